Context: an optimization exercise on an open-source flow, tuned for small area. The choices shown serve that exercise and are no tape-out recipe.
Function was checked by simulation only, so behaviour that the tests miss may differ from the original.
Order is by start time. A run may have started before the one above it ended, and the first run may already hold edits.
Not every run is shown, and edits may drop behaviour that the tests do not exercise.

[flow/design.v]
`timescale 1ns / 1ps
module flexible_clock(input basys_clock, input rst, input [31:0] m, output reg slow_clock, output tick);
    reg [31:0] count;
    assign tick = (count == 0) && !slow_clock;
    always @ (posedge basys_clock) begin
        if (rst) begin
            count <= 0;
            slow_clock <= 0;
        end else begin
            count <= (count == m) ? 0 : count + 1;
            slow_clock <= (count == 0) ? ~slow_clock : slow_clock;
        end
    end
endmodule
`timescale 1ns / 1ps
module lsfr_32bit(input clk, input rst, input en, output reg [3:0] out);
    reg [31:0] tempOut;
    wire random = tempOut[31] ^ tempOut[21] ^ tempOut[1] ^ tempOut[0];
    always @ (*) begin
        out = tempOut % 11;
    end
    always @ (posedge clk) begin
        if (rst) begin
            tempOut <= 1;
        end else if (en) begin
            tempOut <= {tempOut[30:0], random};
        end
    end
endmodule
`timescale 1ns / 1ps
module lfsr_12(
    input RST,
    input CLK,
    input EN,
    output reg [11:0] Q
    );
    always @ (posedge CLK) begin
        if (RST) begin
            Q <= 0;
        end    
        else if (EN) begin
            Q <= { Q[10:6], ~(Q[5]^Q[11]), Q[4], ~(Q[3]^Q[11]), Q[2:0], Q[11] };
        end
    end
endmodule
`timescale 1ns / 1ps
module get_shot_result(
    input rng_rst,
    input clr,
    input en_10hz,
    input clk_25m,
    input [6:0] ball_x,
    output reg scored
    );
    wire [11:0] random_num;
    lfsr_12 ran_gen (rng_rst, clk_25m, en_10hz, random_num);
    always @ (posedge clk_25m) begin
        if (clr) begin
            scored <= 0;
        end
        else begin
            scored <= (ball_x / 10) >= (random_num % 10) ? 1 : 0;
        end
    end
endmodule
`timescale 1ns / 1ps
module left_right_toggler(
    input btnL,
    input btnR,
    input clk,
    input rst,
    input started,
    output reg [1:0] state
    );
    reg [32:0] debounce_counter;  
    always @(posedge clk) begin
      if (rst) begin
        debounce_counter <= 0;
        state <= 0;
      end else begin
        if (btnL || btnR)
        debounce_counter <= debounce_counter + 1;
        else
        debounce_counter <= 0;
        if (debounce_counter == 20_00) begin
        if (btnL && state > 0 && started ==0)
            state <= state - 1;
        else if (btnR && state < 2 && started == 0)
            state <= state + 1;
        end
      end
    end
endmodule
`timescale 1ns / 1ps
module start_screen(
    input [63:0] x,
    input [63:0] y,
    input clk,
    input btnL,
    input btnR,
    input btnC,
    input reset,
    input rst,
    output reg [15:0] oled_data,
    output reg started,
    output reg [1:0] difficulty
    );
    localparam [15:0] orange = 16'b11101_011110_00001;
    localparam [15:0] white = 16'b11111_111111_11111;
    localparam [15:0] green = 16'b00010_100101_00001;
    localparam [15:0] yellow = 16'b11010_110110_00001;
    localparam [15:0] red = 16'b11100_000111_00010;
    localparam [15:0] black = 16'b00000_000000_00000;
    wire [1:0]difficulty_state;
    left_right_toggler difficulty_menu (.btnL(btnL),.btnR(btnR),.clk(clk),.rst(rst),.state(difficulty_state),.started(started));
    reg [32:0] debounce_counter;
    wire signed [40:0] circle_formula;
    assign circle_formula = (x-47)*(x-47) + (y-31)*(y-31);
    wire shouldDisplayCircle;
    assign shouldDisplayCircle = (circle_formula > 60 && circle_formula <68);
    wire signed [40:0] circle_formula_left;
    assign circle_formula_left = (x-0)*(x-0) + (y-31)*(y-31);
    wire shouldDisplayCircleLeft;
    assign shouldDisplayCircleLeft = (circle_formula_left > 390 && circle_formula_left <410);
    wire signed [40:0] circle_formula_right;
    assign circle_formula_right = (x-95)*(x-95) + (y-31)*(y-31);
    wire shouldDisplayCircleRight;
    assign shouldDisplayCircleRight = (circle_formula_right > 390 && circle_formula_right <410);
    always @ (posedge clk) begin
      if (rst) begin
        oled_data <= 0;
        started <= 0;
        debounce_counter <= 0;
        difficulty = 0;
      end else begin
        oled_data <= orange;
        if ( x >46 && x < 48 && y>9 && y< 52) begin
            oled_data <= white;
        end
        if (shouldDisplayCircle) begin
            oled_data <= white;
        end
        if (shouldDisplayCircleLeft) begin
            oled_data <= white;
        end
        if (shouldDisplayCircleRight) begin
            oled_data <= white;
        end
        if (x>0 && x < 10 && y >22 && y < 24) begin
            oled_data <= white;
        end
        else if ( x> 0 && x <10 && y>40 && y<42) begin
            oled_data <= white;
        end
        else if ( x > 8 && x < 11 && y >22 && y <42) begin
            oled_data <= white;
        end
        if (x>85 && x<95 && y>22 && y<24) begin
            oled_data <= white;
        end
        else if ( x>85 && x<95 && y>40 && y <42) begin
            oled_data <= white;
        end
        else if ( x>82 && x<85 && y >22 && y<42) begin
            oled_data <= white;
        end
        if (x > 30 && x <37 && y >50 && y < 52)begin
            oled_data <= green;
        end
        else if (x > 30 && x<37 && y >54 && y < 56)begin
            oled_data <= green;
        end
        else if (x > 30 && x<37 && y >58 && y < 60)begin
            oled_data <= green;
        end
        else if (x > 30 && x <33 && y >50 && y <60) begin
            oled_data <= green;
        end 
        if ( x > 42 && x<45 && y >50 && y <60) begin
            oled_data <= yellow;
        end
        else if ($signed(x - y) > -10&& $signed(x - y)<-6 && x>42 && x<47)begin
            oled_data <= yellow;
        end 
        else if ($signed(x + y) > 100 && $signed(x + y)<104 && x>47 && x<52) begin
            oled_data <= yellow;
        end
        else if ( x >50 && x <53  && y > 50 && y <60) begin
            oled_data <= yellow;
        end
        if ( x >58 && x < 61 && y > 50 && y < 60) begin
            oled_data <= red;
        end
        else if ( x > 65 && x<68 && y > 50 && y< 60 ) begin
            oled_data <= red;
        end
        else if (x>58 && x < 68 && y >54 && y < 56) begin 
            oled_data <= red;
        end
        if ( x > 30 && x <37 && y > 60 && y<63 && difficulty_state == 0) begin
           oled_data <= black ;
        end
        else if (x > 42 && x<53 && y > 60 && y<63 && difficulty_state ==1) begin
           oled_data <= black;
        end 
        else if ( x> 58 && x<68 && y > 60 && y<63 && difficulty_state == 2) begin 
            oled_data <= black;
        end
        if (reset) started <= 0;
        if (started == 0) begin
            if (btnC)
                debounce_counter <= debounce_counter + 1;
            else
                debounce_counter <= 0;
             if (debounce_counter == 20_00) begin
                started <= started+1;
             end
        end
        difficulty = difficulty_state;
      end
    end
endmodule
`timescale 1ns / 1ps
module end_screen(
    input [63:0] x,
    input [63:0] y,
    input clk,
    input btnC,
    input win,
    input reset,
    input rst,
    output reg [15:0] oled_data,
    output reg restart
    );
    reg [31:0] debounce;
    localparam [63:0] centerx = 47;
    localparam [63:0] centery = 31;
    localparam [15:0] brown = 16'b10100_011001_00001;
    localparam [15:0] black = 16'b00000_000000_00000;
    localparam [15:0] red = 16'b11100_000111_00010;
    localparam [15:0] green = 16'b00010_100101_00001;
    always @ (posedge clk) begin
      if (rst) begin
        oled_data <= 0;
        restart <= 0;
        debounce <= 0;
      end else begin
        oled_data <= brown;
        if (x>centerx - 20 && x< centerx-10 && y >10 && y< 13) begin
            oled_data <= black;
        end
        else if (x >centerx-20 && x < centerx-17 && y>10 && y<20) begin
            oled_data <= black;
        end
        else if (x > centerx-20 && x < centerx-10 && y>18 && y<20) begin
            oled_data <= black;
        end
        else if (x > centerx-13 && x < centerx-10 && y>15 && y <20) begin
            oled_data <= black;
        end
        else if ( x>centerx-15 && x<centerx-10 && y>15 && y<18) begin
            oled_data <= black;
        end
        if ($signed(2*x + y) > 90 && $signed(2*x + y) <96 && x>centerx-10 && x<centerx-5 ) begin
            oled_data <= black;
        end
        else if ($signed(y-2*x)< -72 && $signed(y-2*x)>-76 && x>=centerx-5 && x<centerx) begin
            oled_data <= black;
        end
        else if (x>centerx-10&& x<centerx && y>13 && y<15) begin
            oled_data <= black;
        end
        if (x > centerx && x < centerx +3 && y >10 && y <20) begin
            oled_data <= black;
        end
        else if ( x > centerx+7 && x<centerx+10 && y>10 && y<20) begin
            oled_data <= black;
        end
        else if ( $signed(y-x) < -35 &&$signed(y-x)>-39 && x>centerx && x<centerx+5) begin
            oled_data <= black;
        end
        else if ( $signed(x+y) > 65 && $signed(x+y) < 69 && x>centerx+5&& x<centerx+10) begin
            oled_data <= black;
        end
        if (x>centerx+10 && x<centerx+20 && y>10 && y<13) begin
            oled_data <= black;
        end
        else if (x>centerx+10 && x<centerx +13 && y>10 && y<20) begin
            oled_data <= black;
        end
        else if (x> centerx+10 && x <centerx+20 && y>14&& y<17) begin
            oled_data<= black;
        end
        else if (x> centerx+10 && x<centerx+20 && y>18 && y<20) begin
            oled_data <= black;
        end
        if ( x> centerx-20 && x <centerx-11 && y > 21 && y<23) begin
            oled_data <= black;
        end
        else if ( x>centerx-20 && x <centerx - 18 && y>21 && y<30) begin
            oled_data <= black;
        end
        else if ( x> centerx-20 && x < centerx -11 && y >27 && y<30 ) begin
            oled_data <= black;
        end
        else if (x > centerx -13 && x<centerx-11 && y>21 && y<30) begin
            oled_data <= black;
        end
        if ( $signed(y - 2*x) > -54 && $signed(y - 2*x) < -50 && x> centerx-11 && x <centerx-5) begin
            oled_data <= black;
        end
        else if ( $signed(y +2*x) > 112 && $signed(y +2*x) <116 && x>centerx-6 && x<centerx-1) begin
            oled_data <= black;
        end
        if ( x > centerx+1 && x< centerx+10 && y> 21 && y <24) begin
            oled_data <= black;
        end
        else if ( x > centerx+1 && x< centerx+10 && y>24 && y <26) begin
            oled_data <= black;
        end
        else if ( x > centerx+1 && x< centerx+10 && y>28 && y<30) begin
            oled_data <= black;
        end
        else if (x >centerx+1 && x<centerx+3 && y>21 && y<30) begin
            oled_data <= black;
        end
        if ( x > centerx+11 && x < centerx+20 && y>21 && y<24) begin
            oled_data <= black;
        end
        else if (x > centerx+11 && x< centerx+13 && y>21&& y<30) begin
            oled_data <= black;
        end
        else if ( x> centerx+11 && x<centerx+20 && y>24&& y<26) begin
            oled_data <= black;
        end
        else if (x > centerx+18 && x<centerx+20 && y>21 && y<26 ) begin
            oled_data <= black;
        end
        else if ($signed(y - x) < -31 && $signed(y - x)> -35 && x > centerx+11 && x<centerx+20 ) begin
            oled_data <= black;
        end
        if ( win) begin
            if ($signed(y-x) > 11 &&$signed(y-x) < 15 && x >27&& x<37) begin
            oled_data <= green;
            end
            else if ($signed(y+x) > 85 && $signed(y+x) < 89 &&x>37 && x<47) begin
            oled_data <= green;
            end
            else if ( $signed(y-x) > -9 &&$signed(y-x) < -5&& x>47&& x<57) begin
            oled_data <= green;
            end
            else if ( $signed(y+x) > 105&& $signed(y+x) < 109 && x >57 && x<67) begin
            oled_data <= green;
            end
        end
        else if (win == 0) begin 
            if (x > centerx-2 && x < centerx+2&& y > 40 && y <50) begin
                oled_data <= red;
            end
            else if ( x> centerx -2 && x < centerx+8 && y >47 && y<50) begin
                oled_data <= red;
            end
        end
        if (reset) begin
            if (btnC) debounce <= debounce + 1;
            else debounce <= 0;
            if (debounce >= 2000) restart <= 1;
        end else restart <= 0;
      end
    end
endmodule
`timescale 1ns / 1ps
module score_tracker(
    input show_top_score,  
    input clk_25Mhz_seg,  
    input rst,
    input en,  
    output reg [6:0] seg,
    output reg [3:0] an,
    input [5:0] score_player,
    input [5:0] score_ai
    );
    reg [5:0] highScore;
    localparam zero = 7'b1000000;
    localparam one = 7'b1111001;
    localparam two = 7'b0100100;
    localparam three = 7'b0110000;
    localparam four = 7'b0011001;
    localparam five = 7'b0010010;
    localparam six = 7'b0000010;
    localparam seven = 7'b1111000;
    localparam eight = 7'b0000000;
    localparam nine = 7'b0010000;
    reg [2:0] an_state;
    always @ (posedge clk_25Mhz_seg) begin
      if (rst) begin
        seg <= 7'b1111111;
        an <= 4'b1111;
        highScore <= 0;
        an_state <= 3;
      end else if (en) begin
        an_state <= an_state - 1;
        if (score_player > highScore) highScore <= score_player;
        if (show_top_score) begin
            if (an_state == 2) begin
                an <= 4'b1011;
                case (highScore / 10)
                    0: seg <= zero;
                    1: seg <= one;
                    2: seg <= two;
                    3: seg <= three;
                    4: seg <= four;
                    5: seg <= five;
                    6: seg <= six;
                    7: seg <= seven;
                    8: seg <= eight;
                    9: seg <= nine;
                endcase
            end
            if (an_state == 1) begin
                an <= 4'b1101;
                case (highScore % 10)
                    0: seg <= zero;
                    1: seg <= one;
                    2: seg <= two;
                    3: seg <= three;
                    4: seg <= four;
                    5: seg <= five;
                    6: seg <= six;
                    7: seg <= seven;
                    8: seg <= eight;
                    9: seg <= nine;
                endcase
            end
        end
        else if (an_state == 3) begin
            an <= 4'b0111;
            case (score_player / 10)
                0: seg <= zero;
                1: seg <= one;
                2: seg <= two;
                3: seg <= three;
                4: seg <= four;
                5: seg <= five;
                6: seg <= six;
                7: seg <= seven;
                8: seg <= eight;
                9: seg <= nine;
            endcase
        end
        else if (an_state == 2) begin
            an <= 4'b1011;
            case (score_player % 10)
                0: seg <= zero;
                1: seg <= one;
                2: seg <= two;
                3: seg <= three;
                4: seg <= four;
                5: seg <= five;
                6: seg <= six;
                7: seg <= seven;
                8: seg <= eight;
                9: seg <= nine;
            endcase
        end
        else if (an_state == 1) begin
            an <= 4'b1101;
            case (score_ai / 10)
                0: seg <= zero;
                1: seg <= one;
                2: seg <= two;
                3: seg <= three;
                4: seg <= four;
                5: seg <= five;
                6: seg <= six;
                7: seg <= seven;
                8: seg <= eight;
                9: seg <= nine;
            endcase
        end
        else if (an_state == 0) begin
            an <= 4'b1110;
            case (score_ai % 10)
                0: seg <= zero;
                1: seg <= one;
                2: seg <= two;
                3: seg <= three;
                4: seg <= four;
                5: seg <= five;
                6: seg <= six;
                7: seg <= seven;
                8: seg <= eight;
                9: seg <= nine;
            endcase
        end
      end
    end   
endmodule
`timescale 1ns / 1ps
module display_bball_court(
    input [63:0] x,
    input [63:0] y,
    input clk,
    input rst,
    output reg [15:0] oled_data
    );
    localparam [15:0] orange = 16'b11101_011110_00001;
    localparam [15:0] white = 16'b11111_111111_11111;
    localparam [15:0] green = 16'b00010_100101_00001;
    localparam [15:0] yellow = 16'b11010_110110_00001;
    localparam [15:0] red = 16'b11100_000111_00010;
    localparam [15:0] black = 16'b00000_000000_00000;
    localparam [15:0] blue = 16'b00001_101011_11010;
    always @ (posedge clk) begin
      if (rst) oled_data <= 0;
      else begin
        oled_data <= blue;
        if (y>60 && y<=63) begin
            oled_data <= orange;
        end
        else if ( x>=0 && x <2 && y>40 && y<=60) begin
            oled_data <= white;
        end
        else if ( x>=0 && x<2 && y>30 && y<=40) begin
            oled_data <= black;
        end
        else if (x>=0 && x <6 && y>38 && y<42) begin
            oled_data <= red;
        end
        if ( x>93 && x<=95 && y>40 && y<=60) begin
            oled_data <= white;
        end
        else if(x>93 && x <=95 && y>30&& y<=40) begin
            oled_data <= black;
        end
        else if(x>89&& x<=95 && y>38 && y<42) begin
            oled_data <= red;
        end
      end
    end
endmodule
`timescale 1ns / 1ps
module dunk_animation(
    input [63:0] x,
    input [63:0] y,
    input clk,
    input run,
    input rst,
    output reg [15:0] oled_data,
    output reg [1:0] animation_frame
    );
    localparam [15:0] orange = 16'b11101_011110_00001;
    localparam [15:0] black = 16'b00000_000000_00000;
    localparam [15:0] red = 16'b11100_000111_00010;
    localparam [15:0] blue = 16'b00001_101011_11010;
    localparam [15:0] white = 16'b11111_111111_11111;
    reg [63:0] frame_rate_counter;
    always @ (posedge clk) begin
      if (rst) begin
        oled_data <= 0;
        frame_rate_counter = 0;
        animation_frame <= 0;
      end else begin
        oled_data <= blue;
        if (run) begin
            frame_rate_counter = frame_rate_counter + 1;
            if (frame_rate_counter == 5_000) begin
                animation_frame <= animation_frame +1;
                frame_rate_counter = 0;
            end
        end
        else begin
            frame_rate_counter = 0;
            animation_frame <= 0;
        end
        case (run ? animation_frame : 2'd0)
            0: if (x>35 && x < 45 && y>0 && y <10) begin
                oled_data <= orange;
               end
            1: if (x >35 && x<45 && y >10 && y<20) begin
                oled_data <= orange;
               end 
            2: if (x >35 && x<45 && y>20 && y<30) begin
                oled_data <= orange;
               end 
            3: if (x > 35 && x<45 && y>30 && y<40) begin
                 oled_data <= orange;
               end
            default:if (x>35 && x < 45 && y>0 && y <10) begin
                oled_data <= orange;
               end
        endcase
        if (x > 30 && x <50 && y > 20 && y<25) begin
            oled_data <= red;
        end
        else if (x>50&& x<53 && y >0 && y <22) begin
            oled_data <= black;
        end
        else if ( x> 48 && x <50 && y >22 && y < 40) begin
            oled_data <= black;
        end
        else if ( x>40 && x < 43 && y >22 && y<40) begin
            oled_data <= black;
        end
        else if ( x>30 && x <33 && y>22 && y<40) begin
            oled_data <= black;
        end
        else if (x>30 && x <53 && y >28 && y<30) begin
            oled_data <= black;
        end
        else if (x>30 && x <53 && y>34 && y<37) begin
            oled_data <= black;
        end
        else if (x>50&& x<53 && y >22 && y <63)begin
            oled_data <= white;
        end
      end
    end
endmodule
`timescale 1ns / 1ps
module miss_animation(
    input [63:0] x,
    input [63:0] y,
    input clk,
    input run,
    input rst,
    output reg [15:0] oled_data,
    output reg [1:0] animation_frame
    );
    localparam [15:0] orange = 16'b11101_011110_00001;
    localparam [15:0] black = 16'b00000_000000_00000;
    localparam [15:0] red = 16'b11100_000111_00010;
    localparam [15:0] blue = 16'b00001_101011_11010;
    localparam [15:0] white = 16'b11111_111111_11111;
    reg [63:0] frame_rate_counter;
    always @ (posedge clk) begin
      if (rst) begin
        oled_data <= 0;
        frame_rate_counter = 0;
        animation_frame = 0;
      end else begin
        oled_data <= blue;
        if ( run) begin
            frame_rate_counter = frame_rate_counter + 1;
            if (frame_rate_counter == 10_000) begin
                animation_frame = animation_frame +1;
                frame_rate_counter = 0;
            end
        end
        else begin
            frame_rate_counter = 0;
            animation_frame = 0;
        end
        case (animation_frame)
            0: if (x>5 && x < 15 && y>10 && y <20) begin
                oled_data <= orange;
               end
            1: if (x >15 && x<25 && y >0 && y<10) begin
                oled_data <= orange;
               end 
            2: if (x >25 && x<35 && y>10 && y<20) begin
                oled_data <= orange;
               end 
            3: if (x > 15 && x<25 && y>0 && y<10) begin
                 oled_data <= orange;
               end
            default:if (x>5 && x < 15 && y>10 && y <20) begin
                oled_data <= orange;
               end
        endcase
        if (x > 30 && x <50 && y > 20 && y<25) begin
            oled_data <= red;
        end
        else if (x>50&& x<53 && y >0 && y <22) begin
            oled_data <= black;
        end
        else if ( x> 48 && x <50 && y >22 && y < 40) begin
            oled_data <= black;
        end
        else if ( x>40 && x < 43 && y >22 && y<40) begin
            oled_data <= black;
        end
        else if ( x>30 && x <33 && y>22 && y<40) begin
            oled_data <= black;
        end
        else if (x>30 && x <53 && y >28 && y<30) begin
            oled_data <= black;
        end
        else if (x>30 && x <53 && y>34 && y<37) begin
            oled_data <= black;
        end
        else if (x>50&& x<53 && y >22 && y <63)begin
            oled_data <= white;
        end
      end
    end
endmodule
`timescale 1ns / 1ps
module score_animation(
    input [63:0] x,
    input [63:0] y,
    input clk,
    input run,
    input rst,
    output reg [15:0] oled_data,
    output reg [1:0] animation_frame
    );
    localparam [15:0] orange = 16'b11101_011110_00001;
    localparam [15:0] black = 16'b00000_000000_00000;
    localparam [15:0] red = 16'b11100_000111_00010;
    localparam [15:0] blue = 16'b00001_101011_11010;
    localparam [15:0] white = 16'b11111_111111_11111;
    reg [63:0] frame_rate_counter;
    always @ (posedge clk) begin
      if (rst) begin
        oled_data <= 0;
        frame_rate_counter = 0;
        animation_frame = 0;
      end else begin
        oled_data <= blue;
        if (run) begin
            frame_rate_counter = frame_rate_counter + 1;
            if (frame_rate_counter == 10_000) begin
                animation_frame = animation_frame +1;
                frame_rate_counter = 0;
            end
        end
        else begin
            frame_rate_counter = 0;
            animation_frame = 0;
        end
        case (animation_frame)
            0: if (x>15 && x < 25 && y>10 && y <20) begin
                oled_data <= orange;
               end
            1: if (x >25 && x<35 && y >0 && y<10) begin
                oled_data <= orange;
               end 
            2: if (x >35 && x<45 && y>10 && y<20) begin
                oled_data <= orange;
               end 
            3: if (x > 35 && x<45 && y>30 && y<40) begin
                 oled_data <= orange;
               end
            default:if (x>15 && x < 25 && y>10 && y <20) begin
                oled_data <= orange;
               end
        endcase
        if (x > 30 && x <50 && y > 20 && y<25) begin
            oled_data <= red;
        end
        else if (x>50&& x<53 && y >0 && y <22) begin
            oled_data <= black;
        end
        else if ( x> 48 && x <50 && y >22 && y < 40) begin
            oled_data <= black;
        end
        else if ( x>40 && x < 43 && y >22 && y<40) begin
            oled_data <= black;
        end
        else if ( x>30 && x <33 && y>22 && y<40) begin
            oled_data <= black;
        end
        else if (x>30 && x <53 && y >28 && y<30) begin
            oled_data <= black;
        end
        else if (x>30 && x <53 && y>34 && y<37) begin
            oled_data <= black;
        end
        else if (x>50&& x<53 && y >22 && y <63)begin
            oled_data <= white;
        end
      end
    end
endmodule
`timescale 1ns / 1ps
module player(
    input [63:0] x,
    input [63:0] y,
    input [63:0]player_locx,
    input [63:0] player_locy,
    input [15:0] player_jersey_color,
    input clk,
    input rst,
    output reg [15:0] oled_data
    );
    localparam [15:0] beige = 16'b11110_110101_10101;
    localparam [15:0] white = 16'b11111_111111_11111;
    always @(posedge clk) begin
        if (rst) oled_data <= 0; else
        if (x >=player_locx && x<=player_locx+2 && y>=player_locy && y<=player_locy+2) begin
           oled_data <= beige;
        end 
        else if (x >= player_locx && x<=player_locx +2 && y>=player_locy+3 && y<player_locy+8) begin
            oled_data <=player_jersey_color;
        end
    end
endmodule
`timescale 1ns / 1ps
module Top_Student (input clk, input rst, input btnC, btnU, btnL, btnR, btnD, input [12:0] pixel_index,
    output [15:0] pixel_data, output reg [9:0] led, output [6:0] seg, output [3:0] an);
    wire clk_25m = clk;
    wire en_1h;
    wire en_10h;
    wire en_1k;
    wire slow_1h, slow_10h, slow_1k;
    reg [31:0] oled_data;
    assign pixel_data = oled_data[15:0];
    wire [5:0] row;
    wire [6:0] col;
    reg [5:0] game_timer;
    wire [31:0] start_screen_data;
    wire [31:0] end_screen_data;
    wire [31:0] bball_court_data;
    wire [31:0] scored_screen_data;
    wire [31:0] missed_screen_data;
    wire [31:0] dunked_screen_data;
    wire game_started;
    wire game_restart;
    wire [7:0] x;
    wire [7:0] y;
    wire [7:0] JX;
    wire [7:0] JY;
    wire [25:0] gravity = 90;
    wire [5:0] arc_max_height = (63 - 40);
    reg [25:0] player_speed;
    reg [25:0] ball_initial_grav;
    reg [5:0] player_row;
    reg [5:0] player_row_cur;  
    reg [6:0] player_col;
    wire [5:0] hoop_height = (63 - 20);
    wire [6:0] hoop_width = 3;
    wire [5:0] player_jump_max_height = 20;
    reg [5:0] player_curr_jump;
    wire [3:0] player_height = 8;
    wire [1:0] player_width = 2;
    reg [5:0] player_hand_row; 
    wire [1:0] ball_height = 1;
    wire [1:0] ball_width = 1;
    reg [6:0] ball_col;
    reg [5:0] ball_posvert_difference;
    reg [5:0] ball_negvert_difference;
    reg [6:0] initial_ball_col;
    reg [6:0] initial_ball_row;
    reg [5:0] ball_posvert_counter;
    reg [11:0] ball_row;
    wire [6:0] ball_row_offscreen = 0;
    reg [6:0] distance_to_basket;
    reg is_shot;
    reg playerHasBall;
    reg player_is_jumping;
    reg [25:0] player_jump_speed;
    reg [25:0] player_grav;
    reg [25:0] ball_grav;
    reg player_direction;  
    reg playerHasScored;
    wire playerHasScoredTemp;
    wire [1:0] aiState;
    wire [1:0] diffLevel;
    wire [6:0] shootingRange;
    wire [6:0] defendRange;
    wire [6:0] attackRange;
    wire [6:0] aggressiveness;
    wire isAggressive;
    wire canSteal;
    wire [2:0] stealChance;
    reg aiHasBall, isLooseBall, reset, canScore;
    reg aiDirection;  
    reg [6:0] aiLeft;
    reg [6:0] aiRight;
    reg [5:0] aiTop;
    reg [5:0] aiBottom;
    reg [6:0] aiDistanceToBasket;
    reg aiShotBall;
    reg aiScoreChance;
    wire aiHasScored;
    reg aiIsJumping;
    reg aiShotResult;
    wire [5:0] aiMaxJumpHeight;
    reg [5:0] aiCurrHeight;
    reg [25:0] aiJumpSpeed;
    reg [25:0] aiGrav;
    wire lsfrReset = rst;
    reg [31:0] counter;
    wire [3:0] randomCounter;
    wire [31:0] aiSpeed;
    wire [31:0] boost;
    wire [4:0] shotCorrection;
    parameter defending = 2'b00;
    parameter attacking = 2'b01;
    parameter shooting = 2'b10;
    parameter waiting = 2'b11;
    parameter easy = 2'b00;
    parameter normal = 2'b01;
    parameter hard = 2'b10;
    parameter left = 1;
    parameter right = 0;
    reg [31:0] ballSpeed;
    reg [5:0] aiScore;
    reg [5:0] playerScore;
    reg outcome;  
    reg game_end;
    reg resetGame;
    wire scoreUnitReset = rst;
    reg isDunkAni;
    reg isShootAni;
    reg isMissAni;
    wire [1:0] dunkFrame;
    wire [1:0] missFrame;
    wire [1:0] shootFrame;
    wire [31:0] player_data;
    wire [31:0] ai_data;
    reg playerShotResult;
    reg [6:0] playerShotPos;
    flexible_clock clk_1h_unit (.basys_clock(clk), .rst(rst), .m(12499), .slow_clock(slow_1h), .tick(en_1h));
    flexible_clock clk_10h_unit (.basys_clock(clk), .rst(rst), .m(1249), .slow_clock(slow_10h), .tick(en_10h));
    flexible_clock clk_1k_unit (.basys_clock(clk), .rst(rst), .m(12), .slow_clock(slow_1k), .tick(en_1k));
    lsfr_32bit ai_rng_unit (.clk(clk), .rst(lsfrReset), .en(en_1h), .out(randomCounter));
    start_screen start_unit (.x(col), .y(row), .clk(clk_25m), .rst(rst), .btnL(btnL), .btnR(btnR), .btnC(btnD), .oled_data(start_screen_data),
                             .started(game_started), .difficulty(diffLevel), .reset(resetGame));
    end_screen end_unit (.x(col), .y(row), .clk(clk_25m), .rst(rst), .btnC(btnD), .win(outcome), .oled_data(end_screen_data), .restart(game_restart), .reset(game_end));
    score_tracker score_tracker_unit (.show_top_score(!game_started), .clk_25Mhz_seg(clk), .rst(rst), .en(en_1k), .seg(seg[6:0]), .an(an), .score_player(playerScore), .score_ai(aiScore));
    get_shot_result score_unit (.rng_rst(scoreUnitReset), .clr(scoreUnitReset), .en_10hz(en_10h), .clk_25m(clk_25m),
                                .ball_x(player_col), .scored(playerHasScoredTemp));
    display_bball_court bball_court (.x(col), .y(row), .clk(clk_25m), .rst(rst), .oled_data(bball_court_data));
    dunk_animation dunk (.x(col), .y(row), .clk(clk_25m), .rst(rst), .run(isDunkAni), .oled_data(dunked_screen_data), .animation_frame(dunkFrame));
    miss_animation miss (.x(col), .y(row), .clk(clk_25m), .rst(rst), .run(isMissAni), .oled_data(missed_screen_data), .animation_frame(missFrame));
    score_animation score (.x(col), .y(row), .clk(clk_25m), .rst(rst), .run(isShootAni), .oled_data(scored_screen_data), .animation_frame(shootFrame));
    player player_unit (.x(col), .y(row), .player_locx(player_col), .player_locy(player_row), .clk(clk_25m), .rst(rst), .player_jersey_color(16'b00000_000000_11111), .oled_data(player_data));
    player ai_unit (.x(col), .y(row), .player_locx(aiLeft), .player_locy(aiTop), .clk(clk_25m), .rst(rst), .player_jersey_color(16'b00000_111111_00000), .oled_data(ai_data));
    assign col = pixel_index % 96;
    assign row = pixel_index / 96;
    always @ (posedge clk) begin
      if (rst) begin
        game_timer <= 59;
        led = 10'b0;
      end else if (en_1h) begin
        if (!game_started) begin
            game_timer <= 59;
            led[9:0] = 10'b1111111111;
        end
        else if (game_timer < 0) begin
            led[9:0] = 10'b0000000000;
        end
        else begin
            if (game_timer <= 9) begin
                led[game_timer] = 1'b0;
            end
            if (game_timer > 0) begin
                game_timer <= game_timer - 1;
            end
        end
      end
    end
    always @ (posedge clk_25m) begin
      player_row_cur = player_row;
      if (rst) begin
        player_speed <= 0;
        ball_initial_grav <= 0;
        player_row <= 52;
        player_col <= 15;
        player_curr_jump <= 0;
        player_hand_row <= 0;
        ball_col <= 0;
        ball_posvert_difference <= 0;
        ball_negvert_difference <= 0;
        initial_ball_col <= 0;
        initial_ball_row <= 0;
        ball_posvert_counter <= 0;
        ball_row <= 0;
        distance_to_basket <= 0;
        is_shot <= 0;
        playerHasBall <= 1;
        player_is_jumping <= 0;
        player_jump_speed <= 0;
        player_grav <= 0;
        ball_grav <= 0;
        player_direction <= 0;
        aiLeft <= 90;
        aiRight <= 92;
        aiTop <= 52;
        aiBottom <= 60;
        aiDistanceToBasket <= 0;
        aiShotBall <= 0;
        aiIsJumping <= 0;
        aiShotResult <= 0;
        aiCurrHeight <= 0;
        aiJumpSpeed <= 0;
        aiGrav <= 0;
        counter <= 0;
        ballSpeed <= 0;
        aiScore <= 0;
        playerScore <= 0;
        outcome <= 0;
        game_end <= 0;
        resetGame <= 0;
        isDunkAni <= 0;
        isShootAni <= 0;
        isMissAni <= 0;
        playerShotResult <= 0;
        playerShotPos <= 0;
        playerHasScored <= 0;
        aiHasBall <= 0;
        isLooseBall <= 0;
        reset <= 0;
        canScore <= 0;
        aiDirection <= 0;
        oled_data <= 0;
      end else begin
        counter <= counter + 1;
        player_jump_speed <= (player_jump_speed == 10 + player_grav) ? 0 : player_jump_speed + 1;
        ballSpeed <= (ballSpeed == 1 + ball_grav) ? 0 : ballSpeed + 1;
        aiJumpSpeed <= (aiJumpSpeed == 10 + aiGrav) ? 0 : aiJumpSpeed + 1;
        player_speed <= (player_speed == 1033) ? 0 : player_speed + 1;
        player_hand_row <= player_row + 2;
        if (~game_started && ~game_end) begin
            oled_data <= start_screen_data;
            resetGame <= 0;
            aiScore <= 0;
            playerScore <= 0;
            reset <= 1;
            playerHasBall <= 1;
            is_shot <= 0;
            aiIsJumping <= 0;
            aiShotBall <= 0;
            aiHasBall <= 0;
            isLooseBall <= 0;
            aiShotResult <= 0;
            ball_grav <= 0;
            player_grav <= 0;
            aiGrav <= 0;
            distance_to_basket <= 0;
            ball_posvert_counter <= 0;
            ball_negvert_difference <= 0;
            ball_posvert_difference <= 0;
            ball_initial_grav <= 0;
            playerShotResult <= 0;
        end
        else if (game_started && !game_end) begin
            if (game_timer == 0 && !is_shot && !aiShotBall && !aiCurrHeight && !player_curr_jump && !aiIsJumping && !player_is_jumping) begin
                outcome <= aiScore > playerScore ? 0 : 1;
                game_end <= 1;
            end
            if (reset) begin
                reset <= 0;
                aiLeft <= 90;
                aiRight <= 92;
                player_col <= 15;
                isLooseBall <= 0;
                isDunkAni <= 0;
                isShootAni <= 0;
                isMissAni <= 0;
                canScore <= 0;
                aiShotResult <= 0;
                playerShotResult <= 0;
                player_row <= 52;
            end
            if (!reset) begin
                oled_data <= bball_court_data;
                if (row >= player_row && row <= player_row + player_height && col >= player_col && col <= player_col + player_width) begin
                    oled_data <= player_data;
                end    
                if (row >= player_hand_row && row <= player_hand_row + ball_height && col >= player_col + player_width && col <= player_col + player_width + ball_width && player_direction == 0 && playerHasBall) begin
                    ball_col <= player_col + player_width;
                    initial_ball_col <= ball_col;
                    ball_row <= player_hand_row;
                    initial_ball_row <= ball_row;
                    distance_to_basket <= (95 - ball_col);
                    oled_data <= 16'b11111_100000_00000;
                end
                else if (row >= player_hand_row && row <= player_hand_row + ball_height && col >= player_col - ball_width && col <= player_col && player_direction == 1 && playerHasBall) begin
                    ball_col <= player_col + player_width;
                    initial_ball_col <= ball_col;
                    ball_row <= player_hand_row;
                    initial_ball_row <= ball_row;
                    distance_to_basket <= (95 - ball_col);            
                    oled_data <= 16'b11111_100000_00000;
                end
                else if (is_shot && row >= ball_row && row <= ball_row + ball_height && col >= ball_col && col <= ball_col + ball_width) begin
                    oled_data <= 16'b11111_100000_00000;
                end
                if (btnR && btnL) begin
                end
                else if (player_speed == 1033 && btnR) begin
                    player_col <= (player_col + player_width + ball_width == 95) ? 92 : player_col + 1;
                    player_direction <= 0;
                end
                else if (player_speed == 1033 && btnL) begin
                    player_col <= (player_col - ball_width == 0) ? 1 : player_col - 1;
                    player_direction <= 1;
                end
                if (btnU && player_curr_jump == 0) begin
                    player_is_jumping <= 1;
                end
                if (player_is_jumping) begin
                    if (player_jump_speed == 0) begin
                        player_grav <= player_grav + gravity;
                        player_curr_jump <= player_curr_jump + 1;
                        player_row <= (player_row == 0) ? 0 : player_row - 1;
                    end     
                    if (player_curr_jump == player_jump_max_height) begin
                        player_is_jumping <= 0;
                    end
                end
                else if (player_jump_speed == 0 && ~player_is_jumping) begin
                    player_grav <= (player_grav == 0) ? 0 : player_grav - gravity;
                    player_row_cur = (player_row + player_height == 60) ? 52 : player_row + 1;
                    player_row <= player_row_cur;
                    if (player_row_cur == 52) begin
                        player_curr_jump <= 0;
                        player_grav <= 0;
                    end
                end
                if (btnC && playerHasBall) begin
                    is_shot <= 1;
                    if (playerHasScoredTemp) begin
                        playerHasScored <= 1;
                        playerShotPos <= player_col + player_width;
                    end else begin
                        playerHasScored <= 0;
                    end
                    playerHasBall <= 0;
                    isLooseBall <= 1;
                    aiHasBall <= 0;
                end
                if (is_shot) begin
                    if (ballSpeed == 0) begin
                        ball_posvert_difference <= (initial_ball_row < hoop_height) ? hoop_height - initial_ball_row : 0;
                        ball_initial_grav <= (initial_ball_row < hoop_height) ? (hoop_height - initial_ball_row) * gravity * 2 : 0;
                        ball_negvert_difference <= (initial_ball_row > hoop_height) ? initial_ball_row - hoop_height : 0;
                        if (ball_col < (distance_to_basket / 2) + initial_ball_col + ball_negvert_difference / 2 - ball_posvert_difference / 2) begin
                            ball_grav <= ball_initial_grav + gravity * ball_posvert_counter;
                            ball_posvert_counter <= ball_posvert_counter + 1;
                            ball_row <= ball_row - 1;
                        end
                        else begin
                            ball_grav <= (ball_grav <= 0) ? 0 : (ball_grav - gravity);
                            ball_row <= ball_row + 1;                
                        end
                    end
                    if (player_speed == 1033) begin
                        ball_col <= (ball_col + ball_width >= 92) ? 92 : ball_col + 1;
                    end
                    if (ball_col >= 92) begin
                        if (playerShotResult == 0) begin
                            playerShotResult <= 1;
                            if (playerHasScored) begin
                                if (playerShotPos > 85) isDunkAni <= 1;
                                else isShootAni <= 1;
                            end else isMissAni <= 1;
                        end
                        if (dunkFrame == 3 || shootFrame == 3 || missFrame == 3) begin
                            if (dunkFrame == 3 || shootFrame == 3) playerScore <= playerScore + 1;
                            playerHasBall <= 0;
                            aiHasBall <= 1;
                            is_shot <= 0;
                            ball_grav <= 0;
                            ball_posvert_counter <= 0;
                            isLooseBall <= 0;
                            reset <= 1;
                            isDunkAni <= 0;
                            isMissAni <= 0;
                            isShootAni <= 0;
                            playerShotResult <= 0;
                            playerHasScored <= 0;
                            if (game_timer == 0) begin
                                outcome <= aiScore > playerScore ? 0 : 1;
                                game_end <= 1;
                            end
                        end
                    end
                end
                if (~playerHasBall && ~is_shot && ~aiShotBall && btnD && player_row_cur + player_height >= ball_row && player_row_cur <= ball_row + ball_height && player_col <= ball_col + ball_width && player_col + player_width >= ball_col) begin
                    playerHasBall <= 1;
                    aiHasBall <= 0;
                end
                if (aiState == defending) begin
                    if (counter >= aiSpeed) begin  
                        counter <= 0;
                        if ((aiLeft < player_col + defendRange && aiRight < 95)) begin  
                            aiLeft <= aiLeft + 1;
                            aiRight <= aiRight + 1;
                            aiDirection <= right;
                        end else if ((aiLeft > player_col + player_width + defendRange && aiRight > 48) || (player_direction == left && player_col + player_width < 30)) begin
                            aiLeft <= aiLeft - 1;
                            aiRight <= aiRight - 1;
                            aiDirection <= left;
                        end
                    end
                    if (row >= aiTop && row <= aiBottom && col >= aiLeft && col <= aiRight) begin  
                        oled_data <= ai_data;
                    end
                    if (canSteal && (aiLeft <= player_col + player_width && aiLeft >= player_col || aiRight <= player_col + player_width && aiRight >= player_col) &&
                        aiTop <= ball_row)  
                    begin
                        playerHasBall <= 0;
                        aiHasBall <= 1;
                    end
                end else if (aiState == attacking) begin
                    if (row >= aiTop && row <= aiBottom && col >= aiLeft - 1 && col <= aiRight + 1) begin  
                        if (row >= aiTop && row <= aiBottom && col >= aiLeft && col <= aiRight) oled_data <= ai_data;
                        if (aiDirection == left && row >= aiTop + 2 && row <= aiTop + 3 && col >= aiLeft - 1 && col <= aiLeft && ~aiShotBall) begin
                            ball_col <= aiLeft - 1;
                            ball_row <= aiTop + 2;
                            initial_ball_col <= ball_col;
                            aiDistanceToBasket <= ball_col;
                            initial_ball_row <= ball_row;
                            oled_data <= 16'b11111_100000_00000;
                        end else if (aiDirection == right && row >= aiTop + 2 && row <= aiTop + 3 && col >= aiRight && col <= aiRight + 1 && ~aiShotBall) begin
                            ball_col <= aiRight;
                            ball_row <= aiTop + 2;
                            initial_ball_col <= ball_col;
                            aiDistanceToBasket <= ball_col;
                            initial_ball_row <= ball_row;                            
                            oled_data <= 16'b11111_100000_00000;
                        end
                    end
                    if (counter >= aiSpeed - boost * isAggressive) begin  
                        counter <= 0;
                        if (aiLeft < player_col + player_width + attackRange || aiLeft > 80 || player_col + player_width <= 50 || isAggressive) begin
                            aiLeft <= aiLeft - 1;
                            aiRight <= aiRight - 1;
                            aiDirection <= left;
                        end else begin
                            aiLeft <= aiLeft + 1;
                            aiRight <= aiRight + 1;
                            aiDirection <= right;
                        end
                    end
                    if ((aiLeft <= shootingRange && player_col + player_width < aiLeft - 2) && !isAggressive) begin  
                        canScore <= 1;
                        aiIsJumping <= 1;
                    end
                    else if (aiLeft <= 20 - attackRange) begin
                        canScore <= 1;
                    end
                end else if (aiState == shooting) begin
                    if (aiLeft <= 20 - attackRange) begin  
                        if (aiShotResult == 0) begin
                            aiShotResult <= 1;
                            if (aiHasScored) begin
                                aiScore <= aiScore + 1;
                                isDunkAni <= 1;
                            end else begin
                                isMissAni <= 1;
                            end
                        end
                        if (isDunkAni) oled_data <= dunked_screen_data;
                        else if (isMissAni) oled_data <= missed_screen_data;
                        if (dunkFrame == 3 || missFrame == 3) begin
                            canScore <= 0;
                            playerHasBall <= 1;
                            aiHasBall <= 0;
                            reset <= 1;
                            isDunkAni <= 0;
                            isMissAni <= 0;
                            aiShotResult <= 0;
                            if (game_timer == 0) begin
                                outcome <= aiScore > playerScore ? 0 : 1;
                                game_end <= 1;
                            end
                        end
                    end else begin  
                        if (row >= aiTop && row <= aiBottom && col >= aiLeft && col <= aiRight) oled_data <= ai_data;
                        if (row >= ball_row && row <= ball_row + ball_height && col >= ball_col && col <= ball_col + ball_width) oled_data <= 16'b11111_100000_00000;
                    end
                end else if (aiState == waiting) begin
                    if (row >= aiTop && row <= aiBottom && col >= aiLeft && col <= aiRight) oled_data <= ai_data;  
                end
                if (aiIsJumping) begin
                    if (aiJumpSpeed == 0) begin
                        aiGrav <= aiGrav + gravity;
                        aiTop <= aiTop - 1;
                        aiBottom <= aiBottom - 1;
                        ball_row <= aiTop + 2;
                        initial_ball_row <= ball_row;                            
                        ball_col <= aiLeft - 1;
                        aiDistanceToBasket <= ball_col;
                        aiCurrHeight <= aiCurrHeight + 1;
                    end
                    if (aiCurrHeight == aiMaxJumpHeight) begin
                        aiIsJumping <= 0;
                        if (aiHasBall) begin
                            aiShotBall <= 1;
                        end
                    end
                end else if (aiJumpSpeed == 0 && ~aiIsJumping) begin
                    aiGrav <= aiGrav <= 0 ? 0 : aiGrav - gravity;
                    if (aiTop < 52) begin
                        aiTop <= aiTop + 1;
                        aiBottom <= aiBottom + 1;
                    end else begin
                        aiGrav <= 0;
                        aiCurrHeight <= 0;
                    end
                end
                if (aiShotBall) begin
                    if (ballSpeed == 0) begin
                        ball_posvert_difference <= (initial_ball_row < hoop_height) ? hoop_height - initial_ball_row : 0;
                        ball_initial_grav <= (initial_ball_row < hoop_height) ? (hoop_height - initial_ball_row) * gravity * 2 : 0;
                        ball_negvert_difference <= (initial_ball_row > hoop_height) ? initial_ball_row - hoop_height : 0;
                        if (ball_col > (aiDistanceToBasket / 2) - ball_negvert_difference / 2 + ball_posvert_difference / 2) begin
                            ball_grav <= ball_initial_grav + gravity * ball_posvert_counter;
                            ball_posvert_counter <= ball_posvert_counter + 1;
                            ball_row <= ball_row - 1;
                        end
                        else begin
                            ball_grav <= (ball_grav <= 0) ? 0 : (ball_grav - gravity);
                            ball_row <= ball_row + 1;                
                        end
                    end
                    if (player_speed == 1033) begin
                        ball_col <= (ball_col == 0) ? 0 : ball_col - 1;
                    end                
                        if (ball_col <= 3) begin
                            if (aiShotResult == 0) begin
                                aiShotResult <= 1;
                                if (aiHasScored) begin
                                    aiScore <= aiScore + 1;
                                    isShootAni <= 1;
                                end else begin
                                    isMissAni <= 1;
                                end
                            end
                            if (shootFrame == 3 || missFrame == 3) begin
                                playerHasBall <= 1;
                                aiHasBall <= 0;
                                aiShotBall <= 0;
                                canScore <= 0;
                                ball_grav <= 0;
                                ball_posvert_counter <= 0;                                
                                reset <= 1;
                                isShootAni <= 0;
                                isMissAni <= 0;
                                aiShotResult <= 0;
                                if (game_timer == 0) begin
                                    outcome <= aiScore > playerScore ? 0 : 1;
                                    game_end <= 1;
                                end
                            end
                        end
                    if (isShootAni) oled_data <= scored_screen_data;
                    else if (isMissAni) oled_data <= missed_screen_data;
                end
                if (is_shot) begin
                    if (isShootAni) oled_data <= scored_screen_data;
                    else if (isDunkAni) oled_data <= dunked_screen_data;
                    else if (isMissAni) oled_data <= missed_screen_data;
                end
            end
        end
        else if (game_end) begin
            oled_data <= end_screen_data;
            if (game_restart) begin
                resetGame <= 1;
                game_end <= 0;
            end
        end
      end
    end
    assign shootingRange = diffLevel == easy ? 40 : diffLevel == normal ? 50 : diffLevel == hard ? 55 : 40;
    assign defendRange = diffLevel == easy ? 7 : diffLevel == normal ? 3 : diffLevel == hard ? 1 : 8;
    assign attackRange = diffLevel == easy ? 8 : diffLevel == normal ? 5 : diffLevel == hard ? 3 : 8;
    assign aiHasScored = canScore ? diffLevel == easy ? randomCounter <= 3 : diffLevel == normal ? randomCounter <= 6 :
                         diffLevel == hard ? randomCounter <= 9 : 0 : 0;
    assign aggressiveness = diffLevel == easy ? 0 : diffLevel == normal ? 3 : diffLevel == hard ? 6 : 0;
    assign isAggressive = diffLevel == easy ? 0 : randomCounter <= aggressiveness ? 1 : 0;
    assign stealChance = diffLevel == easy ? 0 : diffLevel == normal ? 3 : diffLevel == hard ? 6 : 0;
    assign canSteal = diffLevel == easy ? 0 : randomCounter <= stealChance ? 1 : 0;
    assign boost = diffLevel == easy ? 0 : diffLevel == normal ? 50 : diffLevel == hard ? 100 : 0;
    assign aiMaxJumpHeight = diffLevel == easy ? 15 : diffLevel == normal ? 18 : diffLevel == hard ? 22 : 15;
    assign shotCorrection = diffLevel == easy ? 0 : diffLevel == normal ? 1 : diffLevel == hard ? 2 : 0;
    assign aiSpeed = diffLevel == easy ? 1233 : diffLevel == normal ? 1033 : diffLevel == hard ? 833 : 1233;
    assign aiState = playerHasBall ? defending : aiHasBall ? canScore ? shooting : attacking : isLooseBall ? waiting : defending;
endmodule
[flow/run.sh]
#!/bin/bash
# synth_recipe.tcl (not shown) runs the flow's synth.tcl, then flattens the netlist and writes it again
# the make line also repeats each setting of config.mk as NAME=value (left out here)
make -C /OpenROAD-flow-scripts/flow DESIGN_CONFIG=/design/flow/config.mk WORK_HOME=/design/flow/orfs CLKGATE_MAP_FILE= SYNTH_SCRIPT=/design/flow/synth_recipe.tcl finish
[flow/config.mk]
export PLATFORM = sky130hd
export DESIGN_NAME = Top_Student
export DESIGN_NICKNAME = Top_Student
export VERILOG_FILES = /design/flow/design.v
export SDC_FILE = /design/flow/constraint.sdc
export NUM_CORES = 4
export LEC_CHECK = 0
export CAP_MARGIN = 20
export CORE_MARGIN = 2
export CORE_UTILIZATION = 40
export SLEW_MARGIN = 20
[flow/constraint.sdc]
create_clock -name core_clock -period 35.0 [get_ports {clk}]
set_input_delay 7.0000 -clock core_clock [delete_from_list [all_inputs] [get_ports {clk}]]
set_output_delay 7.0000 -clock core_clock [all_outputs]
set_load 0.01 [all_outputs]
==> report_table.html, run 1 <==
<table>
<tr><th>Metric</th><th>Value</th></tr>
<tr><th colspan="2">Finish</th></tr>
<tr><td>Fillcell total</td><td>28185</td></tr>
<tr><td>Multi-input logic area</td><td>85000 um2</td></tr>
<tr><td>Final layout net count</td><td>15816</td></tr>
<tr><td>Share of final-layout standard cells stronger than drive strength 1</td><td>4.21%</td></tr>
<tr><td>Area growth syn-to-layout</td><td>7.22%</td></tr>
<tr><td>Seq. cell area</td><td>18900 um2</td></tr>
<tr><th colspan="2">Critical path</th></tr>
<tr><td>Crit path max-delay cell type</td><td>sky130_fd_sc_hd__fa_1</td></tr>
<tr><td>Delay of the slowest critical-path stage</td><td>0.83 ns</td></tr>
<tr><td>Dominant delay contributor by cell family on the critical path</td><td>adder cells</td></tr>
<tr><td>Count of buffer and inverter cells on the critical path</td><td>21</td></tr>
<tr><td>Startpoint kind of the worst setup timing path</td><td>primary input</td></tr>
<tr><td>Internal reg-to-reg setup slack</td><td>between 10 and 15 ns</td></tr>
<tr><td>Crit end category</td><td>flop</td></tr>
<tr><td>Data required time at the worst endpoint</td><td>approximately 36 ns</td></tr>
<tr><td>Largest driver fanout on the critical path</td><td>32</td></tr>
<tr><td>Reg2Reg Depth</td><td>79</td></tr>
<tr><td>Capturing point of the worst reg2reg path</td><td>aiLeft[3]</td></tr>
<tr><td>RR Startpoint</td><td>ai_rng_unit.tempOut[27]</td></tr>
<tr><td>Type of the worst setup path</td><td>in2reg</td></tr>
<tr><td>Data arrival time of the critical path</td><td>31.63 ns</td></tr>
<tr><td>Critical Path Most Common Cell</td><td>sky130_fd_sc_hd__a21oi_1</td></tr>
<tr><th colspan="2">Clock tree</th></tr>
<tr><td>Inserted Clock Buffers</td><td>between 100 and 150</td></tr>
<tr><td>Clock transition time at the flip-flop clock pins of the worst setup and hold paths</td><td>~0.06 ns</td></tr>
<tr><td>Total of hold buffers inserted after clock tree synthesis</td><td>0</td></tr>
<tr><td>Worst-skew pair later-pin latency</td><td>approximately 0.77 ns</td></tr>
<tr><td>Sink Count</td><td>between 900 and 1000</td></tr>
<tr><td>Postcts setup bufs</td><td>0</td></tr>
<tr><td>CTS tree</td><td>built</td></tr>
<tr><td>CTS root buffer</td><td>sky130_fd_sc_hd__clkbuf_16</td></tr>
<tr><td>Max H-tree Level</td><td>3</td></tr>
<tr><td>CTS resizes</td><td>0</td></tr>
<tr><td>Largest buffer count on any clock path</td><td>3</td></tr>
<tr><th colspan="2">GRT</th></tr>
<tr><td>Antenna violations before repair</td><td>11</td></tr>
<tr><td>Vias in the first global route</td><td>a little over 90000</td></tr>
<tr><td>All-Layer GR Usage</td><td>a little over a fifth</td></tr>
<tr><td>Grt ovf</td><td>0</td></tr>
<tr><td>Wire length of the first global-routing pass</td><td>~500000 um</td></tr>
<tr><td>Pin count of the biggest net entering global routing</td><td>70</td></tr>
<tr><th colspan="2">Yosys</th></tr>
<tr><td>Count of warnings emitted by yosys</td><td>42</td></tr>
<tr><td>Synth Area in Simple Gates</td><td>about a fifth</td></tr>
<tr><td>Adder-cell share of the synthesized area</td><td>between 20 and 30%</td></tr>
<tr><td>Total standard cell area after synthesis</td><td>roughly 110000 um2</td></tr>
<tr><td>Cell with the most instances after synthesis</td><td>sky130_fd_sc_hd__inv_1</td></tr>
<tr><td>Dominant combinational cell family by area after synthesis</td><td>adder cells</td></tr>
<tr><td>Cell types with the highest counts after synthesis</td><td>sky130_fd_sc_hd__inv_1, sky130_fd_sc_hd__nor2_1, sky130_fd_sc_hd__ha_1</td></tr>
<tr><td>Post-Syn Area per Cell</td><td>between 8 and 9 um2</td></tr>
<tr><td>Area contributors post-synth</td><td>sky130_fd_sc_hd__fa_1, sky130_fd_sc_hd__dfxtp_1, sky130_fd_sc_hd__ha_1, sky130_fd_sc_hd__inv_1, sky130_fd_sc_hd__nor2_1</td></tr>
<tr><td>Synthesized instance count</td><td>approximately 14000</td></tr>
<tr><td>Fraction of registers with async set/reset</td><td>0%</td></tr>
<tr><td>Yosys top cell by area</td><td>sky130_fd_sc_hd__fa_1</td></tr>
<tr><td>Area fraction in compound gates after synthesis</td><td>between 10% and 20%</td></tr>
<tr><td>Mux cell area share after synthesis</td><td>1.39%</td></tr>
<tr><td>Synthesized-area fraction occupied by xor and xnor cells</td><td>~8.6%</td></tr>
<tr><td>Top cell type's share of synthesized area</td><td>17.6%</td></tr>
<tr><td>Sequential share of the synthesized area</td><td>16.8%</td></tr>
<tr><td>Flops &amp; latches, synth</td><td>943</td></tr>
<tr><td>Distinct cell type count after synthesis</td><td>between 100 and 150</td></tr>
<tr><td>Number of enable-type register cells in the synthesized netlist</td><td>0</td></tr>
<tr><td>Prevailing post-synth register cell</td><td>sky130_fd_sc_hd__dfxtp_1</td></tr>
<tr><th colspan="2">Routing</th></tr>
<tr><td>Iteration-0 DRC Markers</td><td>approximately 7400</td></tr>
<tr><td>TritonRoute pass-1 iters</td><td>6</td></tr>
<tr><td>Total Wirelength</td><td>311000 um</td></tr>
<tr><td>Number of vias per cell after detailed routing</td><td>roughly 5.4</td></tr>
<tr><td>Number of antenna-violating nets in the routed design</td><td>0</td></tr>
<tr><td>WL/cell</td><td>17.7 um</td></tr>
<tr><td>Number of vias in the routed layout</td><td>between 90000 and 100k</td></tr>
<tr><td>DRC Markers</td><td>0</td></tr>
<tr><th colspan="2">Place</th></tr>
<tr><td>I/O Buffers</td><td>56</td></tr>
<tr><td>Placer Congestion</td><td>between 0.9 and 1</td></tr>
<tr><td>Detailed placement HPWL</td><td>around 240000 um</td></tr>
<tr><th colspan="2">STA</th></tr>
<tr><td>Sum Neg Setup Slack</td><td>0 ns</td></tr>
<tr><td>Peak Freq</td><td>32.2 MHz</td></tr>
<tr><td>Final Setup Violations</td><td>0</td></tr>
<tr><td>Actual slew at the worst max-slew pin</td><td>approximately 1.1 ns</td></tr>
<tr><td>Unrepaired setup endpoints after global routing</td><td>no</td></tr>
<tr><td>Max_slew headroom</td><td>a little under a quarter</td></tr>
<tr><td>Crit share post-route</td><td>about nine tenths</td></tr>
<tr><td>Worst Hold Margin</td><td>approximately 0.45 ns</td></tr>
<tr><td>Final Slew Violations</td><td>0</td></tr>
<tr><td>Crit path time final</td><td>just over 30 ns</td></tr>
<tr><td>Number of endpoints with negative hold slack in the final report</td><td>0</td></tr>
<tr><td>Post-Route Skew</td><td>between 0.07 and 0.08 ns</td></tr>
<tr><th colspan="2">Hold path</th></tr>
<tr><td>Worst hold path depth</td><td>1</td></tr>
<tr><td>Path category of the worst min-delay check</td><td>reg2reg</td></tr>
<tr><td>Worst Hold End</td><td>dunk.frame_rate_counter[0]</td></tr>
<tr><td>Startpoint of the lowest-slack hold path</td><td>dunk.frame_rate_counter[0]</td></tr>
<tr><th colspan="2">Floorplan</th></tr>
<tr><td>Initial Utilization</td><td>a little over 40%</td></tr>
<tr><td>Die width</td><td>between 500 and 600 um</td></tr>
<tr><td>Number of top-level pins</td><td>57</td></tr>
<tr><td>Standard-cell row count</td><td>approximately 190</td></tr>
<tr><td>Die ar.</td><td>285000 um2</td></tr>
<tr><td>Die Ht</td><td>roughly 530 um</td></tr>
<tr><td>Core region area</td><td>between 200000 and 300000 um2</td></tr>
<tr><th colspan="2">Outcome</th></tr>
<tr><td>Outcome</td><td>finished clean</td></tr>
<tr><th colspan="2">Flow run</th></tr>
<tr><td>Maximum Capacitance Violations</td><td>0</td></tr>
</table>
## cells by family (layout without fill, tap and decap cells)
group,count (synthesis),count (layout)
other cells,1,5
xor+xnor,1101,1101
buf+inv,2310,2098
mux,149,149
flops,943,943
fa+ha+maj,2064,2064
compound gates,2837,2837
simple gates,4640,4640
## sequential cells by signal, summed over array words and instances (netlist names), 26 cells and up
name and count:
aiJumpSpeed 26, miss.frame_rate_counter 64, ball_initial_grav 26, counter 32, clk_10h_unit.count 32, ball_grav 26
end_unit.debounce 32, start_unit.difficulty_menu.debounce_counter 33, start_unit.debounce_counter 33, score.frame_rate_counter 64, clk_1h_unit.count 32, ballSpeed 32
player_speed 26, player_jump_speed 26, dunk.frame_rate_counter 64, ai_rng_unit.tempOut 32, clk_1k_unit.count 32
## routing by layer
metal	vias up	global-route usage [%]	wire length, um
met5	-	0.0666	9
met4	2	7.02	10700
met3	479	2.80	16500
met2	2384	35.2	143000
met1	45520	29.4	141000
li1	47083	-	-
## how the worst max path moves through the flow
stage               startpoint                       to  slack [ns]  cells after the start
2_1_floorplan  pixel_index[11]  start_unit.oled_data[5]        5.17                     81
5_1_grt        pixel_index[12]  start_unit.oled_data[5]        1.89                     98
3_3_place_gp   pixel_index[12]  start_unit.oled_data[5]        3.69                     98
3_5_place_dp   pixel_index[12]  start_unit.oled_data[5]        3.35                     98
4_1_cts        pixel_index[12]  start_unit.oled_data[5]        4.08                     98
6_report       pixel_index[12]  start_unit.oled_data[5]        3.96                     98
## layout make-up
class,count,area share [%]
multi-input cells,10792,70.5
clock buffers,157,2.70
well taps,3724,3.87
repair buffers,202,1.36
inverters,1692,5.27
flip-flops and latches,943,15.7
diodes,4,0.00830
clock inverters,47,0.628
## cells in the final DEF, fill, tap and decap left out, types with 29 or more instances in the layout
cell,n
sky130_fd_sc_hd__o21bai_1,93
sky130_fd_sc_hd__a21o_1,108
sky130_fd_sc_hd__inv_1,1648
sky130_fd_sc_hd__nand4_1,176
sky130_fd_sc_hd__and3_1,187
sky130_fd_sc_hd__a22oi_1,50
sky130_fd_sc_hd__xnor2_1,611
sky130_fd_sc_hd__nor2_1,1502
sky130_fd_sc_hd__xor2_1,485
sky130_fd_sc_hd__clkbuf_8,29
sky130_fd_sc_hd__nand3_1,454
sky130_fd_sc_hd__a31oi_1,112
sky130_fd_sc_hd__ha_1,1063
sky130_fd_sc_hd__o221ai_1,54
sky130_fd_sc_hd__o21ai_0,650
sky130_fd_sc_hd__nand2b_1,151
sky130_fd_sc_hd__o22ai_1,71
sky130_fd_sc_hd__nor3_1,339
sky130_fd_sc_hd__dfxtp_1,941
sky130_fd_sc_hd__mux2i_1,115
sky130_fd_sc_hd__buf_4,146
sky130_fd_sc_hd__o211ai_1,87
sky130_fd_sc_hd__nor4_1,161
sky130_fd_sc_hd__or4_1,29
sky130_fd_sc_hd__o31ai_1,43
sky130_fd_sc_hd__or2_2,57
sky130_fd_sc_hd__and2_1,99
sky130_fd_sc_hd__and4_1,30
sky130_fd_sc_hd__clkdlybuf4s50_1,52
sky130_fd_sc_hd__nand2_1,1028
sky130_fd_sc_hd__clkbuf_16,112
sky130_fd_sc_hd__a21oi_1,888
sky130_fd_sc_hd__a221oi_1,38
sky130_fd_sc_hd__fa_1,988
sky130_fd_sc_hd__nor2b_1,136
sky130_fd_sc_hd__o21a_1,123
sky130_fd_sc_hd__a211oi_1,85
sky130_fd_sc_hd__o2111ai_1,30
sky130_fd_sc_hd__or3_1,108
## through the flow
stage	setup WS (ns)	cell area, um2	cells	utilization [%]
finish	3.96	121000	17561	43.1
global route	1.89	121000	17560	43.1
CTS	4.08	121000	17557	43.1
detailed placement	3.35	117000	17353	41.7
global placement	3.69	117000	17353	41.7
floorplan	5.17	112000	14045	-
Power of run 1 is left out: the tool's default activity adds up to more than one toggle a clock period on the data nets, which glitch-free logic cannot reach.
==> run 2, diff against run 1 <==
==> flow/design.v (replaced) <==
`timescale 1ns / 1ps
module flexible_clock(input clk, input rst, output en_1h, output en_10h, output en_1k);
    reg [4:0] c26;
    reg [11:0] c2500;
    reg [3:0] c10;
    assign en_1k = (c26 == 5'd0);
    assign en_10h = (c2500 == 12'd0);
    assign en_1h = en_10h && (c10 == 4'd0);
    always @ (posedge clk) begin
        if (rst) begin
            c26 <= 0;
            c2500 <= 0;
            c10 <= 0;
        end else begin
            c26 <= (c26 == 5'd25) ? 5'd0 : c26 + 5'd1;
            c2500 <= (c2500 == 12'd2499) ? 12'd0 : c2500 + 12'd1;
            if (c2500 == 12'd2499) c10 <= (c10 == 4'd9) ? 4'd0 : c10 + 4'd1;
        end
    end
endmodule
`timescale 1ns / 1ps
module lsfr_32bit(input clk, input rst, input en, output reg [3:0] out);
    reg [31:0] tempOut;
    wire random = tempOut[31] ^ tempOut[21] ^ tempOut[1] ^ tempOut[0];
    wire [4:0] v = {out, 1'b0} + {4'd0, random} + (tempOut[31] ? 5'd7 : 5'd0);
    wire [4:0] v1 = (v >= 5'd22) ? v - 5'd22 : (v >= 5'd11) ? v - 5'd11 : v;
    always @ (posedge clk) begin
        if (rst) begin
            tempOut <= 1;
            out <= 1;
        end else if (en) begin
            tempOut <= {tempOut[30:0], random};
            out <= v1[3:0];
        end
    end
endmodule
`timescale 1ns / 1ps
module lfsr_12(
    input RST,
    input CLK,
    input EN,
    output reg [11:0] Q
    );
    always @ (posedge CLK) begin
        if (RST) begin
            Q <= 0;
        end
        else if (EN) begin
            Q <= { Q[10:6], ~(Q[5]^Q[11]), Q[4], ~(Q[3]^Q[11]), Q[2:0], Q[11] };
        end
    end
endmodule
`timescale 1ns / 1ps
module get_shot_result(
    input rng_rst,
    input en_10hz,
    input clk_25m,
    input [6:0] ball_x,
    output reg scored
    );
    wire [11:0] q;
    lfsr_12 ran_gen (rng_rst, clk_25m, en_10hz, q);
    wire [5:0] s = q[3:0] + q[7:4] + q[11:8];
    reg [2:0] m5;
    always @ (*) begin
        case (s)
            6'd0, 6'd5, 6'd10, 6'd15, 6'd20, 6'd25, 6'd30, 6'd35, 6'd40, 6'd45: m5 = 3'd0;
            6'd1, 6'd6, 6'd11, 6'd16, 6'd21, 6'd26, 6'd31, 6'd36, 6'd41: m5 = 3'd1;
            6'd2, 6'd7, 6'd12, 6'd17, 6'd22, 6'd27, 6'd32, 6'd37, 6'd42: m5 = 3'd2;
            6'd3, 6'd8, 6'd13, 6'd18, 6'd23, 6'd28, 6'd33, 6'd38, 6'd43: m5 = 3'd3;
            default: m5 = 3'd4;
        endcase
    end
    wire [3:0] r10 = (m5[0] == q[0]) ? {1'b0, m5} : {1'b0, m5} + 4'd5;
    reg [3:0] d10;
    always @ (*) begin
        if (ball_x >= 7'd120) d10 = 12;
        else if (ball_x >= 7'd110) d10 = 11;
        else if (ball_x >= 7'd100) d10 = 10;
        else if (ball_x >= 7'd90) d10 = 9;
        else if (ball_x >= 7'd80) d10 = 8;
        else if (ball_x >= 7'd70) d10 = 7;
        else if (ball_x >= 7'd60) d10 = 6;
        else if (ball_x >= 7'd50) d10 = 5;
        else if (ball_x >= 7'd40) d10 = 4;
        else if (ball_x >= 7'd30) d10 = 3;
        else if (ball_x >= 7'd20) d10 = 2;
        else if (ball_x >= 7'd10) d10 = 1;
        else d10 = 0;
    end
    always @ (posedge clk_25m) begin
        if (rng_rst) scored <= 0;
        else scored <= (d10 >= r10);
    end
endmodule
`timescale 1ns / 1ps
module left_right_toggler(
    input btnL,
    input btnR,
    input clk,
    input rst,
    input started,
    output reg [1:0] state
    );
    reg [32:0] debounce_counter;
    always @(posedge clk) begin
      if (rst) begin
        debounce_counter <= 0;
        state <= 0;
      end else begin
        if (btnL || btnR)
            debounce_counter <= debounce_counter + 1;
        else
            debounce_counter <= 0;
        if (debounce_counter == 33'd2000 && !started) begin
            if (btnL && state != 2'd0)
                state <= state - 2'd1;
            else if (btnR && state < 2'd2)
                state <= state + 2'd1;
        end
      end
    end
endmodule
`timescale 1ns / 1ps
module start_screen(
    input [6:0] x,
    input [5:0] y,
    input clk,
    input btnL,
    input btnR,
    input btnC,
    input reset,
    input rst,
    output reg [2:0] oled_data,
    output reg started,
    output reg [1:0] difficulty
    );
    localparam [2:0] black = 3'd0, white = 3'd1, orange = 3'd3, red = 3'd4, green = 3'd5, yellow = 3'd6;
    wire [1:0] difficulty_state;
    left_right_toggler difficulty_menu (.btnL(btnL),.btnR(btnR),.clk(clk),.rst(rst),.state(difficulty_state),.started(started));
    reg [32:0] debounce_counter;
    wire signed [8:0] sx = {2'b00, x};
    wire signed [8:0] sy = {3'b000, y};
    wire signed [8:0] dxc = sx - 9'sd47;
    wire signed [8:0] dxr = sx - 9'sd95;
    wire signed [8:0] dy = sy - 9'sd31;
    wire [13:0] dx2c = dxc * dxc;
    wire [13:0] dx2l = sx * sx;
    wire [13:0] dx2r = dxr * dxr;
    wire [13:0] dy2 = dy * dy;
    wire [14:0] fc = dx2c + dy2;
    wire [14:0] fl = dx2l + dy2;
    wire [14:0] fr = dx2r + dy2;
    wire circ = (fc > 60 && fc < 68) || (fl > 390 && fl < 410) || (fr > 390 && fr < 410);
    wire cline = (x == 7'd47) && y > 9 && y < 52;
    wire keys = (x > 0 && x < 10 && y > 22 && y < 24) || (x > 0 && x < 10 && y > 40 && y < 42) || (x > 8 && x < 11 && y > 22 && y < 42)
             || (x > 85 && x < 95 && y > 22 && y < 24) || (x > 85 && x < 95 && y > 40 && y < 42) || (x > 82 && x < 85 && y > 22 && y < 42);
    wire easy = (x > 30 && x < 37 && ((y > 50 && y < 52) || (y > 54 && y < 56) || (y > 58 && y < 60))) || (x > 30 && x < 33 && y > 50 && y < 60);
    wire signed [8:0] xmy = sx - sy;
    wire [7:0] xpy = x + y;
    wire mdm = (x > 42 && x < 45 && y > 50 && y < 60) || (xmy > -9'sd10 && xmy < -9'sd6 && x > 42 && x < 47)
               || (xpy > 100 && xpy < 104 && x > 47 && x < 52) || (x > 50 && x < 53 && y > 50 && y < 60);
    wire hard = (x > 58 && x < 61 && y > 50 && y < 60) || (x > 65 && x < 68 && y > 50 && y < 60) || (x > 58 && x < 68 && y > 54 && y < 56);
    wire sel = y > 60 && y < 63 && ((x > 30 && x < 37 && difficulty_state == 2'd0) || (x > 42 && x < 53 && difficulty_state == 2'd1)
                                   || (x > 58 && x < 68 && difficulty_state == 2'd2));
    always @ (posedge clk) begin
      if (rst) begin
        oled_data <= black;
        started <= 0;
        debounce_counter <= 0;
        difficulty <= 0;
      end else begin
        oled_data <= sel ? black : hard ? red : mdm ? yellow : easy ? green : (cline || circ || keys) ? white : orange;
        if (reset) started <= 0;
        if (started == 0) begin
            if (btnC)
                debounce_counter <= debounce_counter + 1;
            else
                debounce_counter <= 0;
            if (debounce_counter == 33'd2000)
                started <= 1;
        end
        difficulty <= difficulty_state;
      end
    end
endmodule
`timescale 1ns / 1ps
module end_screen(
    input [6:0] x,
    input [5:0] y,
    input clk,
    input btnC,
    input win,
    input reset,
    input rst,
    output reg [2:0] oled_data,
    output reg restart
    );
    localparam [2:0] black = 3'd0, red = 3'd4, green = 3'd5, brown = 3'd7;
    reg [31:0] debounce;
    wire signed [9:0] sx = {3'b000, x};
    wire signed [9:0] sy = {4'b0000, y};
    wire signed [9:0] x2py = 2*sx + sy;
    wire signed [9:0] ym2x = sy - 2*sx;
    wire signed [9:0] ymx = sy - sx;
    wire signed [9:0] ypx = sy + sx;
    wire G = (x > 27 && x < 37 && y > 10 && y < 13) || (x > 27 && x < 30 && y > 10 && y < 20) || (x > 27 && x < 37 && y > 18 && y < 20)
          || (x > 34 && x < 37 && y > 15 && y < 20) || (x > 32 && x < 37 && y > 15 && y < 18);
    wire A = (x2py > 90 && x2py < 96 && x > 37 && x < 42) || (ym2x < -72 && ym2x > -76 && x >= 42 && x < 47)
          || (x > 37 && x < 47 && y > 13 && y < 15);
    wire M = (x > 47 && x < 50 && y > 10 && y < 20) || (x > 54 && x < 57 && y > 10 && y < 20)
          || (ymx < -35 && ymx > -39 && x > 47 && x < 52) || (ypx > 65 && ypx < 69 && x > 52 && x < 57);
    wire E1 = (x > 57 && x < 67 && y > 10 && y < 13) || (x > 57 && x < 60 && y > 10 && y < 20)
           || (x > 57 && x < 67 && y > 14 && y < 17) || (x > 57 && x < 67 && y > 18 && y < 20);
    wire O = (x > 27 && x < 36 && y > 21 && y < 23) || (x > 27 && x < 29 && y > 21 && y < 30)
          || (x > 27 && x < 36 && y > 27 && y < 30) || (x > 34 && x < 36 && y > 21 && y < 30);
    wire V = (ym2x > -54 && ym2x < -50 && x > 36 && x < 42) || (x2py > 112 && x2py < 116 && x > 41 && x < 46);
    wire E2 = (x > 48 && x < 57 && y > 21 && y < 24) || (x > 48 && x < 57 && y > 24 && y < 26)
           || (x > 48 && x < 57 && y > 28 && y < 30) || (x > 48 && x < 50 && y > 21 && y < 30);
    wire R = (x > 58 && x < 67 && y > 21 && y < 24) || (x > 58 && x < 60 && y > 21 && y < 30)
          || (x > 58 && x < 67 && y > 24 && y < 26) || (x > 65 && x < 67 && y > 21 && y < 26)
          || (ymx < -31 && ymx > -35 && x > 58 && x < 67);
    wire W = (ymx > 11 && ymx < 15 && x > 27 && x < 37) || (ypx > 85 && ypx < 89 && x > 37 && x < 47)
          || (ymx > -9 && ymx < -5 && x > 47 && x < 57) || (ypx > 105 && ypx < 109 && x > 57 && x < 67);
    wire L = (x > 45 && x < 49 && y > 40 && y < 50) || (x > 45 && x < 55 && y > 47 && y < 50);
    always @ (posedge clk) begin
      if (rst) begin
        oled_data <= black;
        restart <= 0;
        debounce <= 0;
      end else begin
        if (win && W) oled_data <= green;
        else if (!win && L) oled_data <= red;
        else if (G || A || M || E1 || O || V || E2 || R) oled_data <= black;
        else oled_data <= brown;
        if (reset) begin
            if (btnC) debounce <= debounce + 1;
            else debounce <= 0;
            if (debounce >= 2000) restart <= 1;
        end else restart <= 0;
      end
    end
endmodule
`timescale 1ns / 1ps
module score_tracker(
    input show_top_score,
    input clk_25Mhz_seg,
    input rst,
    input en,
    output reg [6:0] seg,
    output reg [3:0] an,
    input [5:0] score_player,
    input [5:0] score_ai
    );
    reg [5:0] highScore;
    reg [2:0] an_state;
    function [6:0] seg7(input [3:0] d);
        case (d)
            4'd0: seg7 = 7'b1000000;
            4'd1: seg7 = 7'b1111001;
            4'd2: seg7 = 7'b0100100;
            4'd3: seg7 = 7'b0110000;
            4'd4: seg7 = 7'b0011001;
            4'd5: seg7 = 7'b0010010;
            4'd6: seg7 = 7'b0000010;
            4'd7: seg7 = 7'b1111000;
            4'd8: seg7 = 7'b0000000;
            default: seg7 = 7'b0010000;
        endcase
    endfunction
    function [7:0] bcd(input [5:0] v);
        reg [5:0] u;
        begin
            u = (v >= 60) ? v - 6'd60 : (v >= 50) ? v - 6'd50 : (v >= 40) ? v - 6'd40 :
                (v >= 30) ? v - 6'd30 : (v >= 20) ? v - 6'd20 : (v >= 10) ? v - 6'd10 : v;
            bcd[7:4] = (v >= 60) ? 4'd6 : (v >= 50) ? 4'd5 : (v >= 40) ? 4'd4 : (v >= 30) ? 4'd3 : (v >= 20) ? 4'd2 : (v >= 10) ? 4'd1 : 4'd0;
            bcd[3:0] = u[3:0];
        end
    endfunction
    wire top_digit = show_top_score ? (an_state == 3'd2 || an_state == 3'd1) : !an_state[2];
    wire [5:0] v = show_top_score ? highScore : an_state[1] ? score_player : score_ai;
    wire [7:0] b = bcd(v);
    wire tens = show_top_score ? an_state[1] : an_state[0];
    always @ (posedge clk_25Mhz_seg) begin
      if (rst) begin
        seg <= 7'b1111111;
        an <= 4'b1111;
        highScore <= 0;
        an_state <= 3;
      end else if (en) begin
        an_state <= an_state - 1;
        if (score_player > highScore) highScore <= score_player;
        if (top_digit) begin
            seg <= seg7(tens ? b[7:4] : b[3:0]);
            case (an_state[1:0])
                2'd3: an <= 4'b0111;
                2'd2: an <= 4'b1011;
                2'd1: an <= 4'b1101;
                default: an <= 4'b1110;
            endcase
        end
      end
    end
endmodule
`timescale 1ns / 1ps
module display_bball_court(
    input [6:0] x,
    input [5:0] y,
    input clk,
    input rst,
    output reg [2:0] oled_data
    );
    localparam [2:0] black = 3'd0, white = 3'd1, blue = 3'd2, orange = 3'd3, red = 3'd4;
    always @ (posedge clk) begin
      if (rst) oled_data <= black;
      else begin
        if (x > 93 && y > 40 && y <= 60) oled_data <= white;
        else if (x > 93 && y > 30 && y <= 40) oled_data <= black;
        else if (x > 89 && y > 38 && y < 42) oled_data <= red;
        else if (y > 60) oled_data <= orange;
        else if (x < 2 && y > 40) oled_data <= white;
        else if (x < 2 && y > 30) oled_data <= black;
        else if (x < 6 && y > 38 && y < 42) oled_data <= red;
        else oled_data <= blue;
      end
    end
endmodule
`timescale 1ns / 1ps
module dunk_animation(
    input [6:0] x,
    input [5:0] y,
    input clk,
    input run,
    input rst,
    output reg [2:0] oled_data,
    output reg [1:0] animation_frame
    );
    localparam [2:0] black = 3'd0, white = 3'd1, blue = 3'd2, orange = 3'd3, red = 3'd4;
    reg [12:0] frame_rate_counter;
    wire wrap = (frame_rate_counter == 5000 - 1);
    wire [1:0] frame_next = run ? (wrap ? animation_frame + 2'd1 : animation_frame) : 2'd0;
    wire [1:0] f = run ? animation_frame : 2'd0;
    reg ball;
    always @ (*) begin
        case (f)
            2'd0: ball = x > 35 && x < 45 && y > 0 && y < 10;
            2'd1: ball = x > 35 && x < 45 && y > 10 && y < 20;
            2'd2: ball = x > 35 && x < 45 && y > 20 && y < 30;
            default: ball = x > 35 && x < 45 && y > 30 && y < 40;
        endcase
    end
    wire hoop_red = x > 30 && x < 50 && y > 20 && y < 25;
    wire hoop_black = (x > 50 && x < 53 && y > 0 && y < 22) || (x > 48 && x < 50 && y > 22 && y < 40)
                   || (x > 40 && x < 43 && y > 22 && y < 40) || (x > 30 && x < 33 && y > 22 && y < 40)
                   || (x > 30 && x < 53 && y > 28 && y < 30) || (x > 30 && x < 53 && y > 34 && y < 37);
    wire hoop_white = x > 50 && x < 53 && y > 22 && y < 63;
    always @ (posedge clk) begin
      if (rst) begin
        oled_data <= black;
        frame_rate_counter <= 0;
        animation_frame <= 0;
      end else begin
        frame_rate_counter <= (run && !wrap) ? frame_rate_counter + 1'b1 : 0;
        animation_frame <= frame_next;
        oled_data <= hoop_red ? red : hoop_black ? black : hoop_white ? white : ball ? orange : blue;
      end
    end
endmodule
`timescale 1ns / 1ps
module miss_animation(
    input [6:0] x,
    input [5:0] y,
    input clk,
    input run,
    input rst,
    output reg [2:0] oled_data,
    output reg [1:0] animation_frame
    );
    localparam [2:0] black = 3'd0, white = 3'd1, blue = 3'd2, orange = 3'd3, red = 3'd4;
    reg [13:0] frame_rate_counter;
    wire wrap = (frame_rate_counter == 10000 - 1);
    wire [1:0] frame_next = run ? (wrap ? animation_frame + 2'd1 : animation_frame) : 2'd0;
    wire [1:0] f = frame_next;
    reg ball;
    always @ (*) begin
        case (f)
            2'd0: ball = x > 5 && x < 15 && y > 10 && y < 20;
            2'd1: ball = x > 15 && x < 25 && y > 0 && y < 10;
            2'd2: ball = x > 25 && x < 35 && y > 10 && y < 20;
            default: ball = x > 15 && x < 25 && y > 0 && y < 10;
        endcase
    end
    wire hoop_red = x > 30 && x < 50 && y > 20 && y < 25;
    wire hoop_black = (x > 50 && x < 53 && y > 0 && y < 22) || (x > 48 && x < 50 && y > 22 && y < 40)
                   || (x > 40 && x < 43 && y > 22 && y < 40) || (x > 30 && x < 33 && y > 22 && y < 40)
                   || (x > 30 && x < 53 && y > 28 && y < 30) || (x > 30 && x < 53 && y > 34 && y < 37);
    wire hoop_white = x > 50 && x < 53 && y > 22 && y < 63;
    always @ (posedge clk) begin
      if (rst) begin
        oled_data <= black;
        frame_rate_counter <= 0;
        animation_frame <= 0;
      end else begin
        frame_rate_counter <= (run && !wrap) ? frame_rate_counter + 1'b1 : 0;
        animation_frame <= frame_next;
        oled_data <= hoop_red ? red : hoop_black ? black : hoop_white ? white : ball ? orange : blue;
      end
    end
endmodule
`timescale 1ns / 1ps
module score_animation(
    input [6:0] x,
    input [5:0] y,
    input clk,
    input run,
    input rst,
    output reg [2:0] oled_data,
    output reg [1:0] animation_frame
    );
    localparam [2:0] black = 3'd0, white = 3'd1, blue = 3'd2, orange = 3'd3, red = 3'd4;
    reg [13:0] frame_rate_counter;
    wire wrap = (frame_rate_counter == 10000 - 1);
    wire [1:0] frame_next = run ? (wrap ? animation_frame + 2'd1 : animation_frame) : 2'd0;
    wire [1:0] f = frame_next;
    reg ball;
    always @ (*) begin
        case (f)
            2'd0: ball = x > 15 && x < 25 && y > 10 && y < 20;
            2'd1: ball = x > 25 && x < 35 && y > 0 && y < 10;
            2'd2: ball = x > 35 && x < 45 && y > 10 && y < 20;
            default: ball = x > 35 && x < 45 && y > 30 && y < 40;
        endcase
    end
    wire hoop_red = x > 30 && x < 50 && y > 20 && y < 25;
    wire hoop_black = (x > 50 && x < 53 && y > 0 && y < 22) || (x > 48 && x < 50 && y > 22 && y < 40)
                   || (x > 40 && x < 43 && y > 22 && y < 40) || (x > 30 && x < 33 && y > 22 && y < 40)
                   || (x > 30 && x < 53 && y > 28 && y < 30) || (x > 30 && x < 53 && y > 34 && y < 37);
    wire hoop_white = x > 50 && x < 53 && y > 22 && y < 63;
    always @ (posedge clk) begin
      if (rst) begin
        oled_data <= black;
        frame_rate_counter <= 0;
        animation_frame <= 0;
      end else begin
        frame_rate_counter <= (run && !wrap) ? frame_rate_counter + 1'b1 : 0;
        animation_frame <= frame_next;
        oled_data <= hoop_red ? red : hoop_black ? black : hoop_white ? white : ball ? orange : blue;
      end
    end
endmodule
`timescale 1ns / 1ps
module player(
    input [6:0] x,
    input [5:0] y,
    input [6:0] player_locx,
    input [5:0] player_locy,
    input clk,
    input rst,
    output reg [1:0] oled_data
    );
    wire inx = x >= player_locx && {1'b0, x} <= {1'b0, player_locx} + 8'd2;
    wire [6:0] ly = {1'b0, player_locy};
    always @(posedge clk) begin
        if (rst) oled_data <= 2'd0;
        else if (inx && y >= player_locy && {1'b0, y} <= ly + 7'd2) oled_data <= 2'd1;
        else if (inx && {1'b0, y} >= ly + 7'd3 && {1'b0, y} < ly + 7'd8) oled_data <= 2'd2;
    end
endmodule
`timescale 1ns / 1ps
module Top_Student (input clk, input rst, input btnC, btnU, btnL, btnR, btnD, input [12:0] pixel_index,
    output reg [15:0] pixel_data, output reg [9:0] led, output [6:0] seg, output [3:0] an);
    wire clk_25m = clk;
    wire en_1h;
    wire en_10h;
    wire en_1k;
    localparam [3:0] C_BLACK = 4'd0, C_ORANGE = 4'd11;
    reg [3:0] oled_data;
    always @ (*) begin
        case (oled_data)
            4'd0: pixel_data = 16'b00000_000000_00000;
            4'd1: pixel_data = 16'b11111_111111_11111;
            4'd2: pixel_data = 16'b00001_101011_11010;
            4'd3: pixel_data = 16'b11101_011110_00001;
            4'd4: pixel_data = 16'b11100_000111_00010;
            4'd5: pixel_data = 16'b00010_100101_00001;
            4'd6: pixel_data = 16'b11010_110110_00001;
            4'd7: pixel_data = 16'b10100_011001_00001;
            4'd8: pixel_data = 16'b11110_110101_10101;
            4'd9: pixel_data = 16'b00000_000000_11111;
            4'd10: pixel_data = 16'b00000_111111_00000;
            default: pixel_data = 16'b11111_100000_00000;
        endcase
    end
    wire [7:0] h = pixel_index[12:5];
    reg [5:0] row;
    reg [1:0] hm3;
    always @ (*) begin
        row = h / 3;
        hm3 = h - 3 * row;
    end
    wire [6:0] col = {hm3, pixel_index[4:0]};
    reg [5:0] game_timer;
    wire [2:0] start_screen_data;
    wire [2:0] end_screen_data;
    wire [2:0] bball_court_data;
    wire [2:0] scored_screen_data;
    wire [2:0] missed_screen_data;
    wire [2:0] dunked_screen_data;
    wire game_started;
    wire game_restart;
    wire [25:0] gravity = 90;
    wire [5:0] arc_max_height = (63 - 40);
    reg [10:0] player_speed;
    reg [12:0] ball_initial_grav;
    reg [5:0] player_row;
    reg [5:0] player_row_cur;  
    reg [6:0] player_col;
    wire [5:0] hoop_height = (63 - 20);
    wire [6:0] hoop_width = 3;
    wire [5:0] player_jump_max_height = 20;
    reg [4:0] player_curr_jump;
    wire [3:0] player_height = 8;
    wire [1:0] player_width = 2;
    reg [5:0] player_hand_row;
    wire [1:0] ball_height = 1;
    wire [1:0] ball_width = 1;
    reg [6:0] ball_col;
    reg [5:0] ball_posvert_difference;
    reg [5:0] ball_negvert_difference;
    reg [6:0] initial_ball_col;
    reg [6:0] initial_ball_row;
    reg [5:0] ball_posvert_counter;
    reg [11:0] ball_row;
    reg [6:0] distance_to_basket;
    reg is_shot;
    reg playerHasBall;
    reg player_is_jumping;
    reg [25:0] player_jump_speed;
    reg [10:0] player_grav;
    reg [13:0] ball_grav;
    reg player_direction;  
    reg playerHasScored;
    wire playerHasScoredTemp;
    wire [1:0] aiState;
    wire [1:0] diffLevel;
    wire [6:0] shootingRange;
    wire [6:0] defendRange;
    wire [6:0] attackRange;
    wire [6:0] aggressiveness;
    wire isAggressive;
    wire canSteal;
    wire [2:0] stealChance;
    reg aiHasBall, isLooseBall, reset, canScore;
    reg aiDirection;  
    reg [6:0] aiLeft;
    wire [6:0] aiRight = aiLeft + 7'd2;    
    reg [5:0] aiTop;
    wire [5:0] aiBottom = aiTop + 6'd8;    
    reg [6:0] aiDistanceToBasket;
    reg aiShotBall;
    wire aiHasScored;
    reg aiIsJumping;
    reg aiShotResult;
    wire [5:0] aiMaxJumpHeight;
    reg [5:0] aiCurrHeight;
    reg [25:0] aiJumpSpeed;
    reg [25:0] aiGrav;
    reg [31:0] counter;
    wire [3:0] randomCounter;
    wire [31:0] aiSpeed;
    wire [31:0] boost;
    parameter defending = 2'b00;
    parameter attacking = 2'b01;
    parameter shooting = 2'b10;
    parameter waiting = 2'b11;
    parameter easy = 2'b00;
    parameter normal = 2'b01;
    parameter hard = 2'b10;
    parameter left = 1;
    parameter right = 0;
    reg [31:0] ballSpeed;
    reg [5:0] aiScore;
    reg [5:0] playerScore;
    reg outcome;  
    reg game_end;
    reg resetGame;
    reg isDunkAni;
    reg isShootAni;
    reg isMissAni;
    wire [1:0] dunkFrame;
    wire [1:0] missFrame;
    wire [1:0] shootFrame;
    wire [1:0] player_data;
    wire [1:0] ai_data;
    wire [3:0] player_code = {|player_data, 2'b00, player_data[1]};    
    wire [3:0] ai_code = {|ai_data, 1'b0, ai_data[1], 1'b0};            
    reg playerShotResult;
    reg [6:0] playerShotPos;
    flexible_clock time_base (.clk(clk), .rst(rst), .en_1h(en_1h), .en_10h(en_10h), .en_1k(en_1k));
    lsfr_32bit ai_rng_unit (.clk(clk), .rst(rst), .en(en_1h), .out(randomCounter));
    start_screen start_unit (.x(col), .y(row), .clk(clk), .rst(rst), .btnL(btnL), .btnR(btnR), .btnC(btnD), .oled_data(start_screen_data),
                             .started(game_started), .difficulty(diffLevel), .reset(resetGame));
    end_screen end_unit (.x(col), .y(row), .clk(clk), .rst(rst), .btnC(btnD), .win(outcome), .oled_data(end_screen_data), .restart(game_restart), .reset(game_end));
    score_tracker score_tracker_unit (.show_top_score(!game_started), .clk_25Mhz_seg(clk), .rst(rst), .en(en_1k), .seg(seg[6:0]), .an(an), .score_player(playerScore), .score_ai(aiScore));
    get_shot_result score_unit (.rng_rst(rst), .en_10hz(en_10h), .clk_25m(clk), .ball_x(player_col), .scored(playerHasScoredTemp));
    display_bball_court bball_court (.x(col), .y(row), .clk(clk), .rst(rst), .oled_data(bball_court_data));
    dunk_animation dunk (.x(col), .y(row), .clk(clk), .rst(rst), .run(isDunkAni), .oled_data(dunked_screen_data), .animation_frame(dunkFrame));
    miss_animation miss (.x(col), .y(row), .clk(clk), .rst(rst), .run(isMissAni), .oled_data(missed_screen_data), .animation_frame(missFrame));
    score_animation score (.x(col), .y(row), .clk(clk), .rst(rst), .run(isShootAni), .oled_data(scored_screen_data), .animation_frame(shootFrame));
    player player_unit (.x(col), .y(row), .player_locx(player_col), .player_locy(player_row), .clk(clk), .rst(rst), .oled_data(player_data));
    player ai_unit (.x(col), .y(row), .player_locx(aiLeft), .player_locy(aiTop), .clk(clk), .rst(rst), .oled_data(ai_data));
    always @ (posedge clk) begin
      if (rst) begin
        game_timer <= 59;
        led = 10'b0;
      end else if (en_1h) begin
        if (!game_started) begin
            game_timer <= 59;
            led[9:0] = 10'b1111111111;
        end
        else begin
            if (game_timer <= 9) begin
                led[game_timer] = 1'b0;
            end
            if (game_timer > 0) begin
                game_timer <= game_timer - 1;
            end
        end
      end
    end
    always @ (posedge clk_25m) begin
      player_row_cur = player_row;
      if (rst) begin
        player_speed <= 0;
        ball_initial_grav <= 0;
        player_row <= 52;
        player_col <= 15;
        player_curr_jump <= 0;
        player_hand_row <= 0;
        ball_col <= 0;
        ball_posvert_difference <= 0;
        ball_negvert_difference <= 0;
        initial_ball_col <= 0;
        initial_ball_row <= 0;
        ball_posvert_counter <= 0;
        ball_row <= 0;
        distance_to_basket <= 0;
        is_shot <= 0;
        playerHasBall <= 1;
        player_is_jumping <= 0;
        player_jump_speed <= 0;
        player_grav <= 0;
        ball_grav <= 0;
        player_direction <= 0;
        aiLeft <= 90;
        aiTop <= 52;
        aiDistanceToBasket <= 0;
        aiShotBall <= 0;
        aiIsJumping <= 0;
        aiShotResult <= 0;
        aiCurrHeight <= 0;
        aiJumpSpeed <= 0;
        aiGrav <= 0;
        counter <= 0;
        ballSpeed <= 0;
        aiScore <= 0;
        playerScore <= 0;
        outcome <= 0;
        game_end <= 0;
        resetGame <= 0;
        isDunkAni <= 0;
        isShootAni <= 0;
        isMissAni <= 0;
        playerShotResult <= 0;
        playerShotPos <= 0;
        playerHasScored <= 0;
        aiHasBall <= 0;
        isLooseBall <= 0;
        reset <= 0;
        canScore <= 0;
        aiDirection <= 0;
        oled_data <= 0;
      end else begin
        counter <= counter + 1;
        player_jump_speed <= (player_jump_speed == 10 + player_grav) ? 0 : player_jump_speed + 1;
        ballSpeed <= (ballSpeed == 1 + ball_grav) ? 0 : ballSpeed + 1;
        aiJumpSpeed <= (aiJumpSpeed == 10 + aiGrav) ? 0 : aiJumpSpeed + 1;
        player_speed <= (player_speed == 1033) ? 0 : player_speed + 1;
        player_hand_row <= player_row + 2;
        if (~game_started && ~game_end) begin
            oled_data <= {1'b0, start_screen_data};
            resetGame <= 0;
            aiScore <= 0;
            playerScore <= 0;
            reset <= 1;
            playerHasBall <= 1;
            is_shot <= 0;
            aiIsJumping <= 0;
            aiShotBall <= 0;
            aiHasBall <= 0;
            isLooseBall <= 0;
            aiShotResult <= 0;
            ball_grav <= 0;
            player_grav <= 0;
            aiGrav <= 0;
            distance_to_basket <= 0;
            ball_posvert_counter <= 0;
            ball_negvert_difference <= 0;
            ball_posvert_difference <= 0;
            ball_initial_grav <= 0;
            playerShotResult <= 0;
        end
        else if (game_started && !game_end) begin
            if (game_timer == 0 && !is_shot && !aiShotBall && !aiCurrHeight && !player_curr_jump && !aiIsJumping && !player_is_jumping) begin
                outcome <= aiScore > playerScore ? 0 : 1;
                game_end <= 1;
            end
            if (reset) begin
                reset <= 0;
                aiLeft <= 90;
                player_col <= 15;
                isLooseBall <= 0;
                isDunkAni <= 0;
                isShootAni <= 0;
                isMissAni <= 0;
                canScore <= 0;
                aiShotResult <= 0;
                playerShotResult <= 0;
                player_row <= 52;
            end
            if (!reset) begin
                oled_data <= {1'b0, bball_court_data};
                if (row >= player_row && row <= player_row + player_height && col >= player_col && col <= player_col + player_width) begin
                    oled_data <= player_code;
                end    
                if (row >= player_hand_row && row <= player_hand_row + ball_height && col >= player_col + player_width && col <= player_col + player_width + ball_width && player_direction == 0 && playerHasBall) begin
                    ball_col <= player_col + player_width;
                    initial_ball_col <= ball_col;
                    ball_row <= player_hand_row;
                    initial_ball_row <= ball_row;
                    distance_to_basket <= (95 - ball_col);
                    oled_data <= C_ORANGE;
                end
                else if (row >= player_hand_row && row <= player_hand_row + ball_height && col >= player_col - ball_width && col <= player_col && player_direction == 1 && playerHasBall) begin
                    ball_col <= player_col + player_width;
                    initial_ball_col <= ball_col;
                    ball_row <= player_hand_row;
                    initial_ball_row <= ball_row;
                    distance_to_basket <= (95 - ball_col);            
                    oled_data <= C_ORANGE;
                end
                else if (is_shot && row >= ball_row && row <= ball_row + ball_height && col >= ball_col && col <= ball_col + ball_width) begin
                    oled_data <= C_ORANGE;
                end
                if (btnR && btnL) begin
                end
                else if (player_speed == 1033 && btnR) begin
                    player_col <= (player_col + player_width + ball_width == 95) ? 92 : player_col + 1;
                    player_direction <= 0;
                end
                else if (player_speed == 1033 && btnL) begin
                    player_col <= (player_col - ball_width == 0) ? 1 : player_col - 1;
                    player_direction <= 1;
                end
                if (btnU && player_curr_jump == 0) begin
                    player_is_jumping <= 1;
                end
                if (player_is_jumping) begin
                    if (player_jump_speed == 0) begin
                        player_grav <= player_grav + gravity;
                        player_curr_jump <= player_curr_jump + 1;
                        player_row <= (player_row == 0) ? 0 : player_row - 1;
                    end     
                    if (player_curr_jump == player_jump_max_height) begin
                        player_is_jumping <= 0;
                    end
                end
                else if (player_jump_speed == 0 && ~player_is_jumping) begin
                    player_grav <= (player_grav == 0) ? 0 : player_grav - gravity;
                    player_row_cur = (player_row + player_height == 60) ? 52 : player_row + 1;
                    player_row <= player_row_cur;
                    if (player_row_cur == 52) begin
                        player_curr_jump <= 0;
                        player_grav <= 0;
                    end
                end
                if (btnC && playerHasBall) begin
                    is_shot <= 1;
                    if (playerHasScoredTemp) begin
                        playerHasScored <= 1;
                        playerShotPos <= player_col + player_width;
                    end else begin
                        playerHasScored <= 0;
                    end
                    playerHasBall <= 0;
                    isLooseBall <= 1;
                    aiHasBall <= 0;
                end
                if (is_shot) begin
                    if (ballSpeed == 0) begin
                        ball_posvert_difference <= (initial_ball_row < hoop_height) ? hoop_height - initial_ball_row : 0;
                        ball_initial_grav <= (initial_ball_row < hoop_height) ? (hoop_height - initial_ball_row) * gravity * 2 : 0;
                        ball_negvert_difference <= (initial_ball_row > hoop_height) ? initial_ball_row - hoop_height : 0;
                        if (ball_col < (distance_to_basket / 2) + initial_ball_col + ball_negvert_difference / 2 - ball_posvert_difference / 2) begin
                            ball_grav <= ball_initial_grav + gravity * ball_posvert_counter;
                            ball_posvert_counter <= ball_posvert_counter + 1;
                            ball_row <= ball_row - 1;
                        end
                        else begin
                            ball_grav <= (ball_grav <= 0) ? 0 : (ball_grav - gravity);
                            ball_row <= ball_row + 1;                
                        end
                    end
                    if (player_speed == 1033) begin
                        ball_col <= (ball_col + ball_width >= 92) ? 92 : ball_col + 1;
                    end
                    if (ball_col >= 92) begin
                        if (playerShotResult == 0) begin
                            playerShotResult <= 1;
                            if (playerHasScored) begin
                                if (playerShotPos > 85) isDunkAni <= 1;
                                else isShootAni <= 1;
                            end else isMissAni <= 1;
                        end
                        if (dunkFrame == 3 || shootFrame == 3 || missFrame == 3) begin
                            if (dunkFrame == 3 || shootFrame == 3) playerScore <= playerScore + 1;
                            playerHasBall <= 0;
                            aiHasBall <= 1;
                            is_shot <= 0;
                            ball_grav <= 0;
                            ball_posvert_counter <= 0;
                            isLooseBall <= 0;
                            reset <= 1;
                            isDunkAni <= 0;
                            isMissAni <= 0;
                            isShootAni <= 0;
                            playerShotResult <= 0;
                            playerHasScored <= 0;
                            if (game_timer == 0) begin
                                outcome <= aiScore > playerScore ? 0 : 1;
                                game_end <= 1;
                            end
                        end
                    end
                end
                if (~playerHasBall && ~is_shot && ~aiShotBall && btnD && player_row_cur + player_height >= ball_row && player_row_cur <= ball_row + ball_height && player_col <= ball_col + ball_width && player_col + player_width >= ball_col) begin
                    playerHasBall <= 1;
                    aiHasBall <= 0;
                end
                if (aiState == defending) begin
                    if (counter >= aiSpeed) begin  
                        counter <= 0;
                        if ((aiLeft < player_col + defendRange && aiRight < 95)) begin  
                            aiLeft <= aiLeft + 1;
                            aiDirection <= right;
                        end else if ((aiLeft > player_col + player_width + defendRange && aiRight > 48) || (player_direction == left && player_col + player_width < 30)) begin
                            aiLeft <= aiLeft - 1;
                            aiDirection <= left;
                        end
                    end
                    if (row >= aiTop && row <= aiBottom && col >= aiLeft && col <= aiRight) begin  
                        oled_data <= ai_code;
                    end
                    if (canSteal && (aiLeft <= player_col + player_width && aiLeft >= player_col || aiRight <= player_col + player_width && aiRight >= player_col) &&
                        aiTop <= ball_row)  
                    begin
                        playerHasBall <= 0;
                        aiHasBall <= 1;
                    end
                end else if (aiState == attacking) begin
                    if (row >= aiTop && row <= aiBottom && col >= aiLeft - 1 && col <= aiRight + 1) begin  
                        if (row >= aiTop && row <= aiBottom && col >= aiLeft && col <= aiRight) oled_data <= ai_code;
                        if (aiDirection == left && row >= aiTop + 2 && row <= aiTop + 3 && col >= aiLeft - 1 && col <= aiLeft && ~aiShotBall) begin
                            ball_col <= aiLeft - 1;
                            ball_row <= aiTop + 2;
                            initial_ball_col <= ball_col;
                            aiDistanceToBasket <= ball_col;
                            initial_ball_row <= ball_row;
                            oled_data <= C_ORANGE;
                        end else if (aiDirection == right && row >= aiTop + 2 && row <= aiTop + 3 && col >= aiRight && col <= aiRight + 1 && ~aiShotBall) begin
                            ball_col <= aiRight;
                            ball_row <= aiTop + 2;
                            initial_ball_col <= ball_col;
                            aiDistanceToBasket <= ball_col;
                            initial_ball_row <= ball_row;                            
                            oled_data <= C_ORANGE;
                        end
                    end
                    if (counter >= aiSpeed - boost * isAggressive) begin  
                        counter <= 0;
                        if (aiLeft < player_col + player_width + attackRange || aiLeft > 80 || player_col + player_width <= 50 || isAggressive) begin
                            aiLeft <= aiLeft - 1;
                            aiDirection <= left;
                        end else begin
                            aiLeft <= aiLeft + 1;
                            aiDirection <= right;
                        end
                    end
                    if ((aiLeft <= shootingRange && player_col + player_width < aiLeft - 2) && !isAggressive) begin  
                        canScore <= 1;
                        aiIsJumping <= 1;
                    end
                    else if (aiLeft <= 20 - attackRange) begin
                        canScore <= 1;
                    end
                end else if (aiState == shooting) begin
                    if (aiLeft <= 20 - attackRange) begin  
                        if (aiShotResult == 0) begin
                            aiShotResult <= 1;
                            if (aiHasScored) begin
                                aiScore <= aiScore + 1;
                                isDunkAni <= 1;
                            end else begin
                                isMissAni <= 1;
                            end
                        end
                        if (isDunkAni) oled_data <= {1'b0, dunked_screen_data};
                        else if (isMissAni) oled_data <= {1'b0, missed_screen_data};
                        if (dunkFrame == 3 || missFrame == 3) begin
                            canScore <= 0;
                            playerHasBall <= 1;
                            aiHasBall <= 0;
                            reset <= 1;
                            isDunkAni <= 0;
                            isMissAni <= 0;
                            aiShotResult <= 0;
                            if (game_timer == 0) begin
                                outcome <= aiScore > playerScore ? 0 : 1;
                                game_end <= 1;
                            end
                        end
                    end else begin  
                        if (row >= aiTop && row <= aiBottom && col >= aiLeft && col <= aiRight) oled_data <= ai_code;
                        if (row >= ball_row && row <= ball_row + ball_height && col >= ball_col && col <= ball_col + ball_width) oled_data <= C_ORANGE;
                    end
                end else if (aiState == waiting) begin
                    if (row >= aiTop && row <= aiBottom && col >= aiLeft && col <= aiRight) oled_data <= ai_code;  
                end
                if (aiIsJumping) begin
                    if (aiJumpSpeed == 0) begin
                        aiGrav <= aiGrav + gravity;
                        aiTop <= aiTop - 1;
                        ball_row <= aiTop + 2;
                        initial_ball_row <= ball_row;                            
                        ball_col <= aiLeft - 1;
                        aiDistanceToBasket <= ball_col;
                        aiCurrHeight <= aiCurrHeight + 1;
                    end
                    if (aiCurrHeight == aiMaxJumpHeight) begin
                        aiIsJumping <= 0;
                        if (aiHasBall) begin
                            aiShotBall <= 1;
                        end
                    end
                end else if (aiJumpSpeed == 0 && ~aiIsJumping) begin
                    aiGrav <= aiGrav <= 0 ? 0 : aiGrav - gravity;
                    if (aiTop < 52) begin
                        aiTop <= aiTop + 1;
                    end else begin
                        aiGrav <= 0;
                        aiCurrHeight <= 0;
                    end
                end
                if (aiShotBall) begin
                    if (ballSpeed == 0) begin
                        ball_posvert_difference <= (initial_ball_row < hoop_height) ? hoop_height - initial_ball_row : 0;
                        ball_initial_grav <= (initial_ball_row < hoop_height) ? (hoop_height - initial_ball_row) * gravity * 2 : 0;
                        ball_negvert_difference <= (initial_ball_row > hoop_height) ? initial_ball_row - hoop_height : 0;
                        if (ball_col > (aiDistanceToBasket / 2) - ball_negvert_difference / 2 + ball_posvert_difference / 2) begin
                            ball_grav <= ball_initial_grav + gravity * ball_posvert_counter;
                            ball_posvert_counter <= ball_posvert_counter + 1;
                            ball_row <= ball_row - 1;
                        end
                        else begin
                            ball_grav <= (ball_grav <= 0) ? 0 : (ball_grav - gravity);
                            ball_row <= ball_row + 1;                
                        end
                    end
                    if (player_speed == 1033) begin
                        ball_col <= (ball_col == 0) ? 0 : ball_col - 1;
                    end                
                        if (ball_col <= 3) begin
                            if (aiShotResult == 0) begin
                                aiShotResult <= 1;
                                if (aiHasScored) begin
                                    aiScore <= aiScore + 1;
                                    isShootAni <= 1;
                                end else begin
                                    isMissAni <= 1;
                                end
                            end
                            if (shootFrame == 3 || missFrame == 3) begin
                                playerHasBall <= 1;
                                aiHasBall <= 0;
                                aiShotBall <= 0;
                                canScore <= 0;
                                ball_grav <= 0;
                                ball_posvert_counter <= 0;                                
                                reset <= 1;
                                isShootAni <= 0;
                                isMissAni <= 0;
                                aiShotResult <= 0;
                                if (game_timer == 0) begin
                                    outcome <= aiScore > playerScore ? 0 : 1;
                                    game_end <= 1;
                                end
                            end
                        end
                    if (isShootAni) oled_data <= {1'b0, scored_screen_data};
                    else if (isMissAni) oled_data <= {1'b0, missed_screen_data};
                end
                if (is_shot) begin
                    if (isShootAni) oled_data <= {1'b0, scored_screen_data};
                    else if (isDunkAni) oled_data <= {1'b0, dunked_screen_data};
                    else if (isMissAni) oled_data <= {1'b0, missed_screen_data};
                end
            end
        end
        else if (game_end) begin
            oled_data <= {1'b0, end_screen_data};
            if (game_restart) begin
                resetGame <= 1;
                game_end <= 0;
            end
        end
      end
    end
    assign shootingRange = diffLevel == easy ? 40 : diffLevel == normal ? 50 : diffLevel == hard ? 55 : 40;
    assign defendRange = diffLevel == easy ? 7 : diffLevel == normal ? 3 : diffLevel == hard ? 1 : 8;
    assign attackRange = diffLevel == easy ? 8 : diffLevel == normal ? 5 : diffLevel == hard ? 3 : 8;
    assign aiHasScored = canScore ? diffLevel == easy ? randomCounter <= 3 : diffLevel == normal ? randomCounter <= 6 :
                         diffLevel == hard ? randomCounter <= 9 : 0 : 0;
    assign aggressiveness = diffLevel == easy ? 0 : diffLevel == normal ? 3 : diffLevel == hard ? 6 : 0;
    assign isAggressive = diffLevel == easy ? 0 : randomCounter <= aggressiveness ? 1 : 0;
    assign stealChance = diffLevel == easy ? 0 : diffLevel == normal ? 3 : diffLevel == hard ? 6 : 0;
    assign canSteal = diffLevel == easy ? 0 : randomCounter <= stealChance ? 1 : 0;
    assign boost = diffLevel == easy ? 0 : diffLevel == normal ? 50 : diffLevel == hard ? 100 : 0;
    assign aiMaxJumpHeight = diffLevel == easy ? 15 : diffLevel == normal ? 18 : diffLevel == hard ? 22 : 15;
    assign aiSpeed = diffLevel == easy ? 1233 : diffLevel == normal ? 1033 : diffLevel == hard ? 833 : 1233;
    assign aiState = playerHasBall ? defending : aiHasBall ? canScore ? shooting : attacking : isLooseBall ? waiting : defending;
endmodule
==> run 2 against run 1 <==
Effect of this change:
- still clean on timing, DRC and antenna
- routed wire length is 46% lower
- die area shrank 49%
- worst setup slack better by 12 ns
- cell count is 48% lower
- synthesized area fell by 50%
- worst hold slack lost 0.0074 ns
- highest routed layer unchanged
==> report_table.html, run 2 <==
<table>
<tr><th>Metric</th><th>Value</th></tr>
<tr><th colspan="2">Routing</th></tr>
<tr><td>Iteration-0 DRC Markers</td><td>3965 (-47%)</td></tr>
<tr><td>TritonRoute pass-1 iters</td><td>6 (unchanged)</td></tr>
<tr><td>Total Wirelength</td><td>167000 um (-46%)</td></tr>
<tr><td>Number of antenna-violating nets in the routed design</td><td>0 (unchanged)</td></tr>
<tr><td>WL/cell</td><td>18.3 um (+3.1%)</td></tr>
<tr><td>Number of vias in the routed layout</td><td>51733 (-46%)</td></tr>
<tr><td>Number of vias per cell after detailed routing</td><td>5.65 (+3.9%)</td></tr>
<tr><td>DRC Markers</td><td>0 (unchanged)</td></tr>
<tr><th colspan="2">Yosys</th></tr>
<tr><td>Post-Syn Area per Cell</td><td>7.77 um2 (-3.0%)</td></tr>
<tr><td>Area contributors post-synth</td><td>sky130_fd_sc_hd__dfxtp_1, sky130_fd_sc_hd__ha_1, sky130_fd_sc_hd__fa_1, sky130_fd_sc_hd__nor2_1, sky130_fd_sc_hd__xnor2_1</td></tr>
<tr><td>Number of enable-type register cells in the synthesized netlist</td><td>0 (unchanged)</td></tr>
<tr><td>Cell with the most instances after synthesis</td><td>sky130_fd_sc_hd__nor2_1</td></tr>
<tr><td>Fraction of registers with async set/reset</td><td>0% (unchanged)</td></tr>
<tr><td>Yosys top cell by area</td><td>sky130_fd_sc_hd__dfxtp_1</td></tr>
<tr><td>Sequential share of the synthesized area</td><td>21.5% (+4.7 points)</td></tr>
<tr><td>Cell types with the highest counts after synthesis</td><td>sky130_fd_sc_hd__nor2_1, sky130_fd_sc_hd__ha_1, sky130_fd_sc_hd__nand2_1</td></tr>
<tr><td>Distinct cell type count after synthesis</td><td>100 (-29%)</td></tr>
<tr><td>Count of warnings emitted by yosys</td><td>14 (-67%)</td></tr>
<tr><td>Prevailing post-synth register cell</td><td>sky130_fd_sc_hd__dfxtp_1</td></tr>
<tr><td>Synthesized instance count</td><td>7309 (-48%)</td></tr>
<tr><td>Top cell type's share of synthesized area</td><td>21.5% (+3.9 points)</td></tr>
<tr><td>Flops &amp; latches, synth</td><td>610 (-35%)</td></tr>
<tr><td>Total standard cell area after synthesis</td><td>56800 um2 (-50%)</td></tr>
<tr><th colspan="2">GRT</th></tr>
<tr><td>All-Layer GR Usage</td><td>22.4% (+0.87 points)</td></tr>
<tr><td>Pin count of the biggest net entering global routing</td><td>70 (unchanged)</td></tr>
<tr><td>Antenna violations before repair</td><td>3 (-8)</td></tr>
<tr><td>Wire length of the first global-routing pass</td><td>269000 um (-47%)</td></tr>
<tr><td>Vias in the first global route</td><td>49695 (-45%)</td></tr>
<tr><td>Grt ovf</td><td>0 (unchanged)</td></tr>
<tr><th colspan="2">STA</th></tr>
<tr><td>Final Slew Violations</td><td>0 (unchanged)</td></tr>
<tr><td>Peak Freq</td><td>53.8 MHz (+67%)</td></tr>
<tr><td>Max_slew headroom</td><td>21.8% (-2.1 points)</td></tr>
<tr><td>Post-Route Skew</td><td>0.0345 ns (-0.0400 ns)</td></tr>
<tr><td>Number of endpoints with negative hold slack in the final report</td><td>0 (unchanged)</td></tr>
<tr><td>Actual slew at the worst max-slew pin</td><td>1.16 ns (+0.0312 ns)</td></tr>
<tr><td>Unrepaired setup endpoints after global routing</td><td>no</td></tr>
<tr><td>Crit share post-route</td><td>53.1% (-36 points)</td></tr>
<tr><td>Crit path time final</td><td>18.57 ns (-12.46 ns)</td></tr>
<tr><td>Sum Neg Setup Slack</td><td>0 ns (unchanged)</td></tr>
<tr><td>Final Setup Violations</td><td>0 (unchanged)</td></tr>
<tr><td>Worst Hold Margin</td><td>0.440 ns (-0.00736 ns)</td></tr>
<tr><th colspan="2">Critical path</th></tr>
<tr><td>Startpoint kind of the worst setup timing path</td><td>primary input</td></tr>
<tr><td>Data required time at the worst endpoint</td><td>35.56 ns (-0.03 ns)</td></tr>
<tr><td>Type of the worst setup path</td><td>in2reg</td></tr>
<tr><td>Data arrival time of the critical path</td><td>19.14 ns (-12.49 ns)</td></tr>
<tr><td>Crit end category</td><td>flop</td></tr>
<tr><td>RR Startpoint</td><td>start_unit.difficulty[0]</td></tr>
<tr><td>Internal reg-to-reg setup slack</td><td>28.39 ns (+16.85 ns)</td></tr>
<tr><td>Reg2Reg Depth</td><td>26 (-67%)</td></tr>
<tr><td>Largest driver fanout on the critical path</td><td>17 (-47%)</td></tr>
<tr><td>Delay of the slowest critical-path stage</td><td>0.80 ns (-0.03 ns)</td></tr>
<tr><td>Capturing point of the worst reg2reg path</td><td>aiLeft[6]</td></tr>
<tr><td>Dominant delay contributor by cell family on the critical path</td><td>adder cells</td></tr>
<tr><td>Count of buffer and inverter cells on the critical path</td><td>6 (-71%)</td></tr>
<tr><td>Crit path max-delay cell type</td><td>sky130_fd_sc_hd__clkdlybuf4s50_1</td></tr>
<tr><th colspan="2">Flow run</th></tr>
<tr><td>Maximum Capacitance Violations</td><td>0 (unchanged)</td></tr>
<tr><th colspan="2">Clock tree</th></tr>
<tr><td>Max H-tree Level</td><td>3 (unchanged)</td></tr>
<tr><td>CTS tree</td><td>built</td></tr>
<tr><td>Inserted Clock Buffers</td><td>76 (-32%)</td></tr>
<tr><td>CTS resizes</td><td>0 (unchanged)</td></tr>
<tr><td>Total of hold buffers inserted after clock tree synthesis</td><td>0 (unchanged)</td></tr>
<tr><td>Largest buffer count on any clock path</td><td>3 (unchanged)</td></tr>
<tr><td>Worst-skew pair later-pin latency</td><td>0.68 ns (-0.09 ns)</td></tr>
<tr><td>Sink Count</td><td>610 (-35%)</td></tr>
<tr><td>CTS root buffer</td><td>sky130_fd_sc_hd__clkbuf_16</td></tr>
<tr><td>Postcts setup bufs</td><td>0 (unchanged)</td></tr>
<tr><td>Clock transition time at the flip-flop clock pins of the worst setup and hold paths</td><td>0.06 ns (about the same)</td></tr>
<tr><th colspan="2">Finish</th></tr>
<tr><td>Share of final-layout standard cells stronger than drive strength 1</td><td>4.14% (-0.073 points)</td></tr>
<tr><td>Post-route non-filler standard cell count</td><td>9159 (-48%)</td></tr>
<tr><td>Post-route design area</td><td>61700 um2 (-49%)</td></tr>
<tr><td>Fillcell total</td><td>14331 (-49%)</td></tr>
<tr><td>Final layout net count</td><td>8084 (-49%)</td></tr>
<tr><td>Leading cell type in the layout, fill and taps excluded</td><td>sky130_fd_sc_hd__nor2_1</td></tr>
<tr><td>Commonest cells after routing, fill and taps aside</td><td>sky130_fd_sc_hd__nor2_1, sky130_fd_sc_hd__ha_1, sky130_fd_sc_hd__nand2_1, sky130_fd_sc_hd__dfxtp_1, sky130_fd_sc_hd__inv_1</td></tr>
<tr><td>Area growth syn-to-layout</td><td>8.66%</td></tr>
<tr><th colspan="2">Floorplan</th></tr>
<tr><td>Die ar.</td><td>145000 um2 (-49%)</td></tr>
<tr><td>Die Ht</td><td>381 um (-29%)</td></tr>
<tr><td>Die width</td><td>381 um (-29%)</td></tr>
<tr><td>Initial Utilization</td><td>40.2% (-0.053 points)</td></tr>
<tr><td>Standard-cell row count</td><td>138 (-29%)</td></tr>
<tr><td>Core region area</td><td>141000 um2 (-49%)</td></tr>
<tr><td>Number of top-level pins</td><td>57 (unchanged)</td></tr>
<tr><th colspan="2">Place</th></tr>
<tr><td>Placed Cells incl. Taps</td><td>9025 (-48%)</td></tr>
<tr><td>I/O Buffers</td><td>56 (unchanged)</td></tr>
<tr><td>Placement Cell Area</td><td>59100 um2 (-49%)</td></tr>
<tr><td>Placer Congestion</td><td>0.979 (+3.5%)</td></tr>
<tr><td>Detailed placement HPWL</td><td>124000 um (-48%)</td></tr>
<tr><th colspan="2">Hold path</th></tr>
<tr><td>Path category of the worst min-delay check</td><td>reg2reg</td></tr>
<tr><td>Worst hold path depth</td><td>2 (+1)</td></tr>
<tr><td>Worst Hold End</td><td>ai_rng_unit.tempOut[11]</td></tr>
<tr><td>Startpoint of the lowest-slack hold path</td><td>ai_rng_unit.tempOut[10]</td></tr>
<tr><th colspan="2">Outcome</th></tr>
<tr><td>Outcome</td><td>finished clean</td></tr>
</table>
run 2: worst min-delay path, cell delays in order (launching register included):
cell	delay (ns)
sky130_fd_sc_hd__dfxtp_1	0.31
sky130_fd_sc_hd__nand2_1	0.05
sky130_fd_sc_hd__a21oi_1	0.05
run 2: routing by layer:
metal  share of wire (%)  global-route usage, %  wire length, um  vias to the layer above
met5              0.0096                      0               16                        -
met4                 2.9                   6.78             4920                        2
met3                 6.0                   3.21            10100                      283
met2                  45                   36.7            75500                     1554
met1                  46                   30.5            76900                    24669
li1                    -                      -                -                    25225
run 2: worst max path at each step:
| stage | startpoint | to | cells past startpoint |
|---|---|---|---|
| global route | pixel_index[12] | start_unit.oled_data[1] | 42 |
| finish | pixel_index[12] | start_unit.oled_data[1] | 41 |
| detailed placement | pixel_index[12] | start_unit.oled_data[1] | 42 |
| floorplan | pixel_index[11] | start_unit.oled_data[1] | 44 |
| global placement | pixel_index[12] | start_unit.oled_data[1] | 42 |
| CTS | pixel_index[12] | start_unit.oled_data[1] | 42 |
run 2: through the flow:
step,setup WS (ns),util (%)
global placement,15.98,41.9
CTS,16.52,43.7
detailed placement,15.82,41.9
floorplan,17.26,-
finish,16.43,43.7
global route,15.68,43.7
run 2: layout make-up:
class | instances | area, um2 | area share, %
multi-input cells | 5773 | 41100 | 66.7
flip-flops and latches | 610 | 12200 | 19.8
well taps | 1890 | 2360 | 3.83
inverters | 619 | 2320 | 3.77
clock buffers | 100 | 2120 | 3.44
repair buffers | 133 | 1120 | 1.82
clock inverters | 32 | 414 | 0.671
diodes | 2 | 5.00 | 0.00811
run 2: cell families (layout without fill, tap and decap cells):
group,count (synthesis),count (layout),synth area share [%]
compound gates,1595,1595,17.9
xor+xnor,622,622,9.64
fa+ha+maj,851,851,21.1
buf+inv,927,884,6.16
flops,610,610,21.5
mux,119,119,2.17
other cells,1,4,0.00661
simple gates,2584,2584,21.5
Power of run 2 is not shown: the default activity estimate is doubtful for this run.
==> run 3, diff against run 2 <==
--- a/flow/config.mk
+++ b/flow/config.mk
@@ -7,2 +7,3 @@
 export LEC_CHECK = 0
+export ABC_AREA = 1
 export CAP_MARGIN = 20
@@ -10,2 +11,4 @@
 export CORE_UTILIZATION = 40
+export CTS_BUF_LIST = sky130_fd_sc_hd__clkbuf_8
+export CTS_CLUSTER_SIZE = 20
 export SLEW_MARGIN = 20
==> run 3 against run 2 <==
Effect of this change:
- still clean
- synthesized cell count increased by 15%
- cell count increased by 13%
- global-route usage up 1.1 points
- via count is 8.1% higher
- worst hold slack better by 0.012 ns
- clock skew increased by 0.0015 ns
- synthesized area is 1.9% higher
- sequential share of layout area shrank 0.39 points
- critical path depth is 30 higher
- register-to-register slack lost 0.38 ns
- flip-flop and latch count unchanged
- first-iteration DRC count is 14% higher
- critical endpoint unchanged
- largest cell class unchanged
==> report_table.html, run 3 <==
<table>
<tr><th>Metric</th><th>Value</th></tr>
<tr><th colspan="2">Outcome</th></tr>
<tr><td>Outcome</td><td>finished clean</td></tr>
<tr><th colspan="2">STA</th></tr>
<tr><td>Crit share post-route</td><td>57.6% (+4.5 points)</td></tr>
<tr><td>Final Setup Violations</td><td>0 (unchanged)</td></tr>
<tr><td>Unrepaired setup endpoints after global routing</td><td>no</td></tr>
<tr><td>Post-Route Skew</td><td>0.0360 ns (+0.00149 ns)</td></tr>
<tr><td>Peak Freq</td><td>49.6 MHz (-7.9%)</td></tr>
<tr><td>Actual slew at the worst max-slew pin</td><td>1.11 ns (-0.0531 ns)</td></tr>
<tr><td>Number of endpoints with negative hold slack in the final report</td><td>0 (unchanged)</td></tr>
<tr><td>Max_slew headroom</td><td>24.1% (+2.3 points)</td></tr>
<tr><td>Sum Neg Setup Slack</td><td>0 ns (unchanged)</td></tr>
<tr><td>Final Slew Violations</td><td>0 (unchanged)</td></tr>
<tr><td>Crit path time final</td><td>20.16 ns (+1.58 ns)</td></tr>
<tr><th colspan="2">Critical path</th></tr>
<tr><td>Capturing point of the worst reg2reg path</td><td>ball_row[4]</td></tr>
<tr><td>Crit end category</td><td>flop</td></tr>
<tr><td>RR Startpoint</td><td>aiLeft[0]</td></tr>
<tr><td>Largest driver fanout on the critical path</td><td>30 (+13)</td></tr>
<tr><td>Crit path max-delay cell type</td><td>sky130_fd_sc_hd__clkdlybuf4s50_1</td></tr>
<tr><td>Reg2Reg Depth</td><td>22 (-15%)</td></tr>
<tr><td>Worst setup endpoint</td><td>start_unit.oled_data[1]</td></tr>
<tr><td>Delay of the slowest critical-path stage</td><td>0.60 ns (-0.20 ns)</td></tr>
<tr><td>Startpoint kind of the worst setup timing path</td><td>primary input</td></tr>
<tr><td>Count of buffer and inverter cells on the critical path</td><td>11 (+5)</td></tr>
<tr><td>Startpoint of the worst setup timing path</td><td>pixel_index[12]</td></tr>
<tr><td>Type of the worst setup path</td><td>in2reg</td></tr>
<tr><td>Critical Path Most Common Cell</td><td>sky130_fd_sc_hd__nand2_1</td></tr>
<tr><td>Internal reg-to-reg setup slack</td><td>28.01 ns (-0.38 ns)</td></tr>
<tr><td>Number of cells on the critical path</td><td>71 (+73%)</td></tr>
<tr><td>Dominant delay contributor by cell family on the critical path</td><td>simple AND/OR/NAND/NOR gates</td></tr>
<tr><td>Data arrival time of the critical path</td><td>20.90 ns (+1.76 ns)</td></tr>
<tr><td>Data required time at the worst endpoint</td><td>35.74 ns (+0.18 ns)</td></tr>
<tr><th colspan="2">Hold path</th></tr>
<tr><td>Worst hold path depth</td><td>1 (-1)</td></tr>
<tr><td>Path category of the worst min-delay check</td><td>reg2reg</td></tr>
<tr><th colspan="2">Clock tree</th></tr>
<tr><td>Worst-skew pair later-pin latency</td><td>0.86 ns (+0.18 ns)</td></tr>
<tr><td>Postcts setup bufs</td><td>0 (unchanged)</td></tr>
<tr><td>Clock transition time at the flip-flop clock pins of the worst setup and hold paths</td><td>0.07 ns (about the same)</td></tr>
<tr><td>Sink Count</td><td>610 (unchanged)</td></tr>
<tr><td>CTS resizes</td><td>0 (unchanged)</td></tr>
<tr><td>Max H-tree Level</td><td>3 (unchanged)</td></tr>
<tr><td>Largest buffer count on any clock path</td><td>3 (unchanged)</td></tr>
<tr><td>CTS root buffer</td><td>sky130_fd_sc_hd__clkbuf_8</td></tr>
<tr><td>Total of hold buffers inserted after clock tree synthesis</td><td>0 (unchanged)</td></tr>
<tr><td>CTS tree</td><td>built</td></tr>
<tr><td>Inserted Clock Buffers</td><td>113 (+49%)</td></tr>
<tr><th colspan="2">Yosys</th></tr>
<tr><td>Synthesized-area fraction occupied by xor and xnor cells</td><td>5.54% (-4.1 points)</td></tr>
<tr><td>Synth Area in Simple Gates</td><td>23.3% (+1.8 points)</td></tr>
<tr><td>Distinct cell type count after synthesis</td><td>78 (-22%)</td></tr>
<tr><td>Area contributors post-synth</td><td>sky130_fd_sc_hd__dfxtp_1, sky130_fd_sc_hd__ha_1, sky130_fd_sc_hd__inv_1, sky130_fd_sc_hd__nand2_1, sky130_fd_sc_hd__nor2_1</td></tr>
<tr><td>Flops &amp; latches, synth</td><td>610 (unchanged)</td></tr>
<tr><td>Yosys top cell by area</td><td>sky130_fd_sc_hd__dfxtp_1</td></tr>
<tr><td>Sequential share of the synthesized area</td><td>21.1% (-0.41 points)</td></tr>
<tr><td>Area fraction in compound gates after synthesis</td><td>18.5% (+0.58 points)</td></tr>
<tr><td>Cell types with the highest counts after synthesis</td><td>sky130_fd_sc_hd__inv_1, sky130_fd_sc_hd__nand2_1, sky130_fd_sc_hd__nor2_1</td></tr>
<tr><td>Cell with the most instances after synthesis</td><td>sky130_fd_sc_hd__inv_1</td></tr>
<tr><td>Synthesized instance count</td><td>8384 (+15%)</td></tr>
<tr><td>Fraction of registers with async set/reset</td><td>0% (unchanged)</td></tr>
<tr><td>Dominant combinational cell family by area after synthesis</td><td>simple AND/OR/NAND/NOR gates</td></tr>
<tr><td>Count of warnings emitted by yosys</td><td>14 (unchanged)</td></tr>
<tr><td>Top cell type's share of synthesized area</td><td>21.1% (-0.41 points)</td></tr>
<tr><td>Prevailing post-synth register cell</td><td>sky130_fd_sc_hd__dfxtp_1</td></tr>
<tr><td>Post-Syn Area per Cell</td><td>6.90 um2 (-11%)</td></tr>
<tr><td>Adder-cell share of the synthesized area</td><td>20.7% (-0.40 points)</td></tr>
<tr><td>Total standard cell area after synthesis</td><td>57900 um2 (+1.9%)</td></tr>
<tr><td>Number of enable-type register cells in the synthesized netlist</td><td>0 (unchanged)</td></tr>
<tr><td>Mux cell area share after synthesis</td><td>0.0346% (-2.1 points)</td></tr>
<tr><th colspan="2">Floorplan</th></tr>
<tr><td>Core region area</td><td>144000 um2 (+1.7%)</td></tr>
<tr><td>Die width</td><td>384 um (+0.96%)</td></tr>
<tr><td>Die Ht</td><td>384 um (+0.96%)</td></tr>
<tr><td>Die ar.</td><td>148000 um2 (+1.9%)</td></tr>
<tr><td>Standard-cell row count</td><td>139 (+0.72%)</td></tr>
<tr><td>Initial Utilization</td><td>40.3% (+0.094 points)</td></tr>
<tr><td>Number of top-level pins</td><td>57 (unchanged)</td></tr>
<tr><th colspan="2">Flow run</th></tr>
<tr><td>Maximum Capacitance Violations</td><td>0 (unchanged)</td></tr>
<tr><th colspan="2">GRT</th></tr>
<tr><td>All-Layer GR Usage</td><td>23.5% (+1.1 points)</td></tr>
<tr><td>Wire length of the first global-routing pass</td><td>285000 um (+5.9%)</td></tr>
<tr><td>Vias in the first global route</td><td>53446 (+7.5%)</td></tr>
<tr><td>Grt ovf</td><td>0 (unchanged)</td></tr>
<tr><td>Antenna violations before repair</td><td>5 (+2)</td></tr>
<tr><td>Pin count of the biggest net entering global routing</td><td>76 (+8.6%)</td></tr>
<tr><th colspan="2">Place</th></tr>
<tr><td>Placer Congestion</td><td>0.970 (-0.88%)</td></tr>
<tr><td>Detailed placement HPWL</td><td>134000 um (+8.3%)</td></tr>
<tr><td>I/O Buffers</td><td>56 (unchanged)</td></tr>
<tr><th colspan="2">Routing</th></tr>
<tr><td>Number of vias in the routed layout</td><td>55921 (+8.1%)</td></tr>
<tr><td>WL/cell</td><td>17.0 um (-7.0%)</td></tr>
<tr><td>Number of antenna-violating nets in the routed design</td><td>0 (unchanged)</td></tr>
<tr><td>DRC Markers</td><td>0 (unchanged)</td></tr>
<tr><td>Number of vias per cell after detailed routing</td><td>5.38 (-4.8%)</td></tr>
<tr><td>TritonRoute pass-1 iters</td><td>8 (+2)</td></tr>
<tr><td>Iteration-0 DRC Markers</td><td>4504 (+14%)</td></tr>
<tr><td>Total Wirelength</td><td>177000 um (+5.5%)</td></tr>
<tr><th colspan="2">Finish</th></tr>
<tr><td>Share of final-layout standard cells stronger than drive strength 1</td><td>4.21% (+0.064 points)</td></tr>
<tr><td>Commonest cells after routing, fill and taps aside</td><td>sky130_fd_sc_hd__inv_1, sky130_fd_sc_hd__nand2_1, sky130_fd_sc_hd__nor2_1, sky130_fd_sc_hd__ha_1, sky130_fd_sc_hd__a21oi_1</td></tr>
<tr><td>Final layout net count</td><td>9276 (+15%)</td></tr>
<tr><td>Leading cell type in the layout, fill and taps excluded</td><td>sky130_fd_sc_hd__inv_1</td></tr>
<tr><td>Area growth syn-to-layout</td><td>8.72% (about the same)</td></tr>
</table>
run 3: cell count changes after synthesis, sizes merged, moves of 114 or more:
cell and delta:
inv +802, nand2 +574, xnor2 -269, o21ai +261, a21oi +149, nand3 +114
run 3: logic make-up after synthesis:
| group | after synthesis |
|---|---|
| AND/OR/NAND/NOR | 3074 |
| AO/OA/AOI/OAI | 1822 |
| buffers and inverters | 1658 |
| adder cells (fa/ha/maj) | 851 |
| flip-flops | 610 |
| XOR/XNOR | 366 |
| multiplexers | 2 |
| other | 1 |
run 3: metrics by stage:
step                util, %  setup WS [ns]  hold WS, ns  std cells  instance area, um2
detailed placement     42.1          14.03        0.442      10193               60500
global placement       42.1          14.38        0.429      10193               60500
floorplan                 -          17.48        0.418       8385               57900
global route           43.8          13.80        0.474      10395               62900
CTS                    43.8          14.91        0.455      10390               62900
finish                 43.8          14.84        0.452      10395               62900
run 3: final cells by class:
type | count | area [um2]
Inverter | 1437 | 5400
Tap cell | 1903 | 2380
Antenna cell | 5 | 12.5
Fill cell | 15003 | 80700
Clock buffer | 139 | 1910
Clock inverter | 58 | 473
Timing Repair Buffer | 126 | 1100
Sequential cell | 610 | 12200
Multi-Input combinational cell | 6117 | 39400
run 3: layer usage:
layer  vias to the layer above  wire, um  track usage (%)
met5                         -        13                0
li1                      27950         -                -
met2                      1617     78400             38.3
met4                         2      4480             6.32
met3                       290     11900             4.13
met1                     26062     81900             31.9
run 3: worst min path at each step:
stage,from,to,slack [ns]
final,start_unit.debounce_counter[32],start_unit.debounce_counter[32],0.45
after CTS,miss.frame_rate_counter[0],miss.frame_rate_counter[0],0.45
after detailed placement,miss.frame_rate_counter[0],miss.frame_rate_counter[0],0.44
after global routing,start_unit.debounce_counter[32],start_unit.debounce_counter[32],0.47
after global placement,dunk.frame_rate_counter[0],dunk.frame_rate_counter[0],0.43
after floorplan,miss.frame_rate_counter[0],miss.frame_rate_counter[0],0.42
Power of run 3 is not shown: the default activity estimate is doubtful for this run.
==> run 4, diff against run 3 <==
--- a/flow/design.v
+++ b/flow/design.v
@@ -2,5 +2,8 @@
 module flexible_clock(input clk, input rst, output en_1h, output en_10h, output en_1k);
-    reg [4:0] c26;
-    reg [11:0] c2500;
-    reg [3:0] c10;
+    reg [4:0] c26;       
+    reg [11:0] c2500;    
+    reg [3:0] c10;       
+    wire c26_end = (c26 == 5'h09);
+    wire c2500_end = (c2500 == 12'h206);
+    wire c10_end = (c10 == 4'h9);
     assign en_1k = (c26 == 5'd0);
@@ -14,5 +17,5 @@
         end else begin
-            c26 <= (c26 == 5'd25) ? 5'd0 : c26 + 5'd1;
-            c2500 <= (c2500 == 12'd2499) ? 12'd0 : c2500 + 12'd1;
-            if (c2500 == 12'd2499) c10 <= (c10 == 4'd9) ? 4'd0 : c10 + 4'd1;
+            c26 <= c26_end ? 5'd0 : {c26[3:0], ~(c26[4] ^ c26[2])};
+            c2500 <= c2500_end ? 12'd0 : {c2500[10:0], ~(c2500[11] ^ c2500[5] ^ c2500[3] ^ c2500[0])};
+            if (c2500_end) c10 <= c10_end ? 4'd0 : {c10[2:0], ~(c10[3] ^ c10[2])};
         end
@@ -105,2 +108,4 @@
     reg [32:0] debounce_counter;
+    wire db_fb = debounce_counter[32] ^ debounce_counter[19] ^ (debounce_counter[31:0] == 32'd0);
+    localparam [32:0] DB_2000 = 33'h0768b168;
     always @(posedge clk) begin
@@ -111,6 +116,6 @@
         if (btnL || btnR)
-            debounce_counter <= debounce_counter + 1;
+            debounce_counter <= {debounce_counter[31:0], db_fb};
         else
             debounce_counter <= 0;
-        if (debounce_counter == 33'd2000 && !started) begin
+        if (debounce_counter == DB_2000 && !started) begin
             if (btnL && state != 2'd0)
@@ -141,15 +146,31 @@
     reg [32:0] debounce_counter;
+    wire db_fb = debounce_counter[32] ^ debounce_counter[19] ^ (debounce_counter[31:0] == 32'd0);
+    localparam [32:0] DB_2000 = 33'h0768b168;
     wire signed [8:0] sx = {2'b00, x};
     wire signed [8:0] sy = {3'b000, y};
-    wire signed [8:0] dxc = sx - 9'sd47;
-    wire signed [8:0] dxr = sx - 9'sd95;
-    wire signed [8:0] dy = sy - 9'sd31;
-    wire [13:0] dx2c = dxc * dxc;
-    wire [13:0] dx2l = sx * sx;
-    wire [13:0] dx2r = dxr * dxr;
-    wire [13:0] dy2 = dy * dy;
-    wire [14:0] fc = dx2c + dy2;
-    wire [14:0] fl = dx2l + dy2;
-    wire [14:0] fr = dx2r + dy2;
-    wire circ = (fc > 60 && fc < 68) || (fl > 390 && fl < 410) || (fr > 390 && fr < 410);
+    wire [6:0] adx = (x >= 7'd47) ? x - 7'd47 : 7'd47 - x;
+    wire [5:0] ady = (y >= 6'd31) ? y - 6'd31 : 6'd31 - y;
+    wire [6:0] u = (x < 7'd48) ? x : 7'd95 - x;
+    reg circ;
+    always @ (*) begin
+        case (ady)
+            6'd0, 6'd1: circ = (adx == 7'd8) || (u == 7'd20);
+            6'd2, 6'd3: circ = (u == 7'd20);
+            6'd4: circ = (adx == 7'd7);
+            6'd5: circ = (adx == 7'd6);
+            6'd6: circ = (adx == 7'd5) || (u == 7'd19);
+            6'd7: circ = (adx == 7'd4);
+            6'd8: circ = (adx <= 7'd1);
+            6'd9: circ = (u == 7'd18);
+            6'd12: circ = (u == 7'd16);
+            6'd13: circ = (u == 7'd15);
+            6'd14: circ = (u == 7'd14);
+            6'd15: circ = (u == 7'd13);
+            6'd16: circ = (u == 7'd12);
+            6'd18: circ = (u == 7'd9);
+            6'd19: circ = (u == 7'd6);
+            6'd20: circ = (u <= 7'd3);
+            default: circ = 1'b0;
+        endcase
+    end
     wire cline = (x == 7'd47) && y > 9 && y < 52;
@@ -176,6 +197,6 @@
             if (btnC)
-                debounce_counter <= debounce_counter + 1;
+                debounce_counter <= {debounce_counter[31:0], db_fb};
             else
                 debounce_counter <= 0;
-            if (debounce_counter == 33'd2000)
+            if (debounce_counter == DB_2000)
                 started <= 1;
@@ -200,2 +221,6 @@
     reg [31:0] debounce;
+    reg debounce_ge;
+    wire db_fb = debounce[31] ^ debounce[21] ^ debounce[1] ^ debounce[0] ^ (debounce[30:0] == 31'd0);
+    localparam [31:0] DB_1999 = 32'h91a947ae;    
+    localparam [31:0] DB_LAST = 32'h80000000;    
     wire signed [9:0] sx = {3'b000, x};
@@ -230,2 +255,3 @@
         debounce <= 0;
+        debounce_ge <= 0;
       end else begin
@@ -236,5 +262,11 @@
         if (reset) begin
-            if (btnC) debounce <= debounce + 1;
-            else debounce <= 0;
-            if (debounce >= 2000) restart <= 1;
+            if (btnC) begin
+                debounce <= {debounce[30:0], db_fb};
+                if (debounce == DB_1999) debounce_ge <= 1;
+                else if (debounce == DB_LAST) debounce_ge <= 0;
+            end else begin
+                debounce <= 0;
+                debounce_ge <= 0;
+            end
+            if (debounce_ge) restart <= 1;
         end else restart <= 0;
@@ -249,4 +281,4 @@
     input en,
-    output reg [6:0] seg,
-    output reg [3:0] an,
+    output [6:0] seg,
+    output [3:0] an,
     input [5:0] score_player,
@@ -256,33 +288,41 @@
     reg [2:0] an_state;
-    function [6:0] seg7(input [3:0] d);
-        case (d)
-            4'd0: seg7 = 7'b1000000;
-            4'd1: seg7 = 7'b1111001;
-            4'd2: seg7 = 7'b0100100;
-            4'd3: seg7 = 7'b0110000;
-            4'd4: seg7 = 7'b0011001;
-            4'd5: seg7 = 7'b0010010;
-            4'd6: seg7 = 7'b0000010;
-            4'd7: seg7 = 7'b1111000;
-            4'd8: seg7 = 7'b0000000;
-            default: seg7 = 7'b0010000;
+    reg [3:0] seg_digit;
+    reg [2:0] an_pos;
+    wire [5:0] v;
+    reg [3:0] v_tens;
+    reg [5:0] v_units;
+    always @ (*) begin
+        if (v >= 6'd60) begin v_tens = 4'd6; v_units = v - 6'd60; end
+        else if (v >= 6'd50) begin v_tens = 4'd5; v_units = v - 6'd50; end
+        else if (v >= 6'd40) begin v_tens = 4'd4; v_units = v - 6'd40; end
+        else if (v >= 6'd30) begin v_tens = 4'd3; v_units = v - 6'd30; end
+        else if (v >= 6'd20) begin v_tens = 4'd2; v_units = v - 6'd20; end
+        else if (v >= 6'd10) begin v_tens = 4'd1; v_units = v - 6'd10; end
+        else begin v_tens = 4'd0; v_units = v; end
+    end
+    reg [6:0] seg_r;
+    always @ (*) begin
+        case (seg_digit)
+            4'd0: seg_r = 7'b1000000;
+            4'd1: seg_r = 7'b1111001;
+            4'd2: seg_r = 7'b0100100;
+            4'd3: seg_r = 7'b0110000;
+            4'd4: seg_r = 7'b0011001;
+            4'd5: seg_r = 7'b0010010;
+            4'd6: seg_r = 7'b0000010;
+            4'd7: seg_r = 7'b1111000;
+            4'd8: seg_r = 7'b0000000;
+            4'd9: seg_r = 7'b0010000;
+            default: seg_r = 7'b1111111;
         endcase
-    endfunction
-    function [7:0] bcd(input [5:0] v);
-        reg [5:0] u;
-        begin
-            u = (v >= 60) ? v - 6'd60 : (v >= 50) ? v - 6'd50 : (v >= 40) ? v - 6'd40 :
-                (v >= 30) ? v - 6'd30 : (v >= 20) ? v - 6'd20 : (v >= 10) ? v - 6'd10 : v;
-            bcd[7:4] = (v >= 60) ? 4'd6 : (v >= 50) ? 4'd5 : (v >= 40) ? 4'd4 : (v >= 30) ? 4'd3 : (v >= 20) ? 4'd2 : (v >= 10) ? 4'd1 : 4'd0;
-            bcd[3:0] = u[3:0];
-        end
-    endfunction
+    end
+    assign seg = seg_r;
     wire top_digit = show_top_score ? (an_state == 3'd2 || an_state == 3'd1) : !an_state[2];
-    wire [5:0] v = show_top_score ? highScore : an_state[1] ? score_player : score_ai;
-    wire [7:0] b = bcd(v);
+    assign v = show_top_score ? highScore : an_state[1] ? score_player : score_ai;
     wire tens = show_top_score ? an_state[1] : an_state[0];
+    assign an = an_pos[2] ? 4'b1111 : ~(4'b0001 << an_pos[1:0]);
     always @ (posedge clk_25Mhz_seg) begin
       if (rst) begin
-        seg <= 7'b1111111;
-        an <= 4'b1111;
+        seg_digit <= 4'd15;
+        an_pos <= 3'd4;
         highScore <= 0;
@@ -293,9 +333,4 @@
         if (top_digit) begin
-            seg <= seg7(tens ? b[7:4] : b[3:0]);
-            case (an_state[1:0])
-                2'd3: an <= 4'b0111;
-                2'd2: an <= 4'b1011;
-                2'd1: an <= 4'b1101;
-                default: an <= 4'b1110;
-            endcase
+            seg_digit <= tens ? v_tens : v_units[3:0];
+            an_pos <= {1'b0, an_state[1:0]};
         end
@@ -339,3 +374,3 @@
     reg [12:0] frame_rate_counter;
-    wire wrap = (frame_rate_counter == 5000 - 1);
+    wire wrap = (frame_rate_counter == 13'h6c1);
     wire [1:0] frame_next = run ? (wrap ? animation_frame + 2'd1 : animation_frame) : 2'd0;
@@ -362,3 +397,3 @@
       end else begin
-        frame_rate_counter <= (run && !wrap) ? frame_rate_counter + 1'b1 : 0;
+        frame_rate_counter <= (run && !wrap) ? {frame_rate_counter[11:0], ~(frame_rate_counter[12] ^ frame_rate_counter[3] ^ frame_rate_counter[2] ^ frame_rate_counter[0])} : 0;
         animation_frame <= frame_next;
@@ -380,3 +415,3 @@
     reg [13:0] frame_rate_counter;
-    wire wrap = (frame_rate_counter == 10000 - 1);
+    wire wrap = (frame_rate_counter == 14'h3ff3);
     wire [1:0] frame_next = run ? (wrap ? animation_frame + 2'd1 : animation_frame) : 2'd0;
@@ -403,3 +438,3 @@
       end else begin
-        frame_rate_counter <= (run && !wrap) ? frame_rate_counter + 1'b1 : 0;
+        frame_rate_counter <= (run && !wrap) ? {frame_rate_counter[12:0], ~(frame_rate_counter[13] ^ frame_rate_counter[4] ^ frame_rate_counter[2] ^ frame_rate_counter[0])} : 0;
         animation_frame <= frame_next;
@@ -421,3 +456,3 @@
     reg [13:0] frame_rate_counter;
-    wire wrap = (frame_rate_counter == 10000 - 1);
+    wire wrap = (frame_rate_counter == 14'h3ff3);
     wire [1:0] frame_next = run ? (wrap ? animation_frame + 2'd1 : animation_frame) : 2'd0;
@@ -444,3 +479,3 @@
       end else begin
-        frame_rate_counter <= (run && !wrap) ? frame_rate_counter + 1'b1 : 0;
+        frame_rate_counter <= (run && !wrap) ? {frame_rate_counter[12:0], ~(frame_rate_counter[13] ^ frame_rate_counter[4] ^ frame_rate_counter[2] ^ frame_rate_counter[0])} : 0;
         animation_frame <= frame_next;
@@ -452,6 +487,4 @@
 module player(
-    input [6:0] x,
-    input [5:0] y,
-    input [6:0] player_locx,
-    input [5:0] player_locy,
+    input signed [7:0] dx,
+    input signed [6:0] dy,
     input clk,
@@ -460,8 +493,7 @@
     );
-    wire inx = x >= player_locx && {1'b0, x} <= {1'b0, player_locx} + 8'd2;
-    wire [6:0] ly = {1'b0, player_locy};
+    wire inx = dx >= 0 && dx <= 2;
     always @(posedge clk) begin
         if (rst) oled_data <= 2'd0;
-        else if (inx && y >= player_locy && {1'b0, y} <= ly + 7'd2) oled_data <= 2'd1;
-        else if (inx && {1'b0, y} >= ly + 7'd3 && {1'b0, y} < ly + 7'd8) oled_data <= 2'd2;
+        else if (inx && dy >= 0 && dy <= 2) oled_data <= 2'd1;
+        else if (inx && dy >= 3 && dy <= 7) oled_data <= 2'd2;
     end
@@ -512,4 +544,5 @@
     wire [5:0] arc_max_height = (63 - 40);
-    reg [10:0] player_speed;
-    reg [12:0] ball_initial_grav;
+    reg [10:0] player_speed;    
+    wire ps_end = (player_speed == 11'h7ef);
+    reg [6:0] ball_initial_grav;    
     reg [5:0] player_row;
@@ -538,4 +571,6 @@
     reg [25:0] player_jump_speed;
-    reg [10:0] player_grav;
-    reg [13:0] ball_grav;
+    reg [4:0] player_grav;          
+    reg [7:0] ball_grav;            
+    wire [11:0] player_grav_v = 12'd10 + player_grav * 7'd90;
+    wire [14:0] ball_grav_v = 15'd1 + ball_grav * 7'd90;
     reg player_direction;  
@@ -597,3 +632,3 @@
     reg playerShotResult;
-    reg [6:0] playerShotPos;
+    reg playerShotPos_gt85;    
     flexible_clock time_base (.clk(clk), .rst(rst), .en_1h(en_1h), .en_10h(en_10h), .en_1k(en_1k));
@@ -609,4 +644,38 @@
     score_animation score (.x(col), .y(row), .clk(clk), .rst(rst), .run(isShootAni), .oled_data(scored_screen_data), .animation_frame(shootFrame));
-    player player_unit (.x(col), .y(row), .player_locx(player_col), .player_locy(player_row), .clk(clk), .rst(rst), .oled_data(player_data));
-    player ai_unit (.x(col), .y(row), .player_locx(aiLeft), .player_locy(aiTop), .clk(clk), .rst(rst), .oled_data(ai_data));
+    player player_unit (.dx(dc_p), .dy(dr_p), .clk(clk), .rst(rst), .oled_data(player_data));
+    player ai_unit (.dx(dc_a), .dy(dr_a), .clk(clk), .rst(rst), .oled_data(ai_data));
+    wire signed [7:0] dc_p = $signed({1'b0, col}) - $signed({1'b0, player_col});
+    wire signed [6:0] dr_p = $signed({1'b0, row}) - $signed({1'b0, player_row});
+    wire signed [6:0] dr_h = $signed({1'b0, row}) - $signed({1'b0, player_hand_row});
+    wire signed [7:0] dc_a = $signed({1'b0, col}) - $signed({1'b0, aiLeft});
+    wire signed [6:0] dr_a = $signed({1'b0, row}) - $signed({1'b0, aiTop});
+    wire signed [7:0] dc_ar = $signed({1'b0, col}) - $signed({1'b0, aiRight});
+    wire signed [7:0] dc_b = $signed({1'b0, col}) - $signed({1'b0, ball_col});
+    wire signed [12:0] dr_b = $signed({7'd0, row}) - $signed({1'b0, ball_row});
+    wire in_player = dr_p >= 0 && dr_p <= 8 && dc_p >= 0 && dc_p <= 2;
+    wire in_hand_r = dr_h >= 0 && dr_h <= 1 && dc_p >= 2 && dc_p <= 3;
+    wire in_hand_l = dr_h >= 0 && dr_h <= 1 && dc_p >= -1 && dc_p <= 0;
+    wire in_ball = dr_b >= 0 && dr_b <= 1 && dc_b >= 0 && dc_b <= 1;                     
+    wire ai_rows = aiTop <= 6'd55 && dr_a >= 0 && dr_a <= 8;                              
+    wire in_ai = ai_rows && aiLeft <= 7'd125 && dc_a >= 0 && dc_a <= 2;                    
+    wire in_ai_wide = ai_rows && aiLeft >= 7'd1 && aiLeft <= 7'd125 && dc_a >= -1 && dc_a <= 3;
+    wire ai_hand_rows = dr_a >= 2 && dr_a <= 3;
+    wire in_ai_hand_l = ai_hand_rows && aiLeft >= 7'd1 && dc_a >= -1 && dc_a <= 0;
+    wire in_ai_hand_r = ai_hand_rows && dc_ar >= 0 && dc_ar <= 1;
+    wire signed [9:0] p_bound = $signed({3'd0, distance_to_basket[6:1]}) + $signed({3'd0, initial_ball_col}) + $signed({4'd0, ball_negvert_difference[5:1]}) - $signed({4'd0, ball_posvert_difference[5:1]});
+    wire p_up = p_bound[9] || ($signed({3'd0, ball_col}) < p_bound);
+    wire signed [9:0] a_bound = $signed({4'd0, aiDistanceToBasket[6:1]}) - $signed({4'd0, ball_negvert_difference[5:1]}) + $signed({4'd0, ball_posvert_difference[5:1]});
+    wire a_up = !a_bound[9] && ($signed({3'd0, ball_col}) > a_bound);
+    wire cnt_hi = |counter[31:11];
+    wire [10:0] cnt_lo = counter[10:0];
+    wire ai_move_def = cnt_hi || (diffLevel == 2'd1 ? cnt_lo >= 11'd1033 : diffLevel == 2'd2 ? cnt_lo >= 11'd833 : cnt_lo >= 11'd1233);
+    wire ai_move_att = cnt_hi || (diffLevel == 2'd1 ? (isAggressive ? cnt_lo >= 11'd983 : cnt_lo >= 11'd1033) :
+                                  diffLevel == 2'd2 ? (isAggressive ? cnt_lo >= 11'd733 : cnt_lo >= 11'd833) : cnt_lo >= 11'd1233);
+    wire ai_shoot_cond = (diffLevel == 2'd1 ? aiLeft <= 7'd50 : diffLevel == 2'd2 ? aiLeft <= 7'd55 : aiLeft <= 7'd40)
+                         && (aiLeft < 7'd2 || {1'b0, player_col} + 8'd4 < {1'b0, aiLeft});
+    wire ai_dunk_cond = (diffLevel == 2'd1 ? aiLeft <= 7'd15 : diffLevel == 2'd2 ? aiLeft <= 7'd17 : aiLeft <= 7'd12);
+    reg led_off, led0_clr;
+    wire [25:0] aiGrav_step = aiGrav + (aiIsJumping ? 26'd90 : -26'd90);
+    wire ball_up = aiShotBall ? a_up : p_up;
+    wire [11:0] ball_row_step = ball_row + (ball_up ? 12'hfff : 12'd1);
     always @ (posedge clk) begin
@@ -614,12 +683,12 @@
         game_timer <= 59;
-        led = 10'b0;
+        led_off <= 1;
+        led0_clr <= 0;
       end else if (en_1h) begin
+        led_off <= 0;
         if (!game_started) begin
             game_timer <= 59;
-            led[9:0] = 10'b1111111111;
+            led0_clr <= 0;
         end
         else begin
-            if (game_timer <= 9) begin
-                led[game_timer] = 1'b0;
-            end
+            if (game_timer == 0) led0_clr <= 1;
             if (game_timer > 0) begin
@@ -630,2 +699,14 @@
     end
+    always @ (*) begin
+        led[0] = !led_off && !led0_clr;
+        led[1] = !led_off && game_timer >= 6'd1;
+        led[2] = !led_off && game_timer >= 6'd2;
+        led[3] = !led_off && game_timer >= 6'd3;
+        led[4] = !led_off && game_timer >= 6'd4;
+        led[5] = !led_off && game_timer >= 6'd5;
+        led[6] = !led_off && game_timer >= 6'd6;
+        led[7] = !led_off && game_timer >= 6'd7;
+        led[8] = !led_off && game_timer >= 6'd8;
+        led[9] = !led_off && game_timer >= 6'd9;
+    end
     always @ (posedge clk_25m) begin
@@ -674,3 +755,3 @@
         playerShotResult <= 0;
-        playerShotPos <= 0;
+        playerShotPos_gt85 <= 0;
         playerHasScored <= 0;
@@ -684,6 +765,6 @@
         counter <= counter + 1;
-        player_jump_speed <= (player_jump_speed == 10 + player_grav) ? 0 : player_jump_speed + 1;
-        ballSpeed <= (ballSpeed == 1 + ball_grav) ? 0 : ballSpeed + 1;
+        player_jump_speed <= (player_jump_speed == {14'd0, player_grav_v}) ? 0 : player_jump_speed + 1;
+        ballSpeed <= (ballSpeed == {17'd0, ball_grav_v}) ? 0 : ballSpeed + 1;
         aiJumpSpeed <= (aiJumpSpeed == 10 + aiGrav) ? 0 : aiJumpSpeed + 1;
-        player_speed <= (player_speed == 1033) ? 0 : player_speed + 1;
+        player_speed <= ps_end ? 11'd0 : {player_speed[9:0], ~(player_speed[10] ^ player_speed[8])};
         player_hand_row <= player_row + 2;
@@ -732,6 +813,6 @@
                 oled_data <= {1'b0, bball_court_data};
-                if (row >= player_row && row <= player_row + player_height && col >= player_col && col <= player_col + player_width) begin
+                if (in_player) begin
                     oled_data <= player_code;
                 end    
-                if (row >= player_hand_row && row <= player_hand_row + ball_height && col >= player_col + player_width && col <= player_col + player_width + ball_width && player_direction == 0 && playerHasBall) begin
+                if (in_hand_r && player_direction == 0 && playerHasBall) begin
                     ball_col <= player_col + player_width;
@@ -743,3 +824,3 @@
                 end
-                else if (row >= player_hand_row && row <= player_hand_row + ball_height && col >= player_col - ball_width && col <= player_col && player_direction == 1 && playerHasBall) begin
+                else if (in_hand_l && player_direction == 1 && playerHasBall) begin
                     ball_col <= player_col + player_width;
@@ -751,3 +832,3 @@
                 end
-                else if (is_shot && row >= ball_row && row <= ball_row + ball_height && col >= ball_col && col <= ball_col + ball_width) begin
+                else if (is_shot && in_ball) begin
                     oled_data <= C_ORANGE;
@@ -756,3 +837,3 @@
                 end
-                else if (player_speed == 1033 && btnR) begin
+                else if (ps_end && btnR) begin
                     player_col <= (player_col + player_width + ball_width == 95) ? 92 : player_col + 1;
@@ -760,3 +841,3 @@
                 end
-                else if (player_speed == 1033 && btnL) begin
+                else if (ps_end && btnL) begin
                     player_col <= (player_col - ball_width == 0) ? 1 : player_col - 1;
@@ -769,3 +850,3 @@
                     if (player_jump_speed == 0) begin
-                        player_grav <= player_grav + gravity;
+                        player_grav <= player_grav + 5'd1;
                         player_curr_jump <= player_curr_jump + 1;
@@ -778,3 +859,3 @@
                 else if (player_jump_speed == 0 && ~player_is_jumping) begin
-                    player_grav <= (player_grav == 0) ? 0 : player_grav - gravity;
+                    player_grav <= (player_grav == 0) ? 5'd0 : player_grav - 5'd1;
                     player_row_cur = (player_row + player_height == 60) ? 52 : player_row + 1;
@@ -790,3 +871,3 @@
                         playerHasScored <= 1;
-                        playerShotPos <= player_col + player_width;
+                        playerShotPos_gt85 <= (player_col + 7'd2) > 7'd85;
                     end else begin
@@ -801,15 +882,15 @@
                         ball_posvert_difference <= (initial_ball_row < hoop_height) ? hoop_height - initial_ball_row : 0;
-                        ball_initial_grav <= (initial_ball_row < hoop_height) ? (hoop_height - initial_ball_row) * gravity * 2 : 0;
+                        ball_initial_grav <= (initial_ball_row < 7'd43) ? {6'd43 - initial_ball_row[5:0], 1'b0} : 7'd0;
                         ball_negvert_difference <= (initial_ball_row > hoop_height) ? initial_ball_row - hoop_height : 0;
-                        if (ball_col < (distance_to_basket / 2) + initial_ball_col + ball_negvert_difference / 2 - ball_posvert_difference / 2) begin
-                            ball_grav <= ball_initial_grav + gravity * ball_posvert_counter;
+                        if (p_up) begin
+                            ball_grav <= ball_initial_grav + ball_posvert_counter;
                             ball_posvert_counter <= ball_posvert_counter + 1;
-                            ball_row <= ball_row - 1;
+                            ball_row <= ball_row_step;
                         end
                         else begin
-                            ball_grav <= (ball_grav <= 0) ? 0 : (ball_grav - gravity);
-                            ball_row <= ball_row + 1;                
+                            ball_grav <= (ball_grav == 0) ? 8'd0 : ball_grav - 8'd1;
+                            ball_row <= ball_row_step;                
                         end
                     end
-                    if (player_speed == 1033) begin
+                    if (ps_end) begin
                         ball_col <= (ball_col + ball_width >= 92) ? 92 : ball_col + 1;
@@ -820,3 +901,3 @@
                             if (playerHasScored) begin
-                                if (playerShotPos > 85) isDunkAni <= 1;
+                                if (playerShotPos_gt85) isDunkAni <= 1;
                                 else isShootAni <= 1;
@@ -850,3 +931,3 @@
                 if (aiState == defending) begin
-                    if (counter >= aiSpeed) begin  
+                    if (ai_move_def) begin  
                         counter <= 0;
@@ -860,3 +941,3 @@
                     end
-                    if (row >= aiTop && row <= aiBottom && col >= aiLeft && col <= aiRight) begin  
+                    if (in_ai) begin  
                         oled_data <= ai_code;
@@ -870,5 +951,5 @@
                 end else if (aiState == attacking) begin
-                    if (row >= aiTop && row <= aiBottom && col >= aiLeft - 1 && col <= aiRight + 1) begin  
-                        if (row >= aiTop && row <= aiBottom && col >= aiLeft && col <= aiRight) oled_data <= ai_code;
-                        if (aiDirection == left && row >= aiTop + 2 && row <= aiTop + 3 && col >= aiLeft - 1 && col <= aiLeft && ~aiShotBall) begin
+                    if (in_ai_wide) begin  
+                        if (in_ai) oled_data <= ai_code;
+                        if (aiDirection == left && in_ai_hand_l && ~aiShotBall) begin
                             ball_col <= aiLeft - 1;
@@ -879,3 +960,3 @@
                             oled_data <= C_ORANGE;
-                        end else if (aiDirection == right && row >= aiTop + 2 && row <= aiTop + 3 && col >= aiRight && col <= aiRight + 1 && ~aiShotBall) begin
+                        end else if (aiDirection == right && in_ai_hand_r && ~aiShotBall) begin
                             ball_col <= aiRight;
@@ -888,3 +969,3 @@
                     end
-                    if (counter >= aiSpeed - boost * isAggressive) begin  
+                    if (ai_move_att) begin  
                         counter <= 0;
@@ -898,3 +979,3 @@
                     end
-                    if ((aiLeft <= shootingRange && player_col + player_width < aiLeft - 2) && !isAggressive) begin  
+                    if (ai_shoot_cond && !isAggressive) begin  
                         canScore <= 1;
@@ -902,3 +983,3 @@
                     end
-                    else if (aiLeft <= 20 - attackRange) begin
+                    else if (ai_dunk_cond) begin
                         canScore <= 1;
@@ -906,3 +987,3 @@
                 end else if (aiState == shooting) begin
-                    if (aiLeft <= 20 - attackRange) begin  
+                    if (ai_dunk_cond) begin  
                         if (aiShotResult == 0) begin
@@ -932,7 +1013,7 @@
                     end else begin  
-                        if (row >= aiTop && row <= aiBottom && col >= aiLeft && col <= aiRight) oled_data <= ai_code;
-                        if (row >= ball_row && row <= ball_row + ball_height && col >= ball_col && col <= ball_col + ball_width) oled_data <= C_ORANGE;
+                        if (in_ai) oled_data <= ai_code;
+                        if (in_ball) oled_data <= C_ORANGE;
                     end
                 end else if (aiState == waiting) begin
-                    if (row >= aiTop && row <= aiBottom && col >= aiLeft && col <= aiRight) oled_data <= ai_code;  
+                    if (in_ai) oled_data <= ai_code;  
                 end
@@ -940,3 +1021,3 @@
                     if (aiJumpSpeed == 0) begin
-                        aiGrav <= aiGrav + gravity;
+                        aiGrav <= aiGrav_step;
                         aiTop <= aiTop - 1;
@@ -955,3 +1036,3 @@
                 end else if (aiJumpSpeed == 0 && ~aiIsJumping) begin
-                    aiGrav <= aiGrav <= 0 ? 0 : aiGrav - gravity;
+                    aiGrav <= (aiGrav == 26'd0) ? 26'd0 : aiGrav_step;
                     if (aiTop < 52) begin
@@ -966,15 +1047,15 @@
                         ball_posvert_difference <= (initial_ball_row < hoop_height) ? hoop_height - initial_ball_row : 0;
-                        ball_initial_grav <= (initial_ball_row < hoop_height) ? (hoop_height - initial_ball_row) * gravity * 2 : 0;
+                        ball_initial_grav <= (initial_ball_row < 7'd43) ? {6'd43 - initial_ball_row[5:0], 1'b0} : 7'd0;
                         ball_negvert_difference <= (initial_ball_row > hoop_height) ? initial_ball_row - hoop_height : 0;
-                        if (ball_col > (aiDistanceToBasket / 2) - ball_negvert_difference / 2 + ball_posvert_difference / 2) begin
-                            ball_grav <= ball_initial_grav + gravity * ball_posvert_counter;
+                        if (a_up) begin
+                            ball_grav <= ball_initial_grav + ball_posvert_counter;
                             ball_posvert_counter <= ball_posvert_counter + 1;
-                            ball_row <= ball_row - 1;
+                            ball_row <= ball_row_step;
                         end
                         else begin
-                            ball_grav <= (ball_grav <= 0) ? 0 : (ball_grav - gravity);
-                            ball_row <= ball_row + 1;                
+                            ball_grav <= (ball_grav == 0) ? 8'd0 : ball_grav - 8'd1;
+                            ball_row <= ball_row_step;                
                         end
                     end
-                    if (player_speed == 1033) begin
+                    if (ps_end) begin
                         ball_col <= (ball_col == 0) ? 0 : ball_col - 1;
==> flow/flow/run.sh (new file) <==
#!/bin/bash
# Own layout flow: the standard synthesis, then the combinational logic
# between the registers is re-mapped with a stronger ABC script (registers,
# their names and cell types are kept as the standard synthesis made them),
# then the standard layout from the re-mapped netlist.
set -euo pipefail
W=$(pwd)
P=${FLOW_PLATFORM:-sky130hd}
R=$W/orfs/results/$P/Top_Student/base
L=$W/orfs/logs/$P/Top_Student/base
LIB=$FLOW_HOME/platforms/$P/lib/sky130_fd_sc_hd__tt_025C_1v80.lib
YOSYS=$FLOW_HOME/../tools/install/yosys/bin/yosys
[ -x "$YOSYS" ] || YOSYS=yosys

bash standard.sh synth > std_synth.log 2>&1

cp $R/1_2_yosys.v $W/std_1_2_yosys.v
DU=$(grep -o -- "-dont_use [A-Za-z0-9_]*" $L/1_2_yosys.log | sort -u | tr '\n' ' ')
SEQ=$(grep -o "sky130_fd_sc_hd__[a-z0-9_]*" $W/std_1_2_yosys.v | sort -u | grep -E "__(df|ed|sd|dl|conb)" | tr '\n' ' ')
sed -e "s#@LIB@#$LIB#g" -e "s#@DU@#$DU#g" -e "s#@SEQ@#$SEQ#g" -e "s#@IN@#$W/std_1_2_yosys.v#g" -e "s#@OUT@#$W/reopt.v#g" \
    $W/flow/reopt.ys.in > $W/reopt.ys
$YOSYS -l $W/reopt.log $W/reopt.ys > /dev/null 2>&1

cp $W/reopt.v $R/1_2_yosys.v
rm -f $R/1_synth.odb $R/1_synth.sdc
bash standard.sh finish > std_finish.log 2>&1
==> flow/flow/reopt.ys.in (new file) <==
read_liberty -ignore_miss_func @LIB@
read_verilog @IN@
hierarchy -top Top_Student
setattr -mod -set keep_hierarchy 1 @SEQ@
flatten
opt -full
abc -liberty @LIB@ @DU@ -script +strash;&get,-n;&fraig,-x;&put;scorr;dc2;strash;&get,-n;&deepsyn,-T,150;&put;&get,-n;&dch,-f;&nf,-R,1000;&put
opt_clean -purge
hilomap -singleton -hicell sky130_fd_sc_hd__conb_1 HI -locell sky130_fd_sc_hd__conb_1 LO
splitnets
insbuf -buf sky130_fd_sc_hd__buf_4 A X
opt_clean -purge
stat -liberty @LIB@
select Top_Student
write_verilog -noattr -noexpr -nohex -nodec -selected @OUT@
==> flow/standard.sh (new file) <==
#!/bin/bash
# synth_recipe.tcl (not shown) runs the flow's synth.tcl, then flattens the netlist and writes it again
# the make line also repeats each setting of config.mk as NAME=value (left out here)
make -C /OpenROAD-flow-scripts/flow DESIGN_CONFIG=/design/flow/config.mk WORK_HOME=/design/flow/orfs CLKGATE_MAP_FILE= SYNTH_SCRIPT=/design/flow/synth_recipe.tcl "${@:-finish}"
--- a/flow/config.mk
+++ b/flow/config.mk
@@ -7,3 +7,2 @@
 export LEC_CHECK = 0
-export ABC_AREA = 1
 export CAP_MARGIN = 20
@@ -11,4 +10,2 @@
 export CORE_UTILIZATION = 40
-export CTS_BUF_LIST = sky130_fd_sc_hd__clkbuf_8
-export CTS_CLUSTER_SIZE = 20
 export SLEW_MARGIN = 20
removed: flow/run.sh
==> run 4 against run 3 <==
Effect of this change:
- still clean
- synthesized cell count decreased by 51%
- global-route usage is 0.59 points higher
- first-iteration DRC count fell by 30%
- synthesized area down 44%
- clock skew fell by 0.014 ns
- register-to-register slack gained 0.88 ns
- fmax is 45% higher
- cell area decreased by 41%
- critical path depth fell by 43
- critical path type unchanged
- highest routed layer unchanged
==> report_table.html, run 4 <==
<table>
<tr><th>Metric</th><th>Value</th></tr>
<tr><th colspan="2">Floorplan</th></tr>
<tr><td>Initial Utilization</td><td>40.2% (-0.11 points)</td></tr>
<tr><td>Die width</td><td>288 um (-25%)</td></tr>
<tr><td>Standard-cell row count</td><td>104 (-25%)</td></tr>
<tr><td>Die ar.</td><td>82800 um2 (-44%)</td></tr>
<tr><td>Core region area</td><td>80200 um2 (-44%)</td></tr>
<tr><td>Number of top-level pins</td><td>57 (unchanged)</td></tr>
<tr><td>Die Ht</td><td>288 um (-25%)</td></tr>
<tr><th colspan="2">Place</th></tr>
<tr><td>Placer Congestion</td><td>1.04 (+7.1%)</td></tr>
<tr><td>I/O Buffers</td><td>56 (unchanged)</td></tr>
<tr><td>Detailed placement HPWL</td><td>73600 um (-45%)</td></tr>
<tr><th colspan="2">Clock tree</th></tr>
<tr><td>Inserted Clock Buffers</td><td>72 (-36%)</td></tr>
<tr><td>Postcts setup bufs</td><td>0 (unchanged)</td></tr>
<tr><td>CTS root buffer</td><td>sky130_fd_sc_hd__clkbuf_16</td></tr>
<tr><td>Largest buffer count on any clock path</td><td>3 (unchanged)</td></tr>
<tr><td>Sink Count</td><td>584 (-4.3%)</td></tr>
<tr><td>Total of hold buffers inserted after clock tree synthesis</td><td>0 (unchanged)</td></tr>
<tr><td>Max H-tree Level</td><td>3 (unchanged)</td></tr>
<tr><td>Worst-skew pair later-pin latency</td><td>0.64 ns (-0.22 ns)</td></tr>
<tr><td>Clock transition time at the flip-flop clock pins of the worst setup and hold paths</td><td>0.06 ns (about the same)</td></tr>
<tr><td>CTS tree</td><td>built</td></tr>
<tr><td>CTS resizes</td><td>0 (unchanged)</td></tr>
<tr><th colspan="2">Critical path</th></tr>
<tr><td>Critical Path Most Common Cell</td><td>sky130_fd_sc_hd__a21oi_1</td></tr>
<tr><td>Startpoint of the worst setup timing path</td><td>pixel_index[10]</td></tr>
<tr><td>Data arrival time of the critical path</td><td>14.36 ns (-6.54 ns)</td></tr>
<tr><td>Crit path max-delay cell type</td><td>sky130_fd_sc_hd__a21oi_1</td></tr>
<tr><td>Capturing point of the worst reg2reg path</td><td>ball_row[10]</td></tr>
<tr><td>Worst setup endpoint</td><td>ball_row[10]</td></tr>
<tr><td>Internal reg-to-reg setup slack</td><td>28.89 ns (+0.88 ns)</td></tr>
<tr><td>Data required time at the worst endpoint</td><td>35.50 ns (-0.24 ns)</td></tr>
<tr><td>Startpoint kind of the worst setup timing path</td><td>primary input</td></tr>
<tr><td>Largest driver fanout on the critical path</td><td>16 (-47%)</td></tr>
<tr><td>RR Startpoint</td><td>ball_posvert_difference[1]</td></tr>
<tr><td>Delay of the slowest critical-path stage</td><td>0.84 ns (+0.24 ns)</td></tr>
<tr><td>Crit end category</td><td>flop</td></tr>
<tr><td>Type of the worst setup path</td><td>in2reg</td></tr>
<tr><td>Reg2Reg Depth</td><td>26 (+18%)</td></tr>
<tr><th colspan="2">Finish</th></tr>
<tr><td>Seq. cell area</td><td>11700 um2 (-4.3%)</td></tr>
<tr><td>Commonest cells after routing, fill and taps aside</td><td>sky130_fd_sc_hd__dfxtp_1, sky130_fd_sc_hd__nor2_1, sky130_fd_sc_hd__nand2_1, sky130_fd_sc_hd__a21oi_1, sky130_fd_sc_hd__o21ai_0</td></tr>
<tr><td>Area growth syn-to-layout</td><td>15.3%</td></tr>
<tr><td>Fillcell total</td><td>8115 (-46%)</td></tr>
<tr><td>Multi-input logic area</td><td>20200 um2 (-49%)</td></tr>
<tr><td>Leading cell type in the layout, fill and taps excluded</td><td>sky130_fd_sc_hd__dfxtp_1</td></tr>
<tr><td>Number of antenna diodes</td><td>0 (-5)</td></tr>
<tr><td>Final layout net count</td><td>4339 (-53%)</td></tr>
<tr><td>Share of final-layout standard cells stronger than drive strength 1</td><td>4.34% (+0.14 points)</td></tr>
<tr><th colspan="2">Routing</th></tr>
<tr><td>Iteration-0 DRC Markers</td><td>3159 (-30%)</td></tr>
<tr><td>Number of antenna-violating nets in the routed design</td><td>0 (unchanged)</td></tr>
<tr><td>Total Wirelength</td><td>103000 um (-42%)</td></tr>
<tr><td>Number of vias per cell after detailed routing</td><td>5.94 (+10%)</td></tr>
<tr><td>TritonRoute pass-1 iters</td><td>6 (-2)</td></tr>
<tr><td>DRC Markers</td><td>0 (unchanged)</td></tr>
<tr><td>Number of vias in the routed layout</td><td>32260 (-42%)</td></tr>
<tr><td>WL/cell</td><td>19.0 um (+12%)</td></tr>
<tr><th colspan="2">GRT</th></tr>
<tr><td>Vias in the first global route</td><td>29579 (-45%)</td></tr>
<tr><td>Grt ovf</td><td>0 (unchanged)</td></tr>
<tr><td>Wire length of the first global-routing pass</td><td>163000 um (-43%)</td></tr>
<tr><td>All-Layer GR Usage</td><td>24.1% (+0.59 points)</td></tr>
<tr><td>Pin count of the biggest net entering global routing</td><td>47 (-38%)</td></tr>
<tr><td>Antenna violations before repair</td><td>1 (-4)</td></tr>
<tr><th colspan="2">STA</th></tr>
<tr><td>Max_slew headroom</td><td>25.9% (+1.7 points)</td></tr>
<tr><td>Peak Freq</td><td>72.1 MHz (+45%)</td></tr>
<tr><td>Final Slew Violations</td><td>0 (unchanged)</td></tr>
<tr><td>Sum Neg Setup Slack</td><td>0 ns (unchanged)</td></tr>
<tr><td>Actual slew at the worst max-slew pin</td><td>1.10 ns (-0.00903 ns)</td></tr>
<tr><td>Final Setup Violations</td><td>0 (unchanged)</td></tr>
<tr><td>Unrepaired setup endpoints after global routing</td><td>no</td></tr>
<tr><td>Number of endpoints with negative hold slack in the final report</td><td>0 (unchanged)</td></tr>
<tr><td>Crit path time final</td><td>13.86 ns (-6.30 ns)</td></tr>
<tr><td>Post-Route Skew</td><td>0.0223 ns (-0.0137 ns)</td></tr>
<tr><td>Crit share post-route</td><td>39.6% (-18 points)</td></tr>
<tr><th colspan="2">Yosys</th></tr>
<tr><td>Synthesized instance count</td><td>4129 (-51%)</td></tr>
<tr><td>Post-Syn Area per Cell</td><td>7.80 um2 (+13%)</td></tr>
<tr><td>Count of warnings emitted by yosys</td><td>14 (unchanged)</td></tr>
<tr><td>Total standard cell area after synthesis</td><td>32200 um2 (-44%)</td></tr>
<tr><th colspan="2">Outcome</th></tr>
<tr><td>Outcome</td><td>finished clean</td></tr>
<tr><th colspan="2">Hold path</th></tr>
<tr><td>Startpoint of the lowest-slack hold path</td><td>player_speed[5]</td></tr>
<tr><td>Path category of the worst min-delay check</td><td>reg2reg</td></tr>
<tr><th colspan="2">Flow run</th></tr>
<tr><td>Maximum Capacitance Violations</td><td>0 (unchanged)</td></tr>
</table>
## run 4: worst min path at each step
stage | end | slack, ns | cells after the start
floorplan | oled_data[2] | 0.40 | 2
global placement | score.frame_rate_counter[4] | 0.43 | 1
finish | player_speed[6] | 0.45 | 1
global route | time_base.c2500[5] | 0.47 | 1
CTS | player_speed[6] | 0.46 | 1
detailed placement | score.frame_rate_counter[4] | 0.44 | 1
## run 4: layout make-up
cell class / count / share of cell area (%)
multi-input cells: 3438 / 54.3
clock buffers: 97 / 5.40
repair buffers: 116 / 2.74
well taps: 1060 / 3.57
flip-flops and latches: 584 / 31.5
clock inverters: 33 / 1.37
inverters: 107 / 1.08
## run 4: worst max-delay path, delay by kind of cell
kind | cells | cell delay, ns
simple gates | 9 | 1.94
compound gates | 12 | 3.04
fa+ha+maj | 1 | 0.26
buf+inv | 3 | 1.23
xor+xnor | 3 | 0.90
## run 4: through the flow
stage               setup slack [ns]  instance area [um2]  cells  hold WS, ns  utilization [%]
floorplan                      22.55                32200   4129        0.401                -
global placement               20.98                34600   5304        0.432             43.1
detailed placement             20.76                34600   5304        0.439             43.1
CTS                            21.40                37100   5434        0.457             46.3
global route                   20.61                37100   5435        0.470             46.3
finish                         21.14                37100   5435        0.453             46.3
## run 4: layer usage
layer	global-route usage (%)	part of all wire [%]	vias up
li1	-	-	15728
met1	32.9	45	15033
met2	37.3	43	1209
met3	4.02	6.7	288
met4	11.0	4.8	2
met5	0	0.015	-
Power of run 4 is not shown: the default activity estimate is doubtful for this run.
==> run 5, diff against run 4 <==
--- a/flow/config.mk
+++ b/flow/config.mk
@@ -10,2 +10,4 @@
 export CORE_UTILIZATION = 40
+export CTS_CLUSTER_DIAMETER = 100
+export CTS_CLUSTER_SIZE = 25
 export SLEW_MARGIN = 20
==> run 5 against run 4 <==
Effect of this change:
- routed wire length increased by 2.2%
- worst hold slack got worse by 0.0054 ns
- largest cell class unchanged
- register-to-register slack improved by 0.07 ns
- cell count decreased by 1.0%
- clock skew increased by 0.010 ns
- fmax decreased by 1.9%
- via count decreased by 0.47%
==> report_table.html, run 5 <==
<table>
<tr><th>Metric</th><th>Value</th></tr>
<tr><th colspan="2">Clock tree</th></tr>
<tr><td>Largest buffer count on any clock path</td><td>3 (unchanged)</td></tr>
<tr><td>Clock transition time at the flip-flop clock pins of the worst setup and hold paths</td><td>0.10 ns (+0.04 ns)</td></tr>
<tr><td>CTS resizes</td><td>0 (unchanged)</td></tr>
<tr><td>Max H-tree Level</td><td>1 (-2)</td></tr>
<tr><td>Total of hold buffers inserted after clock tree synthesis</td><td>0 (unchanged)</td></tr>
<tr><td>Sink Count</td><td>584 (unchanged)</td></tr>
<tr><td>Postcts setup bufs</td><td>0 (unchanged)</td></tr>
<tr><td>Inserted Clock Buffers</td><td>30 (-58%)</td></tr>
<tr><td>Worst-skew pair later-pin latency</td><td>0.65 ns (about the same)</td></tr>
<tr><td>CTS tree</td><td>built</td></tr>
<tr><td>CTS root buffer</td><td>sky130_fd_sc_hd__clkbuf_16</td></tr>
<tr><th colspan="2">Outcome</th></tr>
<tr><td>Outcome</td><td>finished clean</td></tr>
<tr><th colspan="2">Place</th></tr>
<tr><td>Placer Congestion</td><td>0.999 (-3.9%)</td></tr>
<tr><td>Worst slack after detailed placement</td><td>20.47 ns (-0.289 ns)</td></tr>
<tr><td>Detailed placement HPWL</td><td>77500 um (+5.3%)</td></tr>
<tr><td>I/O Buffers</td><td>56 (unchanged)</td></tr>
<tr><th colspan="2">Critical path</th></tr>
<tr><td>Count of buffer and inverter cells on the critical path</td><td>4 (+1)</td></tr>
<tr><td>Crit end category</td><td>flop</td></tr>
<tr><td>Type of the worst setup path</td><td>in2reg</td></tr>
<tr><td>Data arrival time of the critical path</td><td>14.66 ns (+0.30 ns)</td></tr>
<tr><td>Crit path max-delay cell type</td><td>sky130_fd_sc_hd__clkdlybuf4s50_1</td></tr>
<tr><td>Internal reg-to-reg setup slack</td><td>28.96 ns (+0.07 ns)</td></tr>
<tr><td>Data required time at the worst endpoint</td><td>35.53 ns (+0.03 ns)</td></tr>
<tr><td>Startpoint kind of the worst setup timing path</td><td>primary input</td></tr>
<tr><td>Delay of the slowest critical-path stage</td><td>0.68 ns (-0.16 ns)</td></tr>
<tr><td>Largest driver fanout on the critical path</td><td>16 (unchanged)</td></tr>
<tr><td>Dominant delay contributor by cell family on the critical path</td><td>compound AO/OA/AOI/OAI gates</td></tr>
<tr><td>Critical Path Most Common Cell</td><td>sky130_fd_sc_hd__a21oi_1</td></tr>
<tr><th colspan="2">Finish</th></tr>
<tr><td>Leading cell type in the layout, fill and taps excluded</td><td>sky130_fd_sc_hd__dfxtp_1</td></tr>
<tr><td>Area growth syn-to-layout</td><td>10.3%</td></tr>
<tr><td>Fillcell total</td><td>8243 (+1.6%)</td></tr>
<tr><td>Commonest cells after routing, fill and taps aside</td><td>sky130_fd_sc_hd__dfxtp_1, sky130_fd_sc_hd__nor2_1, sky130_fd_sc_hd__nand2_1, sky130_fd_sc_hd__a21oi_1, sky130_fd_sc_hd__o21ai_0</td></tr>
<tr><td>Seq. cell area</td><td>11700 um2 (unchanged)</td></tr>
<tr><td>Final core utilization</td><td>44.3% (-2.0 points)</td></tr>
<tr><td>Multi-input logic area</td><td>20200 um2 (+0.19%)</td></tr>
<tr><td>Final layout net count</td><td>4330 (-0.21%)</td></tr>
<tr><td>Share of final-layout standard cells stronger than drive strength 1</td><td>2.62% (-1.7 points)</td></tr>
<tr><th colspan="2">Routing</th></tr>
<tr><td>Number of vias in the routed layout</td><td>32107 (-0.47%)</td></tr>
<tr><td>Total Wirelength</td><td>105000 um (+2.2%)</td></tr>
<tr><td>TritonRoute pass-1 iters</td><td>8 (+2)</td></tr>
<tr><td>Number of antenna-violating nets in the routed design</td><td>0 (unchanged)</td></tr>
<tr><td>DRC Markers</td><td>0 (unchanged)</td></tr>
<tr><td>Number of vias per cell after detailed routing</td><td>5.97 (+0.54%)</td></tr>
<tr><td>WL/cell</td><td>19.6 um (+3.2%)</td></tr>
<tr><td>Iteration-0 DRC Markers</td><td>3287 (+4.1%)</td></tr>
<tr><th colspan="2">Floorplan</th></tr>
<tr><td>Die ar.</td><td>82800 um2 (about the same)</td></tr>
<tr><td>Die Ht</td><td>288 um (about the same)</td></tr>
<tr><td>Core region area</td><td>80200 um2 (unchanged)</td></tr>
<tr><td>Initial Utilization</td><td>40.2% (about the same)</td></tr>
<tr><td>Number of top-level pins</td><td>57 (unchanged)</td></tr>
<tr><td>Die width</td><td>288 um (about the same)</td></tr>
<tr><td>Standard-cell row count</td><td>104 (unchanged)</td></tr>
<tr><th colspan="2">STA</th></tr>
<tr><td>Number of endpoints with negative hold slack in the final report</td><td>0 (unchanged)</td></tr>
<tr><td>Post-Route Skew</td><td>0.0327 ns (+0.0105 ns)</td></tr>
<tr><td>Final WS setup</td><td>20.88 ns (-0.263 ns)</td></tr>
<tr><td>Final Slew Violations</td><td>0 (unchanged)</td></tr>
<tr><td>Peak Freq</td><td>70.8 MHz (-1.9%)</td></tr>
<tr><td>Crit share post-route</td><td>40.4% (+0.75 points)</td></tr>
<tr><td>Crit path time final</td><td>14.12 ns (+0.263 ns)</td></tr>
<tr><td>Actual slew at the worst max-slew pin</td><td>1.09 ns (-0.00578 ns)</td></tr>
<tr><td>Max_slew headroom</td><td>26.3% (+0.49 points)</td></tr>
<tr><td>Final Setup Violations</td><td>0 (unchanged)</td></tr>
<tr><td>Unrepaired setup endpoints after global routing</td><td>no</td></tr>
<tr><td>Sum Neg Setup Slack</td><td>0 ns (unchanged)</td></tr>
<tr><th colspan="2">Yosys</th></tr>
<tr><td>Total standard cell area after synthesis</td><td>32200 um2 (about the same)</td></tr>
<tr><td>Post-Syn Area per Cell</td><td>7.74 um2 (-0.73%)</td></tr>
<tr><td>Count of warnings emitted by yosys</td><td>14 (unchanged)</td></tr>
<tr><td>Synthesized instance count</td><td>4162 (+0.80%)</td></tr>
<tr><th colspan="2">GRT</th></tr>
<tr><td>Grt ovf</td><td>0 (unchanged)</td></tr>
<tr><td>Antenna violations before repair</td><td>1 (unchanged)</td></tr>
<tr><td>Pin count of the biggest net entering global routing</td><td>39 (-17%)</td></tr>
<tr><td>All-Layer GR Usage</td><td>24.7% (+0.55 points)</td></tr>
<tr><td>Wire length of the first global-routing pass</td><td>166000 um (+2.1%)</td></tr>
<tr><td>Vias in the first global route</td><td>29206 (-1.3%)</td></tr>
<tr><th colspan="2">Flow run</th></tr>
<tr><td>Maximum Capacitance Violations</td><td>0 (unchanged)</td></tr>
<tr><th colspan="2">Hold path</th></tr>
<tr><td>Path category of the worst min-delay check</td><td>reg2reg</td></tr>
</table>
[run 5: final cells by class]
| type | count | share of cell area, % |
|---|---|---|
| diodes | 1 | 0.00704 |
| well taps | 1060 | 3.73 |
| clock buffers | 31 | 2.18 |
| multi-input cells | 3479 | 56.8 |
| repair buffers | 116 | 2.84 |
| clock inverters | 10 | 0.472 |
| flip-flops and latches | 584 | 32.9 |
| inverters | 99 | 1.05 |
[run 5: final timing paths]
check,end,cells past startpoint,from
worst max-delay path,ball_row[8],25,pixel_index[10]
worst min-delay path,miss.frame_rate_counter[11],1,miss.frame_rate_counter[10]
worst max register to register,ball_row[8],19,aiLeft[1]
worst min register to register,miss.frame_rate_counter[11],1,miss.frame_rate_counter[10]
[run 5: routing by layer]
layer  vias up  global-route usage, %  part of all wire, %
met5         -                      0                    0
met4         0                   10.2                  4.4
met3       243                   3.24                  7.0
met2      1176                   38.1                   43
met1     15039                   34.6                   46
li1      15649                      -                    -
[run 5: metrics by stage]
| stage | area (um2) | std cells | hold slack [ns] |
|---|---|---|---|
| final | 35500 | 5380 | 0.447 |
| after global routing | 35500 | 5379 | 0.478 |
| after CTS | 35500 | 5379 | 0.456 |
| after detailed placement | 34600 | 5338 | 0.436 |
| after global placement | 34600 | 5338 | 0.432 |
| after floorplan | 32200 | 4162 | 0.422 |
Power of run 5 is not shown: the default activity estimate is doubtful for this run.
==> run 6, diff against run 5 <==
--- a/flow/design.v
+++ b/flow/design.v
@@ -94,4 +94,3 @@
     always @ (posedge clk_25m) begin
-        if (rng_rst) scored <= 0;
-        else scored <= (d10 >= r10);
+        scored <= (d10 >= r10);
     end
@@ -186,2 +185,3 @@
                                    || (x > 58 && x < 68 && difficulty_state == 2'd2));
+    always @ (posedge clk) difficulty <= difficulty_state;
     always @ (posedge clk) begin
@@ -191,3 +191,2 @@
         debounce_counter <= 0;
-        difficulty <= 0;
       end else begin
@@ -203,3 +202,2 @@
         end
-        difficulty <= difficulty_state;
       end
@@ -251,4 +249,9 @@
     always @ (posedge clk) begin
+        if (win && W) oled_data <= green;
+        else if (!win && L) oled_data <= red;
+        else if (G || A || M || E1 || O || V || E2 || R) oled_data <= black;
+        else oled_data <= brown;
+    end
+    always @ (posedge clk) begin
       if (rst) begin
-        oled_data <= black;
         restart <= 0;
@@ -257,6 +260,2 @@
       end else begin
-        if (win && W) oled_data <= green;
-        else if (!win && L) oled_data <= red;
-        else if (G || A || M || E1 || O || V || E2 || R) oled_data <= black;
-        else oled_data <= brown;
         if (reset) begin
@@ -349,4 +348,3 @@
     always @ (posedge clk) begin
-      if (rst) oled_data <= black;
-      else begin
+      begin
         if (x > 93 && y > 40 && y <= 60) oled_data <= white;
@@ -392,7 +390,3 @@
     always @ (posedge clk) begin
-      if (rst) begin
-        oled_data <= black;
-        frame_rate_counter <= 0;
-        animation_frame <= 0;
-      end else begin
+      begin
         frame_rate_counter <= (run && !wrap) ? {frame_rate_counter[11:0], ~(frame_rate_counter[12] ^ frame_rate_counter[3] ^ frame_rate_counter[2] ^ frame_rate_counter[0])} : 0;
@@ -433,7 +427,3 @@
     always @ (posedge clk) begin
-      if (rst) begin
-        oled_data <= black;
-        frame_rate_counter <= 0;
-        animation_frame <= 0;
-      end else begin
+      begin
         frame_rate_counter <= (run && !wrap) ? {frame_rate_counter[12:0], ~(frame_rate_counter[13] ^ frame_rate_counter[4] ^ frame_rate_counter[2] ^ frame_rate_counter[0])} : 0;
@@ -474,7 +464,3 @@
     always @ (posedge clk) begin
-      if (rst) begin
-        oled_data <= black;
-        frame_rate_counter <= 0;
-        animation_frame <= 0;
-      end else begin
+      begin
         frame_rate_counter <= (run && !wrap) ? {frame_rate_counter[12:0], ~(frame_rate_counter[13] ^ frame_rate_counter[4] ^ frame_rate_counter[2] ^ frame_rate_counter[0])} : 0;
@@ -711,2 +697,3 @@
     end
+    always @ (posedge clk) player_hand_row <= player_row + 2;
     always @ (posedge clk_25m) begin
@@ -719,3 +706,2 @@
         player_curr_jump <= 0;
-        player_hand_row <= 0;
         ball_col <= 0;
@@ -769,3 +755,2 @@
         player_speed <= ps_end ? 11'd0 : {player_speed[9:0], ~(player_speed[10] ^ player_speed[8])};
-        player_hand_row <= player_row + 2;
         if (~game_started && ~game_end) begin
--- a/flow/flow/run.sh
+++ b/flow/flow/run.sh
@@ -19,7 +19,18 @@
 SEQ=$(grep -o "sky130_fd_sc_hd__[a-z0-9_]*" $W/std_1_2_yosys.v | sort -u | grep -E "__(df|ed|sd|dl|conb)" | tr '\n' ' ')
-sed -e "s#@LIB@#$LIB#g" -e "s#@DU@#$DU#g" -e "s#@SEQ@#$SEQ#g" -e "s#@IN@#$W/std_1_2_yosys.v#g" -e "s#@OUT@#$W/reopt.v#g" \
-    $W/flow/reopt.ys.in > $W/reopt.ys
-$YOSYS -l $W/reopt.log $W/reopt.ys > /dev/null 2>&1
 
-cp $W/reopt.v $R/1_2_yosys.v
+# three ABC runs with different seeds for its deepsyn step; the smallest is kept
+for S in 1 2 3; do
+  sed -e "s#@LIB@#$LIB#g" -e "s#@DU@#$DU#g" -e "s#@SEQ@#$SEQ#g" -e "s#@IN@#$W/std_1_2_yosys.v#g" \
+      -e "s#@OUT@#$W/reopt_$S.v#g" -e "s#@SEED@#$S#g" $W/flow/reopt.ys.in > $W/reopt_$S.ys
+  $YOSYS -l $W/reopt_$S.log $W/reopt_$S.ys > /dev/null 2>&1 &
+done
+wait
+BEST=""; BESTA=""
+for S in 1 2 3; do
+  A=$(grep "Chip area for top module" $W/reopt_$S.log | tail -1 | awk '{print $NF}')
+  [ -n "$A" ] && [ -s $W/reopt_$S.v ] || continue
+  if [ -z "$BEST" ] || awk "BEGIN{exit !($A < $BESTA)}"; then BEST=$S; BESTA=$A; fi
+done
+echo "kept ABC run $BEST, area $BESTA" > $W/reopt_choice.log
+cp $W/reopt_$BEST.v $R/1_2_yosys.v
 rm -f $R/1_synth.odb $R/1_synth.sdc
--- a/flow/flow/reopt.ys.in
+++ b/flow/flow/reopt.ys.in
@@ -6,3 +6,3 @@
 opt -full
-abc -liberty @LIB@ @DU@ -script +strash;&get,-n;&fraig,-x;&put;scorr;dc2;strash;&get,-n;&deepsyn,-T,150;&put;&get,-n;&dch,-f;&nf,-R,1000;&put
+abc -liberty @LIB@ @DU@ -script +strash;&get,-n;&fraig,-x;&put;scorr;dc2;strash;&get,-n;&deepsyn,-T,150,-S,@SEED@;&put;&get,-n;&dch,-f;&nf,-R,1000;&put
 opt_clean -purge
==> run 6 against run 5 <==
Effect of this change:
- still clean on timing, DRC and antenna
- via count is 2.3% lower
- register-to-register slack worse by 0.31 ns
- synthesized area is 0.85% lower
- routed wire length is 5.9% lower
- clock skew is 0.012 ns lower
- cell area is 0.78% lower
- clock-buffer cell count is 2 higher
- critical path depth is 3 higher
- largest cell class unchanged
==> report_table.html, run 6 <==
<table>
<tr><th>Metric</th><th>Value</th></tr>
<tr><th colspan="2">Clock tree</th></tr>
<tr><td>CTS resizes</td><td>0 (unchanged)</td></tr>
<tr><td>Inserted Clock Buffers</td><td>31 (+3.3%)</td></tr>
<tr><td>Worst-skew pair later-pin latency</td><td>0.63 ns (-0.02 ns)</td></tr>
<tr><td>Largest buffer count on any clock path</td><td>3 (unchanged)</td></tr>
<tr><td>Postcts setup bufs</td><td>0 (unchanged)</td></tr>
<tr><td>Max H-tree Level</td><td>1 (unchanged)</td></tr>
<tr><td>Total of hold buffers inserted after clock tree synthesis</td><td>0 (unchanged)</td></tr>
<tr><td>CTS root buffer</td><td>sky130_fd_sc_hd__clkbuf_16</td></tr>
<tr><td>Clock transition time at the flip-flop clock pins of the worst setup and hold paths</td><td>0.10 ns (about the same)</td></tr>
<tr><td>CTS tree</td><td>built</td></tr>
<tr><td>Sink Count</td><td>584 (unchanged)</td></tr>
<tr><th colspan="2">STA</th></tr>
<tr><td>Final Slew Violations</td><td>0 (unchanged)</td></tr>
<tr><td>Sum Neg Setup Slack</td><td>0 ns (unchanged)</td></tr>
<tr><td>Peak Freq</td><td>72.4 MHz (+2.2%)</td></tr>
<tr><td>Actual slew at the worst max-slew pin</td><td>1.15 ns (+0.0586 ns)</td></tr>
<tr><td>Crit share post-route</td><td>39.5% (-0.88 points)</td></tr>
<tr><td>Final Setup Violations</td><td>0 (unchanged)</td></tr>
<tr><td>Post-Route Skew</td><td>0.0208 ns (-0.0119 ns)</td></tr>
<tr><td>Number of endpoints with negative hold slack in the final report</td><td>0 (unchanged)</td></tr>
<tr><td>Unrepaired setup endpoints after global routing</td><td>no</td></tr>
<tr><td>Crit path time final</td><td>13.82 ns (-0.307 ns)</td></tr>
<tr><td>Max_slew headroom</td><td>22.8% (-3.6 points)</td></tr>
<tr><th colspan="2">Finish</th></tr>
<tr><td>Share of final-layout standard cells stronger than drive strength 1</td><td>2.75% (+0.14 points)</td></tr>
<tr><td>Final layout net count</td><td>4259 (-1.6%)</td></tr>
<tr><td>Leading cell type in the layout, fill and taps excluded</td><td>sky130_fd_sc_hd__dfxtp_1</td></tr>
<tr><td>Area growth syn-to-layout</td><td>10.4% (about the same)</td></tr>
<tr><td>Commonest cells after routing, fill and taps aside</td><td>sky130_fd_sc_hd__dfxtp_1, sky130_fd_sc_hd__nor2_1, sky130_fd_sc_hd__nand2_1, sky130_fd_sc_hd__a21oi_1, sky130_fd_sc_hd__o21ai_0</td></tr>
<tr><th colspan="2">Place</th></tr>
<tr><td>Placer Congestion</td><td>1.01 (+1.5%)</td></tr>
<tr><td>I/O Buffers</td><td>56 (unchanged)</td></tr>
<tr><td>Detailed placement HPWL</td><td>72400 um (-6.6%)</td></tr>
<tr><th colspan="2">Critical path</th></tr>
<tr><td>Data arrival time of the critical path</td><td>14.35 ns (-0.31 ns)</td></tr>
<tr><td>Data required time at the worst endpoint</td><td>35.53 ns (about the same)</td></tr>
<tr><td>RR Startpoint</td><td>ball_negvert_difference[2]</td></tr>
<tr><td>Largest driver fanout on the critical path</td><td>17 (+1)</td></tr>
<tr><td>Type of the worst setup path</td><td>in2reg</td></tr>
<tr><td>Startpoint kind of the worst setup timing path</td><td>primary input</td></tr>
<tr><td>Startpoint of the worst setup timing path</td><td>pixel_index[11]</td></tr>
<tr><td>Crit end category</td><td>flop</td></tr>
<tr><th colspan="2">Routing</th></tr>
<tr><td>Number of vias in the routed layout</td><td>31380 (-2.3%)</td></tr>
<tr><td>Number of antenna-violating nets in the routed design</td><td>0 (unchanged)</td></tr>
<tr><td>WL/cell</td><td>18.7 um (-4.5%)</td></tr>
<tr><td>TritonRoute pass-1 iters</td><td>6 (-2)</td></tr>
<tr><td>Iteration-0 DRC Markers</td><td>2930 (-11%)</td></tr>
<tr><td>Number of vias per cell after detailed routing</td><td>5.92 (-0.83%)</td></tr>
<tr><td>DRC Markers</td><td>0 (unchanged)</td></tr>
<tr><td>Total Wirelength</td><td>99200 um (-5.9%)</td></tr>
<tr><th colspan="2">Hold path</th></tr>
<tr><td>Startpoint of the lowest-slack hold path</td><td>start_unit.difficulty_menu.state[0]</td></tr>
<tr><td>Path category of the worst min-delay check</td><td>reg2reg</td></tr>
<tr><th colspan="2">Floorplan</th></tr>
<tr><td>Number of top-level pins</td><td>57 (unchanged)</td></tr>
<tr><td>Initial Utilization</td><td>40.4% (+0.24 points)</td></tr>
<tr><td>Die width</td><td>287 um (-0.42%)</td></tr>
<tr><td>Die ar.</td><td>82100 um2 (-0.84%)</td></tr>
<tr><td>Standard-cell row count</td><td>103 (-0.96%)</td></tr>
<tr><td>Core region area</td><td>79000 um2 (-1.4%)</td></tr>
<tr><td>Die Ht</td><td>287 um (-0.42%)</td></tr>
<tr><th colspan="2">Yosys</th></tr>
<tr><td>Count of warnings emitted by yosys</td><td>14 (unchanged)</td></tr>
<tr><td>Synthesized instance count</td><td>4090 (-1.7%)</td></tr>
<tr><td>Post-Syn Area per Cell</td><td>7.81 um2 (+0.89%)</td></tr>
<tr><td>Total standard cell area after synthesis</td><td>31900 um2 (-0.85%)</td></tr>
<tr><th colspan="2">Outcome</th></tr>
<tr><td>Outcome</td><td>finished clean</td></tr>
<tr><th colspan="2">Flow run</th></tr>
<tr><td>Maximum Capacitance Violations</td><td>0 (unchanged)</td></tr>
<tr><th colspan="2">GRT</th></tr>
<tr><td>Wire length of the first global-routing pass</td><td>157000 um (-5.9%)</td></tr>
<tr><td>All-Layer GR Usage</td><td>23.2% (-1.5 points)</td></tr>
<tr><td>Pin count of the biggest net entering global routing</td><td>37 (-5.1%)</td></tr>
<tr><td>Grt ovf</td><td>0 (unchanged)</td></tr>
<tr><td>Antenna violations before repair</td><td>1 (unchanged)</td></tr>
<tr><td>Vias in the first global route</td><td>28252 (-3.3%)</td></tr>
</table>
## run 6: final timing paths
| kind | end | slack, ns | cells after the start |
|---|---|---|---|
| min reg2reg | start_unit.difficulty[0] | 0.45 | 0 |
| max reg2reg | ball_row[9] | 28.65 | 26 |
| max | ball_row[9] | 21.18 | 28 |
| min | start_unit.difficulty[0] | 0.45 | 0 |
## run 6: cell type report
type,count,area [um2]
fillers,7974,43700
multi-input cells,3409,19900
flip-flops and latches,584,11700
well taps,1050,1310
repair buffers,116,1010
clock buffers,33,803
inverters,97,364
clock inverters,12,166
diodes,1,2.50
## run 6: worst max-delay path, cell delays in order
cell and delay (ns):
sky130_fd_sc_hd__clkdlybuf4s50_1 0.43, sky130_fd_sc_hd__nor2b_1 0.14, sky130_fd_sc_hd__buf_4 0.19, sky130_fd_sc_hd__a21oi_1 0.16, sky130_fd_sc_hd__buf_4 0.27, sky130_fd_sc_hd__o21ai_0 0.15
sky130_fd_sc_hd__o21ai_0 0.68, sky130_fd_sc_hd__nand2_1 0.16, sky130_fd_sc_hd__nand2_1 0.13, sky130_fd_sc_hd__nor3_1 0.06, sky130_fd_sc_hd__nor3b_1 0.54, sky130_fd_sc_hd__nand2b_1 0.19
sky130_fd_sc_hd__and2_0 0.17, sky130_fd_sc_hd__buf_4 0.20, sky130_fd_sc_hd__a21oi_1 0.78, sky130_fd_sc_hd__xnor2_2 0.28, sky130_fd_sc_hd__xnor2_1 0.28, sky130_fd_sc_hd__a2111oi_0 0.11
sky130_fd_sc_hd__o21ai_0 0.50, sky130_fd_sc_hd__nor2_1 0.14, sky130_fd_sc_hd__nor2_1 0.31, sky130_fd_sc_hd__nand2_1 0.31, sky130_fd_sc_hd__a211oi_1 0.32, sky130_fd_sc_hd__buf_4 0.20
sky130_fd_sc_hd__nor2b_1 0.23, sky130_fd_sc_hd__nor2_1 0.09, sky130_fd_sc_hd__xor2_1 0.14, sky130_fd_sc_hd__and2_0 0.15
## run 6: per-layer routing
| layer | share of wire (%) | track usage (%) | up-vias |
|---|---|---|---|
| met1 | 47 | 33.1 | 14661 |
| met3 | 6.7 | 2.68 | 207 |
| met5 | 0 | 0 | - |
| met2 | 43 | 35.8 | 1065 |
| li1 | - | - | 15447 |
| met4 | 4.0 | 8.63 | 0 |
## run 6: metrics by stage
stage / cell area (um2) / utilization, % / setup slack (ns) / hold slack, ns / cells
6_report: 35300 / 44.6 / 21.18 / 0.446 / 5302
3_3_place_gp: 34300 / 43.4 / 20.78 / 0.429 / 5256
4_1_cts: 35300 / 44.6 / 21.36 / 0.441 / 5301
2_1_floorplan: 31900 / - / 21.22 / 0.392 / 4090
5_1_grt: 35300 / 44.6 / 20.54 / 0.459 / 5302
3_5_place_dp: 34300 / 43.4 / 20.71 / 0.423 / 5256
Power of run 6 is not shown: the default activity estimate is doubtful for this run.
==> run 7, diff against run 6 <==
--- a/flow/config.mk
+++ b/flow/config.mk
@@ -9,5 +9,6 @@
 export CORE_MARGIN = 2
-export CORE_UTILIZATION = 40
+export CORE_UTILIZATION = 60
 export CTS_CLUSTER_DIAMETER = 100
 export CTS_CLUSTER_SIZE = 25
+export GPL_TIMING_DRIVEN = 0
 export SLEW_MARGIN = 20
==> run 7 against run 6 <==
Effect of this change:
- critical path depth decreased by 3
- utilization up 21 points
- clock skew grew 0.0076 ns
- via count shrank 0.47%
- cell count shrank 7.8%
- global-route usage grew 8.4 points
- sequential share of layout area is 0.76 points higher
- flip-flop and latch count unchanged
- cell area is 2.2% lower
- non-clock buffer count fell by 45
- critical endpoint unchanged
- largest cell class unchanged
==> report_table.html, run 7 <==
<table>
<tr><th>Metric</th><th>Value</th></tr>
<tr><th colspan="2">Critical path</th></tr>
<tr><td>Data arrival time of the critical path</td><td>15.90 ns (+1.55 ns)</td></tr>
<tr><td>Reg2Reg Depth</td><td>26 (unchanged)</td></tr>
<tr><td>Internal reg-to-reg setup slack</td><td>28.70 ns (+0.05 ns)</td></tr>
<tr><td>Capturing point of the worst reg2reg path</td><td>ball_row[9]</td></tr>
<tr><td>Largest driver fanout on the critical path</td><td>17 (unchanged)</td></tr>
<tr><td>Type of the worst setup path</td><td>in2reg</td></tr>
<tr><td>Data required time at the worst endpoint</td><td>35.53 ns (about the same)</td></tr>
<tr><td>Crit end category</td><td>flop</td></tr>
<tr><td>RR Startpoint</td><td>ball_negvert_difference[2]</td></tr>
<tr><td>Startpoint kind of the worst setup timing path</td><td>primary input</td></tr>
<tr><th colspan="2">Clock tree</th></tr>
<tr><td>CTS tree</td><td>built</td></tr>
<tr><td>Total of hold buffers inserted after clock tree synthesis</td><td>0 (unchanged)</td></tr>
<tr><td>Postcts setup bufs</td><td>0 (unchanged)</td></tr>
<tr><td>Worst-skew pair later-pin latency</td><td>0.64 ns (about the same)</td></tr>
<tr><td>Sink Count</td><td>584 (unchanged)</td></tr>
<tr><td>Inserted Clock Buffers</td><td>29 (-6.5%)</td></tr>
<tr><td>Clock transition time at the flip-flop clock pins of the worst setup and hold paths</td><td>0.09 ns (about the same)</td></tr>
<tr><td>Max H-tree Level</td><td>1 (unchanged)</td></tr>
<tr><td>Largest buffer count on any clock path</td><td>3 (unchanged)</td></tr>
<tr><td>CTS resizes</td><td>0 (unchanged)</td></tr>
<tr><td>CTS root buffer</td><td>sky130_fd_sc_hd__clkbuf_16</td></tr>
<tr><th colspan="2">STA</th></tr>
<tr><td>Crit share post-route</td><td>43.9% (+4.4 points)</td></tr>
<tr><td>Post-Route Skew</td><td>0.0284 ns (+0.00757 ns)</td></tr>
<tr><td>Final Slew Violations</td><td>0 (unchanged)</td></tr>
<tr><td>Max_slew headroom</td><td>22.1% (-0.67 points)</td></tr>
<tr><td>Crit path time final</td><td>15.37 ns (+1.55 ns)</td></tr>
<tr><td>Sum Neg Setup Slack</td><td>0 ns (unchanged)</td></tr>
<tr><td>Peak Freq</td><td>65.1 MHz (-10%)</td></tr>
<tr><td>Unrepaired setup endpoints after global routing</td><td>no</td></tr>
<tr><td>Actual slew at the worst max-slew pin</td><td>1.17 ns (+0.0118 ns)</td></tr>
<tr><td>Number of endpoints with negative hold slack in the final report</td><td>0 (unchanged)</td></tr>
<tr><td>Final Setup Violations</td><td>0 (unchanged)</td></tr>
<tr><th colspan="2">Yosys</th></tr>
<tr><td>Count of warnings emitted by yosys</td><td>14 (unchanged)</td></tr>
<tr><td>Total standard cell area after synthesis</td><td>31900 um2 (unchanged)</td></tr>
<tr><td>Synthesized instance count</td><td>4090 (unchanged)</td></tr>
<tr><td>Post-Syn Area per Cell</td><td>7.81 um2 (unchanged)</td></tr>
<tr><th colspan="2">Place</th></tr>
<tr><td>Detailed placement HPWL</td><td>66200 um (-8.6%)</td></tr>
<tr><td>Placer Congestion</td><td>1.02 (+0.44%)</td></tr>
<tr><td>I/O Buffers</td><td>56 (unchanged)</td></tr>
<tr><th colspan="2">Floorplan</th></tr>
<tr><td>Die Ht</td><td>235 um (-18%)</td></tr>
<tr><td>Standard-cell row count</td><td>84 (-18%)</td></tr>
<tr><td>Number of top-level pins</td><td>57 (unchanged)</td></tr>
<tr><td>Die ar.</td><td>55100 um2 (-33%)</td></tr>
<tr><td>Die width</td><td>235 um (-18%)</td></tr>
<tr><td>Initial Utilization</td><td>60.8% (+20 points)</td></tr>
<tr><td>Core region area</td><td>52600 um2 (-33%)</td></tr>
<tr><th colspan="2">Routing</th></tr>
<tr><td>Number of antenna-violating nets in the routed design</td><td>0 (unchanged)</td></tr>
<tr><td>WL/cell</td><td>18.6 um (-0.40%)</td></tr>
<tr><td>Number of vias in the routed layout</td><td>31234 (-0.47%)</td></tr>
<tr><td>Number of vias per cell after detailed routing</td><td>6.39 (+8.0%)</td></tr>
<tr><td>Iteration-0 DRC Markers</td><td>3230 (+10%)</td></tr>
<tr><td>Total Wirelength</td><td>91100 um (-8.2%)</td></tr>
<tr><td>TritonRoute pass-1 iters</td><td>9 (+3)</td></tr>
<tr><td>DRC Markers</td><td>0 (unchanged)</td></tr>
<tr><th colspan="2">Finish</th></tr>
<tr><td>Share of final-layout standard cells stronger than drive strength 1</td><td>1.95% (-0.80 points)</td></tr>
<tr><td>Commonest cells after routing, fill and taps aside</td><td>sky130_fd_sc_hd__dfxtp_1, sky130_fd_sc_hd__nor2_1, sky130_fd_sc_hd__nand2_1, sky130_fd_sc_hd__a21oi_1, sky130_fd_sc_hd__o21ai_0</td></tr>
<tr><td>Number of antenna diodes</td><td>0 (-1)</td></tr>
<tr><td>Area growth syn-to-layout</td><td>7.94%</td></tr>
<tr><td>Final layout net count</td><td>4212 (-1.1%)</td></tr>
<tr><td>Leading cell type in the layout, fill and taps excluded</td><td>sky130_fd_sc_hd__dfxtp_1</td></tr>
<tr><th colspan="2">GRT</th></tr>
<tr><td>Grt ovf</td><td>0 (unchanged)</td></tr>
<tr><td>Pin count of the biggest net entering global routing</td><td>39 (+5.4%)</td></tr>
<tr><td>Vias in the first global route</td><td>28112 (-0.50%)</td></tr>
<tr><td>Wire length of the first global-routing pass</td><td>147000 um (-5.8%)</td></tr>
<tr><td>Antenna violations before repair</td><td>0 (-1)</td></tr>
<tr><td>All-Layer GR Usage</td><td>31.6% (+8.4 points)</td></tr>
<tr><th colspan="2">Hold path</th></tr>
<tr><td>Startpoint of the lowest-slack hold path</td><td>start_unit.difficulty_menu.debounce_counter[0]</td></tr>
<tr><td>Worst Hold End</td><td>start_unit.difficulty_menu.debounce_counter[1]</td></tr>
<tr><td>Worst hold path depth</td><td>1 (+1)</td></tr>
<tr><td>Path category of the worst min-delay check</td><td>reg2reg</td></tr>
<tr><th colspan="2">Outcome</th></tr>
<tr><td>Outcome</td><td>finished clean</td></tr>
<tr><th colspan="2">Flow run</th></tr>
<tr><td>Maximum Capacitance Violations</td><td>0 (unchanged)</td></tr>
</table>
[run 7: changes by cell type in the layout (fill, tap and decap cells not counted), moves of 4 or more]
| cell | before | now |
|---|---|---|
| sky130_fd_sc_hd__buf_6 | 0 | 7 |
| sky130_fd_sc_hd__a21oi_1 | 327 | 323 |
| sky130_fd_sc_hd__nor2_1 | 478 | 473 |
| sky130_fd_sc_hd__nor2_4 | 0 | 4 |
| sky130_fd_sc_hd__a21oi_2 | 0 | 4 |
| sky130_fd_sc_hd__buf_4 | 60 | 3 |
[run 7: metal layers]
layer,share of wire [%],GRT usage [%],vias to the layer above
li1,-,-,15355
met1,45,43.8,14437
met2,44,49.6,1195
met3,7.8,5.27,247
met4,4.0,11.4,0
met5,0,0,-
[run 7: worst max-delay path, stage by stage]
cell                              delay (ns)
sky130_fd_sc_hd__clkdlybuf4s50_1        0.49
sky130_fd_sc_hd__nor2b_2                0.63
sky130_fd_sc_hd__nor3_1                 0.18
sky130_fd_sc_hd__a21oi_1                0.20
sky130_fd_sc_hd__o21ai_0                0.12
sky130_fd_sc_hd__o21ai_0                0.76
sky130_fd_sc_hd__nand2_1                0.19
sky130_fd_sc_hd__nand2_1                0.14
sky130_fd_sc_hd__nor3_1                 0.07
sky130_fd_sc_hd__nor3b_1                0.68
sky130_fd_sc_hd__nand2b_1               0.23
sky130_fd_sc_hd__and2_0                 0.62
sky130_fd_sc_hd__a21oi_2                0.85
sky130_fd_sc_hd__xnor2_2                0.35
sky130_fd_sc_hd__xnor2_1                0.32
sky130_fd_sc_hd__a2111oi_0              0.13
sky130_fd_sc_hd__o21ai_0                0.51
sky130_fd_sc_hd__nor2_1                 0.13
sky130_fd_sc_hd__nor2_1                 0.31
sky130_fd_sc_hd__nand2_1                0.35
sky130_fd_sc_hd__a211oi_1               0.89
sky130_fd_sc_hd__nor2b_1                0.34
sky130_fd_sc_hd__nor2_1                 0.09
sky130_fd_sc_hd__xor2_1                 0.14
sky130_fd_sc_hd__and2_0                 0.14
[run 7: layout make-up]
type	instances	area [um2]
sequential	584	11700
clock buffer	30	739
clock inverter	9	108
timing repair buffer	71	724
inverter	97	365
fill	4740	18100
multi-input combinational	3409	20000
tap	688	861
[run 7: per-stage QoR]
step	setup slack, ns	instances	cell area [um2]	hold WS (ns)	util (%)
CTS	19.58	4885	34500	0.458	65.6
global route	19.10	4888	34500	0.479	65.6
floorplan	21.22	4090	31900	0.392	-
detailed placement	18.93	4846	33600	0.443	63.9
finish	19.63	4888	34500	0.461	65.6
global placement	17.23	4834	33400	0.434	63.5
[run 7: worst max-delay path by stage]
stage / startpoint / endpoint / slack, ns / cells past startpoint
3_3_place_gp: pixel_index[11] / ball_row[9] / 17.23 / 24
4_1_cts: pixel_index[11] / ball_row[9] / 19.58 / 25
6_report: pixel_index[11] / ball_row[9] / 19.63 / 25
2_1_floorplan: pixel_index[11] / ball_row[9] / 21.22 / 23
5_1_grt: pixel_index[11] / ball_row[9] / 19.10 / 25
3_5_place_dp: pixel_index[11] / ball_row[9] / 18.93 / 25
Power of run 7 is not shown: the default activity estimate is doubtful for this run.
==> run 8, diff against run 7 <==
--- a/flow/flow/run.sh
+++ b/flow/flow/run.sh
@@ -36,2 +36,4 @@
 rm -f $R/1_synth.odb $R/1_synth.sdc
-bash standard.sh finish > std_finish.log 2>&1
+# every port still gets a buffer (buffer_ports in global placement), the
+# smallest one, which is plenty for these ports at this clock period
+bash standard.sh finish "BUFFER_PORTS_ARGS=-buffer_cell sky130_fd_sc_hd__buf_1" > std_finish.log 2>&1
--- a/flow/flow/reopt.ys.in
+++ b/flow/flow/reopt.ys.in
@@ -6,3 +6,3 @@
 opt -full
-abc -liberty @LIB@ @DU@ -script +strash;&get,-n;&fraig,-x;&put;scorr;dc2;strash;&get,-n;&deepsyn,-T,150,-S,@SEED@;&put;&get,-n;&dch,-f;&nf,-R,1000;&put
+abc -liberty @LIB@ @DU@ -script +strash;&get,-n;&fraig,-x;&put;scorr;dc2;strash;&get,-n;&deepsyn,-T,300,-S,@SEED@;&put;&get,-n;&dch,-f;&nf,-R,1000;&put
 opt_clean -purge
==> run 8 against run 7 <==
Effect of this change:
- via count down 1.2%
- first-iteration DRC count is 6.6% lower
- synthesized area down 0.63%
- die area decreased by 0.61%
- global-route usage grew 0.47 points
- critical path depth increased by 1
- non-clock buffer count grew 5
- register-to-register slack worse by 0.04 ns
- cell count is 0.82% lower
- utilization fell by 0.44 points
- clock skew down 0.011 ns
==> report_table.html, run 8 <==
<table>
<tr><th>Metric</th><th>Value</th></tr>
<tr><th colspan="2">Finish</th></tr>
<tr><td>Final core utilization</td><td>65.2% (-0.44 points)</td></tr>
<tr><td>Share of final-layout standard cells stronger than drive strength 1</td><td>2.24% (+0.28 points)</td></tr>
<tr><td>Post-route design area</td><td>34200 um2 (-0.87%)</td></tr>
<tr><td>Area growth syn-to-layout</td><td>7.67%</td></tr>
<tr><td>Leading cell type in the layout, fill and taps excluded</td><td>sky130_fd_sc_hd__dfxtp_1</td></tr>
<tr><td>Fillcell total</td><td>4701 (-0.82%)</td></tr>
<tr><td>Commonest cells after routing, fill and taps aside</td><td>sky130_fd_sc_hd__dfxtp_1, sky130_fd_sc_hd__nor2_1, sky130_fd_sc_hd__nand2_1, sky130_fd_sc_hd__a21oi_1, sky130_fd_sc_hd__o21ai_0</td></tr>
<tr><td>Final layout net count</td><td>4169 (-1.0%)</td></tr>
<tr><th colspan="2">Place</th></tr>
<tr><td>Placement Cell Area</td><td>33300 um2 (-0.99%)</td></tr>
<tr><td>I/O Buffers</td><td>56 (unchanged)</td></tr>
<tr><td>Detailed placement HPWL</td><td>65600 um (-0.81%)</td></tr>
<tr><td>Placer Congestion</td><td>0.989 (-2.8%)</td></tr>
<tr><th colspan="2">Critical path</th></tr>
<tr><td>RR Startpoint</td><td>ball_posvert_difference[3]</td></tr>
<tr><td>Data required time at the worst endpoint</td><td>35.52 ns (about the same)</td></tr>
<tr><td>Internal reg-to-reg setup slack</td><td>28.66 ns (-0.04 ns)</td></tr>
<tr><td>Startpoint kind of the worst setup timing path</td><td>primary input</td></tr>
<tr><td>Count of buffer and inverter cells on the critical path</td><td>2 (+1)</td></tr>
<tr><td>Reg2Reg Depth</td><td>25 (-3.8%)</td></tr>
<tr><td>Largest driver fanout on the critical path</td><td>18 (+1)</td></tr>
<tr><td>Capturing point of the worst reg2reg path</td><td>ball_row[10]</td></tr>
<tr><td>Crit end category</td><td>flop</td></tr>
<tr><td>Crit path max-delay cell type</td><td>sky130_fd_sc_hd__a31oi_2</td></tr>
<tr><td>Delay of the slowest critical-path stage</td><td>0.87 ns (-0.02 ns)</td></tr>
<tr><td>Data arrival time of the critical path</td><td>16.68 ns (+0.78 ns)</td></tr>
<tr><td>Type of the worst setup path</td><td>in2reg</td></tr>
<tr><td>Dominant delay contributor by cell family on the critical path</td><td>simple AND/OR/NAND/NOR gates</td></tr>
<tr><td>Critical Path Most Common Cell</td><td>sky130_fd_sc_hd__nand2_1</td></tr>
<tr><th colspan="2">Outcome</th></tr>
<tr><td>Outcome</td><td>finished clean</td></tr>
<tr><th colspan="2">Hold path</th></tr>
<tr><td>Worst hold path depth</td><td>2 (+1)</td></tr>
<tr><td>Path category of the worst min-delay check</td><td>reg2reg</td></tr>
<tr><td>Startpoint of the lowest-slack hold path</td><td>time_base.c26[1]</td></tr>
<tr><td>Worst Hold End</td><td>time_base.c26[2]</td></tr>
<tr><th colspan="2">Clock tree</th></tr>
<tr><td>CTS root buffer</td><td>sky130_fd_sc_hd__clkbuf_16</td></tr>
<tr><td>Total of hold buffers inserted after clock tree synthesis</td><td>0 (unchanged)</td></tr>
<tr><td>Worst-skew pair later-pin latency</td><td>0.62 ns (-0.02 ns)</td></tr>
<tr><td>CTS tree</td><td>built</td></tr>
<tr><td>Clock transition time at the flip-flop clock pins of the worst setup and hold paths</td><td>0.10 ns (about the same)</td></tr>
<tr><td>CTS resizes</td><td>0 (unchanged)</td></tr>
<tr><td>Inserted Clock Buffers</td><td>30 (+3.4%)</td></tr>
<tr><td>Largest buffer count on any clock path</td><td>3 (unchanged)</td></tr>
<tr><td>Postcts setup bufs</td><td>0 (unchanged)</td></tr>
<tr><td>Sink Count</td><td>584 (unchanged)</td></tr>
<tr><td>Max H-tree Level</td><td>1 (unchanged)</td></tr>
<tr><th colspan="2">GRT</th></tr>
<tr><td>Pin count of the biggest net entering global routing</td><td>38 (-2.6%)</td></tr>
<tr><td>All-Layer GR Usage</td><td>32.1% (+0.47 points)</td></tr>
<tr><td>Grt ovf</td><td>0 (unchanged)</td></tr>
<tr><td>Antenna violations before repair</td><td>1 (+1)</td></tr>
<tr><td>Wire length of the first global-routing pass</td><td>144000 um (-2.1%)</td></tr>
<tr><td>Vias in the first global route</td><td>27478 (-2.3%)</td></tr>
<tr><th colspan="2">STA</th></tr>
<tr><td>Number of endpoints with negative hold slack in the final report</td><td>0 (unchanged)</td></tr>
<tr><td>Post-Route Skew</td><td>0.0176 ns (-0.0108 ns)</td></tr>
<tr><td>Final Setup Violations</td><td>0 (unchanged)</td></tr>
<tr><td>Crit share post-route</td><td>46.2% (+2.2 points)</td></tr>
<tr><td>Unrepaired setup endpoints after global routing</td><td>no</td></tr>
<tr><td>Peak Freq</td><td>61.9 MHz (-4.9%)</td></tr>
<tr><td>Max_slew headroom</td><td>18.6% (-3.5 points)</td></tr>
<tr><td>Actual slew at the worst max-slew pin</td><td>1.19 ns (+0.0249 ns)</td></tr>
<tr><td>Sum Neg Setup Slack</td><td>0 ns (unchanged)</td></tr>
<tr><td>Crit path time final</td><td>16.16 ns (+0.787 ns)</td></tr>
<tr><td>Final Slew Violations</td><td>0 (unchanged)</td></tr>
<tr><th colspan="2">Routing</th></tr>
<tr><td>TritonRoute pass-1 iters</td><td>8 (-1)</td></tr>
<tr><td>Iteration-0 DRC Markers</td><td>3018 (-6.6%)</td></tr>
<tr><td>WL/cell</td><td>18.7 um (+0.42%)</td></tr>
<tr><td>Number of vias per cell after detailed routing</td><td>6.37 (-0.37%)</td></tr>
<tr><td>DRC Markers</td><td>0 (unchanged)</td></tr>
<tr><td>Number of antenna-violating nets in the routed design</td><td>0 (unchanged)</td></tr>
<tr><td>Total Wirelength</td><td>90700 um (-0.41%)</td></tr>
<tr><td>Number of vias in the routed layout</td><td>30863 (-1.2%)</td></tr>
<tr><th colspan="2">Floorplan</th></tr>
<tr><td>Number of top-level pins</td><td>57 (unchanged)</td></tr>
<tr><td>Die Ht</td><td>234 um (-0.31%)</td></tr>
<tr><td>Initial Utilization</td><td>60.5% (-0.26 points)</td></tr>
<tr><td>Core region area</td><td>52400 um2 (-0.20%)</td></tr>
<tr><td>Die width</td><td>234 um (-0.31%)</td></tr>
<tr><td>Die ar.</td><td>54800 um2 (-0.61%)</td></tr>
<tr><td>Standard-cell row count</td><td>84 (unchanged)</td></tr>
<tr><th colspan="2">Flow run</th></tr>
<tr><td>Maximum Capacitance Violations</td><td>0 (unchanged)</td></tr>
<tr><th colspan="2">Yosys</th></tr>
<tr><td>Count of warnings emitted by yosys</td><td>14 (unchanged)</td></tr>
<tr><td>Post-Syn Area per Cell</td><td>7.86 um2 (+0.58%)</td></tr>
<tr><td>Total standard cell area after synthesis</td><td>31700 um2 (-0.63%)</td></tr>
<tr><td>Synthesized instance count</td><td>4041 (-1.2%)</td></tr>
</table>
run 8: worst min-delay path, cell delays in order, from the launching register on:
cell and delay (ns):
sky130_fd_sc_hd__dfxtp_1 0.33, sky130_fd_sc_hd__clkinv_1 0.06, sky130_fd_sc_hd__nor2_1 0.03
run 8: routing by layer:
metal  wire length [um]  global-route usage, %  vias to the layer above
met1              39900                   44.0                    14363
met4               3210                   11.3                        2
met2              40600                   52.0                     1177
met3               7070                   4.17                      187
met5                 14                      0                        -
li1                   -                      -                    15134
run 8: through the flow:
step	cells	worst slack (ns)	hold WS [ns]
6_report	4848	18.84	0.452
4_1_cts	4846	19.23	0.458
5_1_grt	4847	18.57	0.471
3_3_place_gp	4785	15.23	0.429
3_5_place_dp	4804	18.60	0.442
2_1_floorplan	4041	20.74	0.378
run 8: cell type report:
class / instances / area, um2 / share of cell area (%)
antenna: 1 / 2.50 / 0.00732
clock buffer: 32 / 779 / 2.28
clock inverter: 10 / 110 / 0.322
inverter: 106 / 398 / 1.16
multi-input combinational: 3351 / 19800 / 57.9
sequential: 584 / 11700 / 34.2
tap: 688 / 861 / 2.52
timing repair buffer: 76 / 536 / 1.57
run 8: worst max path at each step:
stage	depth (start not counted)	from	to
floorplan	26	pixel_index[11]	ball_row[0]
global placement	26	pixel_index[9]	ball_row[3]
detailed placement	27	pixel_index[9]	ball_row[3]
CTS	27	pixel_index[9]	ball_row[3]
global route	26	pixel_index[9]	ball_row[3]
finish	26	pixel_index[9]	ball_row[3]
Power of run 8 is not shown: the default activity estimate is doubtful for this run.
==> run 9, diff against run 8 <==
--- a/flow/config.mk
+++ b/flow/config.mk
@@ -9,5 +9,5 @@
 export CORE_MARGIN = 2
-export CORE_UTILIZATION = 60
-export CTS_CLUSTER_DIAMETER = 100
-export CTS_CLUSTER_SIZE = 25
+export CORE_UTILIZATION = 75
+export CTS_CLUSTER_DIAMETER = 80
+export CTS_CLUSTER_SIZE = 30
 export GPL_TIMING_DRIVEN = 0
==> run 9 against run 8 <==
Effect of this change:
- largest cell class unchanged
- die area decreased by 20%
- still clean on timing, DRC and antenna
- clock skew increased by 0.0078 ns
- register-to-register slack got worse by 0.23 ns
==> report_table.html, run 9 <==
<table>
<tr><th>Metric</th><th>Value</th></tr>
<tr><th colspan="2">Routing</th></tr>
<tr><td>Number of vias per cell after detailed routing</td><td>7.00 (+10%)</td></tr>
<tr><td>WL/cell</td><td>20.2 um (+7.7%)</td></tr>
<tr><td>Number of antenna-violating nets in the routed design</td><td>0 (unchanged)</td></tr>
<tr><td>DRC Markers</td><td>0 (unchanged)</td></tr>
<tr><td>Number of vias in the routed layout</td><td>32911 (+6.6%)</td></tr>
<tr><td>Iteration-0 DRC Markers</td><td>4776 (+58%)</td></tr>
<tr><td>TritonRoute pass-1 iters</td><td>11 (+3)</td></tr>
<tr><td>Total Wirelength</td><td>94700 um (+4.4%)</td></tr>
<tr><th colspan="2">STA</th></tr>
<tr><td>Number of endpoints with negative hold slack in the final report</td><td>0 (unchanged)</td></tr>
<tr><td>Crit path time final</td><td>16.58 ns (+0.415 ns)</td></tr>
<tr><td>Final Slew Violations</td><td>0 (unchanged)</td></tr>
<tr><td>Final Setup Violations</td><td>0 (unchanged)</td></tr>
<tr><td>Max_slew headroom</td><td>20.5% (+1.9 points)</td></tr>
<tr><td>Post-Route Skew</td><td>0.0254 ns (+0.00778 ns)</td></tr>
<tr><td>Sum Neg Setup Slack</td><td>0 ns (unchanged)</td></tr>
<tr><td>Peak Freq</td><td>60.3 MHz (-2.5%)</td></tr>
<tr><td>Actual slew at the worst max-slew pin</td><td>1.19 ns (+0.00263 ns)</td></tr>
<tr><td>Unrepaired setup endpoints after global routing</td><td>no</td></tr>
<tr><td>Crit share post-route</td><td>47.4% (+1.2 points)</td></tr>
<tr><th colspan="2">Yosys</th></tr>
<tr><td>Synthesized instance count</td><td>4041 (unchanged)</td></tr>
<tr><td>Count of warnings emitted by yosys</td><td>14 (unchanged)</td></tr>
<tr><td>Post-Syn Area per Cell</td><td>7.86 um2 (unchanged)</td></tr>
<tr><td>Total standard cell area after synthesis</td><td>31700 um2 (unchanged)</td></tr>
<tr><th colspan="2">Clock tree</th></tr>
<tr><td>Postcts setup bufs</td><td>0 (unchanged)</td></tr>
<tr><td>CTS resizes</td><td>0 (unchanged)</td></tr>
<tr><td>CTS tree</td><td>built</td></tr>
<tr><td>Inserted Clock Buffers</td><td>28 (-6.7%)</td></tr>
<tr><td>Clock transition time at the flip-flop clock pins of the worst setup and hold paths</td><td>0.11 ns (about the same)</td></tr>
<tr><td>Total of hold buffers inserted after clock tree synthesis</td><td>0 (unchanged)</td></tr>
<tr><td>CTS root buffer</td><td>sky130_fd_sc_hd__clkbuf_16</td></tr>
<tr><td>Sink Count</td><td>584 (unchanged)</td></tr>
<tr><td>Largest buffer count on any clock path</td><td>3 (unchanged)</td></tr>
<tr><td>Max H-tree Level</td><td>1 (unchanged)</td></tr>
<tr><td>Worst-skew pair later-pin latency</td><td>0.61 ns (about the same)</td></tr>
<tr><th colspan="2">Critical path</th></tr>
<tr><td>Count of buffer and inverter cells on the critical path</td><td>2 (unchanged)</td></tr>
<tr><td>Crit end category</td><td>flop</td></tr>
<tr><td>Data required time at the worst endpoint</td><td>35.51 ns (about the same)</td></tr>
<tr><td>Type of the worst setup path</td><td>in2reg</td></tr>
<tr><td>Data arrival time of the critical path</td><td>17.09 ns (+0.41 ns)</td></tr>
<tr><td>Dominant delay contributor by cell family on the critical path</td><td>simple AND/OR/NAND/NOR gates</td></tr>
<tr><td>Crit path max-delay cell type</td><td>sky130_fd_sc_hd__xnor2_1</td></tr>
<tr><td>Startpoint kind of the worst setup timing path</td><td>primary input</td></tr>
<tr><td>Internal reg-to-reg setup slack</td><td>28.43 ns (-0.23 ns)</td></tr>
<tr><td>Delay of the slowest critical-path stage</td><td>0.97 ns (+0.10 ns)</td></tr>
<tr><td>Largest driver fanout on the critical path</td><td>23 (+5)</td></tr>
<tr><th colspan="2">Floorplan</th></tr>
<tr><td>Die Ht</td><td>210 um (-10%)</td></tr>
<tr><td>Standard-cell row count</td><td>75 (-11%)</td></tr>
<tr><td>Die width</td><td>210 um (-10%)</td></tr>
<tr><td>Initial Utilization</td><td>75.9% (+15 points)</td></tr>
<tr><td>Number of top-level pins</td><td>57 (unchanged)</td></tr>
<tr><td>Die ar.</td><td>44000 um2 (-20%)</td></tr>
<tr><td>Core region area</td><td>41900 um2 (-20%)</td></tr>
<tr><th colspan="2">Finish</th></tr>
<tr><td>Number of antenna diodes</td><td>0 (-1)</td></tr>
<tr><td>Leading cell type in the layout, fill and taps excluded</td><td>sky130_fd_sc_hd__dfxtp_1</td></tr>
<tr><td>Fillcell total</td><td>2739 (-42%)</td></tr>
<tr><td>Commonest cells after routing, fill and taps aside</td><td>sky130_fd_sc_hd__dfxtp_1, sky130_fd_sc_hd__nor2_1, sky130_fd_sc_hd__nand2_1, sky130_fd_sc_hd__a21oi_1, sky130_fd_sc_hd__o21ai_0</td></tr>
<tr><td>Post-route non-filler standard cell count</td><td>4700 (-3.1%)</td></tr>
<tr><td>Final layout net count</td><td>4166 (-0.072%)</td></tr>
<tr><td>Area growth syn-to-layout</td><td>7.29%</td></tr>
<tr><td>Share of final-layout standard cells stronger than drive strength 1</td><td>2.21% (-0.025 points)</td></tr>
<tr><th colspan="2">GRT</th></tr>
<tr><td>Vias in the first global route</td><td>29893 (+8.8%)</td></tr>
<tr><td>Grt ovf</td><td>0 (unchanged)</td></tr>
<tr><td>All-Layer GR Usage</td><td>41.3% (+9.2 points)</td></tr>
<tr><td>Wire length of the first global-routing pass</td><td>152000 um (+5.1%)</td></tr>
<tr><td>Antenna violations before repair</td><td>1 (unchanged)</td></tr>
<tr><td>Pin count of the biggest net entering global routing</td><td>38 (unchanged)</td></tr>
<tr><th colspan="2">Place</th></tr>
<tr><td>Detailed placement HPWL</td><td>66500 um (+1.3%)</td></tr>
<tr><td>I/O Buffers</td><td>56 (unchanged)</td></tr>
<tr><td>Placed Cells incl. Taps</td><td>4654 (-3.1%)</td></tr>
<tr><td>Placer Congestion</td><td>1.04 (+4.8%)</td></tr>
<tr><th colspan="2">Hold path</th></tr>
<tr><td>Path category of the worst min-delay check</td><td>reg2reg</td></tr>
<tr><th colspan="2">Flow run</th></tr>
<tr><td>Maximum Capacitance Violations</td><td>0 (unchanged)</td></tr>
<tr><th colspan="2">Outcome</th></tr>
<tr><td>Outcome</td><td>finished clean</td></tr>
</table>
run 9: metal layers:
layer | routed length (um) | global-route usage (%) | part of all wire (%) | vias up
met2 | 42400 | 67.1 | 45 | 2073
met5 | 16 | 0 | 0.017 | -
met4 | 5070 | 19.7 | 5.4 | 2
met1 | 37300 | 53.6 | 39 | 15224
li1 | - | - | - | 15165
met3 | 9910 | 7.42 | 10 | 447
run 9: stage by stage:
stage / util [%] / area [um2] / setup slack [ns] / hold WS [ns]
detailed placement: 78.9 / 33000 / 18.54 / 0.404
finish: 81.4 / 34100 / 18.43 / 0.419
CTS: 81.4 / 34100 / 19.16 / 0.419
global placement: 78.0 / 32600 / 15.83 / 0.398
floorplan: - / 31700 / 20.74 / 0.378
global route: 81.4 / 34100 / 18.15 / 0.443
run 9: worst paths after layout:
| kind | from | to | cells after the start |
|---|---|---|---|
| min reg2reg | start_unit.difficulty_menu.state[1] | start_unit.difficulty[1] | 0 |
| min | start_unit.difficulty_menu.state[1] | start_unit.difficulty[1] | 0 |
| max reg2reg | ball_negvert_difference[1] | ball_row[10] | 26 |
| max | pixel_index[9] | ball_row[3] | 28 |
run 9: layout make-up:
class	count	area, um2	share of cell area (%)
multi-input combinational	3351	19800	58.0
sequential	584	11700	34.3
clock buffer	32	767	2.25
tap	539	674	1.98
timing repair buffer	75	522	1.53
inverter	106	398	1.17
clock inverter	13	241	0.709
Power of run 9 is not shown: the default activity estimate is doubtful for this run.
==> run 10, diff against run 9 <==
==> flow/flow/run.sh (replaced) <==
#!/bin/bash
# Own layout flow: the standard synthesis, then the combinational logic
# between the registers is re-mapped with a stronger ABC script (registers,
# their names and cell types are kept as the standard synthesis made them),
# then the standard layout from the re-mapped netlist.
set -euo pipefail
W=$(pwd)
P=${FLOW_PLATFORM:-sky130hd}
R=$W/orfs/results/$P/Top_Student/base
L=$W/orfs/logs/$P/Top_Student/base
LIB=$FLOW_HOME/platforms/$P/lib/sky130_fd_sc_hd__tt_025C_1v80.lib
YOSYS=$FLOW_HOME/../tools/install/yosys/bin/yosys
[ -x "$YOSYS" ] || YOSYS=yosys

bash standard.sh synth > std_synth.log 2>&1

cp $R/1_2_yosys.v $W/std_1_2_yosys.v
DU=$(grep -o -- "-dont_use [A-Za-z0-9_]*" $L/1_2_yosys.log | sort -u | tr '\n' ' ')
SEQ="$(grep -o "sky130_fd_sc_hd__[a-z0-9_]*" $W/std_1_2_yosys.v | sort -u | grep -E "__(df|ed|sd|dl)" | tr '\n' ' ') sky130_fd_sc_hd__conb_1"

# reopt ROUND IN SEED...: one ABC run per seed (its deepsyn step is seeded),
# in parallel; the smallest result becomes $W/best_ROUND.v
reopt() {
  local round=$1 in=$2; shift 2
  for S in "$@"; do
    sed -e "s#@LIB@#$LIB#g" -e "s#@DU@#$DU#g" -e "s#@SEQ@#$SEQ#g" -e "s#@IN@#$in#g" \
        -e "s#@OUT@#$W/reopt_${round}_$S.v#g" -e "s#@SEED@#$S#g" $W/flow/reopt.ys.in > $W/reopt_${round}_$S.ys
    $YOSYS -l $W/reopt_${round}_$S.log $W/reopt_${round}_$S.ys > /dev/null 2>&1 &
  done
  wait
  local best="" besta=""
  for S in "$@"; do
    local a
    a=$(grep "Chip area for top module" $W/reopt_${round}_$S.log | tail -1 | awk '{print $NF}')
    [ -n "$a" ] && [ -s $W/reopt_${round}_$S.v ] || continue
    if [ -z "$best" ] || awk "BEGIN{exit !($a < $besta)}"; then best=$S; besta=$a; fi
  done
  echo "round $round: kept ABC run $best, area $besta" >> $W/reopt_choice.log
  cp $W/reopt_${round}_$best.v $W/best_$round.v
  echo "$besta" > $W/best_$round.area
}
reopt 1 $W/std_1_2_yosys.v 1 2 3
reopt 2 $W/best_1.v 4 5 6

FINAL=$W/best_2.v
if awk "BEGIN{exit !($(cat $W/best_1.area) < $(cat $W/best_2.area))}"; then FINAL=$W/best_1.v; fi
echo "using $FINAL" >> $W/reopt_choice.log
cp $FINAL $R/1_2_yosys.v
rm -f $R/1_synth.odb $R/1_synth.sdc
# every port still gets a buffer (buffer_ports in global placement), the
# smallest one, which is plenty for these ports at this clock period
bash standard.sh finish "BUFFER_PORTS_ARGS=-buffer_cell sky130_fd_sc_hd__buf_1" > std_finish.log 2>&1
--- a/flow/config.mk
+++ b/flow/config.mk
@@ -9,5 +9,5 @@
 export CORE_MARGIN = 2
-export CORE_UTILIZATION = 75
-export CTS_CLUSTER_DIAMETER = 80
-export CTS_CLUSTER_SIZE = 30
+export CORE_UTILIZATION = 60
+export CTS_CLUSTER_DIAMETER = 100
+export CTS_CLUSTER_SIZE = 25
 export GPL_TIMING_DRIVEN = 0
==> run 10 against run 9 <==
Effect of this change:
- flip-flop and latch count unchanged
- non-clock buffer count down 3
- die area grew 24%
- first-iteration DRC count fell by 36%
- synthesized area is 0.45% lower
- routed wire length fell by 3.5%
- synthesized cell count grew 0.15%
- via count down 6.6%
- global-route usage down 8.8 points
- largest cell class unchanged
==> report_table.html, run 10 <==
<table>
<tr><th>Metric</th><th>Value</th></tr>
<tr><th colspan="2">Finish</th></tr>
<tr><td>Commonest cells after routing, fill and taps aside</td><td>sky130_fd_sc_hd__dfxtp_1, sky130_fd_sc_hd__nor2_1, sky130_fd_sc_hd__nand2_1, sky130_fd_sc_hd__a21oi_1, sky130_fd_sc_hd__o21ai_0</td></tr>
<tr><td>Number of antenna diodes</td><td>0 (unchanged)</td></tr>
<tr><td>Final core utilization</td><td>64.7% (-17 points)</td></tr>
<tr><td>Area growth syn-to-layout</td><td>7.21% (about the same)</td></tr>
<tr><td>Leading cell type in the layout, fill and taps excluded</td><td>sky130_fd_sc_hd__dfxtp_1</td></tr>
<tr><td>Share of final-layout standard cells stronger than drive strength 1</td><td>1.95% (-0.26 points)</td></tr>
<tr><td>Final layout net count</td><td>4170 (+0.096%)</td></tr>
<tr><td>Post-route non-filler standard cell count</td><td>4843 (+3.0%)</td></tr>
<tr><th colspan="2">Clock tree</th></tr>
<tr><td>Sink Count</td><td>584 (unchanged)</td></tr>
<tr><td>Postcts setup bufs</td><td>0 (unchanged)</td></tr>
<tr><td>CTS tree</td><td>built</td></tr>
<tr><td>CTS root buffer</td><td>sky130_fd_sc_hd__clkbuf_16</td></tr>
<tr><td>Largest buffer count on any clock path</td><td>3 (unchanged)</td></tr>
<tr><td>Clock transition time at the flip-flop clock pins of the worst setup and hold paths</td><td>0.10 ns (about the same)</td></tr>
<tr><td>Inserted Clock Buffers</td><td>29 (+3.6%)</td></tr>
<tr><td>Total of hold buffers inserted after clock tree synthesis</td><td>0 (unchanged)</td></tr>
<tr><td>Worst-skew pair later-pin latency</td><td>0.62 ns (about the same)</td></tr>
<tr><td>CTS resizes</td><td>0 (unchanged)</td></tr>
<tr><td>Max H-tree Level</td><td>1 (unchanged)</td></tr>
<tr><th colspan="2">STA</th></tr>
<tr><td>Final Slew Violations</td><td>0 (unchanged)</td></tr>
<tr><td>Crit share post-route</td><td>44.0% (-3.4 points)</td></tr>
<tr><td>Unrepaired setup endpoints after global routing</td><td>no</td></tr>
<tr><td>Actual slew at the worst max-slew pin</td><td>1.24 ns (+0.0507 ns)</td></tr>
<tr><td>Number of endpoints with negative hold slack in the final report</td><td>0 (unchanged)</td></tr>
<tr><td>Peak Freq</td><td>65.0 MHz (+7.7%)</td></tr>
<tr><td>Final Setup Violations</td><td>0 (unchanged)</td></tr>
<tr><td>Post-Route Skew</td><td>0.0237 ns (-0.00170 ns)</td></tr>
<tr><td>Max_slew headroom</td><td>17.1% (-3.4 points)</td></tr>
<tr><td>Crit path time final</td><td>15.39 ns (-1.19 ns)</td></tr>
<tr><td>Sum Neg Setup Slack</td><td>0 ns (unchanged)</td></tr>
<tr><td>Worst Hold Margin</td><td>0.448 ns (+0.0292 ns)</td></tr>
<tr><th colspan="2">Critical path</th></tr>
<tr><td>Data arrival time of the critical path</td><td>15.90 ns (-1.19 ns)</td></tr>
<tr><td>Largest driver fanout on the critical path</td><td>11 (-52%)</td></tr>
<tr><td>Crit end category</td><td>flop</td></tr>
<tr><td>Type of the worst setup path</td><td>in2reg</td></tr>
<tr><td>Data required time at the worst endpoint</td><td>35.51 ns (about the same)</td></tr>
<tr><td>Reg2Reg Depth</td><td>19 (-27%)</td></tr>
<tr><td>Startpoint kind of the worst setup timing path</td><td>primary input</td></tr>
<tr><th colspan="2">GRT</th></tr>
<tr><td>Wire length of the first global-routing pass</td><td>145000 um (-4.1%)</td></tr>
<tr><td>Vias in the first global route</td><td>27419 (-8.3%)</td></tr>
<tr><td>Pin count of the biggest net entering global routing</td><td>37 (-2.6%)</td></tr>
<tr><td>All-Layer GR Usage</td><td>32.6% (-8.8 points)</td></tr>
<tr><td>Antenna violations before repair</td><td>1 (unchanged)</td></tr>
<tr><td>Grt ovf</td><td>0 (unchanged)</td></tr>
<tr><th colspan="2">Routing</th></tr>
<tr><td>TritonRoute pass-1 iters</td><td>7 (-4)</td></tr>
<tr><td>Number of antenna-violating nets in the routed design</td><td>0 (unchanged)</td></tr>
<tr><td>DRC Markers</td><td>0 (unchanged)</td></tr>
<tr><td>WL/cell</td><td>18.9 um (-6.4%)</td></tr>
<tr><td>Iteration-0 DRC Markers</td><td>3055 (-36%)</td></tr>
<tr><td>Number of vias per cell after detailed routing</td><td>6.35 (-9.4%)</td></tr>
<tr><td>Number of vias in the routed layout</td><td>30740 (-6.6%)</td></tr>
<tr><td>Total Wirelength</td><td>91400 um (-3.5%)</td></tr>
<tr><th colspan="2">Hold path</th></tr>
<tr><td>Worst hold path depth</td><td>2 (+2)</td></tr>
<tr><td>Path category of the worst min-delay check</td><td>reg2reg</td></tr>
<tr><th colspan="2">Floorplan</th></tr>
<tr><td>Number of top-level pins</td><td>57 (unchanged)</td></tr>
<tr><td>Die width</td><td>234 um (+11%)</td></tr>
<tr><td>Initial Utilization</td><td>60.4% (-15 points)</td></tr>
<tr><td>Die ar.</td><td>54500 um2 (+24%)</td></tr>
<tr><td>Standard-cell row count</td><td>84 (+12%)</td></tr>
<tr><td>Die Ht</td><td>234 um (+11%)</td></tr>
<tr><td>Core region area</td><td>52300 um2 (+25%)</td></tr>
<tr><th colspan="2">Place</th></tr>
<tr><td>Detailed placement HPWL</td><td>66500 um (+0.11%)</td></tr>
<tr><td>Placer Congestion</td><td>1.05 (+0.89%)</td></tr>
<tr><td>I/O Buffers</td><td>56 (unchanged)</td></tr>
<tr><td>Placed Cells incl. Taps</td><td>4807 (+3.3%)</td></tr>
<tr><th colspan="2">Yosys</th></tr>
<tr><td>Synthesized instance count</td><td>4047 (+0.15%)</td></tr>
<tr><td>Total standard cell area after synthesis</td><td>31600 um2 (-0.45%)</td></tr>
<tr><td>Count of warnings emitted by yosys</td><td>14 (unchanged)</td></tr>
<tr><td>Post-Syn Area per Cell</td><td>7.81 um2 (-0.60%)</td></tr>
<tr><th colspan="2">Outcome</th></tr>
<tr><td>Outcome</td><td>finished clean</td></tr>
<tr><th colspan="2">Flow run</th></tr>
<tr><td>Maximum Capacitance Violations</td><td>0 (unchanged)</td></tr>
</table>
run 10: changes by cell type in the layout (fill, tap and decap cells not counted), moves of 12 or more:
cell / delta
sky130_fd_sc_hd__xnor2_1: +12
sky130_fd_sc_hd__o22ai_1: -15
sky130_fd_sc_hd__nor2b_1: +14
sky130_fd_sc_hd__clkinv_1: -12
sky130_fd_sc_hd__o21ai_0: +16
sky130_fd_sc_hd__or3_1: -22
sky130_fd_sc_hd__nand2_1: +50
run 10: area by class of cell:
cell class | count | area, um2
tap | 688 | 861
multi-input combinational | 3368 | 19700
sequential | 584 | 11700
inverter | 95 | 358
timing repair buffer | 72 | 430
fill | 4745 | 18500
clock buffer | 29 | 726
clock inverter | 7 | 144
run 10: layer usage:
metal,global-route usage (%),vias up,wire length (um)
met1,45.9,14182,41200
met4,13.4,2,4250
met5,0,-,13
met3,4.80,239,7600
met2,49.8,1215,38300
li1,-,15102,-
run 10: final timing paths:
| check | start | to | slack (ns) |
|---|---|---|---|
| worst max-delay path | pixel_index[12] | ball_row[3] | 19.61 |
| worst max register to register | player_col[0] | ball_row[3] | 28.26 |
| worst min-delay path | end_unit.oled_data[1] | oled_data[1] | 0.45 |
| worst min register to register | end_unit.oled_data[1] | oled_data[1] | 0.45 |
run 10: critical path: stages:
cell and delay (ns):
sky130_fd_sc_hd__buf_1 0.24, sky130_fd_sc_hd__nor2b_1 0.37, sky130_fd_sc_hd__nor2_1 0.27, sky130_fd_sc_hd__nor2_2 0.74, sky130_fd_sc_hd__a21oi_2 0.40, sky130_fd_sc_hd__xnor2_1 0.73
sky130_fd_sc_hd__nor3_1 0.17, sky130_fd_sc_hd__nand2b_1 0.19, sky130_fd_sc_hd__a32o_1 0.33, sky130_fd_sc_hd__o21ai_1 0.51, sky130_fd_sc_hd__nand2_1 0.33, sky130_fd_sc_hd__a32oi_1 1.06
sky130_fd_sc_hd__xnor2_1 0.23, sky130_fd_sc_hd__nand3b_1 0.24, sky130_fd_sc_hd__a21oi_1 0.27, sky130_fd_sc_hd__nand3_1 0.22, sky130_fd_sc_hd__nor2_1 0.29, sky130_fd_sc_hd__nor2_1 0.17
sky130_fd_sc_hd__a21oi_1 0.68, sky130_fd_sc_hd__nor2_1 0.40, sky130_fd_sc_hd__and3_1 0.39, sky130_fd_sc_hd__nor2_1 0.36, sky130_fd_sc_hd__a21oi_1 0.10, sky130_fd_sc_hd__a21o_1 0.19
run 10: metrics by stage:
step | cell area (um2) | worst slack, ns
CTS | 33900 | 20.07
global placement | 32700 | 15.20
detailed placement | 33000 | 19.42
global route | 33900 | 19.32
floorplan | 31600 | 20.61
finish | 33900 | 19.61
Power of run 10 is not shown: the default activity estimate is doubtful for this run.
==> run 11, diff against run 10 <==
--- a/flow/config.mk
+++ b/flow/config.mk
@@ -11,3 +11,3 @@
 export CTS_CLUSTER_DIAMETER = 100
-export CTS_CLUSTER_SIZE = 25
+export CTS_CLUSTER_SIZE = 30
 export GPL_TIMING_DRIVEN = 0
==> run 11 against run 10 <==
Effect of this change:
- via count up 0.38%
- register-to-register slack worse by 0.07 ns
- sequential share of layout area unchanged
- cell area unchanged
- clock-buffer cell count down 1
- worst hold slack worse by 0.0055 ns
- critical path depth unchanged
- highest routed layer unchanged
- utilization unchanged
- still clean on timing, DRC and antenna
==> report_table.html, run 11 <==
<table>
<tr><th>Metric</th><th>Value</th></tr>
<tr><th colspan="2">Finish</th></tr>
<tr><td>Leading cell type in the layout, fill and taps excluded</td><td>sky130_fd_sc_hd__dfxtp_1</td></tr>
<tr><td>Area growth syn-to-layout</td><td>7.21% (unchanged)</td></tr>
<tr><td>Post-route design area</td><td>33900 um2 (unchanged)</td></tr>
<tr><td>Commonest cells after routing, fill and taps aside</td><td>sky130_fd_sc_hd__dfxtp_1, sky130_fd_sc_hd__nor2_1, sky130_fd_sc_hd__nand2_1, sky130_fd_sc_hd__a21oi_1, sky130_fd_sc_hd__o21ai_0</td></tr>
<tr><td>Final core utilization</td><td>64.7% (unchanged)</td></tr>
<tr><td>Share of final-layout standard cells stronger than drive strength 1</td><td>1.97% (+0.023 points)</td></tr>
<tr><td>Final layout net count</td><td>4168 (-0.048%)</td></tr>
<tr><th colspan="2">Routing</th></tr>
<tr><td>Number of vias per cell after detailed routing</td><td>6.37 (+0.32%)</td></tr>
<tr><td>Number of vias in the routed layout</td><td>30856 (+0.38%)</td></tr>
<tr><td>Total Wirelength</td><td>91100 um (-0.27%)</td></tr>
<tr><td>WL/cell</td><td>18.8 um (-0.33%)</td></tr>
<tr><td>Iteration-0 DRC Markers</td><td>3323 (+8.8%)</td></tr>
<tr><td>Number of antenna-violating nets in the routed design</td><td>0 (unchanged)</td></tr>
<tr><td>DRC Markers</td><td>0 (unchanged)</td></tr>
<tr><td>TritonRoute pass-1 iters</td><td>6 (-1)</td></tr>
<tr><th colspan="2">Clock tree</th></tr>
<tr><td>Total of hold buffers inserted after clock tree synthesis</td><td>0 (unchanged)</td></tr>
<tr><td>CTS root buffer</td><td>sky130_fd_sc_hd__clkbuf_16</td></tr>
<tr><td>Sink Count</td><td>584 (unchanged)</td></tr>
<tr><td>Clock transition time at the flip-flop clock pins of the worst setup and hold paths</td><td>0.12 ns (+0.02 ns)</td></tr>
<tr><td>Largest buffer count on any clock path</td><td>3 (unchanged)</td></tr>
<tr><td>CTS resizes</td><td>0 (unchanged)</td></tr>
<tr><td>Inserted Clock Buffers</td><td>27 (-6.9%)</td></tr>
<tr><td>Max H-tree Level</td><td>1 (unchanged)</td></tr>
<tr><td>Worst-skew pair later-pin latency</td><td>0.61 ns (about the same)</td></tr>
<tr><td>Postcts setup bufs</td><td>0 (unchanged)</td></tr>
<tr><td>CTS tree</td><td>built</td></tr>
<tr><th colspan="2">Yosys</th></tr>
<tr><td>Post-Syn Area per Cell</td><td>7.81 um2 (unchanged)</td></tr>
<tr><td>Total standard cell area after synthesis</td><td>31600 um2 (unchanged)</td></tr>
<tr><td>Synthesized instance count</td><td>4047 (unchanged)</td></tr>
<tr><td>Count of warnings emitted by yosys</td><td>14 (unchanged)</td></tr>
<tr><th colspan="2">Floorplan</th></tr>
<tr><td>Die Ht</td><td>234 um (unchanged)</td></tr>
<tr><td>Die width</td><td>234 um (unchanged)</td></tr>
<tr><td>Die ar.</td><td>54500 um2 (unchanged)</td></tr>
<tr><td>Initial Utilization</td><td>60.4% (unchanged)</td></tr>
<tr><td>Core region area</td><td>52300 um2 (unchanged)</td></tr>
<tr><td>Standard-cell row count</td><td>84 (unchanged)</td></tr>
<tr><td>Number of top-level pins</td><td>57 (unchanged)</td></tr>
<tr><th colspan="2">GRT</th></tr>
<tr><td>Antenna violations before repair</td><td>1 (unchanged)</td></tr>
<tr><td>Pin count of the biggest net entering global routing</td><td>37 (unchanged)</td></tr>
<tr><td>Vias in the first global route</td><td>27340 (-0.29%)</td></tr>
<tr><td>All-Layer GR Usage</td><td>32.5% (-0.10 points)</td></tr>
<tr><td>Grt ovf</td><td>0 (unchanged)</td></tr>
<tr><td>Wire length of the first global-routing pass</td><td>145000 um (-0.44%)</td></tr>
<tr><th colspan="2">Critical path</th></tr>
<tr><td>Delay of the slowest critical-path stage</td><td>1.09 ns (+0.03 ns)</td></tr>
<tr><td>Count of buffer and inverter cells on the critical path</td><td>1 (unchanged)</td></tr>
<tr><td>Data arrival time of the critical path</td><td>15.93 ns (+0.03 ns)</td></tr>
<tr><td>Largest driver fanout on the critical path</td><td>11 (unchanged)</td></tr>
<tr><td>Data required time at the worst endpoint</td><td>35.50 ns (about the same)</td></tr>
<tr><td>Dominant delay contributor by cell family on the critical path</td><td>simple AND/OR/NAND/NOR gates</td></tr>
<tr><td>Crit end category</td><td>flop</td></tr>
<tr><td>Crit path max-delay cell type</td><td>sky130_fd_sc_hd__a32oi_1</td></tr>
<tr><td>Type of the worst setup path</td><td>in2reg</td></tr>
<tr><td>Critical Path Most Common Cell</td><td>sky130_fd_sc_hd__nor2_1</td></tr>
<tr><td>Startpoint kind of the worst setup timing path</td><td>primary input</td></tr>
<tr><td>Cells traversed along the worst timing path</td><td>buf_1, nor2b_1, nor2_1, nor2_2, a21oi_2, xnor2_1, nor3_1, nand2b_1, a32o_1, o21ai_1, nand2_1, a32oi_1, xnor2_1, nand3b_1, a21oi_1, nand3_1, nor2_1, nor2_1, a21oi_1, nor2_1, and3_1, nor2_1, a21oi_1, a21o_1</td></tr>
<tr><th colspan="2">Flow run</th></tr>
<tr><td>Maximum Capacitance Violations</td><td>0 (unchanged)</td></tr>
<tr><th colspan="2">STA</th></tr>
<tr><td>Crit share post-route</td><td>44.1% (+0.11 points)</td></tr>
<tr><td>Final Slew Violations</td><td>0 (unchanged)</td></tr>
<tr><td>Unrepaired setup endpoints after global routing</td><td>no</td></tr>
<tr><td>Number of endpoints with negative hold slack in the final report</td><td>0 (unchanged)</td></tr>
<tr><td>Final Setup Violations</td><td>0 (unchanged)</td></tr>
<tr><td>Sum Neg Setup Slack</td><td>0 ns (unchanged)</td></tr>
<tr><td>Worst Hold Margin</td><td>0.443 ns (-0.00551 ns)</td></tr>
<tr><td>Max_slew headroom</td><td>16.5% (-0.61 points)</td></tr>
<tr><td>Crit path time final</td><td>15.43 ns (+0.0392 ns)</td></tr>
<tr><td>Post-Route Skew</td><td>0.0266 ns (+0.00292 ns)</td></tr>
<tr><td>Actual slew at the worst max-slew pin</td><td>1.25 ns (+0.00983 ns)</td></tr>
<tr><td>Peak Freq</td><td>64.8 MHz (-0.25%)</td></tr>
<tr><th colspan="2">Place</th></tr>
<tr><td>Placer Congestion</td><td>1.05 (unchanged)</td></tr>
<tr><td>I/O Buffers</td><td>56 (unchanged)</td></tr>
<tr><td>Detailed placement HPWL</td><td>66500 um (unchanged)</td></tr>
<tr><td>Placement Cell Area</td><td>33000 um2 (unchanged)</td></tr>
<tr><th colspan="2">Hold path</th></tr>
<tr><td>Path category of the worst min-delay check</td><td>reg2reg</td></tr>
<tr><th colspan="2">Outcome</th></tr>
<tr><td>Outcome</td><td>finished clean</td></tr>
</table>
==> run 11: metal layers <==
layer | part of all wire, % | wire length [um] | track usage (%) | vias up
li1 | - | - | - | 15111
met1 | 45 | 41300 | 45.8 | 14284
met2 | 42 | 38300 | 49.5 | 1215
met3 | 8.0 | 7300 | 4.91 | 244
met4 | 4.7 | 4250 | 13.4 | 2
met5 | 0.014 | 13 | 0 | -
==> run 11: final timing paths <==
kind / slack [ns] / startpoint / to / depth (start not counted)
max reg2reg: 28.19 / player_col[0] / ball_row[3] / 19
max: 19.57 / pixel_index[12] / ball_row[3] / 24
min: 0.44 / start_unit.difficulty_menu.state[0] / start_unit.difficulty[0] / 0
min reg2reg: 0.44 / start_unit.difficulty_menu.state[0] / start_unit.difficulty[0] / 0
==> run 11: layout make-up <==
| cell class | count | area, um2 |
|---|---|---|
| fill | 4743 | 18500 |
| timing repair buffer | 72 | 430 |
| antenna | 1 | 2.50 |
| tap | 688 | 861 |
| clock buffer | 28 | 689 |
| multi-input combinational | 3368 | 19700 |
| clock inverter | 10 | 180 |
| inverter | 95 | 358 |
| sequential | 584 | 11700 |
==> run 11: stage by stage <==
step	setup WS [ns]	std cells
after floorplan	20.61	4047
after global placement	15.20	4791
after detailed placement	19.42	4807
after CTS	20.03	4845
after global routing	19.31	4845
final	19.57	4846
Power of run 11 is not shown: the default activity estimate is doubtful for this run.
==> run 12, diff against run 11 <==
--- a/flow/flow/run.sh
+++ b/flow/flow/run.sh
@@ -43,5 +43,8 @@
 reopt 2 $W/best_1.v 4 5 6
+reopt 3 $W/best_2.v 7 8 9
 
-FINAL=$W/best_2.v
-if awk "BEGIN{exit !($(cat $W/best_1.area) < $(cat $W/best_2.area))}"; then FINAL=$W/best_1.v; fi
+FINAL=$W/best_1.v; FA=$(cat $W/best_1.area)
+for r in 2 3; do
+  if awk "BEGIN{exit !($(cat $W/best_$r.area) < $FA)}"; then FINAL=$W/best_$r.v; FA=$(cat $W/best_$r.area); fi
+done
 echo "using $FINAL" >> $W/reopt_choice.log
==> run 12 against run 11 <==
Effect of this change:
- register-to-register slack improved by 0.09 ns
- via count is 1.3% higher
- critical path type unchanged
- worst setup slack worse by 2.2 ns
- fmax is 13% lower
==> report_table.html, run 12 <==
<table>
<tr><th>Metric</th><th>Value</th></tr>
<tr><th colspan="2">Floorplan</th></tr>
<tr><td>Initial Utilization</td><td>60.7% (+0.28 points)</td></tr>
<tr><td>Core region area</td><td>51300 um2 (-2.0%)</td></tr>
<tr><td>Number of top-level pins</td><td>57 (unchanged)</td></tr>
<tr><td>Die width</td><td>232 um (-0.75%)</td></tr>
<tr><td>Die ar.</td><td>53700 um2 (-1.5%)</td></tr>
<tr><td>Die Ht</td><td>232 um (-0.75%)</td></tr>
<tr><td>Standard-cell row count</td><td>83 (-1.2%)</td></tr>
<tr><th colspan="2">GRT</th></tr>
<tr><td>Wire length of the first global-routing pass</td><td>150000 um (+3.8%)</td></tr>
<tr><td>Pin count of the biggest net entering global routing</td><td>38 (+2.7%)</td></tr>
<tr><td>Antenna violations before repair</td><td>1 (unchanged)</td></tr>
<tr><td>All-Layer GR Usage</td><td>34.0% (+1.5 points)</td></tr>
<tr><td>Grt ovf</td><td>0 (unchanged)</td></tr>
<tr><td>Vias in the first global route</td><td>28590 (+4.6%)</td></tr>
<tr><th colspan="2">Routing</th></tr>
<tr><td>Top layer reached by signal wires</td><td>met4</td></tr>
<tr><td>DRC Markers</td><td>0 (unchanged)</td></tr>
<tr><td>Total Wirelength</td><td>94800 um (+4.0%)</td></tr>
<tr><td>Iteration-0 DRC Markers</td><td>3847 (+16%)</td></tr>
<tr><td>Routed length on met2</td><td>42200 um (+10%)</td></tr>
<tr><td>TritonRoute pass-1 iters</td><td>9 (+3)</td></tr>
<tr><td>Met1 layer wirelength in the final routing</td><td>40500 um (-2.0%)</td></tr>
<tr><td>Number of antenna-violating nets in the routed design</td><td>0 (unchanged)</td></tr>
<tr><td>Routed wl met3</td><td>8220 um (+13%)</td></tr>
<tr><td>Number of vias per cell after detailed routing</td><td>6.61 (+3.8%)</td></tr>
<tr><td>WL/cell</td><td>20.0 um (+6.6%)</td></tr>
<tr><td>Number of vias in the routed layout</td><td>31257 (+1.3%)</td></tr>
<tr><th colspan="2">Critical path</th></tr>
<tr><td>Critical Path Most Common Cell</td><td>sky130_fd_sc_hd__a21oi_1</td></tr>
<tr><td>Number of cells on the critical path</td><td>30 (+25%)</td></tr>
<tr><td>Count of buffer and inverter cells on the critical path</td><td>4 (+3)</td></tr>
<tr><td>Largest driver fanout on the critical path</td><td>24 (+13)</td></tr>
<tr><td>Delay of the slowest critical-path stage</td><td>0.79 ns (-0.30 ns)</td></tr>
<tr><td>Data required time at the worst endpoint</td><td>35.50 ns (about the same)</td></tr>
<tr><td>Crit end category</td><td>flop</td></tr>
<tr><td>Type of the worst setup path</td><td>in2reg</td></tr>
<tr><td>Crit path max-delay cell type</td><td>sky130_fd_sc_hd__xor2_1</td></tr>
<tr><td>Data arrival time of the critical path</td><td>18.15 ns (+2.22 ns)</td></tr>
<tr><td>Capturing point of the worst reg2reg path</td><td>ball_row[3]</td></tr>
<tr><td>Startpoint kind of the worst setup timing path</td><td>primary input</td></tr>
<tr><td>Dominant delay contributor by cell family on the critical path</td><td>simple AND/OR/NAND/NOR gates</td></tr>
<tr><td>Internal reg-to-reg setup slack</td><td>28.28 ns (+0.09 ns)</td></tr>
<tr><td>RR Startpoint</td><td>aiLeft[1]</td></tr>
<tr><td>Reg2Reg Depth</td><td>19 (unchanged)</td></tr>
<tr><th colspan="2">Place</th></tr>
<tr><td>Placed Cells incl. Taps</td><td>4692 (-2.4%)</td></tr>
<tr><td>Detailed placement HPWL</td><td>68900 um (+3.5%)</td></tr>
<tr><td>Placer Congestion</td><td>1.06 (+0.85%)</td></tr>
<tr><td>I/O Buffers</td><td>56 (unchanged)</td></tr>
<tr><th colspan="2">STA</th></tr>
<tr><td>Actual slew at the worst max-slew pin</td><td>1.17 ns (-0.0877 ns)</td></tr>
<tr><td>Number of endpoints with negative hold slack in the final report</td><td>0 (unchanged)</td></tr>
<tr><td>Crit path time final</td><td>17.65 ns (+2.22 ns)</td></tr>
<tr><td>Max_slew headroom</td><td>22.0% (+5.6 points)</td></tr>
<tr><td>Peak Freq</td><td>56.7 MHz (-13%)</td></tr>
<tr><td>Post-Route Skew</td><td>0.0521 ns (+0.0255 ns)</td></tr>
<tr><td>Final Slew Violations</td><td>0 (unchanged)</td></tr>
<tr><td>Crit share post-route</td><td>50.4% (+6.4 points)</td></tr>
<tr><td>Sum Neg Setup Slack</td><td>0 ns (unchanged)</td></tr>
<tr><td>Unrepaired setup endpoints after global routing</td><td>no</td></tr>
<tr><td>Final Setup Violations</td><td>0 (unchanged)</td></tr>
<tr><th colspan="2">Yosys</th></tr>
<tr><td>Count of warnings emitted by yosys</td><td>14 (unchanged)</td></tr>
<tr><td>Post-Syn Area per Cell</td><td>7.89 um2 (+1.0%)</td></tr>
<tr><td>Total standard cell area after synthesis</td><td>31100 um2 (-1.5%)</td></tr>
<tr><td>Synthesized instance count</td><td>3945 (-2.5%)</td></tr>
<tr><th colspan="2">Clock tree</th></tr>
<tr><td>Max H-tree Level</td><td>1 (unchanged)</td></tr>
<tr><td>Postcts setup bufs</td><td>0 (unchanged)</td></tr>
<tr><td>CTS tree</td><td>built</td></tr>
<tr><td>Worst-skew pair later-pin latency</td><td>0.63 ns (+0.02 ns)</td></tr>
<tr><td>CTS resizes</td><td>0 (unchanged)</td></tr>
<tr><td>Total of hold buffers inserted after clock tree synthesis</td><td>0 (unchanged)</td></tr>
<tr><td>CTS root buffer</td><td>sky130_fd_sc_hd__clkbuf_16</td></tr>
<tr><td>Sink Count</td><td>584 (unchanged)</td></tr>
<tr><td>Largest buffer count on any clock path</td><td>3 (unchanged)</td></tr>
<tr><td>Inserted Clock Buffers</td><td>25 (-7.4%)</td></tr>
<tr><td>Clock transition time at the flip-flop clock pins of the worst setup and hold paths</td><td>0.12 ns (about the same)</td></tr>
<tr><th colspan="2">Finish</th></tr>
<tr><td>Multi-input logic area</td><td>19100 um2 (-2.8%)</td></tr>
<tr><td>Fillcell total</td><td>4530 (-4.5%)</td></tr>
<tr><td>Area growth syn-to-layout</td><td>6.71%</td></tr>
<tr><td>Post-route non-filler standard cell count</td><td>4728 (-2.4%)</td></tr>
<tr><td>Leading cell type in the layout, fill and taps excluded</td><td>sky130_fd_sc_hd__dfxtp_1</td></tr>
<tr><td>Share of final-layout standard cells stronger than drive strength 1</td><td>1.68% (-0.29 points)</td></tr>
<tr><td>Final layout net count</td><td>4061 (-2.6%)</td></tr>
<tr><td>Seq. cell area</td><td>11700 um2 (unchanged)</td></tr>
<tr><td>Commonest cells after routing, fill and taps aside</td><td>sky130_fd_sc_hd__dfxtp_1, sky130_fd_sc_hd__nor2_1, sky130_fd_sc_hd__nand2_1, sky130_fd_sc_hd__a21oi_1, sky130_fd_sc_hd__o21ai_0</td></tr>
<tr><th colspan="2">Outcome</th></tr>
<tr><td>Outcome</td><td>finished clean</td></tr>
<tr><th colspan="2">Hold path</th></tr>
<tr><td>Path category of the worst min-delay check</td><td>reg2reg</td></tr>
<tr><td>Startpoint of the lowest-slack hold path</td><td>end_unit.oled_data[2]</td></tr>
<tr><td>Worst hold path depth</td><td>2 (+2)</td></tr>
<tr><td>Worst Hold End</td><td>oled_data[2]</td></tr>
<tr><th colspan="2">Flow run</th></tr>
<tr><td>Maximum Capacitance Violations</td><td>0 (unchanged)</td></tr>
</table>
[run 12: routing by layer]
layer  up-vias  global-route usage [%]
met5         -                       0
met4         0                    13.6
met3       263                    4.14
met2      1539                    54.0
met1     14709                    47.0
li1      14746                       -
[run 12: cell type report]
class / count / share of cell area (%)
Multi-Input combinational cell: 3253 / 57.6
Sequential cell: 584 / 35.2
Tap cell: 680 / 2.56
Clock buffer: 26 / 1.93
Inverter: 108 / 1.22
Timing Repair Buffer: 69 / 1.21
Clock inverter: 7 / 0.283
Antenna cell: 1 / 0.00754
[run 12: worst max path at each step]
| stage | startpoint | to | slack (ns) |
|---|---|---|---|
| finish | pixel_index[12] | ball_row[3] | 17.35 |
| global route | pixel_index[12] | ball_row[3] | 16.47 |
| CTS | pixel_index[12] | ball_row[3] | 17.30 |
| detailed placement | pixel_index[12] | ball_row[3] | 16.68 |
| global placement | pixel_index[12] | ball_row[3] | 14.92 |
| floorplan | pixel_index[12] | ball_row[3] | 20.28 |
[run 12: worst min-delay path: cells and delay by family, from the launching register on]
kind / cells / cell delay, ns
DFF: 1 / 0.33
and+or+nand+nor: 1 / 0.05
AOI/OAI and AO/OA: 1 / 0.05
[run 12: through the flow]
stage / hold slack, ns / worst slack (ns) / instance area [um2] / util [%]
after detailed placement: 0.451 / 16.68 / 32500 / 63.3
after global routing: 0.467 / 16.47 / 33200 / 64.7
final: 0.449 / 17.35 / 33200 / 64.7
after global placement: 0.436 / 14.92 / 32200 / 62.7
after floorplan: 0.385 / 20.28 / 31100 / -
after CTS: 0.446 / 17.30 / 33200 / 64.7
Power of run 12 is not shown: the default activity estimate is doubtful for this run.
==> run 13, diff against run 12 <==
--- a/flow/flow/run.sh
+++ b/flow/flow/run.sh
@@ -44,5 +44,7 @@
 reopt 3 $W/best_2.v 7 8 9
+reopt 4 $W/best_3.v 10 11 12
+reopt 5 $W/best_4.v 13 14 15
 
 FINAL=$W/best_1.v; FA=$(cat $W/best_1.area)
-for r in 2 3; do
+for r in 2 3 4 5; do
   if awk "BEGIN{exit !($(cat $W/best_$r.area) < $FA)}"; then FINAL=$W/best_$r.v; FA=$(cat $W/best_$r.area); fi
--- a/flow/flow/reopt.ys.in
+++ b/flow/flow/reopt.ys.in
@@ -6,3 +6,3 @@
 opt -full
-abc -liberty @LIB@ @DU@ -script +strash;&get,-n;&fraig,-x;&put;scorr;dc2;strash;&get,-n;&deepsyn,-T,300,-S,@SEED@;&put;&get,-n;&dch,-f;&nf,-R,1000;&put
+abc -liberty @LIB@ @DU@ -script +strash;&get,-n;&fraig,-x;&put;scorr;dc2;strash;&get,-n;&deepsyn,-T,240,-S,@SEED@;&put;&get,-n;&dch,-f;&nf,-R,1000;&put
 opt_clean -purge
==> run 13 against run 12 <==
Effect of this change:
- routed wire length decreased by 5.7%
- flip-flop and latch count unchanged
- synthesized area increased by 0.60%
- worst hold slack improved by 0.0055 ns
- via count decreased by 2.9%
- largest cell class unchanged
==> report_table.html, run 13 <==
<table>
<tr><th>Metric</th><th>Value</th></tr>
<tr><th colspan="2">Clock tree</th></tr>
<tr><td>Inserted Clock Buffers</td><td>25 (unchanged)</td></tr>
<tr><td>CTS resizes</td><td>0 (unchanged)</td></tr>
<tr><td>CTS root buffer</td><td>sky130_fd_sc_hd__clkbuf_16</td></tr>
<tr><td>Sink Count</td><td>584 (unchanged)</td></tr>
<tr><td>CTS tree</td><td>built</td></tr>
<tr><td>Total of hold buffers inserted after clock tree synthesis</td><td>0 (unchanged)</td></tr>
<tr><td>Max H-tree Level</td><td>1 (unchanged)</td></tr>
<tr><td>Postcts setup bufs</td><td>0 (unchanged)</td></tr>
<tr><td>Worst-skew pair later-pin latency</td><td>0.64 ns (about the same)</td></tr>
<tr><td>Clock transition time at the flip-flop clock pins of the worst setup and hold paths</td><td>0.13 ns (about the same)</td></tr>
<tr><td>Largest buffer count on any clock path</td><td>3 (unchanged)</td></tr>
<tr><th colspan="2">STA</th></tr>
<tr><td>Final Slew Violations</td><td>0 (unchanged)</td></tr>
<tr><td>Sum Neg Setup Slack</td><td>0 ns (unchanged)</td></tr>
<tr><td>Number of endpoints with negative hold slack in the final report</td><td>0 (unchanged)</td></tr>
<tr><td>Final Setup Violations</td><td>0 (unchanged)</td></tr>
<tr><td>Crit path time final</td><td>17.58 ns (-0.0749 ns)</td></tr>
<tr><td>Actual slew at the worst max-slew pin</td><td>1.23 ns (+0.0648 ns)</td></tr>
<tr><td>Max_slew headroom</td><td>18.0% (-4.0 points)</td></tr>
<tr><td>Unrepaired setup endpoints after global routing</td><td>no</td></tr>
<tr><td>Crit share post-route</td><td>50.2% (-0.21 points)</td></tr>
<tr><td>Peak Freq</td><td>56.9 MHz (+0.43%)</td></tr>
<tr><td>Post-Route Skew</td><td>0.0348 ns (-0.0173 ns)</td></tr>
<tr><th colspan="2">Place</th></tr>
<tr><td>I/O Buffers</td><td>56 (unchanged)</td></tr>
<tr><td>Detailed placement HPWL</td><td>64700 um (-6.0%)</td></tr>
<tr><td>Placer Congestion</td><td>1.01 (-4.1%)</td></tr>
<tr><th colspan="2">Routing</th></tr>
<tr><td>Number of antenna-violating nets in the routed design</td><td>0 (unchanged)</td></tr>
<tr><td>TritonRoute pass-1 iters</td><td>8 (-1)</td></tr>
<tr><td>Number of vias in the routed layout</td><td>30364 (-2.9%)</td></tr>
<tr><td>Iteration-0 DRC Markers</td><td>3031 (-21%)</td></tr>
<tr><td>Number of vias per cell after detailed routing</td><td>6.36 (-3.8%)</td></tr>
<tr><td>DRC Markers</td><td>0 (unchanged)</td></tr>
<tr><td>WL/cell</td><td>18.7 um (-6.7%)</td></tr>
<tr><td>Total Wirelength</td><td>89400 um (-5.7%)</td></tr>
<tr><th colspan="2">Critical path</th></tr>
<tr><td>Data required time at the worst endpoint</td><td>35.51 ns (about the same)</td></tr>
<tr><td>Crit end category</td><td>flop</td></tr>
<tr><td>Data arrival time of the critical path</td><td>18.09 ns (-0.06 ns)</td></tr>
<tr><td>Critical Path Most Common Cell</td><td>sky130_fd_sc_hd__nand2_1</td></tr>
<tr><td>Startpoint kind of the worst setup timing path</td><td>primary input</td></tr>
<tr><td>Crit path max-delay cell type</td><td>sky130_fd_sc_hd__nor4_2</td></tr>
<tr><td>Type of the worst setup path</td><td>in2reg</td></tr>
<tr><td>Largest driver fanout on the critical path</td><td>22 (-8.3%)</td></tr>
<tr><td>Delay of the slowest critical-path stage</td><td>0.85 ns (+0.06 ns)</td></tr>
<tr><th colspan="2">Floorplan</th></tr>
<tr><td>Standard-cell row count</td><td>83 (unchanged)</td></tr>
<tr><td>Core region area</td><td>51400 um2 (+0.20%)</td></tr>
<tr><td>Die ar.</td><td>54000 um2 (+0.59%)</td></tr>
<tr><td>Die width</td><td>232 um (+0.29%)</td></tr>
<tr><td>Initial Utilization</td><td>60.9% (+0.24 points)</td></tr>
<tr><td>Number of top-level pins</td><td>57 (unchanged)</td></tr>
<tr><td>Die Ht</td><td>232 um (+0.29%)</td></tr>
<tr><th colspan="2">Finish</th></tr>
<tr><td>Final layout net count</td><td>4110 (+1.2%)</td></tr>
<tr><td>Commonest cells after routing, fill and taps aside</td><td>sky130_fd_sc_hd__dfxtp_1, sky130_fd_sc_hd__nor2_1, sky130_fd_sc_hd__nand2_1, sky130_fd_sc_hd__o21ai_0, sky130_fd_sc_hd__a21oi_1</td></tr>
<tr><td>Area growth syn-to-layout</td><td>6.86%</td></tr>
<tr><td>Fillcell total</td><td>4662 (+2.9%)</td></tr>
<tr><td>Share of final-layout standard cells stronger than drive strength 1</td><td>1.68% (+0.0043 points)</td></tr>
<tr><td>Leading cell type in the layout, fill and taps excluded</td><td>sky130_fd_sc_hd__dfxtp_1</td></tr>
<tr><td>Number of antenna diodes</td><td>0 (-1)</td></tr>
<tr><th colspan="2">Hold path</th></tr>
<tr><td>Path category of the worst min-delay check</td><td>reg2reg</td></tr>
<tr><th colspan="2">GRT</th></tr>
<tr><td>Wire length of the first global-routing pass</td><td>142000 um (-5.7%)</td></tr>
<tr><td>Vias in the first global route</td><td>26954 (-5.7%)</td></tr>
<tr><td>All-Layer GR Usage</td><td>31.8% (-2.2 points)</td></tr>
<tr><td>Pin count of the biggest net entering global routing</td><td>35 (-7.9%)</td></tr>
<tr><td>Grt ovf</td><td>0 (unchanged)</td></tr>
<tr><td>Antenna violations before repair</td><td>1 (unchanged)</td></tr>
<tr><th colspan="2">Yosys</th></tr>
<tr><td>Total standard cell area after synthesis</td><td>31300 um2 (+0.60%)</td></tr>
<tr><td>Synthesized instance count</td><td>3996 (+1.3%)</td></tr>
<tr><td>Count of warnings emitted by yosys</td><td>14 (unchanged)</td></tr>
<tr><td>Post-Syn Area per Cell</td><td>7.84 um2 (-0.68%)</td></tr>
<tr><th colspan="2">Outcome</th></tr>
<tr><td>Outcome</td><td>finished clean</td></tr>
<tr><th colspan="2">Flow run</th></tr>
<tr><td>Maximum Capacitance Violations</td><td>0 (unchanged)</td></tr>
</table>
run 13: critical path, delay by kind of cell:
family	cells	cell delay [ns]
and+or+nand+nor	14	5.44
AOI/OAI and AO/OA	8	2.87
xor gates and xnor gates	4	1.44
buffers and inverters	1	0.78
muxes	1	0.53
run 13: per-layer routing:
| metal | track usage, % | wire length (um) | up-vias |
|---|---|---|---|
| li1 | - | - | 14902 |
| met1 | 44.5 | 40200 | 14050 |
| met2 | 49.4 | 38600 | 1182 |
| met3 | 5.04 | 7340 | 228 |
| met4 | 11.2 | 3200 | 2 |
| met5 | 0 | 11 | - |
run 13: area by class of cell:
type | instances | area (um2) | share of cell area, %
clock inverters | 7 | 139 | 0.415
flip-flops and latches | 584 | 11700 | 34.9
clock buffers | 26 | 629 | 1.88
repair buffers | 67 | 398 | 1.19
multi-input cells | 3307 | 19400 | 57.8
well taps | 680 | 851 | 2.54
inverters | 105 | 394 | 1.18
run 13: path summary, 6_finish.rpt:
| check | from | endpoint | slack (ns) | depth (start not counted) |
|---|---|---|---|---|
| hold / removal | time_base.c2500[6] | time_base.c2500[7] | 0.45 | 1 |
| setup reg to reg | player_col[1] | ball_row[6] | 27.60 | 17 |
| hold reg to reg | time_base.c2500[6] | time_base.c2500[7] | 0.45 | 1 |
| setup / recovery | pixel_index[10] | ball_row[6] | 17.42 | 28 |
run 13: stage by stage:
stage	std cells	area (um2)	util, %	setup WS [ns]	hold slack (ns)
finish	4776	33500	65.1	17.42	0.455
global route	4776	33500	65.1	16.95	0.477
CTS	4775	33400	65.0	17.84	0.463
detailed placement	4742	32700	63.5	17.24	0.436
global placement	4732	32400	63.0	15.65	0.435
floorplan	3996	31300	-	20.54	0.376
Power of run 13 is not shown: the default activity estimate is doubtful for this run.

==> port drivers added, routing unchanged <==
How much do the figures lean on ideal ports? The routed layouts below were timed once more, with nothing changed but the port constraints. Step 1 assumes that a clkbuf_16 drives the clock port and a buf_2 every other input. Step 2 times the ports against the registers' clock, not the clock port: input delays grow and output delays shrink by t, the midpoint of the rising clock arrivals with the driver on. a / b / c = no drivers / after step 1 / after step 2; a / b = the first two.
run	t (ns)	setup slack, ns	worst setup path after step 2	cell pins on the clock port's net
run 1	0.831	3.964 / 3.971 / 3.140	input to register	1
run 2	0.748	16.426 / 16.481 / 15.733	input to register	1
run 3	0.909	14.842 / 14.891 / 13.981	input to register	1
run 4	0.694	21.138 / 21.181 / 20.487	input to register	1
run 5	0.703	20.876 / 20.902 / 20.200	input to register	1
run 6	0.693	21.182 / 21.227 / 20.534	input to register	1
run 7	0.693	19.627 / 19.665 / 18.973	input to register	1
run 8	0.673	18.840 / 18.872 / 18.199	input to register	1
run 9	0.663	18.425 / 18.458 / 17.794	input to register	1
run 10	0.667	19.612 / 19.639 / 18.972	input to register	1
run 11	0.661	19.573 / 19.609 / 18.948	input to register	1
run 12	0.670	17.349 / 17.382 / 16.712	input to register	1
run 13	0.681	17.423 / 17.453 / 16.772	input to register	1
After both steps every run listed still meets setup and hold. The setup slack of run 3, which loses most, moves by +0.049 ns with the drivers and by -0.861 ns with both steps.
